This is an optimization exercise on Yosys and OpenROAD, whose aim is small area, not a production implementation.
Where RTL was checked, it was by simulation tests only, not by an equivalence proof against the original.
Order is by start time. A run may have started before the one above it ended, and the first run may already hold edits.
Some runs may be left out. An edit can pass the tests and still lose a function that they never use.
No functional check of the RTL was part of runs 7 and 8.
Power and IR drop assume default switching activity.

File: flow/run.sh
#!/bin/bash
# synth_recipe.tcl (not shown) runs the flow's synth.tcl, then flattens the netlist and writes it again
# the make line also repeats each setting of config.mk as NAME=value (left out here)
make -C /OpenROAD-flow-scripts/flow DESIGN_CONFIG=/design/flow/config.mk WORK_HOME=/design/flow/orfs CLKGATE_MAP_FILE= SYNTH_SCRIPT=/design/flow/synth_recipe.tcl finish
File: flow/config.mk
export PLATFORM = sky130hd
export DESIGN_NAME = uart_core
export DESIGN_NICKNAME = uart_core
export VERILOG_FILES = /design/flow/design.v
export SDC_FILE = /design/flow/constraint.sdc
export NUM_CORES = 4
export LEC_CHECK = 0
export CAP_MARGIN = 20
export CORE_MARGIN = 2
export CORE_UTILIZATION = 40
export SLEW_MARGIN = 20
File: flow/constraint.sdc
create_clock -name core_clock -period 10.0 [get_ports {clk}]
set_input_delay 2.0000 -clock core_clock [delete_from_list [all_inputs] [get_ports {clk}]]
set_output_delay 2.0000 -clock core_clock [all_outputs]
set_load 0.01 [all_outputs]
File: flow/design.v
`timescale 1ns / 1ps
module fifo #(
    parameter DATA_WIDTH = 8,
    parameter ADDR_WIDTH = 4   
)(
    input  logic                  clk,
    input  logic                  reset_n,
    input  logic                  wr_en,
    input  logic [DATA_WIDTH-1:0] wr_data,
    output logic                  full,
    input  logic                  rd_en,
    output logic [DATA_WIDTH-1:0] rd_data,
    output logic                  empty
);
    logic [DATA_WIDTH-1:0] mem [0:(2**ADDR_WIDTH)-1];
    logic [ADDR_WIDTH:0] wr_ptr, wr_ptr_next;
    logic [ADDR_WIDTH:0] rd_ptr, rd_ptr_next;
    always_ff @(posedge clk or negedge reset_n) begin
        if (!reset_n) begin
            wr_ptr <= 0;
            rd_ptr <= 0;
        end else begin
            wr_ptr <= wr_ptr_next;
            rd_ptr <= rd_ptr_next;
        end
    end
    always_ff @(posedge clk) begin
        if (wr_en && !full) begin
            mem[wr_ptr[ADDR_WIDTH-1:0]] <= wr_data;
        end
    end
    always_comb begin
        wr_ptr_next = wr_ptr;
        rd_ptr_next = rd_ptr;
        if (wr_en && !full) begin
            wr_ptr_next = wr_ptr + 1;
        end
        if (rd_en && !empty) begin
            rd_ptr_next = rd_ptr + 1;
        end
    end
    assign rd_data = mem[rd_ptr[ADDR_WIDTH-1:0]];
    assign empty = (wr_ptr == rd_ptr);
    assign full = (wr_ptr[ADDR_WIDTH-1:0] == rd_ptr[ADDR_WIDTH-1:0]) &&
                  (wr_ptr[ADDR_WIDTH] != rd_ptr[ADDR_WIDTH]);
endmodule
`timescale 1ns / 1ps
module baud_gen (
    input  logic        clk,         
    input  logic        reset_n,     
    input  logic [15:0] divisor,
    output logic        tick         
);
    logic [15:0] counter;
    always_ff @(posedge clk or negedge reset_n) begin
        if (!reset_n) begin
            counter <= '0;
            tick    <= 1'b0;
        end else begin
            if (counter >= divisor) begin
                counter <= '0;
                tick    <= 1'b1;
            end else begin
                counter <= counter + 1;
                tick    <= 1'b0;
            end
        end
    end
endmodule
`timescale 1ns / 1ps
module uart_tx (
    input  logic       clk,
    input  logic       reset_n,
    input  logic       tick,
    input  logic       tx_start,
    input  logic [7:0] tx_data,
    output logic       tx_pin,
    output logic       tx_done,
    output logic       tx_busy
);
    typedef enum logic [1:0] {
        IDLE,
        START,
        DATA,
        STOP
    } state_t;
    state_t state, state_next;
    logic [3:0] tick_cnt, tick_cnt_next;
    logic [2:0] bit_cnt, bit_cnt_next;
    logic [7:0] shift_reg, shift_reg_next;
    logic       tx_reg, tx_reg_next;
    always_ff @(posedge clk or negedge reset_n) begin
        if (!reset_n) begin
            state     <= IDLE;
            tick_cnt  <= 0;
            bit_cnt   <= 0;
            shift_reg <= 0;
            tx_reg    <= 1'b1;
        end else begin
            state     <= state_next;
            tick_cnt  <= tick_cnt_next;
            bit_cnt   <= bit_cnt_next;
            shift_reg <= shift_reg_next;
            tx_reg    <= tx_reg_next;
        end
    end
    always_comb begin
        state_next     = state;
        tick_cnt_next  = tick_cnt;
        bit_cnt_next   = bit_cnt;
        shift_reg_next = shift_reg;
        tx_reg_next    = tx_reg;
        tx_done = 1'b0;
        tx_busy = 1'b1;
        case (state)
            IDLE: begin
                tx_busy = 1'b0;
                tx_reg_next = 1'b1;  
                if (tx_start) begin
                    state_next = START;
                    tick_cnt_next = 0;
                    shift_reg_next = tx_data;
                end
            end
            START: begin
                tx_reg_next = 1'b0;  
                if (tick) begin
                    if (tick_cnt == 15) begin
                        state_next = DATA;
                        tick_cnt_next = 0;
                        bit_cnt_next = 0;
                    end else begin
                        tick_cnt_next = tick_cnt + 1;
                    end
                end
            end
            DATA: begin
                tx_reg_next = shift_reg[0];
                if (tick) begin
                    if (tick_cnt == 15) begin
                        tick_cnt_next = 0;
                        shift_reg_next = shift_reg >> 1;
                        if (bit_cnt == 7) begin
                            state_next = STOP;
                        end else begin
                            bit_cnt_next = bit_cnt + 1;
                        end
                    end else begin
                        tick_cnt_next = tick_cnt + 1;
                    end
                end
            end
            STOP: begin
                tx_reg_next = 1'b1;  
                if (tick) begin
                    if (tick_cnt == 15) begin
                        state_next = IDLE;
                        tx_done = 1'b1;
                    end else begin
                        tick_cnt_next = tick_cnt + 1;
                    end
                end
            end
        endcase
    end
    assign tx_pin = tx_reg;
endmodule
`timescale 1ns / 1ps
module uart_rx (
    input  logic       clk,
    input  logic       reset_n,
    input  logic       tick,
    input  logic       rx_pin,
    output logic       rx_done,
    output logic [7:0] rx_data,
    output logic       rx_err
);
    typedef enum logic [1:0] {IDLE, START, DATA, STOP} state_t;
    state_t state, state_next;
    logic [3:0] tick_cnt, tick_cnt_next;
    logic [2:0] bit_cnt, bit_cnt_next;
    logic [7:0] shift_reg, shift_reg_next;
    logic rx_sync_0, rx_sync_1;
    always_ff @(posedge clk or negedge reset_n) begin
        if (!reset_n) begin
            rx_sync_0 <= 1'b1;
            rx_sync_1 <= 1'b1;
        end else begin
            rx_sync_0 <= rx_pin;
            rx_sync_1 <= rx_sync_0;
        end
    end
    always_ff @(posedge clk or negedge reset_n) begin
        if (!reset_n) begin
            state     <= IDLE;
            tick_cnt  <= 0;
            bit_cnt   <= 0;
            shift_reg <= 0;
            rx_data   <= 0;
            rx_done   <= 0;     
            rx_err    <= 0;
        end else begin
            rx_done <= 0;
            case (state)
                IDLE: begin
                    if (rx_sync_1 == 1'b0) begin
                        state <= START;
                        tick_cnt <= 0;
                    end
                end
                START: begin
                    if (tick) begin
                        if (tick_cnt == 7) begin
                            if (rx_sync_1 == 1'b0) begin
                                tick_cnt <= 0;
                                bit_cnt  <= 0;
                                state    <= DATA;
                            end else begin
                                state <= IDLE;
                            end
                        end else begin
                            tick_cnt <= tick_cnt + 1;
                        end
                    end
                end
                DATA: begin
                    if (tick) begin
                        if (tick_cnt == 15) begin
                            tick_cnt <= 0;
                            shift_reg <= {rx_sync_1, shift_reg[7:1]};
                            if (bit_cnt == 7) begin
                                state <= STOP;
                            end else begin
                                bit_cnt <= bit_cnt + 1;
                            end
                        end else begin
                            tick_cnt <= tick_cnt + 1;
                        end
                    end
                end
                STOP: begin
                    if (tick) begin
                        if (tick_cnt == 15) begin
                            state <= IDLE;
                            rx_done <= 1'b1;
                            rx_data <= shift_reg;
                            if (rx_sync_1 == 1'b0) rx_err <= 1'b1;
                            else                   rx_err <= 1'b0;
                        end else begin
                            tick_cnt <= tick_cnt + 1;
                        end
                    end
                end
            endcase
        end
    end
endmodule
`timescale 1ns / 1ps
module uart_core (
    input  logic        clk,
    input  logic        reset_n,
    input  logic [15:0] divisor,
    input  logic        rx_pin,
    output logic        tx_pin,
    input  logic        tx_wr_en,
    input  logic [7:0]  tx_wr_data,
    output logic        tx_full,
    input  logic        rx_rd_en,
    output logic [7:0]  rx_rd_data,
    output logic        rx_empty,
    output logic        rx_err
);
    logic       tick;
    logic       tx_fifo_empty;
    logic [7:0] tx_fifo_out;
    logic       tx_core_start;
    logic       tx_core_done;
    logic       tx_core_busy;
    logic       rx_core_done;
    logic [7:0] rx_core_data;
    logic       rx_core_err;
    baud_gen u_baud_gen (
        .clk(clk), .reset_n(reset_n), .divisor(divisor), .tick(tick)
    );
    fifo #(.DATA_WIDTH(8), .ADDR_WIDTH(4)) u_tx_fifo (
        .clk(clk), .reset_n(reset_n),
        .wr_en(tx_wr_en), .wr_data(tx_wr_data), .full(tx_full),  
        .rd_en(tx_core_done), .rd_data(tx_fifo_out), .empty(tx_fifo_empty)  
    );
    assign tx_core_start = (!tx_fifo_empty) && (!tx_core_busy) && (!tx_core_done);
    uart_tx u_uart_tx (
        .clk(clk), .reset_n(reset_n), .tick(tick),
        .tx_start(tx_core_start), .tx_data(tx_fifo_out),
        .tx_pin(tx_pin), .tx_done(tx_core_done), .tx_busy(tx_core_busy)
    );
    uart_rx u_uart_rx (
        .clk(clk), .reset_n(reset_n), .tick(tick), .rx_pin(rx_pin),
        .rx_done(rx_core_done), .rx_data(rx_core_data), .rx_err(rx_core_err)
    );
    fifo #(.DATA_WIDTH(8), .ADDR_WIDTH(4)) u_rx_fifo (
        .clk(clk), .reset_n(reset_n),
        .wr_en(rx_core_done), .wr_data(rx_core_data), .full(),
        .rd_en(rx_rd_en), .rd_data(rx_rd_data), .empty(rx_empty)  
    );
    assign rx_err = rx_core_err;
endmodule
==> results of run 1 <==
[synthesized netlist by cell type, types with 4 or more instances]
cell type  count  area, um^2
a21o_1         4        30.0
a21oi_1       19        95.1
a22o_1         8        70.1
a31oi_1        4        25.0
and3_1        10        62.6
buf_2         13        65.1
buf_4          4        30.0
clkbuf_1      15        56.3
dfrtp_1       81        2030
edfxtp_1     256        7690
ha_1          37         463
inv_1         46         173
mux2_2        21         236
mux2i_1       39         390
mux4_1         4         105
mux4_2        55        1240
nand2_1       35         131
nand2b_1       6        37.5
nand3_1       16        80.1
nand4_1       12        75.1
nor2_1        60         225
nor3_1        15        75.1
nor4_1        11        68.8
o21ai_0       23         115
o22ai_1        8        50.1
xnor2_1       25         219
xor2_1        16         140
[stage by stage]
stage | hold WS (ns) | instance area (um^2) | cells
after floorplan | 0.345 | 14400 | 889
after global placement | 0.348 | 15400 | 1370
after detailed placement | 0.349 | 15400 | 1370
after CTS | 0.358 | 16600 | 1439
after global routing | 0.359 | 16600 | 1439
final | 0.357 | 16600 | 1439
[metal layers]
metal  part of all wire (%)  up-vias
li1                       -     3529
met1                     45     3774
met2                     50      123
met3                    3.7       36
met4                    1.8        0
met5                      0        -
[layout by cell type, fill, tap and decap left out, types with 5 or more instances in the layout]
| cell | count |
|---|---|
| nand2_1 | 35 |
| mux2i_1 | 39 |
| clkbuf_16 | 39 |
| clkdlybuf4s50_1 | 39 |
| o22ai_1 | 8 |
| clkinv_2 | 5 |
| clkbuf_1 | 11 |
| a22o_1 | 8 |
| nor3_1 | 10 |
| inv_1 | 46 |
| and3_1 | 10 |
| nand4_1 | 12 |
| xnor2_1 | 25 |
| mux4_2 | 55 |
| xor2_1 | 16 |
| o21ai_0 | 23 |
| mux2_2 | 21 |
| nor3_2 | 5 |
| nand3_1 | 16 |
| edfxtp_1 | 256 |
| nor2_1 | 59 |
| nor4_1 | 9 |
| nand2b_1 | 6 |
| a21oi_1 | 19 |
| dfrtp_1 | 79 |
| buf_4 | 19 |
| ha_1 | 37 |
[logic make-up after synthesis]
| logic type | after synthesis | synth area share (%) |
|---|---|---|
| DFF | 340 | 68.0 |
| xor gates and xnor gates | 41 | 2.49 |
| buffers and inverters | 84 | 2.56 |
| adders and majority gates | 37 | 3.22 |
| AOI/OAI and AO/OA | 88 | 3.94 |
| and+or+nand+nor | 180 | 6.08 |
| muxes | 119 | 13.7 |
[critical path: stages, from the launching register on]
cell and delay, ns:
dfrtp_2 0.49, buf_4 0.50, mux4_2 0.56, mux4_2 0.52, clkdlybuf4s50_1 0.50
[power by group]
group	internal (W)	leakage, nW	total [W]	switching, W
registers	0.00160	3.16	0.00169	0.0000903
clock network	0.000847	0.612	0.00139	0.000548
logic	0.000203	1.89	0.000416	0.000212
total	0.00265	5.67	0.00350	0.000851
[worst max-delay path by stage]
stage | slack (ns) | end | cells past startpoint
after CTS | 4.78 | rx_rd_data[2] | 4
after floorplan | 6.31 | rx_rd_data[0] | 4
final | 4.86 | rx_rd_data[2] | 4
after detailed placement | 5.37 | rx_rd_data[2] | 4
after global placement | 5.38 | rx_rd_data[1] | 4
after global routing | 4.67 | rx_rd_data[1] | 4
[cell type report]
class	count	area, um^2
well taps	461	577
fillers	3052	18900
clock inverters	16	196
clock buffers	53	1060
repair buffers	58	533
inverters	46	173
multi-input cells	465	4280
flip-flops and latches	340	9800
==> flow_summary.yaml, run 1 <==
status:
  outcome: "complete, no violations"
cts:
  cts_tree: "done"
  clk_pin_slew_ns: 0.06
  h-tree-depth: 2
  cts_hold_buf: 0
  ctsRootBufferMaster: "clkbuf_16"
  post-cts-setup-buffers: 0
  cts_buffers: 38
  max-clock-path-buffers: 3
  clock_latency_ns: 0.54
  cts_resized: 0
  cts_sinks: 340
run:
  maxCapViolCount: 0
detailed_routing:
  route.detailed.drc: 0
  post_drt_via_cell_ratio: 5.19
  dr.pass1.iters: 5
  post_drt_wl_per_cell_um: 19.1
  initialDrtViolationCount: 449
  detail-route-antenna-nets: 0
  vias: 7462
  routed_wirelength_um: 27500
placed_design:
  place_ws_ns: 5.37
  portBuffers: 40
  place_congestion: 0.756
  hpwl_um: 17000
synth:
  synth.avg_cell_area_um2: 16.2
  synth-seq-area-share_pct: 68.0
  async_reset_ff_share_pct: 24.7
  ys_types: 56
  syn_inst: 889
  syn_area_um2: 14400
  ys_warn_count: 4
  synthFlopType: "edfxtp_1"
  synth_nets: 955
  synth-edff-count: 256
  synth_seq_cells: 340
timing:
  tns_ns: 0
  setup_slack_ns: 4.86
  period_needed_ns: 5.14
  final_max_slew_viol_count: 0
  finClkSkew_ns: 0.0243
  fmax_ghz: 0.194
  worst_pin_slew_ns: 1.08
  slew_headroom_pct: 27.6
  finalSetupViolCount: 0
  period_share_pct: 51.4
  hold_violations: 0
  rsz0062_at_grt: "no"
worst_setup_path:
  critPathArrivalTime_ns: 3.14
  crit_path_start_kind: "register"
  endpoint_kind: "output pin"
  worstPathMaxFanout: 29
  reg2regPathDepth: 5
  reg2reg_slack_ns: 6.99
  reg2reg_from: "u_rx_fifo.rd_ptr[2]"
  r2r_end: "u_rx_fifo.mem[14][3]"
  startpoint: "u_rx_fifo.rd_ptr[0]"
  criticalPathCategory: "register to output pin"
  cp.required_ns: 8.00
grt:
  antenna_found_initial: 0
  grt.total_usage_pct: 14.9
  grtUsageMet2_pct: 25.2
  gr-total-overflow: 0
  grt_max_degree: 63
  busiest_layer: "met2"
  grt_pass1_wl_um: 43500
  grt.met1_usage_pct: 19.9
  use_met3_pct: 2.73
  grt_pass1_vias: 7626
min_path:
  hold_path.class: "register to register"
  hp-start: "u_uart_rx.rx_sync_0"
  min_delay_worst_endpoint: "u_uart_rx.rx_sync_1"
  whs_path_depth: 0
floorplanning:
  chipHeight_um: 194
  design.die.area_um2: 37500
  dieWidth_um: 194
  rows: 69
  initial_utilization_pct: 40.6
  pin_count: 41
  core-area_um2: 35500
layout:
  postLayoutCoreUtil_pct: 46.8
  area_delta_synth_final_pct: 15.4
  antennaDiodeCount: 0
  drive_gt1_share_pct: 17.5
  fin_nets: 1015
pwr:
  powerDensity_nw_per_um2: 211
  vdd_drop_max_mv: 0.162
  leakage_nw: 5.67
  power_w: 0.00350
==> inputs of run 2 (changes only) <==
--- a/flow/config.mk
+++ b/flow/config.mk
@@ -8,4 +8,5 @@
 export CAP_MARGIN = 20
 export CORE_MARGIN = 2
 export CORE_UTILIZATION = 40
+export CTS_BUF_LIST = sky130_fd_sc_hd__clkbuf_8
 export SLEW_MARGIN = 20
==> flow_summary.yaml, run 2 <==
min_path:
  whs_path_depth: 0
  hold_path.class: "register to register"
worst_setup_path:
  endpoint_kind: "output pin"
  reg2regPathDepth: 5
  worst_path_largest_cell_delay_ns: 0.58
  cp_cell_sequence: "buf_4 -> mux4_2 -> mux4_2 -> clkdlybuf4s50_1"
  worstPathMaxFanout: 29
  reg2reg_slack_ns: 6.92
  startpoint: "u_rx_fifo.rd_ptr[0]"
  path_common_cell: "mux4_2"
  crit_path_top_delay_cell: "mux4_2"
  cp-endpoint: "rx_rd_data[2]"
  criticalPathCategory: "register to output pin"
  crit_path_start_kind: "register"
  reg2reg_from: "u_rx_fifo.rd_ptr[2]"
  r2r_end: "u_rx_fifo.mem[8][4]"
  cp.required_ns: 8.00
  critPathArrivalTime_ns: 3.20
detailed_routing:
  route.detailed.drc: 0
  dr.pass1.iters: 5
  post_drt_wl_per_cell_um: 18.7
  detail-route-antenna-nets: 0
  post_drt_via_cell_ratio: 5.13
  routed_wirelength_um: 27600
  vias: 7540
  initialDrtViolationCount: 460
placed_design:
  portBuffers: 40
  hpwl_um: 17000
  place_congestion: 0.756
  dpl-instance-area_um2: 15400
synth:
  async_reset_ff_share_pct: 24.7
  synth-seq-area-share_pct: 68.0
  syn_area_um2: 14400
  synthTopCellsByArea: "edfxtp_1 53%, dfrtp_1 14%, mux4_2 8.6%, ha_1 3.2%, mux2i_1 2.7%"
  syn_inst: 889
  synth-edff-count: 256
  synth_nets: 955
  synthFlopType: "edfxtp_1"
  yosysTopAreaCell: "edfxtp_1"
  ys_types: 56
  ys_warn_count: 4
  yosys.cell_count.top_type: "edfxtp_1"
  synth.avg_cell_area_um2: 16.2
  synth_top_area_share_pct: 53.4
  synth_seq_cells: 340
  synthTopCellsByCount: "256 x edfxtp_1, 81 x dfrtp_1, 60 x nor2_1"
cts:
  ctsRootBufferMaster: "clkbuf_8"
  cts_resized: 0
  clock_latency_ns: 0.60
  post-cts-setup-buffers: 0
  max-clock-path-buffers: 3
  cts_sinks: 340
  h-tree-depth: 2
  clk_pin_slew_ns: 0.07
  cts_buffers: 55
  cts_tree: "done"
  cts_hold_buf: 0
timing:
  fmax_ghz: 0.192
  period_needed_ns: 5.20
  finClkSkew_ns: 0.0305
  period_share_pct: 52.0
  slew_headroom_pct: 25.2
  rsz0062_at_grt: "no"
  tns_ns: 0
  finalSetupViolCount: 0
  worst_pin_slew_ns: 1.12
  final_max_slew_viol_count: 0
  hold_violations: 0
pwr:
  pwr-share-comb_pct: 12.7
  seq_power_share_pct: 51.5
  swShare_pct: 25.7
  powerDensity_nw_per_um2: 200
  vdd_drop_max_mv: 0.123
  leakage_nw: 5.68
  internal_power_w: 0.00244
  p_switching_w: 0.000844
  power.share.clock_pct: 35.8
grt:
  grt_pass1_wl_um: 43700
  grt_pass1_vias: 7667
  grt.total_usage_pct: 14.9
  gr-total-overflow: 0
  antenna_found_initial: 0
  grt_max_degree: 63
floorplanning:
  chipHeight_um: 194
  initial_utilization_pct: 40.6
  pin_count: 41
  dieWidth_um: 194
  rows: 69
  design.die.area_um2: 37500
  core-area_um2: 35500
status:
  outcome: "complete, no violations"
layout:
  drive_gt1_share_pct: 18.7
  fin_area_um2: 16400
  antennaDiodeCount: 0
  area_delta_synth_final_pct: 14.1
  layout_commonest_cell: "edfxtp_1"
  final_cell_mix: "256 x edfxtp_1, 79 x dfrtp_1, 64 x inv_1"
  fin_nets: 1032
run:
  maxCapViolCount: 0
==> run 2: cell types whose count changed in the layout (fill, tap and decap cells not counted) <==
cell	change
clkinv_2	+4
inv_16	-1
inv_6	+1
clkinv_1	+7
inv_1	+18
clkbuf_8	+54
clkbuf_1	-11
clkbuf_16	-39
clkinvlp_4	-1
==> run 2: worst min-delay path by stage <==
| stage | from | endpoint | slack (ns) |
|---|---|---|---|
| after floorplan | u_uart_rx.rx_sync_0 | u_uart_rx.rx_sync_1 | 0.35 |
| after global placement | u_uart_rx.rx_sync_0 | u_uart_rx.rx_sync_1 | 0.35 |
| after detailed placement | u_uart_rx.rx_sync_0 | u_uart_rx.rx_sync_1 | 0.35 |
| after CTS | u_uart_rx.rx_sync_0 | u_uart_rx.rx_sync_1 | 0.38 |
| after global routing | u_uart_rx.rx_sync_0 | u_uart_rx.rx_sync_1 | 0.37 |
| final | u_uart_rx.rx_sync_0 | u_uart_rx.rx_sync_1 | 0.37 |
==> run 2: critical path, delay by kind of cell (launching register included) <==
| kind | cells | cell delay [ns] |
|---|---|---|
| mux | 2 | 1.08 |
| flops | 1 | 0.49 |
| buf+inv | 2 | 1.01 |
==> run 2: cell type report <==
cell class              instances  area, um^2
multi-input cells             465        4280
fillers                      3072       19100
clock inverters                44         292
well taps                     461         577
flip-flops and latches        340        9800
inverters                      46         173
repair buffers                 58         533
clock buffers                  57         785
==> run 2: per-layer routing <==
layer	track usage, %	wire (um)	vias up
li1	-	-	3567
met1	20.1	12400	3772
met2	24.9	13600	159
met3	3.03	1210	42
met4	3.93	411	0
met5	0	0	-
==> run 2: power by group through the flow <==
stage	combinational [W]	clock, W	sequential [W]
after CTS	0.000427	0.00122	0.00169
after detailed placement	0.000425	0	0.00172
after global routing	0.000460	0.00127	0.00170
final	0.000416	0.00117	0.00169
after global placement	0.000420	0	0.00172
after floorplan	0.000345	0	0.00166
==> run 2: logic make-up after synthesis <==
family	share of synthesized area, %
DFF	68.0
and+or+nand+nor	6.08
muxes	13.7
AOI/OAI and AO/OA	3.94
buffers and inverters	2.56
xor gates and xnor gates	2.49
adders and majority gates	3.22
==> run 2: metrics by stage <==
stage	hold slack (ns)	util, %	setup WS [ns]	instances	power (W)
finish	0.365	46.3	4.80	1471	0.00328
global route	0.367	46.3	4.59	1471	0.00344
CTS	0.376	46.3	4.70	1471	0.00333
detailed placement	0.349	43.3	5.37	1370	0.00215
global placement	0.348	43.3	5.38	1370	0.00214
floorplan	0.345	-	6.31	889	0.00201
==> inputs of run 3 (changes only) <==
--- a/flow/config.mk
+++ b/flow/config.mk
@@ -8,5 +8,5 @@
 export CAP_MARGIN = 20
 export CORE_MARGIN = 2
 export CORE_UTILIZATION = 40
-export CTS_BUF_LIST = sky130_fd_sc_hd__clkbuf_8
+export CTS_BUF_LIST = sky130_fd_sc_hd__clkbuf_4
 export SLEW_MARGIN = 20
==> flow_summary.yaml, run 3 <==
layout:
  seqCellArea_um2: 9800
  multi_input_area_um2: 4280
  layout_commonest_cell: "edfxtp_1"
  final_cell_mix: "256 x edfxtp_1, 129 x clkbuf_4, 79 x dfrtp_1"
  num-fill-cells: 3145
  area_delta_synth_final_pct: 14.3
  fin_area_um2: 16500
  fin_nets: 1065
  stdcell_count: 1520
  drive_gt1_share_pct: 23.8
cts:
  cts_tree: "done"
  post-cts-setup-buffers: 0
  h-tree-depth: 3
  ctsRootBufferMaster: "clkbuf_4"
  cts_hold_buf: 0
  clk_pin_slew_ns: 0.06
  cts_buffers: 88
  max-clock-path-buffers: 3
  cts_resized: 0
  clock_latency_ns: 0.71
  cts_sinks: 340
floorplanning:
  design.die.area_um2: 37500
  pin_count: 41
  dieWidth_um: 194
  initial_utilization_pct: 40.6
  rows: 69
  core-area_um2: 35500
  chipHeight_um: 194
grt:
  antenna_found_initial: 1
  grt_max_degree: 63
  grt_pass1_wl_um: 44300
  gr-total-overflow: 0
  grt.total_usage_pct: 15.2
  grt_pass1_vias: 8022
synth:
  synthSimpleGateAreaFrac_pct: 6.08
  synth.avg_cell_area_um2: 16.2
  synth_fa_ha_area_share_pct: 3.22
  synth_nets: 955
  ys_warn_count: 4
  yosysTopAreaCell: "edfxtp_1"
  synth-seq-area-share_pct: 68.0
  synthTopCellsByCount: "256 x edfxtp_1, 81 x dfrtp_1, 60 x nor2_1"
  synth_top_family_by_area: "multiplexers"
  synthTopCellsByArea: "edfxtp_1 53%, dfrtp_1 14%, mux4_2 8.6%, ha_1 3.2%, mux2i_1 2.7%"
  synth_top_area_share_pct: 53.4
  synth_xor_area_share_pct: 2.49
  async_reset_ff_share_pct: 24.7
  ys_types: 56
  synth-edff-count: 256
  synthMuxAreaShare_pct: 13.7
  syn_inst: 889
  synth_compound_area_share_pct: 3.94
  synth_seq_cells: 340
  syn_area_um2: 14400
  yosys.cell_count.top_type: "edfxtp_1"
  synthFlopType: "edfxtp_1"
detailed_routing:
  vias: 7776
  post_drt_via_cell_ratio: 5.12
  routed-wl-met2_um: 13600
  route.detailed.drc: 0
  dr.pass1.iters: 4
  routed.top_layer: "met4"
  met1_length_um: 12300
  post_drt_wl_per_cell_um: 18.2
  routed_wirelength_um: 27700
  initialDrtViolationCount: 525
  detail-route-antenna-nets: 0
  wl_met3_um: 1200
timing:
  rsz0062_at_grt: "no"
  tns_ns: 0
  fmax_ghz: 0.189
  hold_violations: 0
  final_max_slew_viol_count: 0
  period_share_pct: 53.0
  period_needed_ns: 5.30
  finClkSkew_ns: 0.0369
  finalSetupViolCount: 0
  slew_headroom_pct: 27.3
  worst_pin_slew_ns: 1.09
pwr:
  powerDensity_nw_per_um2: 199
  vdd_drop_max_mv: 0.0969
  leakage_nw: 5.71
placed_design:
  portBuffers: 40
  dpl-instance-area_um2: 15400
  hpwl_um: 17000
  place_congestion: 0.756
  dpl.cell_count: 1370
worst_setup_path:
  crit_path_start_kind: "register"
  critPathArrivalTime_ns: 3.30
  worstPathMaxFanout: 29
  cp.required_ns: 8.00
  endpoint_kind: "output pin"
  criticalPathCategory: "register to output pin"
min_path:
  hold_path.class: "register to register"
run:
  maxCapViolCount: 0
status:
  outcome: "complete, no violations"
==> run 3: power breakdown <==
part,switching [W],internal [W]
Sequential,0.0000899,0.00160
Clock,0.000533,0.000637
Combinational,0.000212,0.000203
==> run 3: layout make-up <==
type	count	share of cell area [%]
Antenna cell	1	0.0152
Clock buffer	129	5.88
Clock inverter	20	0.829
Inverter	46	1.05
Multi-Input combinational cell	465	26.0
Sequential cell	340	59.5
Tap cell	461	3.50
Timing Repair Buffer	58	3.24
==> run 3: through the flow <==
step	power, W	setup slack (ns)	hold slack [ns]	util, %
after floorplan	0.00201	6.31	0.345	-
after global placement	0.00214	5.38	0.348	43.3
after detailed placement	0.00215	5.37	0.349	43.3
after CTS	0.00334	4.59	0.357	46.4
after global routing	0.00345	4.48	0.358	46.4
final	0.00327	4.70	0.356	46.4
==> run 3: kinds of logic after synthesis <==
family,count (synthesis)
compound gates,88
simple gates,180
buf+inv,84
fa+ha+maj,37
mux,119
xor+xnor,41
flops,340
==> run 3: final timing paths <==
kind,startpoint,depth (start not counted),slack (ns),to
min reg2reg,u_uart_rx.rx_sync_0,0,0.36,u_uart_rx.rx_sync_1
max reg2reg,u_rx_fifo.rd_ptr[2],5,6.96,u_rx_fifo.mem[10][4]
min,u_uart_rx.rx_sync_0,0,0.36,u_uart_rx.rx_sync_1
min in group asynchronous,reset_n,1,1.18,u_tx_fifo.wr_ptr[3]
max,u_rx_fifo.rd_ptr[0],4,4.70,rx_rd_data[1]
max in group asynchronous,reset_n,2,7.64,u_rx_fifo.rd_ptr[0]
==> run 3: critical path: stages (launching register included) <==
cell             delay [ns]
dfrtp_2                0.49
buf_4                  0.50
mux4_2                 0.56
mux4_2                 0.51
clkdlybuf4s50_1        0.51
==> run 3: layer usage <==
layer  vias to the layer above  track usage [%]
met2                       171             24.9
met1                      3870             19.6
met4                         0             5.71
li1                       3680                -
met3                        55             3.57
met5                         -                0
==> inputs of run 4 (changes only) <==
==> flow/design.v (replaced) <==
`timescale 1ns / 1ps
module tx_fifo (
    input  logic       clk,
    input  logic       reset_n,
    input  logic       wr_en,
    input  logic [7:0] wr_data,
    output logic       full,
    input  logic       rd_en,       
    output logic       empty,
    output logic       head_at0,
    output logic [7:0] head
);
    logic [7:0] ring [0:15];
    logic [4:0] wr_ptr, rd_ptr;
    logic       push;
    assign empty = (wr_ptr == rd_ptr);
    assign full  = (wr_ptr[3:0] == rd_ptr[3:0]) && (wr_ptr[4] != rd_ptr[4]);
    assign push  = wr_en && !full;
    always_ff @(posedge clk or negedge reset_n) begin
        if (!reset_n) begin
            wr_ptr <= '0;
            rd_ptr <= '0;
        end else begin
            wr_ptr <= push  ? wr_ptr : wr_ptr - 5'd1;
            rd_ptr <= rd_en ? rd_ptr : rd_ptr - 5'd1;
        end
    end
    always_ff @(posedge clk) begin
        for (int p = 0; p < 16; p++)
            ring[p] <= (push && wr_ptr[3:0] == 4'(p + 1)) ? wr_data : ring[(p + 1) % 16];
    end
    assign head_at0 = (rd_ptr[3:0] == 4'd0);
    assign head     = ring[0];
endmodule
module rx_fifo (
    input  logic       clk,
    input  logic       reset_n,
    input  logic       wr_en,
    input  logic [7:0] wr_data,
    input  logic       rd_en,
    output logic [7:0] rd_data,
    output logic       empty
);
    logic [7:0] ring [0:15];
    logic [4:0] wr_ptr, rd_ptr;
    logic       pending;
    logic       push, pop, full;
    logic [3:0] last;
    assign empty = (wr_ptr == rd_ptr);
    assign full  = (wr_ptr[3:0] == rd_ptr[3:0]) && (wr_ptr[4] != rd_ptr[4]);
    assign push  = wr_en && !full;
    assign pop   = rd_en && !empty;
    assign last  = wr_ptr[3:0] - 4'd1;
    always_ff @(posedge clk or negedge reset_n) begin
        if (!reset_n) begin
            wr_ptr  <= '0;
            rd_ptr  <= '0;
            pending <= 1'b0;
        end else begin
            wr_ptr  <= push ? wr_ptr : wr_ptr - 5'd1;
            rd_ptr  <= pop  ? rd_ptr : rd_ptr - 5'd1;
            if (push)
                pending <= 1'b1;
            else if (last == 4'd0)
                pending <= 1'b0;
        end
    end
    always_ff @(posedge clk) begin
        for (int p = 0; p < 15; p++)
            ring[p] <= ring[p + 1];
        ring[15] <= (pending && last == 4'd0) ? wr_data : ring[0];
    end
    assign rd_data = (pending && rd_ptr[3:0] == last) ? wr_data : ring[rd_ptr[3:0]];
endmodule
`timescale 1ns / 1ps
module baud_gen (
    input  logic        clk,         
    input  logic        reset_n,     
    input  logic [15:0] divisor,
    output logic        tick         
);
    logic [15:0] counter;
    always_ff @(posedge clk or negedge reset_n) begin
        if (!reset_n) begin
            counter <= '0;
            tick    <= 1'b0;
        end else begin
            if (counter >= divisor) begin
                counter <= '0;
                tick    <= 1'b1;
            end else begin
                counter <= counter + 1;
                tick    <= 1'b0;
            end
        end
    end
endmodule
`timescale 1ns / 1ps
module uart_tx (
    input  logic       clk,
    input  logic       reset_n,
    input  logic       tick,
    input  logic       tx_start,
    input  logic       load,
    input  logic [7:0] tx_data,
    output logic       tx_pin,
    output logic       tx_done
);
    localparam logic [1:0] IDLE = 2'd0, START = 2'd1, DATA = 2'd2, STOP = 2'd3;
    logic [1:0] state;
    logic [3:0] tick_cnt;
    logic [2:0] bit_cnt;
    logic [7:0] data;
    logic       tx_reg;
    logic       last_tick;
    assign last_tick = tick && (tick_cnt == 4'd15);
    assign tx_done   = (state == STOP) && last_tick;
    always_ff @(posedge clk) begin
        if (state == START && load)
            data <= tx_data;
    end
    always_ff @(posedge clk or negedge reset_n) begin
        if (!reset_n) begin
            state    <= IDLE;
            tick_cnt <= '0;
            bit_cnt  <= '0;
            tx_reg   <= 1'b1;
        end else begin
            case (state)
                IDLE:    tx_reg <= 1'b1;
                START:   tx_reg <= 1'b0;
                DATA:    tx_reg <= data[bit_cnt];
                default: tx_reg <= 1'b1;
            endcase
            if (state != IDLE && tick)
                tick_cnt <= tick_cnt + 4'd1;
            if (state == DATA && last_tick)
                bit_cnt <= bit_cnt + 3'd1;
            if ((state == IDLE && tx_start) ||
                (state != IDLE && last_tick && (state != DATA || bit_cnt == 3'd7)))
                state <= state + 2'd1;
        end
    end
    assign tx_pin = tx_reg;
endmodule
`timescale 1ns / 1ps
module uart_rx (
    input  logic       clk,
    input  logic       reset_n,
    input  logic       tick,
    input  logic       rx_pin,
    output logic       rx_done,
    output logic [7:0] rx_data,
    output logic       rx_err
);
    localparam logic [1:0] IDLE = 2'd0, START = 2'd1, DATA = 2'd2, STOP = 2'd3;
    logic [1:0] state;
    logic [3:0] tick_cnt;
    logic [2:0] bit_cnt;
    logic [7:0] shift_reg;
    logic       last_tick;
    logic rx_sync_0, rx_sync_1;
    always_ff @(posedge clk or negedge reset_n) begin
        if (!reset_n) begin
            rx_sync_0 <= 1'b1;
            rx_sync_1 <= 1'b1;
        end else begin
            rx_sync_0 <= rx_pin;
            rx_sync_1 <= rx_sync_0;
        end
    end
    assign last_tick = tick && (tick_cnt == 4'd15);
    always_ff @(posedge clk) begin
        if (state == IDLE) begin
            tick_cnt <= 4'd8;
            bit_cnt  <= 3'd0;
        end else begin
            if (tick)
                tick_cnt <= tick_cnt + 4'd1;
            if (state == DATA && last_tick)
                bit_cnt <= bit_cnt + 3'd1;
        end
        if (state == DATA && last_tick)
            shift_reg <= {rx_sync_1, shift_reg[7:1]};
    end
    always_ff @(posedge clk or negedge reset_n) begin
        if (!reset_n) begin
            state   <= IDLE;
            rx_done <= 1'b0;
            rx_err  <= 1'b0;
        end else begin
            rx_done <= (state == STOP) && last_tick;
            if ((state == STOP) && last_tick)
                rx_err <= !rx_sync_1;
            case (state)
                IDLE:  if (!rx_sync_1) state <= START;
                START: if (last_tick) state <= rx_sync_1 ? IDLE : DATA;
                DATA:  if (last_tick && bit_cnt == 3'd7) state <= STOP;
                STOP:  if (last_tick) state <= IDLE;
            endcase
        end
    end
    assign rx_data = shift_reg;
endmodule
`timescale 1ns / 1ps
module uart_core (
    input  logic        clk,
    input  logic        reset_n,
    input  logic [15:0] divisor,
    input  logic        rx_pin,
    output logic        tx_pin,
    input  logic        tx_wr_en,
    input  logic [7:0]  tx_wr_data,
    output logic        tx_full,
    input  logic        rx_rd_en,
    output logic [7:0]  rx_rd_data,
    output logic        rx_empty,
    output logic        rx_err
);
    logic       tick;
    logic       tx_fifo_empty;
    logic       tx_head_at0;
    logic [7:0] tx_head;
    logic       tx_core_done;
    logic       rx_core_done;
    logic [7:0] rx_core_data;
    baud_gen u_baud_gen (
        .clk(clk), .reset_n(reset_n), .divisor(divisor), .tick(tick)
    );
    tx_fifo u_tx_fifo (
        .clk(clk), .reset_n(reset_n),
        .wr_en(tx_wr_en), .wr_data(tx_wr_data), .full(tx_full),
        .rd_en(tx_core_done), .empty(tx_fifo_empty),
        .head_at0(tx_head_at0), .head(tx_head)
    );
    uart_tx u_uart_tx (
        .clk(clk), .reset_n(reset_n), .tick(tick),
        .tx_start(!tx_fifo_empty), .load(tx_head_at0), .tx_data(tx_head),
        .tx_pin(tx_pin), .tx_done(tx_core_done)
    );
    uart_rx u_uart_rx (
        .clk(clk), .reset_n(reset_n), .tick(tick), .rx_pin(rx_pin),
        .rx_done(rx_core_done), .rx_data(rx_core_data), .rx_err(rx_err)
    );
    rx_fifo u_rx_fifo (
        .clk(clk), .reset_n(reset_n),
        .wr_en(rx_core_done), .wr_data(rx_core_data),
        .rd_en(rx_rd_en), .rd_data(rx_rd_data), .empty(rx_empty)
    );
endmodule
--- a/flow/config.mk
+++ b/flow/config.mk
@@ -8,5 +8,4 @@
 export CAP_MARGIN = 20
 export CORE_MARGIN = 2
 export CORE_UTILIZATION = 40
-export CTS_BUF_LIST = sky130_fd_sc_hd__clkbuf_4
 export SLEW_MARGIN = 20
==> flow_summary.yaml, run 4 <==
synth:
  yosysTopAreaCell: "dfxtp_1"
  syn_area_um2: 12200
  syn_inst: 956
  synth.avg_cell_area_um2: 12.8
  synth-seq-area-share_pct: 58.0
  ys_warn_count: 7
  synth_top_area_share_pct: 43.0
  synthFlopType: "dfxtp_1"
  ys_types: 67
  synth_nets: 1025
  synthTopCellsByCount: "263 x dfxtp_1, 115 x mux2_2, 51 x dfrtp_1"
  synth-edff-count: 16
  async_reset_ff_share_pct: 16.2
  synthTopCellsByArea: "dfxtp_1 43%, mux2_2 11%, dfrtp_1 10%, ha_1 4.1%, edfxtp_1 3.9%"
  yosys.cell_count.top_type: "dfxtp_1"
  synth_seq_cells: 333
worst_setup_path:
  endpoint_kind: "output pin"
  cp_cell_sequence: "inv_1 -> ha_1 -> o21ai_0 -> nand2_1 -> o31ai_1 -> a2111oi_0 -> o31ai_1 -> clkdlybuf4s50_1"
  crit_path_top_delay_cell: "ha_1"
  criticalPathCategory: "register to output pin"
  worst_path_largest_cell_delay_ns: 0.69
  r2r_end: "u_tx_fifo.ring[11][4]"
  reg2reg_slack_ns: 7.68
  startpoint: "u_rx_fifo.rd_ptr[0]"
  cp.required_ns: 8.00
  path_common_cell: "o31ai_1"
  worstPathMaxFanout: 17
  reg2regPathDepth: 5
  crit_path_start_kind: "register"
  critPathArrivalTime_ns: 3.72
  reg2reg_from: "u_tx_fifo.wr_ptr[2]"
cts:
  cts_sinks: 333
  cts_tree: "done"
  post-cts-setup-buffers: 0
  clk_pin_slew_ns: 0.06
  cts_resized: 0
  h-tree-depth: 2
  cts_buffers: 35
  ctsRootBufferMaster: "clkbuf_16"
  clock_latency_ns: 0.52
  max-clock-path-buffers: 3
  cts_hold_buf: 0
floorplanning:
  core-area_um2: 30300
  chipHeight_um: 179
  dieWidth_um: 179
  rows: 64
  initial_utilization_pct: 40.3
  pin_count: 41
  design.die.area_um2: 32000
min_path:
  hold_path.class: "register to register"
  min_delay_worst_endpoint: "u_rx_fifo.ring[7][0]"
  hp-start: "u_rx_fifo.ring[8][0]"
  whs_path_depth: 0
layout:
  antennaDiodeCount: 0
  fin_nets: 1073
  stdcell_count: 1427
  drive_gt1_share_pct: 23.5
  area_delta_synth_final_pct: 16.2
  layout_commonest_cell: "dfxtp_1"
  final_cell_mix: "263 x dfxtp_1, 115 x mux2_2, 51 x dfrtp_1"
placed_design:
  dpl.cell_count: 1363
  hpwl_um: 14200
  portBuffers: 40
  place_congestion: 0.759
timing:
  worst_pin_slew_ns: 1.05
  rsz0062_at_grt: "no"
  final_max_slew_viol_count: 0
  period_needed_ns: 5.72
  period_share_pct: 57.2
  tns_ns: 0
  finalSetupViolCount: 0
  finClkSkew_ns: 0.0277
  slew_headroom_pct: 30.0
  hold_violations: 0
  fmax_ghz: 0.175
pwr:
  leakage_nw: 5.71
  powerDensity_nw_per_um2: 295
  vdd_drop_max_mv: 0.158
detailed_routing:
  post_drt_wl_per_cell_um: 15.7
  dr.pass1.iters: 5
  detail-route-antenna-nets: 0
  routed_wirelength_um: 22400
  route.detailed.drc: 0
  post_drt_via_cell_ratio: 4.91
  initialDrtViolationCount: 336
  vias: 7005
grt:
  grt_max_degree: 55
  grt_pass1_wl_um: 37500
  grt.total_usage_pct: 14.5
  antenna_found_initial: 0
  gr-total-overflow: 0
  grt_pass1_vias: 7167
status:
  outcome: "complete, no violations"
run:
  maxCapViolCount: 0
run 4: cell type report:
| class | instances | area (um^2) |
|---|---|---|
| Clock buffer | 53 | 1060 |
| Multi-Input combinational cell | 556 | 4880 |
| Inverter | 31 | 116 |
| Timing Repair Buffer | 47 | 448 |
| Fill cell | 2734 | 16100 |
| Clock inverter | 11 | 125 |
| Sequential cell | 333 | 7100 |
| Tap cell | 396 | 495 |
run 4: through the flow:
stage | cell area (um^2) | util [%] | setup slack, ns | power [W] | hold slack, ns
after global placement | 13000 | 42.9 | 4.92 | 0.00293 | 0.331
after floorplan | 12200 | - | 6.06 | 0.00264 | 0.326
after global routing | 14200 | 46.9 | 4.06 | 0.00445 | 0.342
final | 14200 | 46.9 | 4.28 | 0.00420 | 0.325
after CTS | 14200 | 46.9 | 4.28 | 0.00426 | 0.330
after detailed placement | 13000 | 42.9 | 4.87 | 0.00294 | 0.334
run 4: cell families after synthesis:
logic type,synth area share (%)
compound gates,8.05
xor+xnor,4.01
fa+ha+maj,4.09
buf+inv,2.21
flops,58.0
mux,15.5
simple gates,8.11
run 4: power breakdown:
part	switching, W	total (W)	leakage, nW	internal [W]
clock network	0.000520	0.00129	0.574	0.000770
logic	0.000522	0.00107	2.17	0.000547
registers	0.000168	0.00184	2.96	0.00168
run 4: worst max path at each step:
stage               slack [ns]            end  depth (start not counted)
floorplan                 6.06  rx_rd_data[3]                          9
global placement          4.92  rx_rd_data[4]                          8
detailed placement        4.87  rx_rd_data[4]                          8
CTS                       4.28  rx_rd_data[4]                          8
global route              4.06  rx_rd_data[6]                          8
finish                    4.28  rx_rd_data[4]                          8
run 4: worst max-delay path: cells and delay by family, from the launching register on:
kind / cells / cell delay (ns)
simple gates: 1 / 0.51
flops: 1 / 0.43
buf+inv: 2 / 0.68
compound gates: 4 / 0.88
fa+ha+maj: 1 / 0.69
run 4: metal layers:
layer / GRT usage, % / wire, um / vias up / share of wire [%]
li1: - / - / 3493 / -
met2: 23.1 / 10200 / 113 / 46
met3: 2.59 / 883 / 34 / 3.9
met4: 3.90 / 361 / 0 / 1.6
met1: 20.4 / 11000 / 3365 / 49
met5: 0 / 0 / - / 0
==> inputs of run 5 (changes only) <==
--- a/flow/config.mk
+++ b/flow/config.mk
@@ -7,5 +7,8 @@
 export LEC_CHECK = 0
 export CAP_MARGIN = 20
 export CORE_MARGIN = 2
-export CORE_UTILIZATION = 40
+export CORE_UTILIZATION = 60
+export CTS_BUF_LIST = sky130_fd_sc_hd__clkbuf_8
+export CTS_CLUSTER_DIAMETER = 40
+export CTS_CLUSTER_SIZE = 12
 export SLEW_MARGIN = 20
==> flow_summary.yaml, run 5 <==
timing:
  worst_pin_slew_ns: 1.08
  finClkSkew_ns: 0.0228
  rsz0062_at_grt: "no"
  slew_headroom_pct: 27.8
  fmax_ghz: 0.171
  tns_ns: 0
  period_needed_ns: 5.84
  finalSetupViolCount: 0
  hold_violations: 0
  final_max_slew_viol_count: 0
  period_share_pct: 58.4
pwr:
  leakage_nw: 5.54
  vdd_drop_max_mv: 0.211
  seq_power_share_pct: 48.3
  p_switching_w: 0.00117
  internal_power_w: 0.00266
  power.share.clock_pct: 23.7
  pwr-share-comb_pct: 28.0
  powerDensity_nw_per_um2: 281
  swShare_pct: 30.5
cts:
  clock_latency_ns: 0.53
  max-clock-path-buffers: 3
  cts_resized: 0
  post-cts-setup-buffers: 0
  cts_sinks: 333
  cts_tree: "done"
  cts_hold_buf: 0
  cts_buffers: 39
  ctsRootBufferMaster: "clkbuf_8"
  h-tree-depth: 2
  clk_pin_slew_ns: 0.08
worst_setup_path:
  worstPathMaxFanout: 23
  reg2reg_from: "u_baud_gen.counter[0]"
  cp_cell_sequence: "inv_1 -> ha_1 -> nor3_1 -> nand2_1 -> o31ai_1 -> a2111oi_0 -> o31ai_1 -> clkdlybuf4s50_1"
  cp.required_ns: 8.00
  critPathBufInv: 2
  crit_path_top_delay_cell: "ha_1"
  endpoint_kind: "output pin"
  critPathTopFamily: "adder cells"
  startpoint: "u_rx_fifo.rd_ptr[0]"
  crit_path_start_kind: "register"
  reg2reg_slack_ns: 7.59
  path_common_cell: "o31ai_1"
  worst_path_largest_cell_delay_ns: 0.82
  critPathArrivalTime_ns: 3.84
  criticalPathCategory: "register to output pin"
grt:
  grt_pass1_wl_um: 38100
  grt_max_degree: 55
  antenna_found_initial: 0
  grt.total_usage_pct: 21.7
  gr-total-overflow: 0
  grt_pass1_vias: 7665
synth:
  synth-seq-area-share_pct: 58.0
  ys_warn_count: 7
  synth_seq_cells: 333
  yosys.cell_count.top_type: "dfxtp_1"
  synthFlopType: "dfxtp_1"
  synth_top_area_share_pct: 43.0
  ys_types: 67
  syn_inst: 956
  synth_nets: 1025
  synth-edff-count: 16
  async_reset_ff_share_pct: 16.2
  syn_area_um2: 12200
  synthTopCellsByArea: "dfxtp_1 43%, mux2_2 11%, dfrtp_1 10%, ha_1 4.1%, edfxtp_1 3.9%"
  synthTopCellsByCount: "263 x dfxtp_1, 115 x mux2_2, 51 x dfrtp_1"
  yosysTopAreaCell: "dfxtp_1"
  synth.avg_cell_area_um2: 12.8
floorplanning:
  pin_count: 41
  core-area_um2: 20100
  dieWidth_um: 147
  chipHeight_um: 147
  design.die.area_um2: 21600
  rows: 52
  initial_utilization_pct: 60.9
layout:
  area_delta_synth_final_pct: 11.3
  fin_area_um2: 13600
  final_cell_mix: "263 x dfxtp_1, 115 x mux2_2, 51 x dfrtp_1"
  drive_gt1_share_pct: 23.7
  antennaDiodeCount: 0
  fin_nets: 1075
  layout_commonest_cell: "dfxtp_1"
placed_design:
  dpl-instance-area_um2: 12900
  place_congestion: 0.798
  portBuffers: 40
  hpwl_um: 14900
min_path:
  hp-start: "u_rx_fifo.ring[7][5]"
  hold_path.class: "register to register"
detailed_routing:
  route.detailed.drc: 0
  post_drt_via_cell_ratio: 5.51
  dr.pass1.iters: 5
  vias: 7164
  detail-route-antenna-nets: 0
  routed_wirelength_um: 22600
  initialDrtViolationCount: 364
  post_drt_wl_per_cell_um: 17.4
run:
  maxCapViolCount: 0
status:
  outcome: "complete, no violations"
==> run 5: cell counts after synthesis <==
No cell type changed its count.
==> run 5: power by group through the flow <==
stage               logic [W]  clock network [W]  registers (W)
finish                0.00107           0.000909        0.00185
global route          0.00117           0.000991        0.00188
CTS                   0.00108           0.000936        0.00185
detailed placement    0.00107                  0        0.00188
global placement      0.00104                  0        0.00187
floorplan            0.000838                  0        0.00180
==> run 5: final cells by class <==
cell class,instances,area [um^2]
clock inverters,22,150
clock buffers,44,606
well taps,270,338
fillers,1476,6480
inverters,31,116
repair buffers,45,433
multi-input cells,556,4880
flip-flops and latches,333,7100
==> run 5: through the flow <==
stage	cells	setup WS, ns	power (W)	hold WS, ns	utilization (%)
floorplan	956	6.06	0.00264	0.326	-
global placement	1234	4.77	0.00291	0.333	63.9
detailed placement	1234	4.66	0.00295	0.337	63.9
CTS	1300	4.08	0.00387	0.346	67.7
global route	1301	3.88	0.00405	0.354	67.8
finish	1301	4.16	0.00383	0.342	67.8
==> run 5: worst paths after layout <==
kind                       cells past startpoint                endpoint
max                                            8           rx_rd_data[4]
min                                            0    u_rx_fifo.ring[6][5]
max reg2reg                                    7   u_baud_gen.counter[8]
min reg2reg                                    0    u_rx_fifo.ring[6][5]
max in group asynchronous                      2  u_baud_gen.counter[12]
min in group asynchronous                      2     u_tx_fifo.rd_ptr[3]
==> run 5: kinds of logic after synthesis <==
group / Yosys count / share of synthesized area, %
XOR/XNOR: 53 / 4.01
adder cells (fa/ha/maj): 40 / 4.09
buffers and inverters: 67 / 2.21
AO/OA/AOI/OAI: 128 / 8.05
AND/OR/NAND/NOR: 178 / 8.11
flip-flops: 333 / 58.0
multiplexers: 157 / 15.5
==> run 5: metal layers <==
metal | wire length (um) | vias to the layer above | part of all wire, % | track usage (%)
met1 | 9960 | 3522 | 44 | 27.0
met3 | 734 | 38 | 3.2 | 3.54
li1 | - | 3484 | - | -
met5 | 0 | - | 0 | 0
met4 | 533 | 0 | 2.4 | 7.72
met2 | 11400 | 120 | 50 | 38.5
==> inputs of run 6 (changes only) <==
--- a/flow/config.mk
+++ b/flow/config.mk
@@ -8,7 +8,7 @@
 export CAP_MARGIN = 20
 export CORE_MARGIN = 2
 export CORE_UTILIZATION = 60
-export CTS_BUF_LIST = sky130_fd_sc_hd__clkbuf_8
-export CTS_CLUSTER_DIAMETER = 40
-export CTS_CLUSTER_SIZE = 12
+export CTS_BUF_LIST = sky130_fd_sc_hd__clkbuf_16
+export CTS_CLUSTER_DIAMETER = 50
+export CTS_CLUSTER_SIZE = 24
 export SLEW_MARGIN = 20
==> flow_summary.yaml, run 6 <==
detailed_routing:
  route.detailed.drc: 0
  routed_wirelength_um: 23100
  initialDrtViolationCount: 349
  post_drt_wl_per_cell_um: 17.9
  detail-route-antenna-nets: 0
  post_drt_via_cell_ratio: 5.57
  vias: 7213
  dr.pass1.iters: 5
pwr:
  internal_power_w: 0.00296
  leakage_nw: 5.68
  power.share.clock_pct: 30.1
  pwr-share-comb_pct: 25.7
  p_switching_w: 0.00123
  swShare_pct: 29.3
  powerDensity_nw_per_um2: 300
  vdd_drop_max_mv: 0.197
  seq_power_share_pct: 44.2
worst_setup_path:
  worstPathMaxFanout: 23
  criticalPathCategory: "register to output pin"
  crit_path_start_kind: "register"
  endpoint_kind: "output pin"
  critPathArrivalTime_ns: 3.75
  cp.required_ns: 8.00
  r2r_end: "u_baud_gen.counter[8]"
  reg2reg_slack_ns: 7.60
  reg2reg_from: "u_baud_gen.counter[0]"
  startpoint: "u_rx_fifo.rd_ptr[0]"
  reg2regPathDepth: 7
timing:
  hold_violations: 0
  tns_ns: 0
  finalSetupViolCount: 0
  rsz0062_at_grt: "no"
  finClkSkew_ns: 0.0159
  fmax_ghz: 0.174
  worst_pin_slew_ns: 1.06
  slew_headroom_pct: 29.2
  period_share_pct: 57.5
  period_needed_ns: 5.75
  final_max_slew_viol_count: 0
min_path:
  hp-start: "u_rx_fifo.ring[13][7]"
  min_delay_worst_endpoint: "u_rx_fifo.ring[12][7]"
  whs_path_depth: 0
  hold_path.class: "register to register"
synth:
  synthTopCellsByCount: "263 x dfxtp_1, 115 x mux2_2, 51 x dfrtp_1"
  synth_seq_cells: 333
  ys_types: 67
  synthFlopType: "dfxtp_1"
  yosys.cell_count.top_type: "dfxtp_1"
  synth-edff-count: 16
  async_reset_ff_share_pct: 16.2
  synth_top_area_share_pct: 43.0
  syn_area_um2: 12200
  synth-seq-area-share_pct: 58.0
  synth_nets: 1025
  syn_inst: 956
  ys_warn_count: 7
  synth.avg_cell_area_um2: 12.8
  synthTopCellsByArea: "dfxtp_1 43%, mux2_2 11%, dfrtp_1 10%, ha_1 4.1%, edfxtp_1 3.9%"
  yosysTopAreaCell: "dfxtp_1"
layout:
  drive_gt1_share_pct: 23.7
  final_cell_mix: "263 x dfxtp_1, 115 x mux2_2, 51 x dfrtp_1"
  layout_commonest_cell: "dfxtp_1"
  area_delta_synth_final_pct: 14.3
  fin_nets: 1069
  num-fill-cells: 1428
  postLayoutCoreUtil_pct: 69.6
  antennaDiodeCount: 0
cts:
  ctsRootBufferMaster: "clkbuf_16"
  cts_buffers: 34
  cts_sinks: 333
  cts_tree: "done"
  clk_pin_slew_ns: 0.07
  h-tree-depth: 2
  cts_resized: 0
  max-clock-path-buffers: 3
  clock_latency_ns: 0.50
  cts_hold_buf: 0
  post-cts-setup-buffers: 0
placed_design:
  place_congestion: 0.798
  hpwl_um: 14900
  portBuffers: 40
floorplanning:
  core-area_um2: 20100
  design.die.area_um2: 21600
  dieWidth_um: 147
  initial_utilization_pct: 60.9
  rows: 52
  chipHeight_um: 147
  pin_count: 41
grt:
  grt_pass1_vias: 7628
  grt.total_usage_pct: 22.3
  grt_max_degree: 55
  gr-total-overflow: 0
  antenna_found_initial: 0
  grt_pass1_wl_um: 38900
status:
  outcome: "complete, no violations"
run:
  maxCapViolCount: 0
==> run 6: cell counts after synthesis <==
Identical to the previous run, type by type.
==> run 6: worst max path at each step <==
stage / depth (start not counted) / to
CTS: 7 / rx_rd_data[4]
detailed placement: 7 / rx_rd_data[4]
global route: 8 / rx_rd_data[4]
floorplan: 9 / rx_rd_data[3]
finish: 8 / rx_rd_data[4]
global placement: 7 / rx_rd_data[4]
==> run 6: routing by layer <==
layer  GRT usage, %  wire length, um  share of wire, %  vias to the layer above
met4           8.11              662               2.9                        0
li1               -                -                 -                     3479
met1           28.0            10200                44                     3554
met5              0                0                 0                        -
met3           3.17              631               2.7                       51
met2           39.4            11600                50                      129
==> run 6: cell families (layout without fill, tap and decap cells) <==
kind of cell	count (synthesis)	after routing	synth area share, %
XOR/XNOR	53	53	4.01
buffers and inverters	67	136	2.21
AO/OA/AOI/OAI	128	128	8.05
adder cells (fa/ha/maj)	40	40	4.09
AND/OR/NAND/NOR	178	178	8.11
flip-flops	333	333	58.0
multiplexers	157	157	15.5
==> run 6: per-stage QoR <==
stage	cells	setup slack, ns	power (W)	area, um^2	hold WS [ns]
final	1295	4.25	0.00419	14000	0.343
after CTS	1295	4.12	0.00423	14000	0.344
after detailed placement	1234	4.66	0.00295	12900	0.337
after global placement	1234	4.77	0.00291	12900	0.333
after floorplan	956	6.06	0.00264	12200	0.326
after global routing	1295	3.95	0.00441	14000	0.349
==> run 6: area by class of cell <==
| class | instances | area (um^2) | share of cell area [%] |
|---|---|---|---|
| clock buffer | 36 | 901 | 6.44 |
| clock inverter | 25 | 235 | 1.68 |
| inverter | 31 | 116 | 0.831 |
| multi-input combinational | 556 | 4880 | 34.9 |
| sequential | 333 | 7100 | 50.7 |
| tap | 270 | 338 | 2.41 |
| timing repair buffer | 44 | 425 | 3.04 |
==> run 6: power groups by stage <==
stage	clock network (W)	registers (W)	logic (W)
2_1_floorplan	0	0.00180	0.000838
3_3_place_gp	0	0.00187	0.00104
3_5_place_dp	0	0.00188	0.00107
4_1_cts	0.00129	0.00186	0.00109
5_1_grt	0.00135	0.00189	0.00118
6_report	0.00126	0.00185	0.00108
==> run 6: worst max-delay path, stage by stage, from the launching register on <==
cell and delay [ns]:
dfrtp_1 0.44, inv_1 0.16, ha_1 0.80, nor3_1 0.08, nand2_1 0.51, o31ai_1 0.17
a2111oi_0 0.40, o31ai_1 0.14, clkdlybuf4s50_1 0.52
==> inputs of run 7 (changes only) <==
--- a/flow/design.v
+++ b/flow/design.v
@@ -80,18 +80,24 @@
     output logic        tick         
 );
     logic [15:0] counter;
+    logic [15:0] inc;
+    logic [16:0] carry;      
+    logic [16:0] ge;         
+    assign carry[0] = 1'b1;
+    assign ge[0]    = 1'b1;
+    for (genvar i = 0; i < 16; i++) begin : g_chain
+        assign inc[i]     = counter[i] ^ carry[i];
+        assign carry[i+1] = counter[i] & carry[i];
+        assign ge[i+1]    = (counter[i] & ~divisor[i]) |
+                            ((counter[i] | ~divisor[i]) & ge[i]);
+    end
     always_ff @(posedge clk or negedge reset_n) begin
         if (!reset_n) begin
             counter <= '0;
             tick    <= 1'b0;
         end else begin
-            if (counter >= divisor) begin
-                counter <= '0;
-                tick    <= 1'b1;
-            end else begin
-                counter <= counter + 1;
-                tick    <= 1'b0;
-            end
+            counter <= ge[16] ? 16'd0 : inc;
+            tick    <= ge[16];
         end
     end
 endmodule
==> flow/config.mk (replaced) <==
export PLATFORM = sky130hd
export DESIGN_NAME = uart_core
export DESIGN_NICKNAME = uart_core
export VERILOG_FILES = /design/flow/design.v
export SDC_FILE = /design/flow/constraint.sdc
export NUM_CORES = 4
export LEC_CHECK = 0
export ABC_AREA = 1
export CAP_MARGIN = 20
export CORE_MARGIN = 2
export CORE_UTILIZATION = 60
export CTS_BUF_LIST = sky130_fd_sc_hd__clkbuf_8
export CTS_CLUSTER_DIAMETER = 45
export CTS_CLUSTER_SIZE = 16
export SLEW_MARGIN = 20
==> flow_summary.yaml, run 7 <==
pwr:
  leakage_nw: 5.78
  vdd_drop_max_mv: 0.185
  pwr-share-comb_pct: 24.8
  p_switching_w: 0.00119
  seq_power_share_pct: 49.6
  power.share.clock_pct: 25.6
  powerDensity_nw_per_um2: 280
  internal_power_w: 0.00248
  swShare_pct: 32.5
synth:
  synthTopCellsByCount: "287 x nand2_1, 263 x dfxtp_1, 105 x inv_1"
  synth_compound_area_share_pct: 10.6
  synthSimpleGateAreaFrac_pct: 17.2
  synth-seq-area-share_pct: 60.2
  synth_seq_cells: 333
  synth_nets: 1248
  synthMuxAreaShare_pct: 0.372
  synthFlopType: "dfxtp_1"
  synth_fa_ha_area_share_pct: 3.93
  synth.avg_cell_area_um2: 9.97
  yosysTopAreaCell: "dfxtp_1"
  synthTopCellsByArea: "dfxtp_1 45%, dfrtp_1 11%, nand2_1 9.1%, edfxtp_1 4.1%, ha_1 3.9%"
  yosys.cell_count.top_type: "nand2_1"
  synth-edff-count: 16
  synth_top_area_share_pct: 44.7
  syn_inst: 1182
  ys_warn_count: 7
  ys_types: 51
  syn_area_um2: 11800
  async_reset_ff_share_pct: 16.2
  synth_xor_area_share_pct: 2.45
  synth_top_family_by_area: "simple AND/OR/NAND/NOR gates"
placed_design:
  portBuffers: 40
  place_ws_ns: 5.42
  dpl.cell_count: 1456
  hpwl_um: 14900
  dpl-instance-area_um2: 12300
  place_congestion: 0.842
timing:
  fmax_ghz: 0.194
  finClkSkew_ns: 0.0381
  period_needed_ns: 5.17
  slew_headroom_pct: 40.8
  worst_pin_slew_ns: 0.883
  final_max_slew_viol_count: 0
  hold_violations: 0
  finalSetupViolCount: 0
  tns_ns: 0
  rsz0062_at_grt: "no"
  period_share_pct: 51.7
  setup_slack_ns: 4.83
detailed_routing:
  initialDrtViolationCount: 530
  vias: 7657
  route.detailed.drc: 0
  post_drt_wl_per_cell_um: 14.4
  post_drt_via_cell_ratio: 5.04
  detail-route-antenna-nets: 0
  routed_wirelength_um: 21900
  dr.pass1.iters: 4
worst_setup_path:
  critPathArrivalTime_ns: 3.17
  cp.required_ns: 8.00
  criticalPathCategory: "register to output pin"
  crit_path_start_kind: "register"
  worstPathMaxFanout: 8
  endpoint_kind: "output pin"
grt:
  antenna_found_initial: 0
  grt_max_degree: 55
  grt_pass1_wl_um: 36300
  grt_pass1_vias: 7248
  grt.total_usage_pct: 22.2
  gr-total-overflow: 0
layout:
  final_cell_mix: "287 x nand2_1, 263 x dfxtp_1, 108 x inv_1"
  stdcell_count: 1520
  postLayoutCoreUtil_pct: 67.5
  area_delta_synth_final_pct: 11.2
  drive_gt1_share_pct: 11.1
  fin_area_um2: 13100
  num-fill-cells: 1653
  fin_nets: 1295
  layout_commonest_cell: "nand2_1"
  antennaDiodeCount: 0
cts:
  ctsRootBufferMaster: "clkbuf_8"
  cts_resized: 0
  h-tree-depth: 2
  cts_hold_buf: 0
  cts_buffers: 36
  post-cts-setup-buffers: 0
  cts_tree: "done"
  cts_sinks: 333
  clk_pin_slew_ns: 0.09
  clock_latency_ns: 0.55
  max-clock-path-buffers: 3
floorplanning:
  initial_utilization_pct: 60.8
  core-area_um2: 19400
  chipHeight_um: 144
  design.die.area_um2: 20800
  pin_count: 41
  dieWidth_um: 144
  rows: 51
status:
  outcome: "complete, no violations"
min_path:
  hold_path.class: "register to register"
run:
  maxCapViolCount: 0
-- run 7: kinds of logic after synthesis --
group	Yosys count
buffers and inverters	143
multiplexers	4
AO/OA/AOI/OAI	209
flip-flops	333
AND/OR/NAND/NOR	423
XOR/XNOR	33
adder cells (fa/ha/maj)	37
-- run 7: worst paths after layout --
path | slack, ns | start | to | cells past startpoint
min in group asynchronous | 1.59 | reset_n | u_uart_tx.state[1] | 2
worst min register to register | 0.33 | u_rx_fifo.ring[4][7] | u_rx_fifo.ring[3][7] | 0
worst max register to register | 6.55 | u_baud_gen.counter[0] | u_baud_gen.counter[14] | 16
max in group asynchronous | 7.90 | reset_n | u_rx_fifo.wr_ptr[2] | 2
worst max-delay path | 4.83 | u_rx_fifo.rd_ptr[0] | rx_rd_data[3] | 10
worst min-delay path | 0.33 | u_rx_fifo.ring[4][7] | u_rx_fifo.ring[3][7] | 0
-- run 7: per-stage QoR --
| stage | total power, W | hold WS, ns |
|---|---|---|
| detailed placement | 0.00276 | 0.335 |
| global placement | 0.00275 | 0.333 |
| CTS | 0.00371 | 0.343 |
| global route | 0.00391 | 0.345 |
| floorplan | 0.00248 | 0.327 |
| finish | 0.00367 | 0.333 |
-- run 7: worst max-delay path, cell delays in order (launching register included) --
cell	delay, ns
dfrtp_1	0.46
inv_1	0.13
ha_1	0.21
inv_1	0.15
nor2_1	0.18
a22o_1	0.23
a221oi_1	0.27
nand2_1	0.12
o41ai_1	0.29
o21ai_1	0.11
clkdlybuf4s50_1	0.49
-- run 7: final cells by class --
class / count / area [um^2] / area share, %
Sequential cell: 333 / 7100 / 54.2
Clock buffer: 42 / 578 / 4.41
Tap cell: 265 / 332 / 2.53
Clock inverter: 22 / 198 / 1.51
Timing Repair Buffer: 41 / 403 / 3.08
Inverter: 111 / 422 / 3.22
Multi-Input combinational cell: 706 / 4070 / 31.1
-- run 7: per-layer routing --
metal / wire length [um] / global-route usage, %
met5: 0 / 0
met4: 531 / 8.48
met3: 923 / 3.71
met2: 9840 / 35.7
met1: 10600 / 30.2
-- run 7: power by group through the flow --
stage | combinational, W | clock, W | sequential [W]
finish | 0.000912 | 0.000940 | 0.00182
global route | 0.00105 | 0.00101 | 0.00185
CTS | 0.000923 | 0.000964 | 0.00182
detailed placement | 0.000920 | 0 | 0.00184
global placement | 0.000906 | 0 | 0.00185
floorplan | 0.000693 | 0 | 0.00179
==> inputs of run 8 (changes only) <==
--- a/flow/config.mk
+++ b/flow/config.mk
@@ -10,6 +10,6 @@
 export CORE_MARGIN = 2
 export CORE_UTILIZATION = 60
 export CTS_BUF_LIST = sky130_fd_sc_hd__clkbuf_8
-export CTS_CLUSTER_DIAMETER = 45
-export CTS_CLUSTER_SIZE = 16
+export CTS_CLUSTER_DIAMETER = 50
+export CTS_CLUSTER_SIZE = 20
 export SLEW_MARGIN = 20
==> flow_summary.yaml, run 8 <==
layout:
  antennaDiodeCount: 0
  fin_area_um2: 13100
  fin_nets: 1290
  layout_commonest_cell: "nand2_1"
  drive_gt1_share_pct: 10.7
  final_cell_mix: "287 x nand2_1, 263 x dfxtp_1, 106 x inv_1"
  num-fill-cells: 1659
  area_delta_synth_final_pct: 11.1
timing:
  period_needed_ns: 5.23
  finalSetupViolCount: 0
  slew_headroom_pct: 41.2
  hold_violations: 0
  tns_ns: 0
  rsz0062_at_grt: "no"
  final_max_slew_viol_count: 0
  hold_ws_ns: 0.341
  finClkSkew_ns: 0.0257
  worst_pin_slew_ns: 0.877
  period_share_pct: 52.3
  fmax_ghz: 0.191
cts:
  cts_tree: "done"
  ctsRootBufferMaster: "clkbuf_8"
  h-tree-depth: 1
  cts_hold_buf: 0
  clock_latency_ns: 0.59
  max-clock-path-buffers: 3
  post-cts-setup-buffers: 0
  cts_buffers: 31
  clk_pin_slew_ns: 0.11
  cts_resized: 0
  cts_sinks: 333
pwr:
  leakage_nw: 5.77
  p_switching_w: 0.00123
  powerDensity_nw_per_um2: 281
  pwr-share-comb_pct: 24.8
  swShare_pct: 33.5
  seq_power_share_pct: 49.5
  internal_power_w: 0.00244
  vdd_drop_max_mv: 0.193
  power.share.clock_pct: 25.7
synth:
  synthTopCellsByArea: "dfxtp_1 45%, dfrtp_1 11%, nand2_1 9.1%, edfxtp_1 4.1%, ha_1 3.9%"
  synth_nets: 1248
  syn_area_um2: 11800
  synth_top_area_share_pct: 44.7
  yosys.cell_count.top_type: "nand2_1"
  yosysTopAreaCell: "dfxtp_1"
  synth-seq-area-share_pct: 60.2
  ys_types: 51
  syn_inst: 1182
  ys_warn_count: 7
  synth_seq_cells: 333
  synthTopCellsByCount: "287 x nand2_1, 263 x dfxtp_1, 105 x inv_1"
  async_reset_ff_share_pct: 16.2
  synthFlopType: "dfxtp_1"
  synth-edff-count: 16
  synth.avg_cell_area_um2: 9.97
detailed_routing:
  vias: 7624
  post_drt_via_cell_ratio: 5.04
  initialDrtViolationCount: 514
  post_drt_wl_per_cell_um: 14.4
  routed_wirelength_um: 21700
  route.detailed.drc: 0
  detail-route-antenna-nets: 0
  dr.pass1.iters: 6
worst_setup_path:
  crit_path_start_kind: "register"
  cp.required_ns: 8.00
  endpoint_kind: "output pin"
  worstPathMaxFanout: 8
  criticalPathCategory: "register to output pin"
  critPathArrivalTime_ns: 3.23
placed_design:
  hpwl_um: 14900
  dpl-instance-area_um2: 12300
  portBuffers: 40
  place_congestion: 0.842
floorplanning:
  design.die.area_um2: 20800
  rows: 51
  initial_utilization_pct: 60.8
  pin_count: 41
  core-area_um2: 19400
  chipHeight_um: 144
  dieWidth_um: 144
grt:
  gr-total-overflow: 0
  antenna_found_initial: 0
  grt_max_degree: 55
  use_met3_pct: 3.58
  grt_pass1_vias: 7246
  grt.met1_usage_pct: 30.0
  grtUsageMet2_pct: 36.3
  grt_pass1_wl_um: 36100
  busiest_layer: "met2"
  grt.total_usage_pct: 21.9
min_path:
  hold_path.class: "register to register"
run:
  maxCapViolCount: 0
status:
  outcome: "complete, no violations"
run 8: critical path: stages, from the launching register on:
cell,delay [ns]
dfrtp_1,0.46
inv_1,0.12
ha_1,0.21
inv_1,0.15
nor2_1,0.18
a22o_1,0.23
a221oi_1,0.25
nand2_1,0.11
o41ai_1,0.28
o21ai_1,0.13
clkdlybuf4s50_1,0.49
run 8: per-stage QoR:
step                utilization [%]  power (W)  instances  setup WS, ns
floorplan                         -    0.00248       1182          6.22
detailed placement             63.5    0.00276       1456          5.42
CTS                            67.5    0.00371       1513          4.75
finish                         67.5    0.00367       1513          4.77
global placement               63.5    0.00275       1456          5.48
global route                   67.5    0.00392       1513          4.53
run 8: kinds of logic after synthesis:
kind of cell / Yosys count / synth area share [%]
mux: 4 / 0.372
xor+xnor: 33 / 2.45
fa+ha+maj: 37 / 3.93
simple gates: 423 / 17.2
compound gates: 209 / 10.6
buf+inv: 143 / 5.23
flops: 333 / 60.2
run 8: metal layers:
metal | wire [um] | share of wire [%] | up-vias
met4 | 517 | 2.4 | 0
met1 | 10500 | 48 | 3478
met3 | 886 | 4.1 | 39
met5 | 0 | 0 | -
met2 | 9880 | 45 | 133
li1 | - | - | 3974
run 8: path summary, 6_finish.rpt:
check / slack, ns / from / to / cells past startpoint
min in group asynchronous: 1.53 / reset_n / u_tx_fifo.wr_ptr[3] / 2
min: 0.34 / u_rx_fifo.ring[12][2] / u_rx_fifo.ring[11][2] / 0
max: 4.77 / u_rx_fifo.rd_ptr[0] / rx_rd_data[3] / 10
min reg2reg: 0.34 / u_rx_fifo.ring[12][2] / u_rx_fifo.ring[11][2] / 0
max in group asynchronous: 7.98 / reset_n / u_baud_gen.counter[15] / 2
max reg2reg: 6.55 / u_baud_gen.counter[0] / u_baud_gen.counter[14] / 16
run 8: area by class of cell:
cell class                 count  area [um^2]  area share, %
clock inverter                26          339           2.59
inverter                     111          422           3.22
tap                          265          332           2.53
timing repair buffer          41          403           3.08
multi-input combinational    706         4070           31.1
clock buffer                  31          427           3.26
sequential                   333         7100           54.2
run 8: power by group through the flow:
stage / logic (W) / clock network (W) / registers (W)
final: 0.000912 / 0.000943 / 0.00182
after global routing: 0.00105 / 0.00102 / 0.00185
after CTS: 0.000923 / 0.000967 / 0.00182
after detailed placement: 0.000920 / 0 / 0.00184
after global placement: 0.000906 / 0 / 0.00185
after floorplan: 0.000693 / 0 / 0.00179
==> inputs of run 9 (changes only) <==
--- a/flow/design.v
+++ b/flow/design.v
@@ -70,7 +70,13 @@
             ring[p] <= ring[p + 1];
         ring[15] <= (pending && last == 4'd0) ? wr_data : ring[0];
     end
-    assign rd_data = (pending && rd_ptr[3:0] == last) ? wr_data : ring[rd_ptr[3:0]];
+    logic [7:0] ring_out;
+    always_comb begin
+        ring_out = '0;
+        for (int p = 0; p < 16; p++)
+            ring_out = ring_out | ({8{rd_ptr[3:0] == p[3:0]}} & ring[p]);
+    end
+    assign rd_data = (pending && rd_ptr[3:0] == last) ? wr_data : ring_out;
 endmodule
 `timescale 1ns / 1ps
 module baud_gen (
@@ -116,14 +122,18 @@
     logic [1:0] state;
     logic [3:0] tick_cnt;
     logic [2:0] bit_cnt;
-    logic [7:0] data;
+    logic [2:0] next_idx;
+    logic       next_bit;
+    logic       first;
     logic       tx_reg;
     logic       last_tick;
     assign last_tick = tick && (tick_cnt == 4'd15);
     assign tx_done   = (state == STOP) && last_tick;
-    always_ff @(posedge clk) begin
-        if (state == START && load)
-            data <= tx_data;
+    assign next_idx  = (state == DATA) ? bit_cnt + 3'd1 : 3'd0;
+    always_ff @(posedge clk) begin
+        if (load)
+            next_bit <= tx_data[next_idx];
+        first <= last_tick && (state == START || state == DATA);
     end
     always_ff @(posedge clk or negedge reset_n) begin
         if (!reset_n) begin
@@ -135,7 +145,7 @@
             case (state)
                 IDLE:    tx_reg <= 1'b1;
                 START:   tx_reg <= 1'b0;
-                DATA:    tx_reg <= data[bit_cnt];
+                DATA:    if (first) tx_reg <= next_bit;
                 default: tx_reg <= 1'b1;
             endcase
             if (state != IDLE && tick)
--- a/flow/config.mk
+++ b/flow/config.mk
@@ -11,5 +11,5 @@
 export CORE_UTILIZATION = 60
 export CTS_BUF_LIST = sky130_fd_sc_hd__clkbuf_8
 export CTS_CLUSTER_DIAMETER = 50
-export CTS_CLUSTER_SIZE = 20
+export CTS_CLUSTER_SIZE = 18
 export SLEW_MARGIN = 20
==> flow_summary.yaml, run 9 <==
cts:
  cts_tree: "done"
  max-clock-path-buffers: 3
  clock_latency_ns: 0.61
  post-cts-setup-buffers: 0
  clk_pin_slew_ns: 0.11
  cts_sinks: 327
  cts_buffers: 31
  ctsRootBufferMaster: "clkbuf_8"
  cts_hold_buf: 0
  cts_resized: 0
  h-tree-depth: 1
synth:
  synth_nets: 1223
  yosysTopAreaCell: "dfxtp_1"
  ys_warn_count: 7
  synthTopCellsByArea: "dfxtp_1 46%, dfrtp_1 11%, nand2_1 8.7%, o21ai_0 4.1%, ha_1 4.0%"
  syn_area_um2: 11500
  synth.avg_cell_area_um2: 9.90
  ys_types: 44
  synth_seq_cells: 327
  synthTopCellsByCount: "265 x nand2_1, 264 x dfxtp_1, 103 x inv_1"
  yosys.cell_count.top_type: "nand2_1"
  synthFlopType: "dfxtp_1"
  synth_top_area_share_pct: 46.1
  syn_inst: 1157
  synth-seq-area-share_pct: 60.3
  async_reset_ff_share_pct: 16.5
  synth-edff-count: 9
timing:
  period_share_pct: 54.0
  period_needed_ns: 5.40
  hold_violations: 0
  finalSetupViolCount: 0
  final_max_slew_viol_count: 0
  slew_headroom_pct: 36.9
  worst_pin_slew_ns: 0.941
  finClkSkew_ns: 0.0152
  fmax_ghz: 0.185
  tns_ns: 0
  rsz0062_at_grt: "no"
  hold_ws_ns: 0.343
layout:
  final_cell_mix: "265 x nand2_1, 264 x dfxtp_1, 106 x inv_1"
  stdcell_count: 1458
  num-fill-cells: 1518
  antennaDiodeCount: 0
  fin_nets: 1265
  area_delta_synth_final_pct: 9.92
  drive_gt1_share_pct: 8.09
  layout_commonest_cell: "nand2_1"
worst_setup_path:
  critPathTopFamily: "simple AND/OR/NAND/NOR gates"
  critPathBufInv: 2
  worst_path_largest_cell_delay_ns: 0.60
  endpoint_kind: "output pin"
  cp.depth: 7
  worstPathMaxFanout: 14
  criticalPathCategory: "register to output pin"
  reg2regPathDepth: 16
  crit_path_start_kind: "register"
  cp_cell_sequence: "inv_1 -> ha_1 -> xnor2_1 -> nor4_2 -> nand3_1 -> a21oi_1 -> clkdlybuf4s50_1"
  crit_path_top_delay_cell: "clkdlybuf4s50_1"
  cp.required_ns: 8.00
  critPathArrivalTime_ns: 3.40
placed_design:
  hpwl_um: 14300
  place_congestion: 0.816
  dpl.cell_count: 1400
  portBuffers: 40
detailed_routing:
  initialDrtViolationCount: 414
  route.detailed.drc: 0
  routed_wirelength_um: 21400
  post_drt_via_cell_ratio: 5.13
  detail-route-antenna-nets: 0
  dr.pass1.iters: 5
  post_drt_wl_per_cell_um: 14.7
  vias: 7473
min_path:
  hold_path.class: "register to register"
  whs_path_depth: 0
grt:
  grt_pass1_vias: 7015
  antenna_found_initial: 0
  grt_max_degree: 55
  gr-total-overflow: 0
  grt_pass1_wl_um: 35700
  grt.total_usage_pct: 22.1
status:
  outcome: "complete, no violations"
floorplanning:
  rows: 50
  chipHeight_um: 142
  pin_count: 41
  dieWidth_um: 142
  initial_utilization_pct: 61.3
  design.die.area_um2: 20200
  core-area_um2: 18700
run:
  maxCapViolCount: 0
pwr:
  seq_power_share_pct: 49.2
  pwr-share-comb_pct: 27.9
  vdd_drop_max_mv: 0.202
  power.share.clock_pct: 22.9
  p_switching_w: 0.00123
  swShare_pct: 33.9
  powerDensity_nw_per_um2: 288
  leakage_nw: 5.61
  internal_power_w: 0.00240
run 9: cell families (layout without fill, tap and decap cells):
kind of cell | Yosys count | count (layout) | synth area share (%)
AND/OR/NAND/NOR | 374 | 374 | 15.4
buffers and inverters | 141 | 208 | 5.48
multiplexers | 6 | 6 | 0.590
XOR/XNOR | 35 | 35 | 2.68
flip-flops | 327 | 327 | 60.3
AO/OA/AOI/OAI | 237 | 237 | 11.5
adder cells (fa/ha/maj) | 37 | 37 | 4.04
run 9: path summary, 6_finish.rpt:
| path | from | endpoint | slack, ns |
|---|---|---|---|
| min in group asynchronous | reset_n | u_uart_tx.state[0] | 1.51 |
| hold reg to reg | u_rx_fifo.ring[3][4] | u_rx_fifo.ring[2][4] | 0.34 |
| setup / recovery | u_rx_fifo.wr_ptr[0] | rx_rd_data[6] | 4.60 |
| setup reg to reg | u_baud_gen.counter[0] | u_baud_gen.counter[15] | 6.50 |
| max in group asynchronous | reset_n | u_baud_gen.counter[7] | 8.02 |
| hold / removal | u_rx_fifo.ring[3][4] | u_rx_fifo.ring[2][4] | 0.34 |
run 9: per-layer routing:
layer  vias to the layer above  track usage (%)  routed length, um
met5                         -                0                  0
met4                         0             6.05                499
met3                        37             3.26                901
met2                       133             37.5              10100
met1                      3381             29.8               9900
li1                       3922                -                  -
run 9: cell type report:
type / instances / area, um^2 / share of cell area (%)
clock buffer: 31 / 427 / 3.39
clock inverter: 27 / 228 / 1.81
inverter: 109 / 414 / 3.29
multi-input combinational: 689 / 3920 / 31.1
sequential: 327 / 6910 / 54.9
tap: 234 / 293 / 2.32
timing repair buffer: 41 / 403 / 3.20
run 9: metrics by stage:
stage	area (um^2)	total power [W]	worst slack, ns	utilization (%)
floorplan	11500	0.00251	6.27	-
global placement	11900	0.00281	5.28	63.8
detailed placement	11900	0.00283	5.24	63.8
CTS	12600	0.00365	4.58	67.3
global route	12600	0.00387	4.45	67.3
finish	12600	0.00362	4.60	67.3
run 9: power by group through the flow:
stage                     clock network, W  logic (W)  registers [W]
after global placement                   0    0.00100        0.00181
after floorplan                          0   0.000765        0.00174
after global routing              0.000900    0.00116        0.00182
after detailed placement                 0    0.00101        0.00181
final                             0.000830    0.00101        0.00178
after CTS                         0.000848    0.00102        0.00178
==> inputs of run 10 (changes only) <==
--- a/flow/config.mk
+++ b/flow/config.mk
@@ -8,7 +8,7 @@
 export ABC_AREA = 1
 export CAP_MARGIN = 20
 export CORE_MARGIN = 2
-export CORE_UTILIZATION = 60
+export CORE_UTILIZATION = 75
 export CTS_BUF_LIST = sky130_fd_sc_hd__clkbuf_8
 export CTS_CLUSTER_DIAMETER = 50
 export CTS_CLUSTER_SIZE = 18
==> flow_summary.yaml, run 10 <==
status:
  outcome: "complete, no violations"
synth:
  syn_inst: 1157
  ys_types: 44
  async_reset_ff_share_pct: 16.5
  synth-seq-area-share_pct: 60.3
  ys_warn_count: 7
  syn_area_um2: 11500
  yosys.cell_count.top_type: "nand2_1"
  synth_top_area_share_pct: 46.1
  synthFlopType: "dfxtp_1"
  synthTopCellsByCount: "265 x nand2_1, 264 x dfxtp_1, 103 x inv_1"
  yosysTopAreaCell: "dfxtp_1"
  synth_seq_cells: 327
  synth_nets: 1223
  synth.avg_cell_area_um2: 9.90
  synthTopCellsByArea: "dfxtp_1 46%, dfrtp_1 11%, nand2_1 8.7%, o21ai_0 4.1%, ha_1 4.0%"
  synth-edff-count: 9
worst_setup_path:
  endpoint_kind: "output pin"
  criticalPathCategory: "register to output pin"
  critPathTopFamily: "simple AND/OR/NAND/NOR gates"
  path_common_cell: "inv_1"
  crit_path_start_kind: "register"
  crit_path_top_delay_cell: "nor2_1"
  critPathBufInv: 3
  critPathArrivalTime_ns: 3.36
  worst_path_largest_cell_delay_ns: 0.68
  cp.required_ns: 8.00
  cp_cell_sequence: "inv_1 -> ha_1 -> inv_1 -> nor2_1 -> nand2_1 -> o2111ai_1 -> nor4_1 -> a21oi_1 -> clkdlybuf4s50_1"
  worstPathMaxFanout: 8
detailed_routing:
  vias: 7818
  detail-route-antenna-nets: 0
  post_drt_via_cell_ratio: 5.60
  post_drt_wl_per_cell_um: 16.1
  dr.pass1.iters: 5
  routed_wirelength_um: 22500
  initialDrtViolationCount: 569
  route.detailed.drc: 0
grt:
  grt.total_usage_pct: 28.4
  gr-total-overflow: 0
  antenna_found_initial: 1
  grt_max_degree: 55
  grt_pass1_wl_um: 37300
  grt_pass1_vias: 7838
cts:
  h-tree-depth: 1
  max-clock-path-buffers: 3
  ctsRootBufferMaster: "clkbuf_8"
  cts_sinks: 327
  cts_tree: "done"
  clk_pin_slew_ns: 0.10
  clock_latency_ns: 0.58
  cts_resized: 0
  cts_buffers: 25
  post-cts-setup-buffers: 0
  cts_hold_buf: 0
timing:
  rsz0062_at_grt: "no"
  period_needed_ns: 5.36
  tns_ns: 0
  worst_pin_slew_ns: 0.970
  finClkSkew_ns: 0.0240
  hold_violations: 0
  period_share_pct: 53.6
  fmax_ghz: 0.187
  setup_slack_ns: 4.64
  slew_headroom_pct: 35.0
  finalSetupViolCount: 0
  final_max_slew_viol_count: 0
layout:
  fin_nets: 1259
  seqCellArea_um2: 6910
  layout_commonest_cell: "nand2_1"
  multi_input_area_um2: 3920
  drive_gt1_share_pct: 6.78
  final_cell_mix: "265 x nand2_1, 264 x dfxtp_1, 108 x inv_1"
  area_delta_synth_final_pct: 8.71
  num-fill-cells: 904
  antennaDiodeCount: 0
placed_design:
  place_ws_ns: 5.33
  place_congestion: 0.905
  portBuffers: 40
  hpwl_um: 15100
floorplanning:
  rows: 45
  pin_count: 41
  chipHeight_um: 128
  core-area_um2: 15100
  initial_utilization_pct: 75.9
  dieWidth_um: 128
  design.die.area_um2: 16300
pwr:
  leakage_nw: 5.59
  powerDensity_nw_per_um2: 291
  vdd_drop_max_mv: 0.211
run:
  maxCapViolCount: 0
min_path:
  hold_path.class: "register to register"
-- run 10: kinds of logic (layout without fill, tap and decap cells) --
| kind of cell | after synthesis | in the layout | synth area share [%] |
|---|---|---|---|
| fa+ha+maj | 37 | 37 | 4.04 |
| simple gates | 374 | 374 | 15.4 |
| xor+xnor | 35 | 35 | 2.68 |
| mux | 6 | 6 | 0.590 |
| flops | 327 | 327 | 60.3 |
| buf+inv | 141 | 193 | 5.48 |
| compound gates | 237 | 237 | 11.5 |
-- run 10: metrics by stage --
step / std cells / total power [W] / hold slack (ns) / utilization, % / cell area (um^2)
6_report: 1397 / 0.00362 / 0.354 / 82.5 / 12500
5_1_grt: 1397 / 0.00385 / 0.358 / 82.5 / 12500
4_1_cts: 1397 / 0.00363 / 0.343 / 82.5 / 12500
3_5_place_dp: 1354 / 0.00285 / 0.336 / 78.7 / 11900
3_3_place_gp: 1354 / 0.00280 / 0.333 / 78.7 / 11900
2_1_floorplan: 1157 / 0.00251 / 0.327 / - / 11500
-- run 10: routing by layer --
layer	vias up	GRT usage, %	share of wire, %
li1	3902	-	-
met4	0	10.6	2.9
met3	62	4.10	4.7
met1	3645	35.2	43
met2	209	50.5	50
met5	-	0	0
-- run 10: power breakdown --
part           switching [W]  internal (W)  leakage (nW)  total (W)
Sequential          0.000165       0.00162          2.91    0.00179
Combinational       0.000595      0.000448          2.37    0.00104
Clock               0.000427      0.000364         0.306   0.000791
-- run 10: area by class of cell --
class / instances / share of cell area, %
Sequential cell: 327 / 55.5
Multi-Input combinational cell: 689 / 31.5
Inverter: 109 / 3.32
Timing Repair Buffer: 41 / 3.23
Clock buffer: 27 / 2.98
Tap cell: 188 / 1.89
Clock inverter: 16 / 1.63
-- run 10: worst paths after layout --
path,from,endpoint,slack (ns),cells after the start
worst max register to register,u_baud_gen.counter[1],u_baud_gen.counter[15],6.41,16
worst max-delay path,u_rx_fifo.rd_ptr[1],rx_rd_data[6],4.64,9
worst min-delay path,u_rx_fifo.ring[3][0],u_rx_fifo.ring[2][0],0.35,0
worst min register to register,u_rx_fifo.ring[3][0],u_rx_fifo.ring[2][0],0.35,0
max in group asynchronous,reset_n,u_rx_fifo.wr_ptr[3],7.99,2
min in group asynchronous,reset_n,u_tx_fifo.rd_ptr[2],1.52,2
-- run 10: worst register-to-register path, delay by kind of cell (launching register included) --
family	cells	cell delay, ns
AOI/OAI and AO/OA	1	0.05
xor gates and xnor gates	1	0.14
adders and majority gates	14	2.86
DFF	1	0.43
==> inputs of run 11 (changes only) <==
==> flow/flow/run.sh (new file) <==
#!/bin/bash
# Own layout flow: the standard ORFS flow (standard.sh, standard synthesis
# unchanged) with three layout choices changed through ORFS's own variables:
#  - port buffers are buf_1 cells (the standard flow picks clkdlybuf4s50_1);
#  - clock tree synthesis inserts no dummy loads and uses clkbuf_8 clusters;
# Each make step's full output goes to flow_make.log here, and ORFS keeps its
# per-step logs under orfs/logs/.
set -euo pipefail
export BUFFER_PORTS_ARGS="-buffer_cell sky130_fd_sc_hd__buf_1"
export CTS_ARGS="-sink_clustering_enable -repair_clock_nets -dont_use_dummy_load -buf_list sky130_fd_sc_hd__clkbuf_8 -sink_clustering_size 18 -sink_clustering_max_diameter 50"
bash standard.sh > flow_make.log 2>&1
==> flow/standard.sh (new file) <==
#!/bin/bash
# synth_recipe.tcl (not shown) runs the flow's synth.tcl, then flattens the netlist and writes it again
# the make line also repeats each setting of config.mk as NAME=value (left out here)
make -C /OpenROAD-flow-scripts/flow DESIGN_CONFIG=/design/flow/config.mk WORK_HOME=/design/flow/orfs CLKGATE_MAP_FILE= SYNTH_SCRIPT=/design/flow/synth_recipe.tcl "${@:-finish}"
removed: flow/run.sh
==> flow_summary.yaml, run 11 <==
cts:
  cts_buffers: 26
  cts_resized: 0
  clk_pin_slew_ns: 0.10
  cts_hold_buf: 0
  cts_sinks: 327
  clock_latency_ns: 0.56
  post-cts-setup-buffers: 0
  cts_tree: "done"
  h-tree-depth: 1
  max-clock-path-buffers: 3
  ctsRootBufferMaster: "clkbuf_8"
synth:
  synth_seq_cells: 327
  synth_top_family_by_area: "simple AND/OR/NAND/NOR gates"
  synthTopCellsByCount: "265 x nand2_1, 264 x dfxtp_1, 103 x inv_1"
  synthTopCellsByArea: "dfxtp_1 46%, dfrtp_1 11%, nand2_1 8.7%, o21ai_0 4.1%, ha_1 4.0%"
  yosysTopAreaCell: "dfxtp_1"
  ys_types: 44
  ys_warn_count: 7
  syn_inst: 1157
  synth.avg_cell_area_um2: 9.90
  synth_fa_ha_area_share_pct: 4.04
  synthMuxAreaShare_pct: 0.590
  synth-seq-area-share_pct: 60.3
  async_reset_ff_share_pct: 16.5
  synth_top_area_share_pct: 46.1
  syn_area_um2: 11500
  synth_nets: 1223
  yosys.cell_count.top_type: "nand2_1"
  synth_compound_area_share_pct: 11.5
  synth-edff-count: 9
  synthFlopType: "dfxtp_1"
  synth_xor_area_share_pct: 2.68
  synthSimpleGateAreaFrac_pct: 15.4
min_path:
  hp-start: "u_rx_fifo.ring[5][1]"
  hold_path.class: "register to register"
worst_setup_path:
  crit_path_top_delay_cell: "nor2_1"
  crit_path_start_kind: "register"
  cp_cell_sequence: "inv_1 -> ha_1 -> inv_1 -> nor2_1 -> a22o_1 -> a221oi_1 -> nand3_1 -> o22a_1 -> buf_1"
  cp-endpoint: "rx_rd_data[7]"
  path_common_cell: "inv_1"
  startpoint: "u_rx_fifo.rd_ptr[0]"
  criticalPathCategory: "register to output pin"
  endpoint_kind: "output pin"
  cp.depth: 9
  reg2reg_from: "u_baud_gen.counter[1]"
  worst_path_largest_cell_delay_ns: 0.65
  critPathBufInv: 3
  critPathArrivalTime_ns: 2.83
  reg2regPathDepth: 16
  critPathTopFamily: "simple AND/OR/NAND/NOR gates"
  worstPathMaxFanout: 8
  cp.required_ns: 8.00
  reg2reg_slack_ns: 6.44
  r2r_end: "u_baud_gen.counter[15]"
grt:
  grt_pass1_vias: 7228
  grt_max_degree: 55
  gr-total-overflow: 0
  grt.total_usage_pct: 26.9
  antenna_found_initial: 1
  grt_pass1_wl_um: 35300
timing:
  finalSetupViolCount: 0
  slew_headroom_pct: 36.3
  finClkSkew_ns: 0.0314
  final_max_slew_viol_count: 0
  period_share_pct: 48.3
  hold_violations: 0
  rsz0062_at_grt: "no"
  fmax_ghz: 0.207
  worst_pin_slew_ns: 0.950
  period_needed_ns: 4.83
  tns_ns: 0
floorplanning:
  chipHeight_um: 128
  core-area_um2: 15100
  initial_utilization_pct: 75.9
  design.die.area_um2: 16300
  rows: 45
  dieWidth_um: 128
  pin_count: 41
pwr:
  powerDensity_nw_per_um2: 279
  leakage_nw: 5.36
  vdd_drop_max_mv: 0.204
placed_design:
  portBuffers: 40
  hpwl_um: 14700
  place_congestion: 0.857
  dpl-instance-area_um2: 11600
detailed_routing:
  dr.pass1.iters: 5
  detail-route-antenna-nets: 0
  post_drt_via_cell_ratio: 5.51
  vias: 7606
  routed_wirelength_um: 21200
  route.detailed.drc: 0
  post_drt_wl_per_cell_um: 15.3
  initialDrtViolationCount: 507
layout:
  fin_area_um2: 12000
  antennaDiodeCount: 0
  final_cell_mix: "265 x nand2_1, 264 x dfxtp_1, 103 x inv_1"
  drive_gt1_share_pct: 5.87
  area_delta_synth_final_pct: 4.70
  num-fill-cells: 1021
  fin_nets: 1260
  layout_commonest_cell: "nand2_1"
run:
  maxCapViolCount: 0
status:
  outcome: "complete, no violations"
[run 11: changes by cell type in the layout (fill, tap and decap cells not counted), sizes merged]
cell	change
buf	+38
bufinv	-4
clkdlybuf4s50	-39
clkinv	-2
clkinvlp	-1
inv	-9
[run 11: power by group]
part	total [W]	internal, W	switching [W]
logic	0.000952	0.000376	0.000576
clock network	0.000609	0.000232	0.000377
registers	0.00178	0.00163	0.000160
total	0.00335	0.00223	0.00111
[run 11: final cells by class]
type                    instances  area (um^2)  area share [%]
multi-input cells             689         3920            32.7
well taps                     188          235            1.96
inverters                     109          414            3.45
flip-flops and latches        327         6910            57.6
repair buffers                 41          159            1.32
clock buffers                  26          358            2.98
[run 11: through the flow]
step	setup WS [ns]	hold WS, ns	std cells	utilization [%]	total power, W
finish	5.17	0.333	1380	79.5	0.00335
global route	4.96	0.341	1380	79.5	0.00358
global placement	5.84	0.333	1354	77.1	0.00272
CTS	5.19	0.337	1380	79.5	0.00336
detailed placement	5.79	0.335	1354	77.1	0.00276
floorplan	6.27	0.327	1157	-	0.00251
[run 11: cells by family after synthesis]
group,count (synthesis)
AO/OA/AOI/OAI,237
buffers and inverters,141
multiplexers,6
XOR/XNOR,35
adder cells (fa/ha/maj),37
AND/OR/NAND/NOR,374
flip-flops,327
[run 11: metal layers]
layer	track usage, %	vias up	routed length, um	share of wire, %
met4	6.92	2	503	2.4
met2	46.6	181	10100	48
met5	0	-	13	0.061
met3	3.85	40	953	4.5
li1	-	3867	-	-
met1	36.0	3516	9630	46
[run 11: worst min-delay path by stage]
stage	endpoint	slack (ns)	cells after the start
2_1_floorplan	u_rx_fifo.ring[11][2]	0.33	0
3_3_place_gp	u_rx_fifo.ring[13][3]	0.33	0
3_5_place_dp	u_rx_fifo.ring[5][5]	0.33	0
4_1_cts	u_rx_fifo.ring[4][1]	0.34	0
5_1_grt	u_rx_fifo.ring[4][1]	0.34	0
6_report	u_rx_fifo.ring[4][1]	0.33	0
==> inputs of run 12 (changes only) <==
==> flow/flow/run.sh (replaced) <==
#!/bin/bash
# Own layout flow: the standard ORFS flow (standard.sh, with the standard
# synthesis unchanged) with three layout choices changed through ORFS's own
# variables and hooks:
#  - port buffers are buf_1 cells (the standard flow picks clkdlybuf4s50_1);
#  - before the placement resizer, combinational cells go to their smallest
#    drive strength (flow/downsize.tcl); repair_design then upsizes only where
#    slew or capacitance need it;
#  - clock tree synthesis inserts no dummy loads and uses clkbuf_4 and clkbuf_8.
# The make output goes to flow_make.log here; ORFS keeps per-step logs in orfs/logs/.
set -euo pipefail
export BUFFER_PORTS_ARGS="-buffer_cell sky130_fd_sc_hd__buf_1"
export PRE_RESIZE_TCL="$PWD/flow/downsize.tcl"
export CTS_ARGS='-sink_clustering_enable -repair_clock_nets -dont_use_dummy_load -buf_list {sky130_fd_sc_hd__clkbuf_4 sky130_fd_sc_hd__clkbuf_8} -sink_clustering_size 24 -sink_clustering_max_diameter 45'
bash standard.sh > flow_make.log 2>&1
==> flow/flow/downsize.tcl (new file) <==
# Downsize every combinational cell to its smallest drive strength; the
# repair_design that follows upsizes again only where slew or capacitance need it.
set db [ord::get_db]
set n 0
foreach inst [[ord::get_db_block] getInsts] {
  set name [[$inst getMaster] getName]
  if {![regexp {^sky130_fd_sc_hd__([a-z0-9]+)_([0-9]+)$} $name -> base drive]} { continue }
  if {[regexp {^(df|edf|sdf|sedf|dl|clk|tap|fill|decap|conb|diode|probe|lpflow)} $base]} { continue }
  foreach d {1 0} {
    if {$d >= $drive} { continue }
    set m [$db findMaster sky130_fd_sc_hd__${base}_$d]
    if {$m ne "NULL"} {
      replace_cell [$inst getName] sky130_fd_sc_hd__${base}_$d
      incr n
      break
    }
  }
}
puts "downsize: $n cells replaced"
==> flow_summary.yaml, run 12 <==
detailed_routing:
  vias: 7672
  routed-wl-met2_um: 10200
  post_drt_via_cell_ratio: 5.54
  route.detailed.drc: 0
  dr.pass1.iters: 5
  wl_met3_um: 970
  routed_wirelength_um: 21300
  met1_length_um: 9800
  post_drt_wl_per_cell_um: 15.4
  detail-route-antenna-nets: 0
  initialDrtViolationCount: 532
  routed.top_layer: "met5"
cts:
  cts_hold_buf: 0
  clock_latency_ns: 0.57
  cts_tree: "done"
  cts_buffers: 29
  max-clock-path-buffers: 3
  h-tree-depth: 1
  clk_pin_slew_ns: 0.11
  post-cts-setup-buffers: 0
  cts_sinks: 327
  cts_resized: 0
  ctsRootBufferMaster: "clkbuf_8"
floorplanning:
  dieWidth_um: 128
  pin_count: 41
  core-area_um2: 15100
  initial_utilization_pct: 75.9
  rows: 45
  chipHeight_um: 128
  design.die.area_um2: 16300
synth:
  syn_area_um2: 11500
  synth_xor_area_share_pct: 2.68
  synth.avg_cell_area_um2: 9.90
  yosysTopAreaCell: "dfxtp_1"
  syn_inst: 1157
  synthTopCellsByArea: "dfxtp_1 46%, dfrtp_1 11%, nand2_1 8.7%, o21ai_0 4.1%, ha_1 4.0%"
  synth_seq_cells: 327
  synth-edff-count: 9
  synth-seq-area-share_pct: 60.3
  yosys.cell_count.top_type: "nand2_1"
  synthMuxAreaShare_pct: 0.590
  synth_nets: 1223
  synth_compound_area_share_pct: 11.5
  synth_fa_ha_area_share_pct: 4.04
  synthFlopType: "dfxtp_1"
  async_reset_ff_share_pct: 16.5
  synthSimpleGateAreaFrac_pct: 15.4
  ys_warn_count: 7
  ys_types: 44
  synth_top_area_share_pct: 46.1
  synthTopCellsByCount: "265 x nand2_1, 264 x dfxtp_1, 103 x inv_1"
  synth_top_family_by_area: "simple AND/OR/NAND/NOR gates"
layout:
  area_delta_synth_final_pct: 3.33
  num-fill-cells: 983
  fin_nets: 1266
  layout_commonest_cell: "nand2_1"
  drive_gt1_share_pct: 3.26
  stdcell_count: 1386
  final_cell_mix: "271 x nand2_1, 264 x dfxtp_1, 159 x o21ai_0"
  antennaDiodeCount: 0
timing:
  fmax_ghz: 0.206
  period_share_pct: 48.6
  finalSetupViolCount: 0
  rsz0062_at_grt: "no"
  period_needed_ns: 4.86
  tns_ns: 0
  finClkSkew_ns: 0.0610
  hold_violations: 0
  worst_pin_slew_ns: 0.864
  final_max_slew_viol_count: 0
  slew_headroom_pct: 42.2
  hold_ws_ns: 0.319
min_path:
  hold_path.class: "register to register"
grt:
  grt_pass1_wl_um: 35700
  grt_max_degree: 32
  antenna_found_initial: 1
  gr-total-overflow: 0
  grt_pass1_vias: 7245
  grt.total_usage_pct: 27.1
pwr:
  leakage_nw: 5.33
  powerDensity_nw_per_um2: 279
  vdd_drop_max_mv: 0.214
placed_design:
  dpl.cell_count: 1357
  hpwl_um: 14700
  place_congestion: 0.857
  portBuffers: 40
worst_setup_path:
  critPathArrivalTime_ns: 2.86
  crit_path_start_kind: "register"
  endpoint_kind: "output pin"
  worstPathMaxFanout: 14
  critPathBufInv: 2
  cp.required_ns: 8.00
  critPathTopFamily: "simple AND/OR/NAND/NOR gates"
  worst_path_largest_cell_delay_ns: 0.52
  criticalPathCategory: "register to output pin"
  cp_cell_sequence: "inv_1 -> ha_1 -> xnor2_1 -> nor4_1 -> nand3_1 -> mux2_1 -> buf_1"
  crit_path_top_delay_cell: "nand3_1"
status:
  outcome: "complete, no violations"
run:
  maxCapViolCount: 0
[run 12: cell count changes in the layout (fill, tap and decap cells not counted), moves of 3 or more]
| cell | delta |
|---|---|
| inv_2 | -5 |
| nand2_1 | +6 |
| o21ai_1 | -65 |
| nand4_4 | -8 |
| mux2_2 | -6 |
| mux2_1 | +6 |
| nor4_1 | +3 |
| nand4_1 | +16 |
| nand2_2 | -4 |
| clkbuf_8 | +3 |
| o21ai_0 | +65 |
| nand4_2 | -8 |
| inv_1 | +6 |
[run 12: worst paths after layout]
kind                                       startpoint                      to  slack [ns]  cells past startpoint
worst min-delay path             u_rx_fifo.ring[5][1]    u_rx_fifo.ring[4][1]        0.32                      0
worst max-delay path              u_rx_fifo.wr_ptr[0]           rx_rd_data[1]        5.14                      7
min in group asynchronous                     reset_n     u_tx_fifo.wr_ptr[2]        1.50                      2
worst min register to register   u_rx_fifo.ring[5][1]    u_rx_fifo.ring[4][1]        0.32                      0
worst max register to register  u_baud_gen.counter[1]  u_baud_gen.counter[15]        6.45                     16
max in group asynchronous                     reset_n     u_uart_rx.rx_sync_0        7.82                      3
[run 12: cells by family (layout without fill, tap and decap cells)]
family	after synthesis	count (layout)
compound gates	237	237
xor+xnor	35	35
fa+ha+maj	37	37
buf+inv	141	182
flops	327	327
mux	6	6
simple gates	374	374
[run 12: where the power goes]
group          switching, W  internal, W
registers          0.000151      0.00163
clock network      0.000381     0.000258
logic              0.000540     0.000352
total               0.00107      0.00224
[run 12: routing by layer]
layer	vias up	track usage [%]
met1	3582	36.7
met4	2	6.40
met2	183	46.7
li1	3879	-
met3	26	4.10
met5	-	0
[run 12: layout make-up]
cell class | count | area (um^2) | share of cell area, %
repair buffers | 44 | 189 | 1.60
flip-flops and latches | 327 | 6910 | 58.4
multi-input cells | 689 | 3700 | 31.2
inverters | 109 | 409 | 3.46
well taps | 188 | 235 | 1.99
clock buffers | 29 | 399 | 3.37
[run 12: per-stage QoR]
| stage | total power, W | setup WS, ns | util, % | instance area, um^2 |
|---|---|---|---|---|
| global placement | 0.00272 | 5.84 | 77.1 | 11600 |
| finish | 0.00331 | 5.14 | 78.5 | 11800 |
| detailed placement | 0.00269 | 5.73 | 75.8 | 11400 |
| global route | 0.00354 | 4.85 | 78.5 | 11800 |
| floorplan | 0.00251 | 6.27 | - | 11500 |
| CTS | 0.00332 | 5.16 | 78.5 | 11800 |
[run 12: worst reg2reg max path, stage by stage (launching register included)]
cell and delay (ns):
dfrtp_1 0.41, ha_1 0.19, ha_1 0.19, ha_1 0.19, ha_1 0.19, ha_1 0.20, ha_1 0.20, ha_1 0.20
ha_1 0.20, ha_1 0.21, ha_1 0.20, ha_1 0.20, ha_1 0.21, ha_1 0.20, ha_1 0.20, xnor2_1 0.15
a21oi_1 0.06
==> inputs of run 13 (changes only) <==
==> flow/flow/run.sh (replaced) <==
#!/bin/bash
# Own layout flow: the standard ORFS flow (standard.sh, with the standard
# synthesis unchanged) with three layout choices changed through ORFS's own
# variables and hooks:
#  - port buffers are buf_1 cells (the standard flow picks clkdlybuf4s50_1);
#  - before the placement resizer, combinational cells go to their smallest
#    drive strength (flow/downsize.tcl); repair_design then upsizes only where
#    slew or capacitance need it;
#  - clock tree synthesis inserts no dummy loads and uses clkbuf_8 clusters.
# The make output goes to flow_make.log here; ORFS keeps per-step logs in orfs/logs/.
set -euo pipefail
export BUFFER_PORTS_ARGS="-buffer_cell sky130_fd_sc_hd__buf_1"
export PRE_RESIZE_TCL="$PWD/flow/downsize.tcl"
export CTS_ARGS="-sink_clustering_enable -repair_clock_nets -dont_use_dummy_load -buf_list sky130_fd_sc_hd__clkbuf_8 -sink_clustering_size 18 -sink_clustering_max_diameter 50"
bash standard.sh > flow_make.log 2>&1
==> flow_summary.yaml, run 13 <==
grt:
  grt_pass1_vias: 7197
  grt_max_degree: 32
  gr-total-overflow: 0
  grt_pass1_wl_um: 35400
  grt.total_usage_pct: 27.0
  antenna_found_initial: 1
timing:
  period_needed_ns: 4.86
  slew_headroom_pct: 39.2
  final_max_slew_viol_count: 0
  rsz0062_at_grt: "no"
  tns_ns: 0
  hold_violations: 0
  finalSetupViolCount: 0
  period_share_pct: 48.6
  fmax_ghz: 0.206
  finClkSkew_ns: 0.0391
  worst_pin_slew_ns: 0.908
synth:
  synth_nets: 1223
  synthTopCellsByCount: "265 x nand2_1, 264 x dfxtp_1, 103 x inv_1"
  synth-seq-area-share_pct: 60.3
  synth_compound_area_share_pct: 11.5
  yosysTopAreaCell: "dfxtp_1"
  synth_fa_ha_area_share_pct: 4.04
  synthMuxAreaShare_pct: 0.590
  syn_area_um2: 11500
  syn_inst: 1157
  synth-edff-count: 9
  synth_seq_cells: 327
  ys_warn_count: 7
  synthFlopType: "dfxtp_1"
  synth_top_area_share_pct: 46.1
  synthTopCellsByArea: "dfxtp_1 46%, dfrtp_1 11%, nand2_1 8.7%, o21ai_0 4.1%, ha_1 4.0%"
  synth_top_family_by_area: "simple AND/OR/NAND/NOR gates"
  yosys.cell_count.top_type: "nand2_1"
  async_reset_ff_share_pct: 16.5
  synthSimpleGateAreaFrac_pct: 15.4
  synth.avg_cell_area_um2: 9.90
  ys_types: 44
  synth_xor_area_share_pct: 2.68
placed_design:
  portBuffers: 40
  place_congestion: 0.857
  hpwl_um: 14700
cts:
  cts_buffers: 26
  h-tree-depth: 1
  clock_latency_ns: 0.55
  cts_resized: 0
  clk_pin_slew_ns: 0.10
  ctsRootBufferMaster: "clkbuf_8"
  post-cts-setup-buffers: 0
  cts_tree: "done"
  cts_sinks: 327
  cts_hold_buf: 0
  max-clock-path-buffers: 3
worst_setup_path:
  worstPathMaxFanout: 14
  cp.required_ns: 8.00
  critPathArrivalTime_ns: 2.86
  endpoint_kind: "output pin"
  crit_path_start_kind: "register"
  criticalPathCategory: "register to output pin"
layout:
  fin_nets: 1263
  drive_gt1_share_pct: 3.01
  antennaDiodeCount: 0
  final_cell_mix: "271 x nand2_1, 264 x dfxtp_1, 159 x o21ai_0"
  layout_commonest_cell: "nand2_1"
  area_delta_synth_final_pct: 2.97
pwr:
  p_switching_w: 0.00107
  powerDensity_nw_per_um2: 278
  swShare_pct: 32.5
  internal_power_w: 0.00221
  power_w: 0.00328
  pwr-share-comb_pct: 27.3
  power.share.clock_pct: 18.5
  vdd_drop_max_mv: 0.210
  leakage_nw: 5.30
  seq_power_share_pct: 54.2
detailed_routing:
  routed_wirelength_um: 21100
  post_drt_via_cell_ratio: 5.54
  post_drt_wl_per_cell_um: 15.3
  route.detailed.drc: 0
  detail-route-antenna-nets: 0
  dr.pass1.iters: 7
  vias: 7655
  initialDrtViolationCount: 532
status:
  outcome: "complete, no violations"
floorplanning:
  initial_utilization_pct: 75.9
  chipHeight_um: 128
  dieWidth_um: 128
  rows: 45
  design.die.area_um2: 16300
  pin_count: 41
  core-area_um2: 15100
min_path:
  hold_path.class: "register to register"
run:
  maxCapViolCount: 0
## run 13: cell counts after synthesis
No cell type changed its count.
## run 13: power by group through the flow
| stage | clock [W] | combinational (W) | sequential, W |
|---|---|---|---|
| final | 0.000607 | 0.000893 | 0.00178 |
| after global routing | 0.000663 | 0.00104 | 0.00181 |
| after CTS | 0.000619 | 0.000894 | 0.00178 |
| after detailed placement | 0 | 0.000884 | 0.00180 |
| after global placement | 0 | 0.000918 | 0.00181 |
| after floorplan | 0 | 0.000765 | 0.00174 |
## run 13: metrics by stage
step                util, %  hold WS [ns]  std cells  cell area (um^2)  worst slack, ns
global route           78.2         0.340       1383             11800             4.83
floorplan                 -         0.327       1157             11500             6.27
detailed placement     75.8         0.335       1357             11400             5.73
CTS                    78.2         0.335       1383             11800             5.16
finish                 78.2         0.330       1383             11800             5.14
global placement       77.1         0.333       1354             11600             5.84
## run 13: worst max-delay path, cell delays in order (launching register included)
cell and delay [ns]:
dfrtp_1 0.42, inv_1 0.08, ha_1 0.32, xnor2_1 0.13, nor4_1 0.24, nand3_1 0.51
mux2_1 0.51, buf_1 0.13
## run 13: area by class of cell
type,count,area (um^2)
Multi-Input combinational cell,689,3700
Tap cell,188,235
Clock buffer,26,358
Inverter,109,409
Sequential cell,327,6910
Fill cell,989,3290
Timing Repair Buffer,44,189
## run 13: metal layers
layer	vias up	GRT usage [%]	wire length [um]
met5	-	0	13
met4	2	6.53	451
met3	40	3.56	1130
met2	212	46.6	10100
met1	3530	36.5	9490
li1	3871	-	-
## run 13: cells by family after synthesis
kind of cell               after synthesis
and+or+nand+nor                        374
DFF                                    327
AOI/OAI and AO/OA                      237
buffers and inverters                  141
adders and majority gates               37
xor gates and xnor gates                35
muxes                                    6
## run 13: path summary, 6_finish.rpt
path / start / to / slack, ns / cells after the start
max reg2reg: u_baud_gen.counter[1] / u_baud_gen.counter[15] / 6.44 / 16
min reg2reg: u_rx_fifo.ring[5][1] / u_rx_fifo.ring[4][1] / 0.33 / 0
max in group asynchronous: reset_n / u_uart_rx.rx_sync_0 / 7.84 / 3
min: u_rx_fifo.ring[5][1] / u_rx_fifo.ring[4][1] / 0.33 / 0
max: u_rx_fifo.wr_ptr[0] / rx_rd_data[1] / 5.14 / 7
min in group asynchronous: reset_n / u_tx_fifo.wr_ptr[2] / 1.51 / 2
==> inputs of run 14 (changes only) <==
==> flow/flow/run.sh (replaced) <==
#!/bin/bash
# Own layout flow: the standard ORFS flow (standard.sh) with these changes,
# all made through ORFS's own variables and hooks:
#  - synthesis is synth_recipe.tcl with an area-oriented abc mapping script
#    (flow/own_synth.tcl, flow/abc_area_amap.script); the registers are the
#    standard synthesis's;
#  - port buffers are buf_1 cells (the standard flow picks clkdlybuf4s50_1);
#  - before the placement resizer, combinational cells go to their smallest
#    drive strength (flow/downsize.tcl); repair_design then upsizes only where
#    slew or capacitance need it;
#  - clock tree synthesis inserts no dummy loads and uses clkbuf_16 clusters.
# The make output goes to flow_make.log here; ORFS keeps per-step logs in orfs/logs/.
set -euo pipefail
F="$PWD/flow"
export OWN_ABC_SCRIPT="$F/abc_area_amap.script"
export BUFFER_PORTS_ARGS="-buffer_cell sky130_fd_sc_hd__buf_1"
export PRE_RESIZE_TCL="$F/downsize.tcl"
export CTS_ARGS="-sink_clustering_enable -repair_clock_nets -dont_use_dummy_load -buf_list sky130_fd_sc_hd__clkbuf_16 -sink_clustering_size 30 -sink_clustering_max_diameter 60"
grep -q 'SYNTH_SCRIPT=[^ ]*synth_recipe.tcl' standard.sh
sed "s|SYNTH_SCRIPT=[^ ]*synth_recipe.tcl|SYNTH_SCRIPT=$F/own_synth.tcl|" standard.sh > own_standard.sh
bash own_standard.sh > flow_make.log 2>&1
==> flow/flow/abc_area_amap.script (new file) <==
strash
dc2
dch -f
amap
topo
==> flow/flow/own_synth.tcl (new file) <==
# The standard synthesis script (synth_recipe.tcl), unchanged except that
# the technology-mapping abc call runs flow/abc_area_amap.script, an
# area-oriented mapping (amap), in place of ORFS's abc script. Registers are
# mapped before abc, by the same dfflibmap, so they are the standard ones.
proc synth {args} { yosys synth -nofsm -noshare {*}$args }
proc abc {args} {
  set i [lsearch -exact $args -script]
  if { $i >= 0 } {
    set args [lreplace $args [expr { $i + 1 }] [expr { $i + 1 }] $::env(OWN_ABC_SCRIPT)]
  }
  yosys abc {*}$args
}
source $::env(SCRIPTS_DIR)/synth.tcl
# left out here: clear keep_hierarchy, flatten, clean up, hide names made inside functions, write 1_2_yosys.v
==> flow_summary.yaml, run 14 <==
status:
  outcome: "complete, no violations"
detailed_routing:
  dr.pass1.iters: 8
  routed_wirelength_um: 22000
  initialDrtViolationCount: 713
  vias: 7615
  route.detailed.drc: 0
  post_drt_wl_per_cell_um: 17.2
  post_drt_via_cell_ratio: 5.95
  detail-route-antenna-nets: 0
pwr:
  powerDensity_nw_per_um2: 281
  p_switching_w: 0.00101
  seq_power_share_pct: 55.6
  power_w: 0.00326
  vdd_drop_max_mv: 0.205
  swShare_pct: 31.0
  leakage_nw: 4.72
  pwr-share-comb_pct: 24.0
  power.share.clock_pct: 20.3
  internal_power_w: 0.00225
layout:
  num-fill-cells: 819
  antennaDiodeCount: 0
  multi_input_area_um2: 3510
  layout_commonest_cell: "dfxtp_1"
  fin_nets: 1167
  seqCellArea_um2: 6910
  final_cell_mix: "264 x dfxtp_1, 168 x nor2_1, 131 x a21oi_1"
  drive_gt1_share_pct: 2.27
  area_delta_synth_final_pct: 7.69
cts:
  cts_buffers: 16
  cts_tree: "done"
  cts_hold_buf: 0
  post-cts-setup-buffers: 0
  max-clock-path-buffers: 3
  h-tree-depth: 1
  cts_resized: 0
  cts_sinks: 327
  clk_pin_slew_ns: 0.09
  ctsRootBufferMaster: "clkbuf_16"
  clock_latency_ns: 0.51
worst_setup_path:
  reg2reg_slack_ns: 6.51
  worstPathMaxFanout: 10
  crit_path_start_kind: "register"
  criticalPathCategory: "register to output pin"
  critPathArrivalTime_ns: 3.45
  cp.required_ns: 8.00
  endpoint_kind: "output pin"
timing:
  fmax_ghz: 0.184
  hold_violations: 0
  finClkSkew_ns: 0.0585
  slew_headroom_pct: 33.0
  finalSetupViolCount: 0
  final_max_slew_viol_count: 0
  rsz0062_at_grt: "no"
  tns_ns: 0
  period_share_pct: 54.5
  period_needed_ns: 5.45
  worst_pin_slew_ns: 1.00
synth:
  synthTopCellsByCount: "264 x dfxtp_1, 168 x nor2_1, 131 x a21oi_1"
  async_reset_ff_share_pct: 16.5
  synthTopCellsByArea: "dfxtp_1 49%, dfrtp_1 12%, a21oi_1 6.1%, nor2_1 5.9%, ha_1 4.3%"
  synthFlopType: "dfxtp_1"
  synth_nets: 1103
  yosysTopAreaCell: "dfxtp_1"
  synth.avg_cell_area_um2: 10.4
  ys_warn_count: 7
  syn_inst: 1037
  synth_seq_cells: 327
  syn_area_um2: 10800
  synth-edff-count: 9
  synth-seq-area-share_pct: 64.2
  ys_types: 39
  synth_top_area_share_pct: 49.1
  yosys.cell_count.top_type: "dfxtp_1"
floorplanning:
  initial_utilization_pct: 77.3
  rows: 43
  design.die.area_um2: 15300
  pin_count: 41
  core-area_um2: 13900
  chipHeight_um: 124
  dieWidth_um: 124
placed_design:
  place_congestion: 0.844
  portBuffers: 40
  hpwl_um: 14300
grt:
  grt.total_usage_pct: 29.5
  gr-total-overflow: 0
  antenna_found_initial: 0
  grt_max_degree: 33
  grt_pass1_vias: 7252
  grt_pass1_wl_um: 35500
min_path:
  hold_path.class: "register to register"
run:
  maxCapViolCount: 0
run 14: cell count changes in the layout (fill, tap and decap cells not counted), moves of 25 or more:
cell	delta
o22ai_1	+25
nand2_1	-211
inv_1	-109
clkbuf_8	-26
a21oi_1	+98
nor2_1	+125
o21ai_0	-125
clkinv_1	+93
run 14: critical path: stages, from the launching register on:
cell	delay [ns]
dfrtp_1	0.42
clkinv_1	0.09
ha_1	0.17
clkinv_1	0.08
o22ai_1	0.21
clkinv_1	0.16
o22ai_1	0.17
nor3_1	0.06
o2111ai_1	0.09
buf_1	0.36
clkinv_1	0.41
a2111oi_0	0.43
a32oi_1	0.18
buf_1	0.16
run 14: metrics by stage:
stage               instance area, um^2  std cells  hold slack [ns]  util, %  worst slack [ns]
floorplan                         10800       1037            0.324        -              5.25
global placement                  11200       1259            0.332     80.1              5.01
detailed placement                11200       1261            0.331     80.2              5.00
global route                      11600       1279            0.337     83.2              4.29
finish                            11600       1279            0.322     83.2              4.55
CTS                               11600       1277            0.334     83.1              4.59
run 14: logic make-up (layout without fill, tap and decap cells):
family | after synthesis | count (layout) | synth area share (%)
flip-flops | 327 | 327 | 64.2
AND/OR/NAND/NOR | 297 | 297 | 11.8
AO/OA/AOI/OAI | 283 | 283 | 16.5
buffers and inverters | 93 | 155 | 3.24
adder cells (fa/ha/maj) | 37 | 37 | 4.30
run 14: layout make-up:
cell class,instances,area share (%)
Multi-Input combinational cell,617,30.2
Sequential cell,327,59.6
Timing Repair Buffer,46,1.75
Clock buffer,16,3.45
Inverter,93,3.01
Tap cell,180,1.94
run 14: power by group through the flow:
| stage | sequential [W] | combinational (W) | clock [W] |
|---|---|---|---|
| floorplan | 0.00179 | 0.000576 | 0 |
| global placement | 0.00183 | 0.000727 | 0 |
| detailed placement | 0.00183 | 0.000763 | 0 |
| CTS | 0.00181 | 0.000776 | 0.000669 |
| global route | 0.00185 | 0.000896 | 0.000713 |
| finish | 0.00181 | 0.000783 | 0.000663 |
run 14: final timing paths:
check / cells past startpoint / startpoint / to
min in group asynchronous: 2 / reset_n / u_baud_gen.counter[11]
hold / removal: 0 / u_rx_fifo.ring[11][6] / u_rx_fifo.ring[10][6]
max in group asynchronous: 3 / reset_n / u_uart_rx.rx_sync_1
setup / recovery: 13 / u_rx_fifo.wr_ptr[0] / rx_rd_data[0]
setup reg to reg: 15 / u_baud_gen.counter[0] / u_baud_gen.counter[14]
hold reg to reg: 0 / u_rx_fifo.ring[11][6] / u_rx_fifo.ring[10][6]
run 14: layer usage:
layer,wire length (um),global-route usage [%],vias up,share of wire [%]
met5,0,0,-,0
met4,634,9.02,0,2.9
met3,1350,5.68,53,6.1
met2,9980,46.5,259,45
met1,10000,41.9,3565,46
li1,-,-,3738,-
==> inputs of run 15 (changes only) <==
--- a/flow/design.v
+++ b/flow/design.v
@@ -186,6 +186,16 @@
         end
     end
     assign last_tick = tick && (tick_cnt == 4'd15);
+    logic [1:0] state_next;
+    always_comb begin
+        state_next = state;
+        case (state)
+            IDLE:    if (!rx_sync_1) state_next = START;
+            START:   if (last_tick) state_next = rx_sync_1 ? IDLE : DATA;
+            DATA:    if (last_tick && bit_cnt == 3'd7) state_next = STOP;
+            default: if (last_tick) state_next = IDLE;
+        endcase
+    end
     always_ff @(posedge clk) begin
         if (state == IDLE) begin
             tick_cnt <= 4'd8;
@@ -208,12 +218,7 @@
             rx_done <= (state == STOP) && last_tick;
             if ((state == STOP) && last_tick)
                 rx_err <= !rx_sync_1;
-            case (state)
-                IDLE:  if (!rx_sync_1) state <= START;
-                START: if (last_tick) state <= rx_sync_1 ? IDLE : DATA;
-                DATA:  if (last_tick && bit_cnt == 3'd7) state <= STOP;
-                STOP:  if (last_tick) state <= IDLE;
-            endcase
+            state <= state_next;
         end
     end
     assign rx_data = shift_reg;
--- a/flow/flow/run.sh
+++ b/flow/flow/run.sh
@@ -8,14 +8,14 @@
 #  - before the placement resizer, combinational cells go to their smallest
 #    drive strength (flow/downsize.tcl); repair_design then upsizes only where
 #    slew or capacitance need it;
-#  - clock tree synthesis inserts no dummy loads and uses clkbuf_16 clusters.
+#  - clock tree synthesis inserts no dummy loads and uses clkbuf_8 clusters.
 # The make output goes to flow_make.log here; ORFS keeps per-step logs in orfs/logs/.
 set -euo pipefail
 F="$PWD/flow"
 export OWN_ABC_SCRIPT="$F/abc_area_amap.script"
 export BUFFER_PORTS_ARGS="-buffer_cell sky130_fd_sc_hd__buf_1"
 export PRE_RESIZE_TCL="$F/downsize.tcl"
-export CTS_ARGS="-sink_clustering_enable -repair_clock_nets -dont_use_dummy_load -buf_list sky130_fd_sc_hd__clkbuf_16 -sink_clustering_size 30 -sink_clustering_max_diameter 60"
+export CTS_ARGS="-sink_clustering_enable -repair_clock_nets -dont_use_dummy_load -buf_list sky130_fd_sc_hd__clkbuf_8 -sink_clustering_size 18 -sink_clustering_max_diameter 50"
 grep -q 'SYNTH_SCRIPT=[^ ]*synth_recipe.tcl' standard.sh
 sed "s|SYNTH_SCRIPT=[^ ]*synth_recipe.tcl|SYNTH_SCRIPT=$F/own_synth.tcl|" standard.sh > own_standard.sh
 bash own_standard.sh > flow_make.log 2>&1
==> flow/flow/abc_area_amap.script (replaced) <==
strash
dc2
dch -f
amap -m -F 3 -A 8 -C 1000
topo
--- a/flow/flow/own_synth.tcl
+++ b/flow/flow/own_synth.tcl
@@ -1,6 +1,6 @@
 # The standard synthesis script (synth_recipe.tcl), unchanged except that
 # the technology-mapping abc call runs flow/abc_area_amap.script, an
-# area-oriented mapping (amap), in place of ORFS's abc script. Registers are
+# area-oriented mapping (dc2, dch, amap with more area-recovery passes), in place of ORFS's abc script. Registers are
 # mapped before abc, by the same dfflibmap, so they are the standard ones.
 proc synth {args} { yosys synth -nofsm -noshare {*}$args }
 proc abc {args} {
==> flow_summary.yaml, run 15 <==
grt:
  grt.met1_usage_pct: 38.5
  gr-total-overflow: 0
  grt_pass1_wl_um: 34800
  grt.total_usage_pct: 29.0
  grt_pass1_vias: 7224
  grtUsageMet2_pct: 49.0
  antenna_found_initial: 0
  busiest_layer: "met2"
  use_met3_pct: 4.20
  grt_max_degree: 33
layout:
  final_cell_mix: "264 x dfxtp_1, 181 x nor2_1, 133 x a21oi_1"
  area_delta_synth_final_pct: 7.07
  drive_gt1_share_pct: 2.95
  fin_nets: 1152
  layout_commonest_cell: "dfxtp_1"
  antennaDiodeCount: 0
  fin_area_um2: 11400
cts:
  clock_latency_ns: 0.55
  cts_tree: "done"
  cts_hold_buf: 0
  cts_buffers: 25
  cts_resized: 0
  clk_pin_slew_ns: 0.11
  cts_sinks: 327
  h-tree-depth: 1
  post-cts-setup-buffers: 0
  ctsRootBufferMaster: "clkbuf_8"
  max-clock-path-buffers: 3
placed_design:
  portBuffers: 40
  dpl-instance-area_um2: 11100
  place_congestion: 0.826
  hpwl_um: 14400
timing:
  slew_headroom_pct: 32.1
  rsz0062_at_grt: "no"
  period_needed_ns: 5.84
  hold_violations: 0
  finalSetupViolCount: 0
  fmax_ghz: 0.171
  worst_pin_slew_ns: 1.02
  finClkSkew_ns: 0.0300
  tns_ns: 0
  period_share_pct: 58.4
  final_max_slew_viol_count: 0
pwr:
  vdd_drop_max_mv: 0.201
  leakage_nw: 4.61
  powerDensity_nw_per_um2: 274
worst_setup_path:
  critPathBufInv: 5
  worstPathMaxFanout: 9
  crit_path_start_kind: "register"
  critPathTopFamily: "compound AO/OA/AOI/OAI gates"
  path_common_cell: "clkinv_1"
  cp_cell_sequence: "clkinv_1 -> ha_1 -> clkinv_1 -> o22ai_1 -> clkinv_1 -> o221ai_1 -> clkinv_1 -> a2111oi_0 -> a21oi_1 -> buf_1"
  worst_path_largest_cell_delay_ns: 0.78
  cp.required_ns: 8.00
  criticalPathCategory: "register to output pin"
  crit_path_top_delay_cell: "o221ai_1"
  endpoint_kind: "output pin"
  critPathArrivalTime_ns: 3.84
floorplanning:
  dieWidth_um: 123
  rows: 43
  chipHeight_um: 123
  design.die.area_um2: 15200
  core-area_um2: 13900
  pin_count: 41
  initial_utilization_pct: 76.8
synth:
  async_reset_ff_share_pct: 16.5
  synthFlopType: "dfxtp_1"
  syn_area_um2: 10700
  synth-edff-count: 9
  ys_warn_count: 7
  synth_top_area_share_pct: 49.6
  ys_types: 37
  synth_seq_cells: 327
  yosysTopAreaCell: "dfxtp_1"
  synth-seq-area-share_pct: 64.8
  synthTopCellsByArea: "dfxtp_1 50%, dfrtp_1 12%, nor2_1 6.4%, a21oi_1 6.2%, ha_1 4.3%"
  synthTopCellsByCount: "264 x dfxtp_1, 181 x nor2_1, 133 x a21oi_1"
  synth_nets: 1082
  yosys.cell_count.top_type: "dfxtp_1"
  syn_inst: 1016
  synth.avg_cell_area_um2: 10.5
detailed_routing:
  vias: 7602
  routed_wirelength_um: 21600
  initialDrtViolationCount: 684
  detail-route-antenna-nets: 0
  route.detailed.drc: 0
  post_drt_via_cell_ratio: 6.01
  post_drt_wl_per_cell_um: 17.1
  dr.pass1.iters: 6
min_path:
  hold_path.class: "register to register"
status:
  outcome: "complete, no violations"
run:
  maxCapViolCount: 0
## run 15: changes by cell type in the layout (fill, tap and decap cells not counted), sizes merged, moves of 3 or more
cell	before	now
nand2	60	51
nor2	168	181
buf	45	42
and3	12	0
a222oi	17	28
a22o	11	7
nor4	1	4
nor2b	23	17
o32ai	3	0
nand3	10	6
nand4	8	11
clkbuf	17	26
clkinv	93	85
## run 15: cell type report
type | instances | area, um^2
Clock buffer | 25 | 344
Tap cell | 180 | 225
Timing Repair Buffer | 43 | 180
Inverter | 85 | 319
Sequential cell | 327 | 6910
Fill cell | 856 | 2470
Multi-Input combinational cell | 604 | 3430
## run 15: cells by family (layout without fill, tap and decap cells)
logic type | count (synthesis) | in the layout | share of synthesized area (%)
flip-flops | 327 | 327 | 64.8
AO/OA/AOI/OAI | 283 | 283 | 16.7
AND/OR/NAND/NOR | 283 | 283 | 11.0
buffers and inverters | 85 | 153 | 2.99
adder cells (fa/ha/maj) | 37 | 37 | 4.34
XOR/XNOR | 1 | 1 | 0.0822
## run 15: final timing paths
| kind | from | to | depth (start not counted) | slack [ns] |
|---|---|---|---|---|
| max | u_rx_fifo.wr_ptr[0] | rx_rd_data[7] | 10 | 4.16 |
| min | u_rx_fifo.ring[2][7] | u_rx_fifo.ring[1][7] | 0 | 0.35 |
| max reg2reg | u_baud_gen.counter[0] | u_baud_gen.counter[14] | 15 | 6.55 |
| min reg2reg | u_rx_fifo.ring[2][7] | u_rx_fifo.ring[1][7] | 0 | 0.35 |
| max in group asynchronous | reset_n | u_uart_rx.rx_sync_0 | 3 | 7.84 |
| min in group asynchronous | reset_n | u_tx_fifo.rd_ptr[3] | 2 | 1.51 |
## run 15: power breakdown
part	total [W]	internal [W]	switching (W)
Sequential	0.00182	0.00166	0.000153
Clock	0.000597	0.000224	0.000373
Combinational	0.000716	0.000265	0.000451
## run 15: per-layer routing
| metal | up-vias | part of all wire (%) |
|---|---|---|
| met1 | 3576 | 42 |
| met5 | - | 0 |
| met3 | 70 | 6.3 |
| li1 | 3698 | - |
| met2 | 258 | 48 |
| met4 | 0 | 3.5 |
## run 15: per-stage QoR
step / cells / setup slack, ns / power, W / utilization [%] / hold slack [ns]
final: 1264 / 4.16 / 0.00313 / 82.2 / 0.348
after CTS: 1264 / 4.19 / 0.00314 / 82.2 / 0.345
after floorplan: 1016 / 5.33 / 0.00233 / - / 0.327
after detailed placement: 1239 / 4.77 / 0.00255 / 79.7 / 0.336
after global placement: 1238 / 4.90 / 0.00251 / 79.6 / 0.332
after global routing: 1264 / 3.90 / 0.00332 / 82.2 / 0.345
==> inputs of run 16 (changes only) <==
--- a/flow/config.mk
+++ b/flow/config.mk
@@ -8,7 +8,7 @@
 export ABC_AREA = 1
 export CAP_MARGIN = 20
 export CORE_MARGIN = 2
-export CORE_UTILIZATION = 75
+export CORE_UTILIZATION = 85
 export CTS_BUF_LIST = sky130_fd_sc_hd__clkbuf_8
 export CTS_CLUSTER_DIAMETER = 50
 export CTS_CLUSTER_SIZE = 18
==> flow_summary.yaml, run 16 <==
status:
  outcome: "complete, no violations"
pwr:
  power_w: 0.00320
  leakage_nw: 4.59
  vdd_drop_max_mv: 0.236
  powerDensity_nw_per_um2: 282
synth:
  synthTopCellsByCount: "264 x dfxtp_1, 181 x nor2_1, 133 x a21oi_1"
  syn_area_um2: 10700
  yosys.cell_count.top_type: "dfxtp_1"
  async_reset_ff_share_pct: 16.5
  synth-seq-area-share_pct: 64.8
  synth-edff-count: 9
  yosysTopAreaCell: "dfxtp_1"
  syn_inst: 1016
  synth.avg_cell_area_um2: 10.5
  ys_types: 37
  synthFlopType: "dfxtp_1"
  synth_seq_cells: 327
  synth_nets: 1082
  synth_top_area_share_pct: 49.6
  ys_warn_count: 7
  synthTopCellsByArea: "dfxtp_1 50%, dfrtp_1 12%, nor2_1 6.4%, a21oi_1 6.2%, ha_1 4.3%"
grt:
  grt_pass1_wl_um: 43100
  grt.total_usage_pct: 42.0
  grt_pass1_vias: 8472
  antenna_found_initial: 1
  gr-total-overflow: 0
  grt_max_degree: 32
worst_setup_path:
  criticalPathCategory: "register to output pin"
  crit_path_start_kind: "register"
  worstPathMaxFanout: 9
  critPathArrivalTime_ns: 3.82
  endpoint_kind: "output pin"
  cp.required_ns: 8.00
cts:
  post-cts-setup-buffers: 0
  cts_hold_buf: 0
  cts_buffers: 22
  max-clock-path-buffers: 3
  cts_sinks: 327
  cts_tree: "done"
  clk_pin_slew_ns: 0.10
  clock_latency_ns: 0.55
  h-tree-depth: 1
  cts_resized: 0
  ctsRootBufferMaster: "clkbuf_8"
timing:
  period_share_pct: 58.2
  hold_violations: 0
  tns_ns: 0
  finClkSkew_ns: 0.0444
  hold_ws_ns: 0.323
  worst_pin_slew_ns: 1.05
  slew_headroom_pct: 29.5
  final_max_slew_viol_count: 0
  finalSetupViolCount: 0
  fmax_ghz: 0.172
  setup_slack_ns: 4.18
  period_needed_ns: 5.82
  rsz0062_at_grt: "no"
layout:
  drive_gt1_share_pct: 2.77
  layout_commonest_cell: "dfxtp_1"
  fin_nets: 1150
  antennaDiodeCount: 0
  final_cell_mix: "264 x dfxtp_1, 180 x nor2_1, 133 x a21oi_1"
  num-fill-cells: 405
  area_delta_synth_final_pct: 6.60
detailed_routing:
  detail-route-antenna-nets: 0
  initialDrtViolationCount: 1252
  dr.pass1.iters: 6
  vias: 8414
  post_drt_via_cell_ratio: 6.73
  routed_wirelength_um: 27200
  post_drt_wl_per_cell_um: 21.8
  route.detailed.drc: 0
run:
  maxCapViolCount: 0
placed_design:
  portBuffers: 40
  place_congestion: 0.901
  hpwl_um: 16800
  place_ws_ns: 4.68
floorplanning:
  initial_utilization_pct: 88.0
  rows: 40
  core-area_um2: 12100
  design.die.area_um2: 13400
  dieWidth_um: 116
  pin_count: 41
  chipHeight_um: 116
min_path:
  hold_path.class: "register to register"
-- run 16: cell counts after synthesis --
Identical to the previous run, type by type.
-- run 16: cells by family (layout without fill, tap and decap cells) --
kind of cell             after synthesis  after routing  synth area share, %
flip-flops                           327            327                 64.8
AO/OA/AOI/OAI                        283            283                 16.7
buffers and inverters                 85            151                 2.99
AND/OR/NAND/NOR                      283            283                 11.0
adder cells (fa/ha/maj)               37             37                 4.34
XOR/XNOR                               1              1               0.0822
-- run 16: per-layer routing --
metal	vias up	part of all wire, %	global-route usage, %
met2	612	50	70.6
met5	-	0.048	0
met3	192	9.3	10.6
met1	3911	35	49.4
met4	2	5.8	23.7
li1	3697	-	-
-- run 16: worst max-delay path, stage by stage (launching register included) --
cell       delay [ns]
dfrtp_1          0.48
clkinv_1         0.20
ha_1             0.27
o22ai_1          0.23
clkinv_1         0.20
o221ai_1         0.25
buf_1            0.44
clkinv_1         0.45
a2111oi_0        0.47
a21oi_1          0.11
buf_1            0.15
-- run 16: area by class of cell --
type / instances / area, um^2 / area share, %
flip-flops and latches: 327 / 6910 / 60.8
multi-input cells: 604 / 3430 / 30.2
inverters: 85 / 319 / 2.81
clock buffers: 22 / 303 / 2.67
well taps: 168 / 210 / 1.85
repair buffers: 44 / 184 / 1.62
-- run 16: final timing paths --
kind / start / cells past startpoint / slack (ns) / end
hold reg to reg: u_rx_fifo.ring[13][4] / 0 / 0.32 / u_rx_fifo.ring[12][4]
hold / removal: u_rx_fifo.ring[13][4] / 0 / 0.32 / u_rx_fifo.ring[12][4]
min in group asynchronous: reset_n / 2 / 1.51 / u_uart_tx.tick_cnt[2]
setup reg to reg: u_baud_gen.counter[0] / 16 / 6.45 / u_baud_gen.counter[15]
setup / recovery: u_rx_fifo.wr_ptr[0] / 10 / 4.18 / rx_rd_data[7]
max in group asynchronous: reset_n / 3 / 7.84 / u_uart_tx.tx_reg
-- run 16: per-stage QoR --
stage	util (%)	std cells	area, um^2
floorplan	-	1016	10700
global placement	91.2	1227	11000
detailed placement	91.2	1228	11100
CTS	93.7	1250	11400
global route	93.8	1250	11400
finish	93.8	1250	11400
-- run 16: report_power, final --
group,internal [W],switching [W],total [W]
clock,0.000199,0.000378,0.000576
sequential,0.00167,0.000182,0.00185
combinational,0.000267,0.000510,0.000777
total,0.00213,0.00107,0.00320
==> inputs of run 17 (changes only) <==
--- a/flow/flow/run.sh
+++ b/flow/flow/run.sh
@@ -15,7 +15,7 @@
 export OWN_ABC_SCRIPT="$F/abc_area_amap.script"
 export BUFFER_PORTS_ARGS="-buffer_cell sky130_fd_sc_hd__buf_1"
 export PRE_RESIZE_TCL="$F/downsize.tcl"
-export CTS_ARGS="-sink_clustering_enable -repair_clock_nets -dont_use_dummy_load -buf_list sky130_fd_sc_hd__clkbuf_8 -sink_clustering_size 18 -sink_clustering_max_diameter 50"
+export CTS_ARGS="-sink_clustering_enable -repair_clock_nets -dont_use_dummy_load -buf_list sky130_fd_sc_hd__clkbuf_8 -sink_clustering_size 22 -sink_clustering_max_diameter 45"
 grep -q 'SYNTH_SCRIPT=[^ ]*synth_recipe.tcl' standard.sh
 sed "s|SYNTH_SCRIPT=[^ ]*synth_recipe.tcl|SYNTH_SCRIPT=$F/own_synth.tcl|" standard.sh > own_standard.sh
 bash own_standard.sh > flow_make.log 2>&1
--- a/flow/config.mk
+++ b/flow/config.mk
@@ -8,7 +8,7 @@
 export ABC_AREA = 1
 export CAP_MARGIN = 20
 export CORE_MARGIN = 2
-export CORE_UTILIZATION = 85
+export CORE_UTILIZATION = 75
 export CTS_BUF_LIST = sky130_fd_sc_hd__clkbuf_8
 export CTS_CLUSTER_DIAMETER = 50
 export CTS_CLUSTER_SIZE = 18
==> flow_summary.yaml, run 17 <==
grt:
  grt_pass1_wl_um: 35100
  grt.total_usage_pct: 29.3
  grt_max_degree: 33
  grt_pass1_vias: 7262
  antenna_found_initial: 0
  gr-total-overflow: 0
timing:
  tns_ns: 0
  finClkSkew_ns: 0.0459
  fmax_ghz: 0.171
  setup_slack_ns: 4.14
  finalSetupViolCount: 0
  hold_violations: 0
  period_share_pct: 58.6
  final_max_slew_viol_count: 0
  slew_headroom_pct: 33.9
  worst_pin_slew_ns: 0.988
  period_needed_ns: 5.86
  rsz0062_at_grt: "no"
detailed_routing:
  routed_wirelength_um: 21800
  post_drt_via_cell_ratio: 5.99
  post_drt_wl_per_cell_um: 17.2
  initialDrtViolationCount: 652
  detail-route-antenna-nets: 0
  dr.pass1.iters: 5
  vias: 7589
  route.detailed.drc: 0
floorplanning:
  initial_utilization_pct: 76.8
  pin_count: 41
  dieWidth_um: 123
  core-area_um2: 13900
  design.die.area_um2: 15200
  rows: 43
  chipHeight_um: 123
synth:
  synthTopCellsByCount: "264 x dfxtp_1, 181 x nor2_1, 133 x a21oi_1"
  synth_top_area_share_pct: 49.6
  synthFlopType: "dfxtp_1"
  syn_inst: 1016
  syn_area_um2: 10700
  yosys.cell_count.top_type: "dfxtp_1"
  synth.avg_cell_area_um2: 10.5
  synth_nets: 1082
  synth-edff-count: 9
  synthTopCellsByArea: "dfxtp_1 50%, dfrtp_1 12%, nor2_1 6.4%, a21oi_1 6.2%, ha_1 4.3%"
  yosysTopAreaCell: "dfxtp_1"
  synth-seq-area-share_pct: 64.8
  ys_types: 37
  synth_seq_cells: 327
  ys_warn_count: 7
  async_reset_ff_share_pct: 16.5
worst_setup_path:
  crit_path_start_kind: "register"
  criticalPathCategory: "register to output pin"
  cp.required_ns: 8.00
  startpoint: "u_rx_fifo.wr_ptr[0]"
  reg2reg_slack_ns: 6.56
  worstPathMaxFanout: 9
  critPathArrivalTime_ns: 3.86
  reg2regPathDepth: 15
  reg2reg_from: "u_baud_gen.counter[0]"
  r2r_end: "u_baud_gen.counter[14]"
  endpoint_kind: "output pin"
cts:
  clock_latency_ns: 0.57
  post-cts-setup-buffers: 0
  cts_sinks: 327
  cts_resized: 0
  cts_buffers: 27
  cts_hold_buf: 0
  clk_pin_slew_ns: 0.09
  ctsRootBufferMaster: "clkbuf_8"
  max-clock-path-buffers: 3
  h-tree-depth: 1
  cts_tree: "done"
placed_design:
  place_ws_ns: 4.77
  dpl-instance-area_um2: 11100
  portBuffers: 40
  hpwl_um: 14400
  place_congestion: 0.826
  dpl.cell_count: 1239
min_path:
  hold_path.class: "register to register"
  hp-start: "u_rx_fifo.ring[1][0]"
  min_delay_worst_endpoint: "u_rx_fifo.ring[0][0]"
  whs_path_depth: 0
layout:
  num-fill-cells: 847
  area_delta_synth_final_pct: 7.33
  antennaDiodeCount: 0
  seqCellArea_um2: 6910
  final_cell_mix: "264 x dfxtp_1, 181 x nor2_1, 133 x a21oi_1"
  layout_commonest_cell: "dfxtp_1"
  stdcell_count: 1266
  multi_input_area_um2: 3430
  fin_area_um2: 11400
  fin_nets: 1154
  postLayoutCoreUtil_pct: 82.4
  drive_gt1_share_pct: 3.13
pwr:
  powerDensity_nw_per_um2: 275
  leakage_nw: 4.63
  vdd_drop_max_mv: 0.201
run:
  maxCapViolCount: 0
status:
  outcome: "complete, no violations"
==> run 17: changes by cell type in the layout (fill, tap and decap cells not counted), sizes merged <==
cell    delta
buf        -1
clkbuf     +5
==> run 17: layer usage <==
metal  vias up  GRT usage, %  share of wire (%)
li1       3691             -                  -
met1      3604          38.6                 43
met3        56          4.75                5.6
met2       238          49.5                 49
met4         0          10.4                3.0
met5         -             0                  0
==> run 17: worst max path at each step <==
stage / cells past startpoint / slack, ns / to
floorplan: 19 / 5.33 / u_baud_gen.counter[15]
global placement: 20 / 4.90 / u_baud_gen.counter[15]
detailed placement: 20 / 4.77 / u_baud_gen.counter[15]
CTS: 10 / 4.17 / rx_rd_data[7]
global route: 10 / 3.88 / rx_rd_data[7]
finish: 10 / 4.14 / rx_rd_data[7]
==> run 17: area by class of cell <==
cell class | instances | share of cell area [%]
flip-flops and latches | 327 | 60.4
repair buffers | 43 | 1.58
multi-input cells | 604 | 30.0
inverters | 85 | 2.79
well taps | 180 | 1.97
clock buffers | 27 | 3.25
==> run 17: metrics by stage <==
stage,hold slack (ns),total power (W)
floorplan,0.327,0.00233
global placement,0.332,0.00251
detailed placement,0.336,0.00255
CTS,0.333,0.00316
global route,0.326,0.00334
finish,0.323,0.00315
==> run 17: logic make-up (layout without fill, tap and decap cells) <==
family | count (synthesis) | in the layout | share of synthesized area, %
and+or+nand+nor | 283 | 283 | 11.0
buffers and inverters | 85 | 155 | 2.99
xor gates and xnor gates | 1 | 1 | 0.0822
DFF | 327 | 327 | 64.8
adders and majority gates | 37 | 37 | 4.34
AOI/OAI and AO/OA | 283 | 283 | 16.7
==> run 17: where the power goes <==
group | internal [W] | total (W) | leakage, nW | switching, W
clock | 0.000241 | 0.000617 | 0.194 | 0.000377
combinational | 0.000264 | 0.000714 | 1.51 | 0.000449
sequential | 0.00167 | 0.00182 | 2.92 | 0.000154
total | 0.00217 | 0.00315 | 4.63 | 0.000980
==> run 17: worst max-delay path, stage by stage, from the launching register on <==
cell and delay [ns]:
dfrtp_1 0.43, clkinv_1 0.09, ha_1 0.17, clkinv_1 0.09
o22ai_1 0.24, clkinv_1 0.17, o221ai_1 0.77, clkinv_1 0.56
a2111oi_0 0.51, a21oi_1 0.11, buf_1 0.15
==> inputs of run 18 (changes only) <==
--- a/flow/flow/run.sh
+++ b/flow/flow/run.sh
@@ -15,7 +15,7 @@
 export OWN_ABC_SCRIPT="$F/abc_area_amap.script"
 export BUFFER_PORTS_ARGS="-buffer_cell sky130_fd_sc_hd__buf_1"
 export PRE_RESIZE_TCL="$F/downsize.tcl"
-export CTS_ARGS="-sink_clustering_enable -repair_clock_nets -dont_use_dummy_load -buf_list sky130_fd_sc_hd__clkbuf_8 -sink_clustering_size 22 -sink_clustering_max_diameter 45"
+export CTS_ARGS="-sink_clustering_enable -repair_clock_nets -dont_use_dummy_load -buf_list sky130_fd_sc_hd__clkbuf_8 -sink_clustering_size 20 -sink_clustering_max_diameter 50"
 grep -q 'SYNTH_SCRIPT=[^ ]*synth_recipe.tcl' standard.sh
 sed "s|SYNTH_SCRIPT=[^ ]*synth_recipe.tcl|SYNTH_SCRIPT=$F/own_synth.tcl|" standard.sh > own_standard.sh
 bash own_standard.sh > flow_make.log 2>&1
==> flow_summary.yaml, run 18 <==
detailed_routing:
  initialDrtViolationCount: 649
  routed_wirelength_um: 21700
  post_drt_via_cell_ratio: 6.01
  dr.pass1.iters: 7
  vias: 7587
  route.detailed.drc: 0
  detail-route-antenna-nets: 0
  post_drt_wl_per_cell_um: 17.2
synth:
  async_reset_ff_share_pct: 16.5
  syn_inst: 1016
  ys_warn_count: 7
  synth-edff-count: 9
  yosysTopAreaCell: "dfxtp_1"
  synthTopCellsByCount: "264 x dfxtp_1, 181 x nor2_1, 133 x a21oi_1"
  synth_seq_cells: 327
  synth-seq-area-share_pct: 64.8
  synthTopCellsByArea: "dfxtp_1 50%, dfrtp_1 12%, nor2_1 6.4%, a21oi_1 6.2%, ha_1 4.3%"
  yosys.cell_count.top_type: "dfxtp_1"
  synth_nets: 1082
  synthFlopType: "dfxtp_1"
  syn_area_um2: 10700
  synth_top_area_share_pct: 49.6
  synth.avg_cell_area_um2: 10.5
  ys_types: 37
min_path:
  hp-start: "u_rx_fifo.ring[13][4]"
  hold_path.class: "register to register"
  whs_path_depth: 0
  min_delay_worst_endpoint: "u_rx_fifo.ring[12][4]"
layout:
  stdcell_count: 1263
  fin_nets: 1151
  area_delta_synth_final_pct: 6.94
  drive_gt1_share_pct: 2.86
  antennaDiodeCount: 0
  final_cell_mix: "264 x dfxtp_1, 181 x nor2_1, 133 x a21oi_1"
  layout_commonest_cell: "dfxtp_1"
worst_setup_path:
  reg2regPathDepth: 15
  r2r_end: "u_baud_gen.counter[14]"
  reg2reg_from: "u_baud_gen.counter[0]"
  cp.required_ns: 8.00
  worstPathMaxFanout: 9
  endpoint_kind: "output pin"
  reg2reg_slack_ns: 6.55
  criticalPathCategory: "register to output pin"
  crit_path_start_kind: "register"
  critPathArrivalTime_ns: 3.85
floorplanning:
  chipHeight_um: 123
  design.die.area_um2: 15200
  dieWidth_um: 123
  core-area_um2: 13900
  initial_utilization_pct: 76.8
  rows: 43
  pin_count: 41
placed_design:
  portBuffers: 40
  place_congestion: 0.826
  dpl.cell_count: 1239
  hpwl_um: 14400
timing:
  period_needed_ns: 5.85
  fmax_ghz: 0.171
  slew_headroom_pct: 32.2
  finClkSkew_ns: 0.0471
  final_max_slew_viol_count: 0
  period_share_pct: 58.5
  finalSetupViolCount: 0
  rsz0062_at_grt: "no"
  tns_ns: 0
  worst_pin_slew_ns: 1.01
  hold_violations: 0
grt:
  grt_max_degree: 33
  grt.total_usage_pct: 29.1
  grt_pass1_vias: 7256
  antenna_found_initial: 0
  grt_pass1_wl_um: 34900
  gr-total-overflow: 0
pwr:
  vdd_drop_max_mv: 0.200
  leakage_nw: 4.60
  powerDensity_nw_per_um2: 274
cts:
  cts_sinks: 327
  clk_pin_slew_ns: 0.10
  cts_resized: 0
  ctsRootBufferMaster: "clkbuf_8"
  max-clock-path-buffers: 3
  cts_buffers: 24
  post-cts-setup-buffers: 0
  cts_hold_buf: 0
  h-tree-depth: 1
  cts_tree: "done"
  clock_latency_ns: 0.56
run:
  maxCapViolCount: 0
status:
  outcome: "complete, no violations"
==> run 18: cell types whose count changed in the layout (fill, tap and decap cells not counted), sizes merged <==
cell    before  now
clkbuf      28   25
==> run 18: worst max path at each step <==
stage                                   start                endpoint  slack (ns)  depth (start not counted)
after CTS                 u_rx_fifo.wr_ptr[0]           rx_rd_data[7]        4.19                         10
after floorplan                    divisor[2]  u_baud_gen.counter[15]        5.33                         19
after detailed placement           divisor[2]  u_baud_gen.counter[15]        4.77                         20
after global placement             divisor[2]  u_baud_gen.counter[15]        4.90                         20
after global routing      u_rx_fifo.wr_ptr[0]           rx_rd_data[7]        3.90                         10
final                     u_rx_fifo.wr_ptr[0]           rx_rd_data[7]        4.15                         10
==> run 18: stage by stage <==
| stage | setup slack (ns) | total power (W) | hold slack, ns | area [um^2] | util, % |
|---|---|---|---|---|---|
| after floorplan | 5.33 | 0.00233 | 0.327 | 10700 | - |
| after global placement | 4.90 | 0.00251 | 0.332 | 11000 | 79.6 |
| after detailed placement | 4.77 | 0.00255 | 0.336 | 11100 | 79.7 |
| after CTS | 4.19 | 0.00313 | 0.335 | 11400 | 82.1 |
| after global routing | 3.90 | 0.00331 | 0.336 | 11400 | 82.1 |
| final | 4.15 | 0.00312 | 0.341 | 11400 | 82.1 |
==> run 18: cells by family (layout without fill, tap and decap cells) <==
group | after synthesis | count (layout) | share of synthesized area (%)
xor+xnor | 1 | 1 | 0.0822
compound gates | 283 | 283 | 16.7
simple gates | 283 | 283 | 11.0
flops | 327 | 327 | 64.8
fa+ha+maj | 37 | 37 | 4.34
buf+inv | 85 | 152 | 2.99
==> run 18: power by group <==
group | leakage [nW] | internal, W | switching [W]
combinational | 1.51 | 0.000265 | 0.000451
sequential | 2.92 | 0.00166 | 0.000154
clock | 0.173 | 0.000216 | 0.000373
==> run 18: routing by layer <==
metal	vias to the layer above	GRT usage, %	wire length (um)
met5	-	0	0
met4	0	10.8	736
li1	3691	-	-
met2	238	49.0	10500
met3	62	4.61	1200
met1	3596	38.3	9260
==> run 18: area by class of cell <==
class,instances,area (um^2)
inverters,85,319
well taps,180,225
flip-flops and latches,327,6910
multi-input cells,604,3430
fillers,858,2480
clock buffers,24,330
repair buffers,43,180
==> run 18: worst max-delay path, stage by stage, from the launching register on <==
cell       delay, ns
dfrtp_1         0.43
clkinv_1        0.09
ha_1            0.17
clkinv_1        0.09
o22ai_1         0.24
clkinv_1        0.17
o221ai_1        0.77
clkinv_1        0.57
a2111oi_0       0.51
a21oi_1         0.11
buf_1           0.15
==> inputs of run 19 (changes only) <==
==> flow/flow/run.sh (replaced) <==
#!/bin/bash
# Own layout flow: the standard ORFS flow (standard.sh) with these changes,
# all made through ORFS's own variables and hooks:
#  - synthesis is synth_recipe.tcl with an area-oriented abc mapping script
#    (flow/own_synth.tcl, flow/abc_area_amap.script) and without ORFS's
#    half/full-adder extraction (ADDER_MAP_FILE empty), which leaves all
#    arithmetic to abc; the registers are the standard synthesis's;
#  - port buffers are buf_1 cells (the standard flow picks clkdlybuf4s50_1);
#  - before the placement resizer, combinational cells go to their smallest
#    drive strength (flow/downsize.tcl); repair_design then upsizes only where
#    slew or capacitance need it;
#  - clock tree synthesis inserts no dummy loads and uses clkbuf_8 clusters.
# The make output goes to flow_make.log here; ORFS keeps per-step logs in orfs/logs/.
set -euo pipefail
F="$PWD/flow"
export OWN_ABC_SCRIPT="$F/abc_area_amap.script"
export ADDER_MAP_FILE=
export BUFFER_PORTS_ARGS="-buffer_cell sky130_fd_sc_hd__buf_1"
export PRE_RESIZE_TCL="$F/downsize.tcl"
export CTS_ARGS="-sink_clustering_enable -repair_clock_nets -dont_use_dummy_load -buf_list sky130_fd_sc_hd__clkbuf_8 -sink_clustering_size 18 -sink_clustering_max_diameter 50"
grep -q 'SYNTH_SCRIPT=[^ ]*synth_recipe.tcl' standard.sh
sed "s|SYNTH_SCRIPT=[^ ]*synth_recipe.tcl|SYNTH_SCRIPT=$F/own_synth.tcl|" standard.sh > own_standard.sh
bash own_standard.sh > flow_make.log 2>&1
==> flow_summary.yaml, run 19 <==
cts:
  cts_hold_buf: 0
  clk_pin_slew_ns: 0.10
  cts_tree: "done"
  ctsRootBufferMaster: "clkbuf_8"
  cts_buffers: 22
  post-cts-setup-buffers: 0
  cts_resized: 0
  cts_sinks: 327
  clock_latency_ns: 0.54
  h-tree-depth: 1
  max-clock-path-buffers: 3
pwr:
  power.share.clock_pct: 19.2
  seq_power_share_pct: 59.2
  vdd_drop_max_mv: 0.159
  pwr-share-comb_pct: 21.6
  p_switching_w: 0.000892
  swShare_pct: 30.1
  internal_power_w: 0.00207
  leakage_nw: 4.26
  powerDensity_nw_per_um2: 268
floorplanning:
  core-area_um2: 13300
  initial_utilization_pct: 77.4
  chipHeight_um: 121
  pin_count: 41
  dieWidth_um: 121
  rows: 42
  design.die.area_um2: 14700
detailed_routing:
  initialDrtViolationCount: 768
  post_drt_via_cell_ratio: 5.94
  routed_wirelength_um: 21300
  dr.pass1.iters: 8
  detail-route-antenna-nets: 0
  route.detailed.drc: 0
  post_drt_wl_per_cell_um: 16.9
  vias: 7475
layout:
  fin_nets: 1114
  num-fill-cells: 809
  antennaDiodeCount: 0
  drive_gt1_share_pct: 2.68
  area_delta_synth_final_pct: 6.88
  layout_commonest_cell: "dfxtp_1"
  final_cell_mix: "264 x dfxtp_1, 206 x nor2_1, 137 x a21oi_1"
  postLayoutCoreUtil_pct: 82.7
  stdcell_count: 1259
run:
  maxCapViolCount: 0
timing:
  tns_ns: 0
  fmax_ghz: 0.201
  rsz0062_at_grt: "no"
  period_share_pct: 49.8
  final_max_slew_viol_count: 0
  worst_pin_slew_ns: 1.03
  slew_headroom_pct: 31.0
  finalSetupViolCount: 0
  finClkSkew_ns: 0.0417
  hold_violations: 0
  period_needed_ns: 4.98
synth:
  yosys.cell_count.top_type: "dfxtp_1"
  ys_warn_count: 7
  syn_area_um2: 10300
  synth_seq_cells: 327
  synth-seq-area-share_pct: 66.9
  yosysTopAreaCell: "dfxtp_1"
  synthTopCellsByArea: "dfxtp_1 51%, dfrtp_1 12%, nor2_1 7.5%, a21oi_1 6.6%, clkinv_1 3.6%"
  synth.avg_cell_area_um2: 10.2
  synthTopCellsByCount: "264 x dfxtp_1, 206 x nor2_1, 137 x a21oi_1"
  synth_nets: 1046
  synthFlopType: "dfxtp_1"
  async_reset_ff_share_pct: 16.5
  ys_types: 36
  syn_inst: 1017
  synth_top_area_share_pct: 51.2
  synth-edff-count: 9
worst_setup_path:
  r2r_end: "u_baud_gen.counter[15]"
  reg2reg_from: "u_baud_gen.counter[1]"
  worstPathMaxFanout: 11
  reg2regPathDepth: 30
  criticalPathCategory: "register to output pin"
  crit_path_start_kind: "register"
  crit_path_top_delay_cell: "o32a_1"
  worst_path_largest_cell_delay_ns: 0.42
  cp_cell_sequence: "clkinv_1 -> o21ai_0 -> xor2_1 -> a2111oi_0 -> o311ai_0 -> buf_1 -> clkinv_1 -> o32a_1 -> buf_1"
  cp.required_ns: 8.00
  critPathArrivalTime_ns: 2.98
  endpoint_kind: "output pin"
  reg2reg_slack_ns: 5.61
placed_design:
  place_congestion: 0.865
  dpl.cell_count: 1237
  hpwl_um: 14100
  portBuffers: 40
grt:
  grt_pass1_wl_um: 34500
  gr-total-overflow: 0
  grt.total_usage_pct: 29.6
  grt_max_degree: 35
  grt_pass1_vias: 7103
  antenna_found_initial: 0
status:
  outcome: "complete, no violations"
min_path:
  hold_path.class: "register to register"
  hp-start: "u_rx_fifo.ring[6][4]"
  whs_path_depth: 0
  min_delay_worst_endpoint: "u_rx_fifo.ring[5][4]"
## run 19: cell types whose count changed in the layout (fill, tap and decap cells not counted), sizes merged, moves of 4 or more
cell	delta
ha	-37
nor2	+25
a211oi	+15
clkinv	+15
nor2b	-15
a21o	+8
o22ai	-8
a221oi	+7
nand4	-6
nand3	+5
o21ai	+5
a21oi	+4
a222oi	-4
## run 19: cells by family after synthesis
kind of cell,count (synthesis),share of synthesized area (%)
XOR/XNOR,1,0.0848
buffers and inverters,100,3.63
AO/OA/AOI/OAI,305,18.5
AND/OR/NAND/NOR,284,10.9
flip-flops,327,66.9
## run 19: worst max-delay path by stage
| stage | startpoint | endpoint | depth (start not counted) |
|---|---|---|---|
| floorplan | divisor[1] | u_baud_gen.counter[10] | 23 |
| global placement | divisor[1] | u_baud_gen.counter[1] | 24 |
| detailed placement | divisor[1] | u_baud_gen.counter[10] | 24 |
| CTS | u_rx_fifo.rd_ptr[3] | rx_rd_data[2] | 9 |
| global route | divisor[1] | u_baud_gen.counter[1] | 24 |
| finish | u_rx_fifo.rd_ptr[3] | rx_rd_data[2] | 9 |
## run 19: critical path: cells and delay by family (launching register included)
family / cells / cell delay, ns
AOI/OAI and AO/OA: 4 / 0.87
xor gates and xnor gates: 1 / 0.17
buffers and inverters: 4 / 1.01
DFF: 1 / 0.39
## run 19: area by class of cell
cell class	count	area [um^2]	area share, %
clock buffer	22	303	2.74
sequential	327	6910	62.6
inverter	100	375	3.40
multi-input combinational	590	3050	27.6
timing repair buffer	44	184	1.67
tap	176	220	1.99
## run 19: through the flow
stage / hold WS [ns] / power (W) / area, um^2 / setup WS (ns)
CTS: 0.322 / 0.00295 / 11000 / 5.05
floorplan: 0.330 / 0.00221 / 10300 / 4.65
global route: 0.336 / 0.00312 / 11000 / 4.55
finish: 0.318 / 0.00296 / 11000 / 5.02
detailed placement: 0.335 / 0.00240 / 10700 / 4.58
global placement: 0.334 / 0.00236 / 10700 / 4.40
## run 19: layer usage
metal | vias up | GRT usage (%) | wire length [um] | part of all wire, %
li1 | 3666 | - | - | -
met1 | 3517 | 44.1 | 9710 | 46
met5 | - | 0 | 0 | 0
met2 | 255 | 46.2 | 9680 | 46
met3 | 37 | 4.70 | 1490 | 7.0
met4 | 0 | 7.26 | 373 | 1.8
## run 19: power by group through the flow
| stage | combinational, W | clock (W) | sequential [W] |
|---|---|---|---|
| 2_1_floorplan | 0.000471 | 0 | 0.00174 |
| 4_1_cts | 0.000632 | 0.000571 | 0.00175 |
| 3_5_place_dp | 0.000626 | 0 | 0.00178 |
| 5_1_grt | 0.000726 | 0.000618 | 0.00178 |
| 6_report | 0.000639 | 0.000567 | 0.00175 |
| 3_3_place_gp | 0.000594 | 0 | 0.00177 |
==> inputs of run 20 (changes only) <==
--- a/flow/config.mk
+++ b/flow/config.mk
@@ -8,7 +8,7 @@
 export ABC_AREA = 1
 export CAP_MARGIN = 20
 export CORE_MARGIN = 2
-export CORE_UTILIZATION = 75
+export CORE_UTILIZATION = 85
 export CTS_BUF_LIST = sky130_fd_sc_hd__clkbuf_8
 export CTS_CLUSTER_DIAMETER = 50
 export CTS_CLUSTER_SIZE = 18
==> flow_summary.yaml, run 20 <==
cts:
  h-tree-depth: 1
  clk_pin_slew_ns: 0.10
  max-clock-path-buffers: 3
  ctsRootBufferMaster: "clkbuf_8"
  cts_tree: "done"
  post-cts-setup-buffers: 0
  cts_sinks: 327
  clock_latency_ns: 0.55
  cts_resized: 0
  cts_hold_buf: 0
  cts_buffers: 22
synth:
  synth-edff-count: 9
  yosysTopAreaCell: "dfxtp_1"
  synth.avg_cell_area_um2: 10.2
  synth_nets: 1046
  ys_types: 36
  async_reset_ff_share_pct: 16.5
  synth_seq_cells: 327
  synthTopCellsByCount: "264 x dfxtp_1, 206 x nor2_1, 137 x a21oi_1"
  synth_top_area_share_pct: 51.2
  yosys.cell_count.top_type: "dfxtp_1"
  syn_area_um2: 10300
  synthFlopType: "dfxtp_1"
  synthTopCellsByArea: "dfxtp_1 51%, dfrtp_1 12%, nor2_1 7.5%, a21oi_1 6.6%, clkinv_1 3.6%"
  syn_inst: 1017
  synth-seq-area-share_pct: 66.9
  ys_warn_count: 7
detailed_routing:
  post_drt_via_cell_ratio: 6.58
  dr.pass1.iters: 6
  vias: 8090
  detail-route-antenna-nets: 0
  routed_wirelength_um: 25400
  initialDrtViolationCount: 1002
  post_drt_wl_per_cell_um: 20.7
  route.detailed.drc: 0
worst_setup_path:
  critPathArrivalTime_ns: 3.36
  cp_cell_sequence: "clkinv_1 -> o21ai_0 -> xor2_1 -> a2111oi_0 -> o311ai_0 -> buf_1 -> clkinv_1 -> nor3_1 -> a21oi_1 -> buf_1"
  cp.required_ns: 8.00
  crit_path_top_delay_cell: "clkinv_1"
  endpoint_kind: "output pin"
  worst_path_largest_cell_delay_ns: 0.48
  worstPathMaxFanout: 11
  reg2reg_from: "u_baud_gen.counter[0]"
  crit_path_start_kind: "register"
  reg2regPathDepth: 30
  criticalPathCategory: "register to output pin"
  r2r_end: "u_baud_gen.counter[15]"
  critPathBufInv: 4
  reg2reg_slack_ns: 5.50
  critPathTopFamily: "buffers and inverters"
  cp.depth: 10
grt:
  grt_pass1_wl_um: 40400
  grt_pass1_vias: 7877
  gr-total-overflow: 0
  grt_max_degree: 34
  antenna_found_initial: 0
  grt.total_usage_pct: 39.8
placed_design:
  place_congestion: 0.879
  hpwl_um: 15800
  portBuffers: 40
timing:
  final_max_slew_viol_count: 0
  finalSetupViolCount: 0
  fmax_ghz: 0.187
  tns_ns: 0
  period_share_pct: 53.6
  hold_ws_ns: 0.306
  slew_headroom_pct: 27.5
  hold_violations: 0
  rsz0062_at_grt: "no"
  worst_pin_slew_ns: 1.08
  finClkSkew_ns: 0.0520
  period_needed_ns: 5.36
layout:
  layout_commonest_cell: "dfxtp_1"
  fin_nets: 1114
  final_cell_mix: "264 x dfxtp_1, 205 x nor2_1, 137 x a21oi_1"
  drive_gt1_share_pct: 2.77
  num-fill-cells: 441
  seqCellArea_um2: 6910
  antennaDiodeCount: 0
  multi_input_area_um2: 3050
  area_delta_synth_final_pct: 6.55
min_path:
  whs_path_depth: 0
  min_delay_worst_endpoint: "u_rx_fifo.ring[9][7]"
  hold_path.class: "register to register"
  hp-start: "u_rx_fifo.ring[10][7]"
pwr:
  p_switching_w: 0.000942
  pwr-share-comb_pct: 22.5
  seq_power_share_pct: 58.5
  powerDensity_nw_per_um2: 273
  internal_power_w: 0.00207
  vdd_drop_max_mv: 0.242
  power.share.clock_pct: 19.0
  swShare_pct: 31.3
  leakage_nw: 4.26
  power_w: 0.00301
floorplanning:
  dieWidth_um: 114
  design.die.area_um2: 13100
  pin_count: 41
  rows: 40
  core-area_um2: 12000
  initial_utilization_pct: 86.4
  chipHeight_um: 114
status:
  outcome: "complete, no violations"
run:
  maxCapViolCount: 0
==> run 20: cell counts after synthesis <==
Identical to the previous run, type by type.
==> run 20: power by group through the flow <==
| stage | combinational [W] | clock [W] | sequential [W] |
|---|---|---|---|
| 2_1_floorplan | 0.000471 | 0 | 0.00174 |
| 3_3_place_gp | 0.000591 | 0 | 0.00177 |
| 3_5_place_dp | 0.000642 | 0 | 0.00178 |
| 4_1_cts | 0.000659 | 0.000567 | 0.00175 |
| 5_1_grt | 0.000749 | 0.000609 | 0.00178 |
| 6_report | 0.000676 | 0.000573 | 0.00176 |
==> run 20: area by class of cell <==
class                   count  area share (%)
flip-flops and latches    327            62.8
clock buffers              22            2.75
multi-input cells         590            27.7
well taps                 147            1.67
inverters                 100            3.41
repair buffers             44            1.67
==> run 20: worst max path at each step <==
stage / start / end / slack [ns]
finish: u_rx_fifo.rd_ptr[3] / rx_rd_data[4] / 4.64
global route: divisor[1] / u_baud_gen.counter[9] / 4.34
CTS: u_rx_fifo.rd_ptr[3] / rx_rd_data[4] / 4.80
detailed placement: divisor[1] / u_baud_gen.counter[4] / 4.46
global placement: divisor[1] / u_baud_gen.counter[3] / 4.41
floorplan: divisor[1] / u_baud_gen.counter[10] / 4.65
==> run 20: through the flow <==
step                      instances  utilization (%)  area (um^2)  setup slack (ns)
after floorplan                1017                -        10300              4.65
after global placement         1207             89.4        10700              4.41
after detailed placement       1208             89.5        10700              4.46
after CTS                      1230             92.0        11000              4.80
after global routing           1230             92.0        11000              4.34
final                          1230             92.0        11000              4.64
==> run 20: kinds of logic after synthesis <==
logic type      synth area share (%)
compound gates                  18.5
flops                           66.9
buf+inv                         3.63
xor+xnor                      0.0848
simple gates                    10.9
==> run 20: layer usage <==
layer / share of wire (%) / global-route usage (%)
met1: 37 / 48.5
met2: 50 / 69.2
met3: 7.6 / 7.36
met4: 5.2 / 18.2
met5: 0 / 0
==> inputs of run 21 (changes only) <==
--- a/flow/flow/run.sh
+++ b/flow/flow/run.sh
@@ -9,7 +9,7 @@
 #  - before the placement resizer, combinational cells go to their smallest
 #    drive strength (flow/downsize.tcl); repair_design then upsizes only where
 #    slew or capacitance need it;
-#  - clock tree synthesis inserts no dummy loads and uses clkbuf_8 clusters.
+#  - clock tree synthesis inserts no dummy loads and uses clkbuf_16 clusters.
 # The make output goes to flow_make.log here; ORFS keeps per-step logs in orfs/logs/.
 set -euo pipefail
 F="$PWD/flow"
@@ -17,7 +17,7 @@
 export ADDER_MAP_FILE=
 export BUFFER_PORTS_ARGS="-buffer_cell sky130_fd_sc_hd__buf_1"
 export PRE_RESIZE_TCL="$F/downsize.tcl"
-export CTS_ARGS="-sink_clustering_enable -repair_clock_nets -dont_use_dummy_load -buf_list sky130_fd_sc_hd__clkbuf_8 -sink_clustering_size 18 -sink_clustering_max_diameter 50"
+export CTS_ARGS="-sink_clustering_enable -repair_clock_nets -dont_use_dummy_load -buf_list sky130_fd_sc_hd__clkbuf_16 -sink_clustering_size 36 -sink_clustering_max_diameter 60"
 grep -q 'SYNTH_SCRIPT=[^ ]*synth_recipe.tcl' standard.sh
 sed "s|SYNTH_SCRIPT=[^ ]*synth_recipe.tcl|SYNTH_SCRIPT=$F/own_synth.tcl|" standard.sh > own_standard.sh
 bash own_standard.sh > flow_make.log 2>&1
==> flow_summary.yaml, run 21 <==
synth:
  synth_nets: 1046
  synth-seq-area-share_pct: 66.9
  syn_area_um2: 10300
  synthSimpleGateAreaFrac_pct: 10.9
  synthMuxAreaShare_pct: 0
  synth_xor_area_share_pct: 0.0848
  synth_compound_area_share_pct: 18.5
  syn_inst: 1017
  synthTopCellsByCount: "264 x dfxtp_1, 206 x nor2_1, 137 x a21oi_1"
  synth_seq_cells: 327
  synth_top_area_share_pct: 51.2
  yosysTopAreaCell: "dfxtp_1"
  synthFlopType: "dfxtp_1"
  synth.avg_cell_area_um2: 10.2
  ys_types: 36
  synth_top_family_by_area: "compound AO/OA/AOI/OAI gates"
  async_reset_ff_share_pct: 16.5
  synthTopCellsByArea: "dfxtp_1 51%, dfrtp_1 12%, nor2_1 7.5%, a21oi_1 6.6%, clkinv_1 3.6%"
  synth-edff-count: 9
  yosys.cell_count.top_type: "dfxtp_1"
  ys_warn_count: 7
  synth_fa_ha_area_share_pct: 0
detailed_routing:
  route.detailed.drc: 0
  vias: 8060
  post_drt_via_cell_ratio: 6.59
  routed_wirelength_um: 25400
  post_drt_wl_per_cell_um: 20.8
  initialDrtViolationCount: 1048
  detail-route-antenna-nets: 0
  dr.pass1.iters: 7
timing:
  final_max_slew_viol_count: 0
  period_share_pct: 52.6
  hold_violations: 0
  tns_ns: 0
  fmax_ghz: 0.190
  worst_pin_slew_ns: 1.07
  slew_headroom_pct: 28.2
  finClkSkew_ns: 0.0683
  hold_ws_ns: 0.305
  period_needed_ns: 5.26
  rsz0062_at_grt: "no"
  finalSetupViolCount: 0
floorplanning:
  dieWidth_um: 114
  pin_count: 41
  core-area_um2: 12000
  chipHeight_um: 114
  design.die.area_um2: 13100
  rows: 40
  initial_utilization_pct: 86.4
min_path:
  hp-start: "u_rx_fifo.ring[11][2]"
  hold_path.class: "register to register"
  min_delay_worst_endpoint: "u_rx_fifo.ring[10][2]"
  whs_path_depth: 0
cts:
  clk_pin_slew_ns: 0.11
  clock_latency_ns: 0.50
  cts_buffers: 15
  cts_hold_buf: 0
  cts_tree: "done"
  max-clock-path-buffers: 3
  cts_sinks: 327
  cts_resized: 0
  h-tree-depth: 1
  ctsRootBufferMaster: "clkbuf_16"
  post-cts-setup-buffers: 0
placed_design:
  hpwl_um: 15800
  dpl.cell_count: 1208
  portBuffers: 40
  place_congestion: 0.879
grt:
  grt_pass1_vias: 7966
  antenna_found_initial: 0
  grt_max_degree: 37
  grt.total_usage_pct: 39.8
  grt_pass1_wl_um: 40300
  gr-total-overflow: 0
pwr:
  power.share.clock_pct: 20.9
  leakage_nw: 4.28
  p_switching_w: 0.000947
  power_w: 0.00309
  internal_power_w: 0.00214
  swShare_pct: 30.7
  powerDensity_nw_per_um2: 279
  vdd_drop_max_mv: 0.296
  seq_power_share_pct: 57.1
  pwr-share-comb_pct: 22.0
worst_setup_path:
  r2r_end: "u_baud_gen.counter[15]"
  critPathArrivalTime_ns: 3.26
  worstPathMaxFanout: 11
  criticalPathCategory: "register to output pin"
  endpoint_kind: "output pin"
  crit_path_start_kind: "register"
  reg2reg_from: "u_baud_gen.counter[0]"
  reg2regPathDepth: 30
  reg2reg_slack_ns: 5.54
  cp.required_ns: 8.00
layout:
  final_cell_mix: "264 x dfxtp_1, 206 x nor2_1, 137 x a21oi_1"
  drive_gt1_share_pct: 2.04
  stdcell_count: 1223
  layout_commonest_cell: "dfxtp_1"
  antennaDiodeCount: 0
  fin_nets: 1107
  area_delta_synth_final_pct: 7.23
status:
  outcome: "complete, no violations"
run:
  maxCapViolCount: 0
[run 21: stage by stage]
step                util (%)  worst slack (ns)  cell area (um^2)
floorplan                  -              4.65             10300
global route            92.6              4.46             11100
CTS                     92.6              4.87             11100
global placement        89.4              4.41             10700
finish                  92.6              4.74             11100
detailed placement      89.5              4.46             10700
[run 21: power groups by stage]
stage / Clock [W] / Sequential [W] / Combinational, W
4_1_cts: 0.000641 / 0.00176 / 0.000666
3_3_place_gp: 0 / 0.00177 / 0.000591
3_5_place_dp: 0 / 0.00178 / 0.000642
5_1_grt: 0.000687 / 0.00179 / 0.000753
6_report: 0.000646 / 0.00176 / 0.000679
2_1_floorplan: 0 / 0.00174 / 0.000471
[run 21: cell type report]
type	count	area, um^2
Fill cell	436	883
Tap cell	147	184
Inverter	100	375
Multi-Input combinational cell	590	3050
Sequential cell	327	6910
Timing Repair Buffer	44	184
Clock buffer	15	375
[run 21: logic make-up after synthesis]
kind of cell	count (synthesis)
xor gates and xnor gates	1
buffers and inverters	100
DFF	327
and+or+nand+nor	284
AOI/OAI and AO/OA	305
[run 21: how the worst max path moves through the flow]
stage,start,endpoint,slack [ns],depth (start not counted)
detailed placement,divisor[1],u_baud_gen.counter[4],4.46,24
finish,u_rx_fifo.rd_ptr[3],rx_rd_data[6],4.74,10
global placement,divisor[1],u_baud_gen.counter[3],4.41,24
global route,divisor[1],u_baud_gen.counter[6],4.46,24
CTS,u_rx_fifo.rd_ptr[3],rx_rd_data[6],4.87,10
floorplan,divisor[1],u_baud_gen.counter[10],4.65,23
[run 21: per-layer routing]
metal	vias up	track usage, %	routed length [um]
li1	3649	-	-
met1	3812	48.8	9210
met2	489	69.4	12900
met3	110	7.41	2120
met4	0	17.2	1110
met5	-	0	0
[run 21: critical path, stage by stage (launching register included)]
cell and delay (ns):
dfrtp_1 0.39, clkinv_1 0.16, o21ai_0 0.32, xor2_1 0.20, a2111oi_0 0.09, o311ai_0 0.13
buf_1 0.43, clkinv_1 0.48, nor3_1 0.36, a21oi_1 0.11, buf_1 0.14
==> inputs of run 22 (changes only) <==
--- a/flow/design.v
+++ b/flow/design.v
@@ -27,7 +27,8 @@
     end
     always_ff @(posedge clk) begin
         for (int p = 0; p < 16; p++)
-            ring[p] <= (push && wr_ptr[3:0] == 4'(p + 1)) ? wr_data : ring[(p + 1) % 16];
+            ring[p] <= (push && wr_ptr[3:0] == 4'(p + 1)) ? (wr_data ^ {8{p[0]}})
+                                                          : ~ring[(p + 1) % 16];
     end
     assign head_at0 = (rd_ptr[3:0] == 4'd0);
     assign head     = ring[0];
--- a/flow/flow/run.sh
+++ b/flow/flow/run.sh
@@ -9,7 +9,7 @@
 #  - before the placement resizer, combinational cells go to their smallest
 #    drive strength (flow/downsize.tcl); repair_design then upsizes only where
 #    slew or capacitance need it;
-#  - clock tree synthesis inserts no dummy loads and uses clkbuf_16 clusters.
+#  - clock tree synthesis inserts no dummy loads and uses clkbuf_8 clusters.
 # The make output goes to flow_make.log here; ORFS keeps per-step logs in orfs/logs/.
 set -euo pipefail
 F="$PWD/flow"
@@ -17,7 +17,7 @@
 export ADDER_MAP_FILE=
 export BUFFER_PORTS_ARGS="-buffer_cell sky130_fd_sc_hd__buf_1"
 export PRE_RESIZE_TCL="$F/downsize.tcl"
-export CTS_ARGS="-sink_clustering_enable -repair_clock_nets -dont_use_dummy_load -buf_list sky130_fd_sc_hd__clkbuf_16 -sink_clustering_size 36 -sink_clustering_max_diameter 60"
+export CTS_ARGS="-sink_clustering_enable -repair_clock_nets -dont_use_dummy_load -buf_list sky130_fd_sc_hd__clkbuf_8 -sink_clustering_size 18 -sink_clustering_max_diameter 50"
 grep -q 'SYNTH_SCRIPT=[^ ]*synth_recipe.tcl' standard.sh
 sed "s|SYNTH_SCRIPT=[^ ]*synth_recipe.tcl|SYNTH_SCRIPT=$F/own_synth.tcl|" standard.sh > own_standard.sh
 bash own_standard.sh > flow_make.log 2>&1
--- a/flow/config.mk
+++ b/flow/config.mk
@@ -8,7 +8,7 @@
 export ABC_AREA = 1
 export CAP_MARGIN = 20
 export CORE_MARGIN = 2
-export CORE_UTILIZATION = 85
+export CORE_UTILIZATION = 75
 export CTS_BUF_LIST = sky130_fd_sc_hd__clkbuf_8
 export CTS_CLUSTER_DIAMETER = 50
 export CTS_CLUSTER_SIZE = 18
==> flow_summary.yaml, run 22 <==
timing:
  worst_pin_slew_ns: 0.994
  tns_ns: 0
  period_needed_ns: 5.46
  finClkSkew_ns: 0.0566
  finalSetupViolCount: 0
  setup_slack_ns: 4.54
  hold_violations: 0
  period_share_pct: 54.6
  rsz0062_at_grt: "no"
  fmax_ghz: 0.183
  slew_headroom_pct: 33.5
  final_max_slew_viol_count: 0
floorplanning:
  design.die.area_um2: 14300
  rows: 42
  dieWidth_um: 120
  initial_utilization_pct: 76.4
  chipHeight_um: 120
  pin_count: 41
  core-area_um2: 13100
cts:
  cts_tree: "done"
  cts_sinks: 327
  clock_latency_ns: 0.54
  cts_hold_buf: 0
  ctsRootBufferMaster: "clkbuf_8"
  cts_resized: 0
  clk_pin_slew_ns: 0.10
  post-cts-setup-buffers: 0
  cts_buffers: 24
  h-tree-depth: 1
  max-clock-path-buffers: 3
layout:
  final_cell_mix: "264 x dfxtp_1, 143 x o22ai_1, 103 x clkinv_1"
  antennaDiodeCount: 0
  drive_gt1_share_pct: 3.18
  area_delta_synth_final_pct: 7.47
  multi_input_area_um2: 2740
  fin_nets: 1005
  seqCellArea_um2: 6910
  layout_commonest_cell: "dfxtp_1"
  num-fill-cells: 758
  fin_area_um2: 10800
worst_setup_path:
  worstPathMaxFanout: 11
  reg2regPathDepth: 30
  cp.depth: 10
  crit_path_top_delay_cell: "buf_1"
  worst_path_largest_cell_delay_ns: 0.52
  criticalPathCategory: "register to output pin"
  cp.required_ns: 8.00
  crit_path_start_kind: "register"
  cp_cell_sequence: "clkinv_1 -> o21ai_0 -> a21oi_1 -> and3_1 -> o2111ai_1 -> buf_1 -> clkinv_1 -> a2111oi_0 -> a21oi_1 -> buf_1"
  endpoint_kind: "output pin"
  critPathBufInv: 4
  critPathArrivalTime_ns: 3.46
  critPathTopFamily: "buffers and inverters"
synth:
  yosys.cell_count.top_type: "dfxtp_1"
  synthTopCellsByArea: "dfxtp_1 53%, dfrtp_1 13%, o22ai_1 8.9%, clkinv_1 3.9%, nor2_1 3.5%"
  ys_types: 33
  synth-seq-area-share_pct: 68.9
  synth.avg_cell_area_um2: 11.1
  syn_inst: 905
  async_reset_ff_share_pct: 16.5
  synthTopCellsByCount: "264 x dfxtp_1, 143 x o22ai_1, 103 x clkinv_1"
  synth_top_area_share_pct: 52.7
  synth-edff-count: 9
  ys_warn_count: 7
  yosysTopAreaCell: "dfxtp_1"
  synth_seq_cells: 327
  synth_nets: 934
  synthFlopType: "dfxtp_1"
  syn_area_um2: 10000
grt:
  antenna_found_initial: 0
  grt_max_degree: 31
  grt_pass1_wl_um: 36000
  gr-total-overflow: 0
  grt_pass1_vias: 7196
  grt.total_usage_pct: 31.7
placed_design:
  place_congestion: 0.942
  portBuffers: 40
  hpwl_um: 14800
  dpl-instance-area_um2: 10500
  place_ws_ns: 5.06
pwr:
  swShare_pct: 29.0
  internal_power_w: 0.00207
  power.share.clock_pct: 20.2
  p_switching_w: 0.000845
  seq_power_share_pct: 61.2
  leakage_nw: 4.02
  powerDensity_nw_per_um2: 270
  pwr-share-comb_pct: 18.6
  vdd_drop_max_mv: 0.224
detailed_routing:
  dr.pass1.iters: 6
  vias: 7409
  detail-route-antenna-nets: 0
  post_drt_via_cell_ratio: 6.44
  initialDrtViolationCount: 852
  routed_wirelength_um: 22600
  route.detailed.drc: 0
  post_drt_wl_per_cell_um: 19.7
status:
  outcome: "complete, no violations"
min_path:
  hold_path.class: "register to register"
  whs_path_depth: 0
run:
  maxCapViolCount: 0
## run 22: final timing paths
check,startpoint,endpoint,slack (ns)
worst max-delay path,u_rx_fifo.rd_ptr[3],rx_rd_data[1],4.54
worst min-delay path,u_rx_fifo.ring[2][5],u_rx_fifo.ring[1][5],0.33
worst max register to register,u_baud_gen.counter[1],u_baud_gen.counter[15],5.89
worst min register to register,u_rx_fifo.ring[2][5],u_rx_fifo.ring[1][5],0.33
max in group asynchronous,reset_n,u_uart_tx.tick_cnt[2],7.84
min in group asynchronous,reset_n,u_uart_rx.state[0],1.58
## run 22: routing by layer
metal / wire length, um / global-route usage [%] / vias up
li1: - / - / 3458
met1: 9220 / 41.2 / 3523
met2: 11100 / 53.9 / 353
met3: 1650 / 5.23 / 75
met4: 708 / 11.8 / 0
met5: 0 / 0 / -
## run 22: area by class of cell
type / count / share of cell area, %
Clock buffer: 24 / 3.06
Inverter: 103 / 3.59
Multi-Input combinational cell: 475 / 25.4
Sequential cell: 327 / 64.1
Tap cell: 176 / 2.04
Timing Repair Buffer: 45 / 1.84
## run 22: power groups by stage
stage,Clock (W),Sequential [W],Combinational (W)
finish,0.000589,0.00179,0.000541
global route,0.000638,0.00181,0.000597
CTS,0.000588,0.00178,0.000534
detailed placement,0,0.00180,0.000534
global placement,0,0.00180,0.000498
floorplan,0,0.00176,0.000386
## run 22: cells by family (layout without fill, tap and decap cells)
group           count (synthesis)  after routing  share of synthesized area (%)
compound gates                299            299                           20.1
buf+inv                       103            172                           3.85
flops                         327            327                           68.9
simple gates                  176            176                           7.17
## run 22: stage by stage
step	hold WS (ns)	std cells	power (W)	util, %
after floorplan	0.327	905	0.00214	-
after global placement	0.334	1124	0.00229	79.4
after detailed placement	0.336	1126	0.00233	79.6
after CTS	0.333	1150	0.00290	82.1
after global routing	0.345	1150	0.00304	82.1
final	0.330	1150	0.00292	82.1
==> inputs of run 23 (changes only) <==
==> flow/flow/abc_area_amap.script (replaced) <==
strash
dc2
resub -K 8
dc2
dch -f
amap -m -F 3 -A 8 -C 1000
topo
--- a/flow/flow/own_synth.tcl
+++ b/flow/flow/own_synth.tcl
@@ -1,6 +1,6 @@
 # The standard synthesis script (synth_recipe.tcl), unchanged except that
 # the technology-mapping abc call runs flow/abc_area_amap.script, an
-# area-oriented mapping (dc2, dch, amap with more area-recovery passes), in place of ORFS's abc script. Registers are
+# area-oriented mapping (dc2, resub, dch, then amap with more area-recovery passes), in place of ORFS's abc script. Registers are
 # mapped before abc, by the same dfflibmap, so they are the standard ones.
 proc synth {args} { yosys synth -nofsm -noshare {*}$args }
 proc abc {args} {
==> flow_summary.yaml, run 23 <==
cts:
  cts_sinks: 327
  cts_tree: "done"
  ctsRootBufferMaster: "clkbuf_8"
  cts_resized: 0
  post-cts-setup-buffers: 0
  cts_hold_buf: 0
  h-tree-depth: 1
  clk_pin_slew_ns: 0.10
  max-clock-path-buffers: 3
  clock_latency_ns: 0.54
  cts_buffers: 23
worst_setup_path:
  startpoint: "u_rx_fifo.rd_ptr[2]"
  cp.required_ns: 8.00
  reg2reg_from: "u_baud_gen.counter[0]"
  endpoint_kind: "output pin"
  criticalPathCategory: "register to output pin"
  critPathArrivalTime_ns: 3.33
  worstPathMaxFanout: 11
  crit_path_start_kind: "register"
synth:
  syn_area_um2: 10000
  synth_seq_cells: 327
  synth_nets: 916
  synth-edff-count: 9
  synth-seq-area-share_pct: 69.1
  yosysTopAreaCell: "dfxtp_1"
  ys_types: 38
  yosys.cell_count.top_type: "dfxtp_1"
  async_reset_ff_share_pct: 16.5
  synthFlopType: "dfxtp_1"
  ys_warn_count: 7
  synthTopCellsByArea: "dfxtp_1 53%, dfrtp_1 13%, o22ai_1 8.8%, clkinv_1 3.6%, nor2_1 3.5%"
  syn_inst: 887
  synthTopCellsByCount: "264 x dfxtp_1, 140 x o22ai_1, 95 x clkinv_1"
  synth.avg_cell_area_um2: 11.3
  synth_top_area_share_pct: 52.8
detailed_routing:
  route.detailed.drc: 0
  post_drt_via_cell_ratio: 6.38
  detail-route-antenna-nets: 0
  vias: 7221
  routed_wirelength_um: 22500
  dr.pass1.iters: 6
  post_drt_wl_per_cell_um: 19.9
  initialDrtViolationCount: 801
floorplanning:
  design.die.area_um2: 14300
  core-area_um2: 13100
  pin_count: 41
  chipHeight_um: 120
  rows: 42
  dieWidth_um: 120
  initial_utilization_pct: 76.2
placed_design:
  portBuffers: 40
  place_ws_ns: 5.26
  hpwl_um: 14800
  place_congestion: 0.915
  dpl.cell_count: 1108
timing:
  rsz0062_at_grt: "no"
  fmax_ghz: 0.187
  setup_slack_ns: 4.67
  slew_headroom_pct: 32.6
  finClkSkew_ns: 0.0257
  finalSetupViolCount: 0
  final_max_slew_viol_count: 0
  hold_violations: 0
  tns_ns: 0
  period_needed_ns: 5.33
  worst_pin_slew_ns: 1.01
  period_share_pct: 53.3
grt:
  antenna_found_initial: 0
  grt_max_degree: 35
  grt_pass1_vias: 7099
  grt_pass1_wl_um: 36000
  gr-total-overflow: 0
  grt.total_usage_pct: 32.1
run:
  maxCapViolCount: 0
min_path:
  hold_path.class: "register to register"
  hp-start: "u_rx_fifo.ring[2][6]"
layout:
  final_cell_mix: "264 x dfxtp_1, 140 x o22ai_1, 95 x clkinv_1"
  drive_gt1_share_pct: 3.14
  area_delta_synth_final_pct: 7.28
  fin_nets: 986
  num-fill-cells: 781
  antennaDiodeCount: 0
  layout_commonest_cell: "dfxtp_1"
  stdcell_count: 1131
pwr:
  vdd_drop_max_mv: 0.231
  powerDensity_nw_per_um2: 269
  leakage_nw: 3.98
status:
  outcome: "complete, no violations"
==> run 23: cell type report <==
| class | count | area (um^2) | share of cell area [%] |
|---|---|---|---|
| Multi-Input combinational cell | 465 | 2740 | 25.5 |
| Clock buffer | 23 | 317 | 2.95 |
| Inverter | 95 | 357 | 3.32 |
| Sequential cell | 327 | 6910 | 64.4 |
| Tap cell | 176 | 220 | 2.05 |
| Timing Repair Buffer | 45 | 191 | 1.78 |
==> run 23: kinds of logic after synthesis <==
| family | synth area share (%) |
|---|---|
| flops | 69.1 |
| compound gates | 20.5 |
| simple gates | 6.85 |
| buf+inv | 3.56 |
==> run 23: final timing paths <==
path / to / slack, ns / depth (start not counted)
setup / recovery: rx_rd_data[5] / 4.67 / 10
min in group asynchronous: u_rx_fifo.wr_ptr[3] / 1.50 / 2
hold reg to reg: u_rx_fifo.ring[1][6] / 0.34 / 0
hold / removal: u_rx_fifo.ring[1][6] / 0.34 / 0
setup reg to reg: u_baud_gen.counter[15] / 5.92 / 30
max in group asynchronous: u_uart_tx.tx_reg / 7.89 / 3
==> run 23: worst max-delay path: stages (launching register included) <==
cell	delay [ns]
dfrtp_1	0.44
clkinv_1	0.20
o21ai_0	0.25
o21a_1	0.15
nor3_1	0.04
o21ai_0	0.11
buf_1	0.54
clkinv_1	0.43
a2111oi_0	0.36
a21oi_1	0.13
buf_1	0.14
==> run 23: where the power goes <==
| group | internal [W] | switching [W] |
|---|---|---|
| clock network | 0.000207 | 0.000366 |
| registers | 0.00164 | 0.000135 |
| logic | 0.000207 | 0.000331 |
| total | 0.00206 | 0.000832 |
==> run 23: layer usage <==
layer  up-vias  global-route usage [%]  wire (um)  part of all wire [%]
li1       3404                       -          -                     -
met3        75                    5.94       1580                   7.0
met2       309                    53.9      11000                    49
met4         0                    12.7        763                   3.4
met1      3433                    41.5       9190                    41
met5         -                       0          0                     0
==> run 23: per-stage QoR <==
step / hold slack (ns) / cell area [um^2] / utilization [%] / total power (W)
3_3_place_gp: 0.334 / 10400 / 79.2 / 0.00228
4_1_cts: 0.337 / 10700 / 81.7 / 0.00288
3_5_place_dp: 0.336 / 10400 / 79.3 / 0.00232
2_1_floorplan: 0.327 / 10000 / - / 0.00214
6_report: 0.343 / 10700 / 81.7 / 0.00289
5_1_grt: 0.337 / 10700 / 81.7 / 0.00302
==> inputs of run 24 (changes only) <==
--- a/flow/design.v
+++ b/flow/design.v
@@ -87,6 +87,8 @@
     output logic        tick         
 );
     logic [15:0] counter;
+    logic [15:0] counter_n;      
+    assign counter = ~counter_n;
     logic [15:0] inc;
     logic [16:0] carry;      
     logic [16:0] ge;         
@@ -100,10 +102,10 @@
     end
     always_ff @(posedge clk or negedge reset_n) begin
         if (!reset_n) begin
-            counter <= '0;
-            tick    <= 1'b0;
-        end else begin
-            counter <= ge[16] ? 16'd0 : inc;
+            counter_n <= '1;
+            tick      <= 1'b0;
+        end else begin
+            counter_n <= ge[16] ? 16'hffff : ~inc;
             tick    <= ge[16];
         end
     end
==> flow_summary.yaml, run 24 <==
status:
  outcome: "complete, no violations"
floorplanning:
  chipHeight_um: 119
  pin_count: 41
  dieWidth_um: 119
  rows: 42
  initial_utilization_pct: 75.9
  design.die.area_um2: 14200
  core-area_um2: 13100
synth:
  synthSimpleGateAreaFrac_pct: 7.49
  ys_warn_count: 7
  synth-seq-area-share_pct: 69.5
  synth_compound_area_share_pct: 20.1
  synthTopCellsByArea: "dfxtp_1 53%, o22ai_1 8.8%, dfrtp_1 8.8%, dfstp_2 5.0%, nor2_1 3.5%"
  synthMuxAreaShare_pct: 0
  yosys.cell_count.top_type: "dfxtp_1"
  synthTopCellsByCount: "264 x dfxtp_1, 141 x o22ai_1, 94 x nor2_1"
  syn_inst: 884
  synth_xor_area_share_pct: 0
  syn_area_um2: 9970
  synth-edff-count: 9
  synth.avg_cell_area_um2: 11.3
  async_reset_ff_share_pct: 16.5
  synth_fa_ha_area_share_pct: 0
  synth_nets: 913
  synth_seq_cells: 327
  yosysTopAreaCell: "dfxtp_1"
  synthFlopType: "dfxtp_1"
  synth_top_family_by_area: "compound AO/OA/AOI/OAI gates"
  ys_types: 38
  synth_top_area_share_pct: 53.0
detailed_routing:
  vias: 7364
  post_drt_wl_per_cell_um: 20.3
  dr.pass1.iters: 6
  route.detailed.drc: 0
  initialDrtViolationCount: 778
  post_drt_via_cell_ratio: 6.53
  routed_wirelength_um: 22900
  detail-route-antenna-nets: 0
placed_design:
  portBuffers: 40
  hpwl_um: 14900
  place_congestion: 0.923
cts:
  post-cts-setup-buffers: 0
  cts_sinks: 327
  cts_resized: 0
  clk_pin_slew_ns: 0.10
  max-clock-path-buffers: 3
  h-tree-depth: 1
  ctsRootBufferMaster: "clkbuf_8"
  cts_buffers: 24
  cts_hold_buf: 0
  clock_latency_ns: 0.55
  cts_tree: "done"
timing:
  tns_ns: 0
  finalSetupViolCount: 0
  rsz0062_at_grt: "no"
  final_max_slew_viol_count: 0
  period_needed_ns: 5.59
  worst_pin_slew_ns: 0.961
  hold_violations: 0
  slew_headroom_pct: 35.7
  period_share_pct: 55.9
  fmax_ghz: 0.179
  finClkSkew_ns: 0.0464
pwr:
  vdd_drop_max_mv: 0.215
  leakage_nw: 3.97
  powerDensity_nw_per_um2: 270
grt:
  antenna_found_initial: 0
  grt_pass1_vias: 7336
  grt.total_usage_pct: 32.8
  grt_max_degree: 36
  gr-total-overflow: 0
  grt_pass1_wl_um: 37100
worst_setup_path:
  crit_path_top_delay_cell: "buf_1"
  r2r_end: "u_baud_gen.counter_n[15]"
  reg2reg_from: "u_baud_gen.counter_n[1]"
  crit_path_start_kind: "register"
  worstPathMaxFanout: 12
  reg2reg_slack_ns: 6.20
  cp.required_ns: 8.00
  critPathArrivalTime_ns: 3.59
  criticalPathCategory: "register to output pin"
  endpoint_kind: "output pin"
  worst_path_largest_cell_delay_ns: 0.59
  reg2regPathDepth: 25
  startpoint: "u_rx_fifo.rd_ptr[2]"
  cp_cell_sequence: "clkinv_1 -> o21ai_0 -> o21a_1 -> nor3_1 -> o21ai_0 -> buf_1 -> clkinv_1 -> a2111oi_0 -> a21oi_1 -> buf_1"
  cp-endpoint: "rx_rd_data[5]"
layout:
  final_cell_mix: "264 x dfxtp_1, 141 x o22ai_1, 94 x nor2_1"
  multi_input_area_um2: 2760
  drive_gt1_share_pct: 4.83
  num-fill-cells: 777
  antennaDiodeCount: 0
  area_delta_synth_final_pct: 7.36
  seqCellArea_um2: 6930
  layout_commonest_cell: "dfxtp_1"
  postLayoutCoreUtil_pct: 81.5
  fin_nets: 983
min_path:
  hold_path.class: "register to register"
  whs_path_depth: 0
run:
  maxCapViolCount: 0
[run 24: cell count changes in the layout (fill, tap and decap cells not counted), moves of 3 or more]
cell | previous run | this run
a22oi_1 | 19 | 15
dfrtp_1 | 51 | 35
dfstp_2 | 3 | 19
a21oi_1 | 14 | 27
a211oi_1 | 17 | 2
a222oi_1 | 27 | 30
clkinv_1 | 95 | 77
nand2_1 | 48 | 64
[run 24: worst max-delay path, delay by kind of cell (launching register included)]
kind,cells,cell delay (ns)
simple gates,1,0.04
compound gates,5,1.21
flops,1,0.41
buf+inv,4,1.37
[run 24: per-layer routing]
| metal | vias to the layer above | routed length (um) | global-route usage, % |
|---|---|---|---|
| li1 | 3410 | - | - |
| met1 | 3545 | 9080 | 42.6 |
| met2 | 339 | 11400 | 56.7 |
| met3 | 70 | 1710 | 4.74 |
| met4 | 0 | 716 | 11.6 |
| met5 | - | 0 | 0 |
[run 24: logic make-up (layout without fill, tap and decap cells)]
group,after synthesis,after routing
DFF,327,327
and+or+nand+nor,185,185
buffers and inverters,77,145
AOI/OAI and AO/OA,295,295
[run 24: area by class of cell]
type                            count  share of cell area [%]
Sequential cell                   327                    64.7
Multi-Input combinational cell    480                    25.7
Clock buffer                       24                    3.08
Inverter                           77                    2.70
Tap cell                          176                    2.06
Timing Repair Buffer               44                    1.72
[run 24: power by group]
group | total [W] | internal (W) | switching (W)
sequential | 0.00179 | 0.00165 | 0.000142
clock | 0.000582 | 0.000215 | 0.000366
combinational | 0.000516 | 0.000201 | 0.000315
[run 24: worst min-delay path by stage]
stage,to,start,slack [ns]
2_1_floorplan,u_rx_fifo.ring[0][5],u_rx_fifo.ring[1][5],0.33
3_3_place_gp,u_rx_fifo.ring[9][7],u_rx_fifo.ring[10][7],0.33
3_5_place_dp,u_rx_fifo.ring[3][3],u_rx_fifo.ring[4][3],0.34
4_1_cts,u_rx_fifo.ring[2][7],u_rx_fifo.ring[3][7],0.34
5_1_grt,u_rx_fifo.ring[2][7],u_rx_fifo.ring[3][7],0.34
6_report,u_rx_fifo.ring[10][7],u_rx_fifo.ring[11][7],0.34
[run 24: metrics by stage]
stage | cell area, um^2 | std cells | hold WS [ns] | setup slack, ns | total power, W
2_1_floorplan | 9970 | 884 | 0.327 | 5.54 | 0.00213
3_3_place_gp | 10400 | 1103 | 0.334 | 5.20 | 0.00227
3_5_place_dp | 10400 | 1104 | 0.338 | 5.06 | 0.00231
4_1_cts | 10700 | 1128 | 0.340 | 4.59 | 0.00288
5_1_grt | 10700 | 1128 | 0.342 | 4.33 | 0.00303
6_report | 10700 | 1128 | 0.336 | 4.41 | 0.00289
==> inputs of run 25 (changes only) <==
--- a/flow/flow/run.sh
+++ b/flow/flow/run.sh
@@ -9,7 +9,7 @@
 #  - before the placement resizer, combinational cells go to their smallest
 #    drive strength (flow/downsize.tcl); repair_design then upsizes only where
 #    slew or capacitance need it;
-#  - clock tree synthesis inserts no dummy loads and uses clkbuf_8 clusters.
+#  - clock tree synthesis inserts no dummy loads and uses clkbuf_4 clusters.
 # The make output goes to flow_make.log here; ORFS keeps per-step logs in orfs/logs/.
 set -euo pipefail
 F="$PWD/flow"
@@ -17,7 +17,7 @@
 export ADDER_MAP_FILE=
 export BUFFER_PORTS_ARGS="-buffer_cell sky130_fd_sc_hd__buf_1"
 export PRE_RESIZE_TCL="$F/downsize.tcl"
-export CTS_ARGS="-sink_clustering_enable -repair_clock_nets -dont_use_dummy_load -buf_list sky130_fd_sc_hd__clkbuf_8 -sink_clustering_size 18 -sink_clustering_max_diameter 50"
+export CTS_ARGS="-sink_clustering_enable -repair_clock_nets -dont_use_dummy_load -buf_list sky130_fd_sc_hd__clkbuf_4 -sink_clustering_size 10 -sink_clustering_max_diameter 30"
 grep -q 'SYNTH_SCRIPT=[^ ]*synth_recipe.tcl' standard.sh
 sed "s|SYNTH_SCRIPT=[^ ]*synth_recipe.tcl|SYNTH_SCRIPT=$F/own_synth.tcl|" standard.sh > own_standard.sh
 bash own_standard.sh > flow_make.log 2>&1
==> flow_summary.yaml, run 25 <==
status:
  outcome: "complete, no violations"
timing:
  rsz0062_at_grt: "no"
  tns_ns: 0
  period_needed_ns: 5.57
  period_share_pct: 55.7
  hold_ws_ns: 0.328
  hold_violations: 0
  worst_pin_slew_ns: 0.960
  setup_slack_ns: 4.43
  slew_headroom_pct: 35.8
  final_max_slew_viol_count: 0
  fmax_ghz: 0.179
  finalSetupViolCount: 0
  finClkSkew_ns: 0.0583
grt:
  grt_max_degree: 36
  grt_pass1_wl_um: 37100
  antenna_found_initial: 0
  grt_pass1_vias: 7438
  grt.total_usage_pct: 33.3
  gr-total-overflow: 0
layout:
  seqCellArea_um2: 6930
  layout_commonest_cell: "dfxtp_1"
  area_delta_synth_final_pct: 7.44
  multi_input_area_um2: 2760
  antennaDiodeCount: 0
  final_cell_mix: "264 x dfxtp_1, 141 x o22ai_1, 94 x nor2_1"
  drive_gt1_share_pct: 6.89
  fin_nets: 1004
  num-fill-cells: 796
  stdcell_count: 1149
detailed_routing:
  route.detailed.drc: 0
  post_drt_via_cell_ratio: 6.51
  dr.pass1.iters: 9
  post_drt_wl_per_cell_um: 20.0
  initialDrtViolationCount: 912
  vias: 7484
  routed_wirelength_um: 23000
  detail-route-antenna-nets: 0
placed_design:
  portBuffers: 40
  hpwl_um: 14900
  place_ws_ns: 5.06
  place_congestion: 0.923
  dpl.cell_count: 1104
synth:
  synthTopCellsByCount: "264 x dfxtp_1, 141 x o22ai_1, 94 x nor2_1"
  ys_types: 38
  yosys.cell_count.top_type: "dfxtp_1"
  synth.avg_cell_area_um2: 11.3
  syn_inst: 884
  syn_area_um2: 9970
  synthFlopType: "dfxtp_1"
  async_reset_ff_share_pct: 16.5
  synth_nets: 913
  yosysTopAreaCell: "dfxtp_1"
  synth-seq-area-share_pct: 69.5
  synth_top_area_share_pct: 53.0
  synthTopCellsByArea: "dfxtp_1 53%, o22ai_1 8.8%, dfrtp_1 8.8%, dfstp_2 5.0%, nor2_1 3.5%"
  synth_seq_cells: 327
  synth-edff-count: 9
  ys_warn_count: 7
floorplanning:
  chipHeight_um: 119
  dieWidth_um: 119
  design.die.area_um2: 14200
  pin_count: 41
  rows: 42
  initial_utilization_pct: 75.9
  core-area_um2: 13100
cts:
  clock_latency_ns: 0.69
  post-cts-setup-buffers: 0
  h-tree-depth: 2
  clk_pin_slew_ns: 0.10
  cts_tree: "done"
  max-clock-path-buffers: 3
  ctsRootBufferMaster: "clkbuf_4"
  cts_sinks: 327
  cts_resized: 0
  cts_hold_buf: 0
  cts_buffers: 45
worst_setup_path:
  crit_path_start_kind: "register"
  cp_cell_sequence: "clkinv_1 -> o21ai_0 -> o21a_1 -> nor3_1 -> o21ai_0 -> buf_1 -> clkinv_1 -> a2111oi_0 -> a21oi_1 -> buf_1"
  worst_path_largest_cell_delay_ns: 0.57
  critPathArrivalTime_ns: 3.57
  endpoint_kind: "output pin"
  cp.required_ns: 8.00
  criticalPathCategory: "register to output pin"
  crit_path_top_delay_cell: "buf_1"
  reg2regPathDepth: 25
  reg2reg_slack_ns: 6.34
  worstPathMaxFanout: 12
  reg2reg_from: "u_baud_gen.counter_n[1]"
  r2r_end: "u_baud_gen.counter_n[15]"
min_path:
  whs_path_depth: 0
  min_delay_worst_endpoint: "u_rx_fifo.ring[6][2]"
  hp-start: "u_rx_fifo.ring[7][2]"
  hold_path.class: "register to register"
pwr:
  powerDensity_nw_per_um2: 271
  leakage_nw: 4.01
  vdd_drop_max_mv: 0.209
  power_w: 0.00291
run:
  maxCapViolCount: 0
[run 25: routing by layer]
metal / wire [um] / track usage [%] / share of wire, % / vias to the layer above
li1: - / - / - / 3470
met1: 9200 / 42.7 / 40 / 3571
met2: 11400 / 56.1 / 50 / 385
met3: 1820 / 6.94 / 7.9 / 58
met4: 561 / 12.6 / 2.4 / 0
met5: 0 / 0 / 0 / -
[run 25: worst max path at each step]
stage | slack, ns | from | endpoint | depth (start not counted)
2_1_floorplan | 5.54 | divisor[2] | u_baud_gen.counter_n[11] | 21
3_3_place_gp | 5.20 | divisor[2] | u_baud_gen.counter_n[11] | 22
3_5_place_dp | 5.06 | divisor[2] | u_baud_gen.counter_n[11] | 22
4_1_cts | 4.49 | u_rx_fifo.rd_ptr[2] | rx_rd_data[5] | 10
5_1_grt | 4.20 | u_rx_fifo.rd_ptr[2] | rx_rd_data[5] | 10
6_report | 4.43 | u_rx_fifo.rd_ptr[2] | rx_rd_data[5] | 10
[run 25: where the power goes]
part           internal [W]  switching [W]
Sequential          0.00165       0.000141
Clock              0.000207       0.000395
Combinational      0.000201       0.000313
[run 25: through the flow]
step           area, um^2  utilization (%)
3_3_place_gp        10400             78.9
4_1_cts             10700             81.6
6_report            10700             81.6
3_5_place_dp        10400             79.0
2_1_floorplan        9970                -
5_1_grt             10700             81.6
[run 25: cell families after synthesis]
kind of cell	share of synthesized area, %
simple gates	7.49
flops	69.5
compound gates	20.1
buf+inv	2.90
[run 25: cell type report]
type / instances / area share, %
clock buffers: 45 / 3.15
repair buffers: 44 / 1.72
multi-input cells: 480 / 25.7
inverters: 77 / 2.70
well taps: 176 / 2.05
flip-flops and latches: 327 / 64.7
[run 25: critical path: cells and delay by family (launching register included)]
kind | cells | cell delay [ns]
compound gates | 5 | 1.13
simple gates | 1 | 0.04
flops | 1 | 0.41
buf+inv | 4 | 1.32
==> inputs of run 26 (changes only) <==
--- a/flow/flow/run.sh
+++ b/flow/flow/run.sh
@@ -17,7 +17,7 @@
 export ADDER_MAP_FILE=
 export BUFFER_PORTS_ARGS="-buffer_cell sky130_fd_sc_hd__buf_1"
 export PRE_RESIZE_TCL="$F/downsize.tcl"
-export CTS_ARGS="-sink_clustering_enable -repair_clock_nets -dont_use_dummy_load -buf_list sky130_fd_sc_hd__clkbuf_4 -sink_clustering_size 10 -sink_clustering_max_diameter 30"
+export CTS_ARGS="-sink_clustering_enable -repair_clock_nets -dont_use_dummy_load -buf_list sky130_fd_sc_hd__clkbuf_4 -sink_clustering_size 11 -sink_clustering_max_diameter 32"
 grep -q 'SYNTH_SCRIPT=[^ ]*synth_recipe.tcl' standard.sh
 sed "s|SYNTH_SCRIPT=[^ ]*synth_recipe.tcl|SYNTH_SCRIPT=$F/own_synth.tcl|" standard.sh > own_standard.sh
 bash own_standard.sh > flow_make.log 2>&1
==> flow_summary.yaml, run 26 <==
status:
  outcome: "complete, no violations"
detailed_routing:
  vias: 7439
  met1_length_um: 9150
  post_drt_wl_per_cell_um: 19.9
  routed-wl-met2_um: 11200
  detail-route-antenna-nets: 0
  initialDrtViolationCount: 892
  routed.top_layer: "met4"
  routed_wirelength_um: 22800
  post_drt_via_cell_ratio: 6.50
  route.detailed.drc: 0
  wl_met3_um: 1670
  dr.pass1.iters: 6
worst_setup_path:
  critPathArrivalTime_ns: 3.57
  r2r_end: "u_baud_gen.counter_n[15]"
  worst_path_largest_cell_delay_ns: 0.56
  crit_path_start_kind: "register"
  crit_path_top_delay_cell: "buf_1"
  criticalPathCategory: "register to output pin"
  cp_cell_sequence: "clkinv_1 -> o21ai_0 -> o21a_1 -> nor3_1 -> o21ai_0 -> buf_1 -> clkinv_1 -> a2111oi_0 -> a21oi_1 -> buf_1"
  endpoint_kind: "output pin"
  reg2reg_from: "u_baud_gen.counter_n[1]"
  reg2regPathDepth: 25
  cp.required_ns: 8.00
  worstPathMaxFanout: 12
  reg2reg_slack_ns: 6.33
synth:
  synthTopCellsByCount: "264 x dfxtp_1, 141 x o22ai_1, 94 x nor2_1"
  synth_nets: 913
  synthTopCellsByArea: "dfxtp_1 53%, o22ai_1 8.8%, dfrtp_1 8.8%, dfstp_2 5.0%, nor2_1 3.5%"
  synthFlopType: "dfxtp_1"
  syn_area_um2: 9970
  syn_inst: 884
  async_reset_ff_share_pct: 16.5
  yosysTopAreaCell: "dfxtp_1"
  synth_top_area_share_pct: 53.0
  ys_warn_count: 7
  synth-seq-area-share_pct: 69.5
  ys_types: 38
  synth_seq_cells: 327
  synth.avg_cell_area_um2: 11.3
  yosys.cell_count.top_type: "dfxtp_1"
  synth-edff-count: 9
floorplanning:
  dieWidth_um: 119
  rows: 42
  design.die.area_um2: 14200
  core-area_um2: 13100
  initial_utilization_pct: 75.9
  chipHeight_um: 119
  pin_count: 41
cts:
  ctsRootBufferMaster: "clkbuf_4"
  cts_buffers: 41
  post-cts-setup-buffers: 0
  cts_resized: 0
  clk_pin_slew_ns: 0.10
  cts_tree: "done"
  max-clock-path-buffers: 3
  cts_hold_buf: 0
  clock_latency_ns: 0.66
  cts_sinks: 327
  h-tree-depth: 2
layout:
  postLayoutCoreUtil_pct: 81.3
  drive_gt1_share_pct: 6.50
  fin_area_um2: 10700
  fin_nets: 1000
  layout_commonest_cell: "dfxtp_1"
  area_delta_synth_final_pct: 7.14
  final_cell_mix: "264 x dfxtp_1, 141 x o22ai_1, 94 x nor2_1"
  stdcell_count: 1145
  antennaDiodeCount: 0
  num-fill-cells: 809
grt:
  antenna_found_initial: 0
  gr-total-overflow: 0
  grt_max_degree: 36
  grt.total_usage_pct: 32.7
  grt_pass1_vias: 7395
  grt_pass1_wl_um: 36600
timing:
  finClkSkew_ns: 0.0522
  tns_ns: 0
  slew_headroom_pct: 32.9
  final_max_slew_viol_count: 0
  fmax_ghz: 0.179
  finalSetupViolCount: 0
  hold_violations: 0
  worst_pin_slew_ns: 1.00
  period_share_pct: 55.7
  rsz0062_at_grt: "no"
  period_needed_ns: 5.57
min_path:
  hp-start: "u_rx_fifo.ring[9][4]"
  hold_path.class: "register to register"
  min_delay_worst_endpoint: "u_rx_fifo.ring[8][4]"
  whs_path_depth: 0
pwr:
  leakage_nw: 3.99
  vdd_drop_max_mv: 0.216
  powerDensity_nw_per_um2: 269
placed_design:
  dpl.cell_count: 1104
  dpl-instance-area_um2: 10400
  portBuffers: 40
  place_congestion: 0.923
  hpwl_um: 14900
run:
  maxCapViolCount: 0
[run 26: cell counts after synthesis]
Identical to the previous run, type by type.
[run 26: logic make-up after synthesis]
| logic type | after synthesis | synth area share [%] |
|---|---|---|
| AOI/OAI and AO/OA | 295 | 20.1 |
| DFF | 327 | 69.5 |
| and+or+nand+nor | 185 | 7.49 |
| buffers and inverters | 77 | 2.90 |
[run 26: stage by stage]
step | power, W | setup slack [ns] | hold WS [ns]
after floorplan | 0.00213 | 5.54 | 0.327
after global placement | 0.00227 | 5.20 | 0.334
after detailed placement | 0.00231 | 5.06 | 0.338
after CTS | 0.00287 | 4.50 | 0.329
after global routing | 0.00301 | 4.22 | 0.329
final | 0.00288 | 4.43 | 0.331
[run 26: how the worst max path moves through the flow]
stage                              from                  endpoint  slack [ns]
global placement             divisor[2]  u_baud_gen.counter_n[11]        5.20
detailed placement           divisor[2]  u_baud_gen.counter_n[11]        5.06
finish              u_rx_fifo.rd_ptr[2]             rx_rd_data[5]        4.43
global route        u_rx_fifo.rd_ptr[2]             rx_rd_data[5]        4.22
floorplan                    divisor[2]  u_baud_gen.counter_n[11]        5.54
CTS                 u_rx_fifo.rd_ptr[2]             rx_rd_data[5]        4.50
[run 26: layout make-up]
class | instances | area, um^2 | share of cell area, %
Sequential cell | 327 | 6930 | 64.9
Inverter | 77 | 289 | 2.70
Timing Repair Buffer | 44 | 184 | 1.72
Clock buffer | 41 | 308 | 2.88
Multi-Input combinational cell | 480 | 2760 | 25.8
Tap cell | 176 | 220 | 2.06
[run 26: critical path: cells and delay by family, from the launching register on]
family | cells | cell delay, ns
AO/OA/AOI/OAI | 5 | 1.15
flip-flops | 1 | 0.41
buffers and inverters | 4 | 1.31
AND/OR/NAND/NOR | 1 | 0.05
[run 26: metal layers]
layer / GRT usage, % / vias to the layer above
li1: - / 3453
met1: 41.6 / 3547
met2: 55.8 / 371
met3: 5.46 / 68
met4: 14.1 / 0
met5: 0 / -
[run 26: power by group]
part	leakage [nW]	total, W	internal, W	switching (W)
clock	0.189	0.000574	0.000189	0.000384
sequential	2.87	0.00179	0.00165	0.000141
combinational	0.927	0.000515	0.000201	0.000314

## afterwards: timing with drivers on the ports
The flow's constraints put no driver on any port. The routed layouts listed below were extracted and timed again, unchanged, in two steps. Step 1 assumes that a clkbuf_16 drives the clock port and a buf_2 every other input. Step 2 adds t to the input delays and takes it off the output delays; t is the mean of the earliest and latest rising clock arrival at the registers after step 1. Input paths then give back, and output paths get back, about the clock's delay inside the block. Three values: ideal ports, drivers, drivers and shift; two values: the first two.
| run | t (ns) | setup slack, ns | worst data-port slew with drivers (ns) |
|---|---|---|---|
| run 1 | 0.581 | 4.857 / 4.806 / 5.387 | 0.04 |
| run 2 | 0.632 | 4.799 / 4.753 / 5.385 | 0.04 |
| run 3 | 0.738 | 4.704 / 4.658 / 5.395 | 0.04 |
| run 4 | 0.553 | 4.282 / 4.237 / 4.791 | 0.03 |
| run 5 | 0.560 | 4.159 / 4.118 / 4.678 | 0.04 |
| run 6 | 0.540 | 4.252 / 4.204 / 4.744 | 0.04 |
| run 7 | 0.574 | 4.835 / 4.791 / 5.364 | 0.03 |
| run 8 | 0.623 | 4.774 / 4.732 / 5.355 | 0.03 |
| run 9 | 0.639 | 4.598 / 4.557 / 5.196 | 0.04 |
| run 10 | 0.599 | 4.640 / 4.603 / 5.202 | 0.03 |
| run 11 | 0.577 | 5.168 / 5.132 / 5.709 | 0.03 |
| run 12 | 0.577 | 5.137 / 5.102 / 5.679 | 0.03 |
| run 13 | 0.572 | 5.141 / 5.105 / 5.677 | 0.03 |
| run 14 | 0.518 | 4.551 / 4.510 / 4.976 | 0.05 |
| run 15 | 0.574 | 4.155 / 4.116 / 4.690 | 0.03 |
| run 16 | 0.574 | 4.178 / 4.139 / 4.713 | 0.05 |
| run 17 | 0.584 | 4.145 / 4.105 / 4.689 | 0.03 |
| run 18 | 0.576 | 4.155 / 4.115 / 4.691 | 0.03 |
| run 19 | 0.556 | 5.020 / 4.980 / 4.590 | 0.03 |
| run 20 | 0.560 | 4.641 / 4.601 / 4.127 | 0.04 |
| run 21 | 0.508 | 4.739 / 4.697 / 4.361 | 0.04 |
| run 22 | 0.557 | 4.544 / 4.506 / 5.063 | 0.04 |
| run 23 | 0.568 | 4.665 / 4.630 / 5.197 | 0.04 |
| run 24 | 0.563 | 4.409 / 4.369 / 4.932 | 0.04 |
| run 25 | 0.692 | 4.426 / 4.388 / 5.045 | 0.03 |
| run 26 | 0.668 | 4.427 / 4.390 / 5.046 | 0.04 |
After both steps every run listed still meets setup and hold. The setup slack of run 20, which loses most, moves by -0.040 ns with the drivers and by -0.514 ns with both steps.
